Background: an optimization exercise with open tools, aiming at small area, a short achievable clock period and few clock cycles per item. Do not read the settings as production practice. RTL that was checked went through simulation tests only; none was proved equivalent to the original. Runs are listed by start time; runs that overlapped did not see each other's results, and the first one shown may already differ from the original design. The series may have gaps, and a smaller design here may also do less where the tests do not look. The RTL of runs 1, 4 to 8, 15 and 16 was laid out without a check of its function. Power and IR drop assume default switching activity.

==> run.sh <==
#!/bin/bash
# synth_recipe.tcl (not shown) runs the flow's synth.tcl, then flattens the netlist and writes it again
# the make line also repeats each setting of config.mk as NAME=value (left out here)
make -C /OpenROAD-flow-scripts/flow DESIGN_CONFIG=/design/flow/config.mk WORK_HOME=/design/flow/orfs CLKGATE_MAP_FILE= SYNTH_SCRIPT=/design/flow/synth_recipe.tcl finish
==> design.v <==
`timescale 1ns / 1ps
`default_nettype none
module lc4_div_steps #(parameter R = 4)
   (input  wire [15:0]  rem_in,
    input  wire [R-1:0] din,
    input  wire [15:0]  divisor,
    output wire [15:0]  rem_out,
    output wire [15:0]  rem_1,      
    output wire [R-1:0] q);
   wire [15:0] r [0:R];
   assign r[0] = rem_in;
   genvar i, j;
   generate
      for (i = 0; i < R; i = i + 1) begin : g_st
         wire [16:0] x = {r[i], din[R-1-i]};
         wire [16:0] bw;                         
         assign bw[0] = 1'b0;
         for (j = 0; j < 16; j = j + 1) begin : g_b
            assign bw[j+1] = (~x[j] & divisor[j]) | (~x[j] & bw[j]) | (divisor[j] & bw[j]);
         end
         wire [15:0] d = x[15:0] ^ divisor ^ bw[15:0];
         wire ok = x[16] | ~bw[16];
         assign q[R-1-i] = ok;
         assign r[i+1] = ok ? d : x[15:0];
      end
   endgenerate
   assign rem_out = r[R];
   assign rem_1 = r[1];
endmodule
`timescale 1ns / 1ps
`default_nettype none
module lc4_processor
   (input  wire        clk,
    input  wire        rst,
    input  wire        gwe,
    output wire [15:0] o_cur_pc,
    input  wire [15:0] i_cur_insn,
    output wire [15:0] o_dmem_addr,
    input  wire [15:0] i_cur_dmem_data,
    output wire        o_dmem_we,
    output wire [15:0] o_dmem_towrite,
    output wire [1:0]  test_stall,
    output wire [15:0] test_cur_pc,
    output wire [15:0] test_cur_insn,
    output wire        test_regfile_we,
    output wire [2:0]  test_regfile_wsel,
    output wire [15:0] test_regfile_data,
    output wire        test_nzp_we,
    output wire [2:0]  test_nzp_new_bits,
    output wire        test_dmem_we,
    output wire [15:0] test_dmem_addr,
    output wire [15:0] test_dmem_data,
    input  wire [7:0]  switch_data,
    output wire [7:0]  led_data);
   assign led_data = switch_data;
   reg [15:0]  pc;       
   reg [15:0]  ir;
   reg         valid;    
   reg [2:0]   dcnt;     
   reg [15:0]  remr;     
   reg [14:0]  qr;       
   reg [2:0]   nzp;
   reg [127:0] rf;       
   wire [3:0] op = ir[15:12];
   wire is_br    = op == 4'h0;
   wire is_arith = op == 4'h1;
   wire is_cmp   = op == 4'h2;
   wire is_jsr   = op == 4'h4;
   wire is_logic = op == 4'h5;
   wire is_ldr   = op == 4'h6;
   wire is_str   = op == 4'h7;
   wire is_rti   = op == 4'h8;
   wire is_const = op == 4'h9;
   wire is_shift = op == 4'ha;
   wire is_jmp   = op == 4'hc;
   wire is_hic   = op == 4'hd;
   wire is_trap  = op == 4'hf;
   wire is_mul  = is_arith & ir[5:3] == 3'b001;
   wire is_div  = is_arith & ir[5:3] == 3'b011;
   wire is_mod  = is_shift & ir[5:4] == 2'b11;
   wire is_long = is_div | is_mod;
   wire dlast   = dcnt[2] & dcnt[0];
   wire busy    = is_long & ~dlast;       
   wire rf_we_d  = is_arith | is_jsr | is_logic | is_ldr | is_const |
                   is_shift | is_hic | is_trap;
   wire nzp_we_d = rf_we_d | is_cmp;
   wire link     = is_jsr | is_trap;
   wire [2:0] wsel = link ? 3'd7 : ir[11:9];
   wire [2:0] ra = (is_cmp | is_hic) ? ir[11:9] :
                   is_rti ? 3'd7 : ir[8:6];
   wire [2:0] rb = is_str ? ir[11:9] : ir[2:0];
   wire [15:0] a = rf[ra*16 +: 16];
   wire [15:0] b = rf[rb*16 +: 16];
   wire [15:0] sx5  = {{11{ir[4]}}, ir[4:0]};
   wire [15:0] sx6  = {{10{ir[5]}}, ir[5:0]};
   wire [15:0] sx7  = {{9{ir[6]}}, ir[6:0]};
   wire [15:0] zx7  = {9'd0, ir[6:0]};
   wire [15:0] sx9  = {{7{ir[8]}}, ir[8:0]};
   wire [15:0] sx11 = {{5{ir[10]}}, ir[10:0]};
   wire use_pc = is_br | is_jmp;
   wire [15:0] opa = use_pc ? pc : a;
   reg  [15:0] opb;
   reg         neg;        
   always @* begin
      neg = 1'b0;
      opb = b;
      if (is_arith) begin
         if (ir[5]) opb = sx5;
         else neg = ir[4];
      end else if (is_cmp) begin
         neg = 1'b1;
         case (ir[8:7])
           2'b10: opb = sx7;
           2'b11: opb = zx7;
           default: opb = b;
         endcase
      end else if (is_ldr | is_str) opb = sx6;
      else if (is_br) opb = sx9;
      else if (is_jmp) opb = sx11;
   end
   wire        cin = neg | use_pc;
   wire [16:0] sum = {1'b0, opa} + {1'b0, opb ^ {16{neg}}} + {16'd0, cin};
   wire [15:0] s = sum[15:0];
   wire lt = ir[7] ? ~sum[16] : ((opa[15] ^ opb[15]) ? opa[15] : s[15]);
   wire [15:0] addres = is_cmp ? {lt, s[14:1], s[0] | s[15]} : s;
   wire [15:0] mul = a * b;
   wire [15:0] lb = ir[5] ? sx5 : b;
   reg  [15:0] logres;
   always @* begin
      case (ir[5] ? 2'b00 : ir[4:3])
        2'b00: logres = a & lb;
        2'b01: logres = ~a;
        2'b10: logres = a | b;
        default: logres = a ^ b;
      endcase
   end
   reg [15:0] shres;
   always @* begin
      case (ir[5:4])
        2'b00: shres = a << ir[3:0];
        2'b01: shres = $signed(a) >>> ir[3:0];
        default: shres = a >> ir[3:0];
      endcase
   end
   wire [15:0] pc1 = pc + 16'd1;
   reg [2:0] din;
   always @* begin
      case (dcnt)
        3'd0: din = a[15:13];
        3'd1: din = a[12:10];
        3'd2: din = a[9:7];
        3'd3: din = a[6:4];
        3'd4: din = a[3:1];
        default: din = {a[0], 2'b00};
      endcase
   end
   wire [15:0] rem_in = (dcnt == 3'd0) ? 16'd0 : remr;
   wire [15:0] rem_out, rem_1;
   wire [2:0]  q3;
   lc4_div_steps #(.R(3)) div(.rem_in(rem_in), .din(din), .divisor(b),
                              .rem_out(rem_out), .rem_1(rem_1), .q(q3));
   wire [15:0] divres = (b == 16'd0) ? 16'd0 : is_div ? {qr, q3[2]} : rem_1;
   reg [15:0] res;
   always @* begin
      case (op)
        4'h1: res = is_mul ? mul : addres;
        4'h2: res = addres;
        4'h5: res = logres;
        4'h9: res = sx9;
        4'ha: res = shres;
        4'hd: res = {ir[7:0], a[7:0]};
        4'h4, 4'hf: res = pc1;
        default: res = addres;
      endcase
      if (is_long) res = divres;
   end
   wire [15:0] wdata = is_ldr ? i_cur_dmem_data : res;
   wire [2:0]  nzp_new = {wdata[15], wdata == 16'd0, ~wdata[15] & (wdata != 16'd0)};
   wire taken = is_br & |(ir[11:9] & nzp);
   reg [15:0] npc;
   always @* begin
      npc = pc1;
      if (valid) begin
         if (taken | (is_jmp & ir[11])) npc = s;
         else if (is_jsr & ir[11]) npc = {pc[15], ir[10:0], 4'd0};
         else if (is_jsr | is_jmp | is_rti) npc = a;
         else if (is_trap) npc = {8'h80, ir[7:0]};
      end
   end
   assign o_cur_pc = npc;
   wire adv = ~(valid & busy);       
   wire rf_we = valid & rf_we_d & ~busy;
   wire [15:0] rf_wd = wdata;
   always @(posedge clk) begin
      if (gwe) begin
         if (rst) begin
            pc    <= 16'h81ff;
            valid <= 1'b0;
            dcnt  <= 3'd0;
            nzp   <= 3'b000;
         end else begin
            if (adv) begin
               pc    <= npc;
               ir    <= i_cur_insn;
               valid <= 1'b1;
            end
            if (valid & is_long) begin
               dcnt <= dlast ? 3'd0 : dcnt + 3'd1;
               if (busy) begin
                  remr <= rem_out;
                  qr   <= {qr[11:0], q3};
               end
            end
            if (valid & nzp_we_d & ~busy) nzp <= nzp_new;
         end
      end
   end
   wire [15:0] rf_in = rst ? 16'd0 : rf_wd;
   genvar gi;
   generate
      for (gi = 0; gi < 8; gi = gi + 1) begin : g_rf
         always @(posedge clk)
            if (gwe & (rst | (rf_we & wsel == gi)))
               rf[gi*16 +: 16] <= rf_in;
      end
   endgenerate
   assign o_dmem_addr    = s;
   assign o_dmem_we      = valid & is_str;
   assign o_dmem_towrite = b;
   assign test_stall        = {1'b0, ~valid | busy};
   assign test_cur_pc       = pc;
   assign test_cur_insn     = ir;
   assign test_regfile_we   = rf_we_d;
   assign test_regfile_wsel = wsel;
   assign test_regfile_data = wdata;
   assign test_nzp_we       = nzp_we_d;
   assign test_nzp_new_bits = nzp_new;
   assign test_dmem_we      = is_str;
   assign test_dmem_addr    = (is_ldr | is_str) ? s : 16'd0;
   assign test_dmem_data    = is_ldr ? i_cur_dmem_data : is_str ? b : 16'd0;
endmodule
==> config.mk <==
export PLATFORM = sky130hd
export DESIGN_NAME = lc4_processor
export DESIGN_NICKNAME = lc4_processor
export VERILOG_FILES = /design/flow/design.v
export SDC_FILE = /design/flow/constraint.sdc
export NUM_CORES = 4
export LEC_CHECK = 0
export ABC_AREA = 1
export CAP_MARGIN = 20
export CORE_MARGIN = 2
export CORE_UTILIZATION = 30
export SLEW_MARGIN = 20
==> constraint.sdc <==
create_clock -name core_clock -period 70.0 [get_ports {clk}]
set_input_delay 14.0000 -clock core_clock [delete_from_list [all_inputs] [get_ports {clk}]]
set_output_delay 14.0000 -clock core_clock [all_outputs]
set_load 0.01 [all_outputs]
==> metrics.cfg, run 1 <==
[status]
status=finished clean

[power_and_ir_drop]
p_leak_uw=0.0115
power.density_mw_per_mm2=34.8
report.power.total_uw=881
irDropWorstVdd_uv=44.9

[route]
postRouteAntennaNets=0
wire_per_inst_um=23.2
viasPerCell=5.47
detail_route.iter0.violations=3009
drc=0
routed_wl_um=96900
first_pass_iters=7
dr_total_vias=22800

[critical_path]
path_max_fanout=3
end_kind=primary output
critical_path.startpoint=i_cur_dmem_data[3]
arrival_ns=16.41
rr_endpoint=remr[10]
reg2reg_depth=92
crit-reg2reg-launch=ir[12]
required_ns=56.00
r2r_setup_slack_ns=44.22
start_kind=primary input
crit_type=primary input to primary output
crit_path_end=test_nzp_new_bits[1]

[timing]
setup_viol=0
clock.fmax_ghz=0.0329
hold_viol_final=0
fin_ws_ns=39.59
slew_headroom_pct=22.4
tightest_slew_ns=1.16
post-route-period-util_pct=43.4
skew_ns=0.0376
slew_violations=0
fin_crit_ns=30.41
grt_setup_unrepaired=false
timing.setup.tns_ns=0

[layout]
syn_to_final_growth_pct=14.9
fillers=7809
drive_gt1_share_pct=6.51
nets=3463
final_util_pct=34.8

[synthesis]
yosys_register_bits=198
netlist_area_mm2=0.0221
ys_warn_count=2
synth_top_area_share_pct=27.0
syn_inst=3093
yosys_most_used_dff=edfxtp_1
synth_top_cell_by_area=edfxtp_1
synth.avg_cell_area_um2=7.13
synth_cell_type_count=54
ys_seq_area_share_pct=27.0
yosys-top-cells-area=edfxtp_1 27%, nand2_1 15%, fa_1 12%
synth-edff-count=198
synthArstFlopShare_pct=0

[floorplan]
die_area_mm2=0.0757
fp-row-count=99
die_h_um=275
dieWidth_um=275
io_pins=191
start_util_pct=30.3
fp.coreArea_mm2=0.0728

[place]
detailedPlace.worstSlack_ns=39.65
io_buffers=173
gp_congestion=1.04
dp_hpwl_um=71400

[clock_tree]
tritoncts=yes
htreeDepth=4
cts_resized=0
cts_hold_buf=0
cts_sinks=198
cts_buffers=17
clockBufferDepth=2
clkTransAtPathRegs_ns=0.07
post-cts-setup-buffers=0
insertion_delay_ns=0.51
root_buffer=clkbuf_16

[global_route]
grt.overflow.total=0
grt_max_degree=62
grt_pass1_wl_um=141000
grt_use_total_pct=25.5
grt_pass1_vias=21600
antenna_found_initial=3

[job]
maxCapViolations=0

[min_path]
hp-class=flop to flop

[how the worst min path moves through the flow]
| stage | from | cells past startpoint | slack, ns | end |
|---|---|---|---|---|
| 2_1_floorplan | qr[4] | 0 | 0.42 | qr[7] |
| 3_3_place_gp | qr[11] | 0 | 0.43 | qr[14] |
| 3_5_place_dp | qr[4] | 0 | 0.43 | qr[7] |
| 4_1_cts | qr[3] | 0 | 0.45 | qr[6] |
| 5_1_grt | qr[3] | 0 | 0.46 | qr[6] |
| 6_report | qr[3] | 0 | 0.46 | qr[6] |
[layout make-up]
class	count	area [um2]	area share (%)
antenna	2	5.00	0.0197
clock buffer	17	425	1.68
inverter	401	1510	5.94
timing repair buffer	241	2240	8.84
tap	959	1200	4.73
sequential	198	5950	23.5
clock inverter	15	183	0.721
multi-input combinational	2337	13800	54.6
[Yosys cell counts, types with 3 or more instances]
cell	number
mux2i_1	11
edfxtp_1	198
a21oi_1	138
nor2_2	7
nand3_1	385
o21ai_0	194
buf_4	28
o211ai_1	31
a211oi_1	5
o211ai_2	7
o21ai_2	6
a21o_1	6
a221oi_1	6
clkbuf_1	66
o2111ai_1	9
buf_2	43
ha_1	97
o21a_1	5
nand2_4	4
clkinv_1	11
xor2_1	38
or2_2	18
nor3_1	14
inv_1	369
inv_2	20
nand4_1	17
o22ai_1	16
o221ai_1	21
xnor2_1	6
nand2_2	26
fa_1	127
nand2_1	863
a31oi_1	10
nand3b_1	4
buf_6	7
a22oi_1	7
o21ai_4	3
o21ai_1	13
nor2_1	221
buf_1	13
o21bai_1	4
[stage by stage]
| stage | instance area (um2) | hold slack (ns) | cells |
|---|---|---|---|
| global placement | 24700 | 0.434 | 4136 |
| detailed placement | 24700 | 0.431 | 4136 |
| floorplan | 22100 | 0.421 | 3093 |
| finish | 25400 | 0.459 | 4170 |
| CTS | 25300 | 0.451 | 4168 |
| global route | 25300 | 0.463 | 4168 |
[power by group]
| part | switching, uW | internal (uW) |
|---|---|---|
| Clock | 50.5 | 54.1 |
| Sequential | 4.69 | 149 |
| Combinational | 397 | 227 |
[flip-flops by register name, indices dropped and copies added, names as in the netlist]
| signal | flops |
|---|---|
| rf | 128 |
| ir | 16 |
| pc | 16 |
| remr | 16 |
| qr | 15 |
| dcnt | 3 |
| nzp | 3 |
| valid | 1 |
[routing by layer]
metal	track usage, %	up-vias	share of wire, %
li1	-	10400	-
met1	33.6	10800	40
met2	39.8	1363	43
met3	4.81	265	11
met4	12.8	4	5.4
met5	0	-	0.028
[cells in the final DEF (no fill, tap or decap), types with 18 or more instances in the layout]
cell	count
buf_4	68
nand2_1	862
clkdlybuf4s50_1	173
nand3_1	385
inv_1	369
a21oi_1	130
or2_2	18
o21ai_0	192
xor2_1	38
ha_1	97
nand2_2	27
edfxtp_1	198
fa_1	127
o221ai_1	21
inv_2	20
o211ai_1	31
nor2_1	220
[worst max-delay path: stages]
cell,delay (ns)
clkdlybuf4s50_1,0.40
inv_1,0.09
nor2_1,0.06
a21oi_1,0.67
nand2_1,0.14
nor2_2,0.17
nand3_1,0.08
nor2_1,0.09
nand2_1,0.10
inv_1,0.08
clkdlybuf4s50_1,0.53
[logic make-up after synthesis]
family	share of synthesized area, %
AND/OR/NAND/NOR	30.0
buffers and inverters	10.5
AO/OA/AOI/OAI	13.2
adder cells (fa/ha/maj)	17.1
flip-flops	27.0
XOR/XNOR	1.75
multiplexers	0.499
other	0.0170
==> run 2: changes to the inputs <==
--- a/design.v
+++ b/design.v
@@ -31,2 +31,221 @@
 `default_nettype none
+module lc4_mul16(input  wire [15:0] a,
+                 input  wire [15:0] b,
+                 output wire [15:0] p);
+   wire [15:0] pn [0:15];
+   genvar gi;
+   generate
+      for (gi = 0; gi < 16; gi = gi + 1) begin : g_pp
+         assign pn[gi] = ~(a & {16{b[gi]}});
+      end
+   endgenerate
+   wire w1 = ~(pn[0][13] ^ pn[1][12]);
+   wire w2 = pn[0][13] | pn[1][12];
+   wire w3 = pn[0][14] ^ pn[1][13] ^ pn[2][12];
+   wire w4 = (pn[0][14] & pn[1][13]) | (pn[0][14] & pn[2][12]) | (pn[1][13] & pn[2][12]);
+   wire w5 = ~(pn[3][11] ^ pn[4][10]);
+   wire w6 = pn[3][11] | pn[4][10];
+   wire w7 = pn[0][15] ^ pn[1][14] ^ pn[2][13];
+   wire w9 = pn[3][12] ^ pn[4][11] ^ pn[5][10];
+   wire w11 = ~(pn[6][9] ^ pn[7][8]);
+   wire w13 = ~(pn[0][9] ^ pn[1][8]);
+   wire w14 = pn[0][9] | pn[1][8];
+   wire w15 = pn[0][10] ^ pn[1][9] ^ pn[2][8];
+   wire w16 = (pn[0][10] & pn[1][9]) | (pn[0][10] & pn[2][8]) | (pn[1][9] & pn[2][8]);
+   wire w17 = ~(pn[3][7] ^ pn[4][6]);
+   wire w18 = pn[3][7] | pn[4][6];
+   wire w19 = pn[0][11] ^ pn[1][10] ^ pn[2][9];
+   wire w20 = (pn[0][11] & pn[1][10]) | (pn[0][11] & pn[2][9]) | (pn[1][10] & pn[2][9]);
+   wire w21 = pn[3][8] ^ pn[4][7] ^ pn[5][6];
+   wire w22 = (pn[3][8] & pn[4][7]) | (pn[3][8] & pn[5][6]) | (pn[4][7] & pn[5][6]);
+   wire w23 = ~(pn[6][5] ^ pn[7][4]);
+   wire w24 = pn[6][5] | pn[7][4];
+   wire w25 = pn[0][12] ^ pn[1][11] ^ pn[2][10];
+   wire w26 = (pn[0][12] & pn[1][11]) | (pn[0][12] & pn[2][10]) | (pn[1][11] & pn[2][10]);
+   wire w27 = pn[3][9] ^ pn[4][8] ^ pn[5][7];
+   wire w28 = (pn[3][9] & pn[4][8]) | (pn[3][9] & pn[5][7]) | (pn[4][8] & pn[5][7]);
+   wire w29 = pn[6][6] ^ pn[7][5] ^ pn[8][4];
+   wire w30 = (pn[6][6] & pn[7][5]) | (pn[6][6] & pn[8][4]) | (pn[7][5] & pn[8][4]);
+   wire w31 = ~(pn[9][3] ^ pn[10][2]);
+   wire w32 = pn[9][3] | pn[10][2];
+   wire w33 = pn[2][11] ^ pn[3][10] ^ pn[4][9];
+   wire w34 = (pn[2][11] & pn[3][10]) | (pn[2][11] & pn[4][9]) | (pn[3][10] & pn[4][9]);
+   wire w35 = pn[5][8] ^ pn[6][7] ^ pn[7][6];
+   wire w36 = (pn[5][8] & pn[6][7]) | (pn[5][8] & pn[7][6]) | (pn[6][7] & pn[7][6]);
+   wire w37 = pn[8][5] ^ pn[9][4] ^ pn[10][3];
+   wire w38 = (pn[8][5] & pn[9][4]) | (pn[8][5] & pn[10][3]) | (pn[9][4] & pn[10][3]);
+   wire w39 = pn[11][2] ^ pn[12][1] ^ pn[13][0];
+   wire w40 = (pn[11][2] & pn[12][1]) | (pn[11][2] & pn[13][0]) | (pn[12][1] & pn[13][0]);
+   wire w41 = pn[5][9] ^ pn[6][8] ^ pn[7][7];
+   wire w42 = (pn[5][9] & pn[6][8]) | (pn[5][9] & pn[7][7]) | (pn[6][8] & pn[7][7]);
+   wire w43 = pn[8][6] ^ pn[9][5] ^ pn[10][4];
+   wire w44 = (pn[8][6] & pn[9][5]) | (pn[8][6] & pn[10][4]) | (pn[9][5] & pn[10][4]);
+   wire w45 = pn[11][3] ^ pn[12][2] ^ pn[13][1];
+   wire w46 = (pn[11][3] & pn[12][2]) | (pn[11][3] & pn[13][1]) | (pn[12][2] & pn[13][1]);
+   wire w47 = pn[14][0] ^ w3 ^ w5;
+   wire w48 = (pn[14][0] & w3) | (pn[14][0] & w5) | (w3 & w5);
+   wire w49 = pn[8][7] ^ pn[9][6] ^ pn[10][5];
+   wire w51 = pn[11][4] ^ pn[12][3] ^ pn[13][2];
+   wire w53 = pn[14][1] ^ pn[15][0] ^ w7;
+   wire w55 = w9 ^ w11 ^ w4;
+   wire w57 = ~(pn[0][6] ^ pn[1][5]);
+   wire w58 = pn[0][6] | pn[1][5];
+   wire w59 = pn[0][7] ^ pn[1][6] ^ pn[2][5];
+   wire w60 = (pn[0][7] & pn[1][6]) | (pn[0][7] & pn[2][5]) | (pn[1][6] & pn[2][5]);
+   wire w61 = ~(pn[3][4] ^ pn[4][3]);
+   wire w62 = pn[3][4] | pn[4][3];
+   wire w63 = pn[0][8] ^ pn[1][7] ^ pn[2][6];
+   wire w64 = (pn[0][8] & pn[1][7]) | (pn[0][8] & pn[2][6]) | (pn[1][7] & pn[2][6]);
+   wire w65 = pn[3][5] ^ pn[4][4] ^ pn[5][3];
+   wire w66 = (pn[3][5] & pn[4][4]) | (pn[3][5] & pn[5][3]) | (pn[4][4] & pn[5][3]);
+   wire w67 = ~(pn[6][2] ^ pn[7][1]);
+   wire w68 = pn[6][2] | pn[7][1];
+   wire w69 = pn[2][7] ^ pn[3][6] ^ pn[4][5];
+   wire w70 = (pn[2][7] & pn[3][6]) | (pn[2][7] & pn[4][5]) | (pn[3][6] & pn[4][5]);
+   wire w71 = pn[5][4] ^ pn[6][3] ^ pn[7][2];
+   wire w72 = (pn[5][4] & pn[6][3]) | (pn[5][4] & pn[7][2]) | (pn[6][3] & pn[7][2]);
+   wire w73 = pn[8][1] ^ pn[9][0] ^ w13;
+   wire w74 = (pn[8][1] & pn[9][0]) | (pn[8][1] & w13) | (pn[9][0] & w13);
+   wire w75 = pn[5][5] ^ pn[6][4] ^ pn[7][3];
+   wire w76 = (pn[5][5] & pn[6][4]) | (pn[5][5] & pn[7][3]) | (pn[6][4] & pn[7][3]);
+   wire w77 = pn[8][2] ^ pn[9][1] ^ pn[10][0];
+   wire w78 = (pn[8][2] & pn[9][1]) | (pn[8][2] & pn[10][0]) | (pn[9][1] & pn[10][0]);
+   wire w79 = w15 ^ w17 ^ w14;
+   wire w80 = (w15 & w17) | (w15 & w14) | (w17 & w14);
+   wire w81 = pn[8][3] ^ pn[9][2] ^ pn[10][1];
+   wire w82 = (pn[8][3] & pn[9][2]) | (pn[8][3] & pn[10][1]) | (pn[9][2] & pn[10][1]);
+   wire w83 = pn[11][0] ^ w19 ^ w21;
+   wire w84 = (pn[11][0] & w19) | (pn[11][0] & w21) | (w19 & w21);
+   wire w85 = w23 ^ w16 ^ w18;
+   wire w86 = (w23 & w16) | (w23 & w18) | (w16 & w18);
+   wire w87 = pn[11][1] ^ pn[12][0] ^ w25;
+   wire w88 = (pn[11][1] & pn[12][0]) | (pn[11][1] & w25) | (pn[12][0] & w25);
+   wire w89 = w27 ^ w29 ^ w31;
+   wire w90 = (w27 & w29) | (w27 & w31) | (w29 & w31);
+   wire w91 = w20 ^ w22 ^ w24;
+   wire w92 = (w20 & w22) | (w20 & w24) | (w22 & w24);
+   wire w93 = w1 ^ w33 ^ w35;
+   wire w94 = (w1 & w33) | (w1 & w35) | (w33 & w35);
+   wire w95 = w37 ^ w39 ^ w26;
+   wire w96 = (w37 & w39) | (w37 & w26) | (w39 & w26);
+   wire w97 = w28 ^ w30 ^ w32;
+   wire w98 = (w28 & w30) | (w28 & w32) | (w30 & w32);
+   wire w99 = w2 ^ w41 ^ w43;
+   wire w100 = (w2 & w41) | (w2 & w43) | (w41 & w43);
+   wire w101 = w45 ^ w47 ^ w34;
+   wire w102 = (w45 & w47) | (w45 & w34) | (w47 & w34);
+   wire w103 = w36 ^ w38 ^ w40;
+   wire w104 = (w36 & w38) | (w36 & w40) | (w38 & w40);
+   wire w105 = w6 ^ w49 ^ w51;
+   wire w107 = w53 ^ w55 ^ w42;
+   wire w109 = w44 ^ w46 ^ w48;
+   wire w111 = ~(pn[0][4] ^ pn[1][3]);
+   wire w112 = pn[0][4] | pn[1][3];
+   wire w113 = pn[0][5] ^ pn[1][4] ^ pn[2][3];
+   wire w114 = (pn[0][5] & pn[1][4]) | (pn[0][5] & pn[2][3]) | (pn[1][4] & pn[2][3]);
+   wire w115 = ~(pn[3][2] ^ pn[4][1]);
+   wire w116 = pn[3][2] | pn[4][1];
+   wire w117 = pn[2][4] ^ pn[3][3] ^ pn[4][2];
+   wire w118 = (pn[2][4] & pn[3][3]) | (pn[2][4] & pn[4][2]) | (pn[3][3] & pn[4][2]);
+   wire w119 = pn[5][1] ^ pn[6][0] ^ w57;
+   wire w120 = (pn[5][1] & pn[6][0]) | (pn[5][1] & w57) | (pn[6][0] & w57);
+   wire w121 = pn[5][2] ^ pn[6][1] ^ pn[7][0];
+   wire w122 = (pn[5][2] & pn[6][1]) | (pn[5][2] & pn[7][0]) | (pn[6][1] & pn[7][0]);
+   wire w123 = w59 ^ w61 ^ w58;
+   wire w124 = (w59 & w61) | (w59 & w58) | (w61 & w58);
+   wire w125 = pn[8][0] ^ w63 ^ w65;
+   wire w126 = (pn[8][0] & w63) | (pn[8][0] & w65) | (w63 & w65);
+   wire w127 = w67 ^ w60 ^ w62;
+   wire w128 = (w67 & w60) | (w67 & w62) | (w60 & w62);
+   wire w129 = w69 ^ w71 ^ w73;
+   wire w130 = (w69 & w71) | (w69 & w73) | (w71 & w73);
+   wire w131 = w64 ^ w66 ^ w68;
+   wire w132 = (w64 & w66) | (w64 & w68) | (w66 & w68);
+   wire w133 = w75 ^ w77 ^ w79;
+   wire w134 = (w75 & w77) | (w75 & w79) | (w77 & w79);
+   wire w135 = w70 ^ w72 ^ w74;
+   wire w136 = (w70 & w72) | (w70 & w74) | (w72 & w74);
+   wire w137 = w81 ^ w83 ^ w85;
+   wire w138 = (w81 & w83) | (w81 & w85) | (w83 & w85);
+   wire w139 = w76 ^ w78 ^ w80;
+   wire w140 = (w76 & w78) | (w76 & w80) | (w78 & w80);
+   wire w141 = w87 ^ w89 ^ w91;
+   wire w142 = (w87 & w89) | (w87 & w91) | (w89 & w91);
+   wire w143 = w82 ^ w84 ^ w86;
+   wire w144 = (w82 & w84) | (w82 & w86) | (w84 & w86);
+   wire w145 = w93 ^ w95 ^ w97;
+   wire w146 = (w93 & w95) | (w93 & w97) | (w95 & w97);
+   wire w147 = w88 ^ w90 ^ w92;
+   wire w148 = (w88 & w90) | (w88 & w92) | (w90 & w92);
+   wire w149 = w99 ^ w101 ^ w103;
+   wire w150 = (w99 & w101) | (w99 & w103) | (w101 & w103);
+   wire w151 = w94 ^ w96 ^ w98;
+   wire w152 = (w94 & w96) | (w94 & w98) | (w96 & w98);
+   wire w153 = w105 ^ w107 ^ w109;
+   wire w155 = w100 ^ w102 ^ w104;
+   wire w157 = ~(pn[0][3] ^ pn[1][2]);
+   wire w158 = pn[0][3] | pn[1][2];
+   wire w159 = pn[2][2] ^ pn[3][1] ^ pn[4][0];
+   wire w160 = (pn[2][2] & pn[3][1]) | (pn[2][2] & pn[4][0]) | (pn[3][1] & pn[4][0]);
+   wire w161 = pn[5][0] ^ w113 ^ w115;
+   wire w162 = (pn[5][0] & w113) | (pn[5][0] & w115) | (w113 & w115);
+   wire w163 = w117 ^ w119 ^ w114;
+   wire w164 = (w117 & w119) | (w117 & w114) | (w119 & w114);
+   wire w165 = w121 ^ w123 ^ w118;
+   wire w166 = (w121 & w123) | (w121 & w118) | (w123 & w118);
+   wire w167 = w125 ^ w127 ^ w122;
+   wire w168 = (w125 & w127) | (w125 & w122) | (w127 & w122);
+   wire w169 = w129 ^ w131 ^ w126;
+   wire w170 = (w129 & w131) | (w129 & w126) | (w131 & w126);
+   wire w171 = w133 ^ w135 ^ w130;
+   wire w172 = (w133 & w135) | (w133 & w130) | (w135 & w130);
+   wire w173 = w137 ^ w139 ^ w134;
+   wire w174 = (w137 & w139) | (w137 & w134) | (w139 & w134);
+   wire w175 = w141 ^ w143 ^ w138;
+   wire w176 = (w141 & w143) | (w141 & w138) | (w143 & w138);
+   wire w177 = w145 ^ w147 ^ w142;
+   wire w178 = (w145 & w147) | (w145 & w142) | (w147 & w142);
+   wire w179 = w149 ^ w151 ^ w146;
+   wire w180 = (w149 & w151) | (w149 & w146) | (w151 & w146);
+   wire w181 = w153 ^ w155 ^ w150;
+   wire w183 = ~(pn[0][2] ^ pn[1][1]);
+   wire w184 = pn[0][2] | pn[1][1];
+   wire w185 = pn[2][1] ^ pn[3][0] ^ w157;
+   wire w186 = (pn[2][1] & pn[3][0]) | (pn[2][1] & w157) | (pn[3][0] & w157);
+   wire w187 = w111 ^ w159 ^ w158;
+   wire w188 = (w111 & w159) | (w111 & w158) | (w159 & w158);
+   wire w189 = w112 ^ w161 ^ w160;
+   wire w190 = (w112 & w161) | (w112 & w160) | (w161 & w160);
+   wire w191 = w116 ^ w163 ^ w162;
+   wire w192 = (w116 & w163) | (w116 & w162) | (w163 & w162);
+   wire w193 = w120 ^ w165 ^ w164;
+   wire w194 = (w120 & w165) | (w120 & w164) | (w165 & w164);
+   wire w195 = w124 ^ w167 ^ w166;
+   wire w196 = (w124 & w167) | (w124 & w166) | (w167 & w166);
+   wire w197 = w128 ^ w169 ^ w168;
+   wire w198 = (w128 & w169) | (w128 & w168) | (w169 & w168);
+   wire w199 = w132 ^ w171 ^ w170;
+   wire w200 = (w132 & w171) | (w132 & w170) | (w171 & w170);
+   wire w201 = w136 ^ w173 ^ w172;
+   wire w202 = (w136 & w173) | (w136 & w172) | (w173 & w172);
+   wire w203 = w140 ^ w175 ^ w174;
+   wire w204 = (w140 & w175) | (w140 & w174) | (w175 & w174);
+   wire w205 = w144 ^ w177 ^ w176;
+   wire w206 = (w144 & w177) | (w144 & w176) | (w177 & w176);
+   wire w207 = w148 ^ w179 ^ w178;
+   wire w208 = (w148 & w179) | (w148 & w178) | (w179 & w178);
+   wire w209 = w152 ^ w181 ^ w180;
+   wire [15:0] ra = {w209, w207, w205, w203, w201, w199, w197, w195, w193, w191, w189, w187, w185, pn[2][0], pn[0][1], pn[0][0]};
+   wire [15:0] rb = {w208, w206, w204, w202, w200, w198, w196, w194, w192, w190, w188, w186, w184, w183, pn[1][0], 1'b1};
+   wire [16:0] cy;
+   assign cy[0] = 1'b1;
+   generate
+      for (gi = 0; gi < 16; gi = gi + 1) begin : g_add
+         assign cy[gi+1] = (ra[gi] & rb[gi]) | (ra[gi] & cy[gi]) | (rb[gi] & cy[gi]);
+      end
+   endgenerate
+   assign p = ~(ra ^ rb ^ cy[15:0]);
+endmodule
+`timescale 1ns / 1ps
+`default_nettype none
 module lc4_processor
@@ -116,2 +335,8 @@
          endcase
+      end else if (is_logic) begin
+         if (ir[5]) opb = sx5;
+         else if (ir[4:3] == 2'b01) begin
+            opb = 16'd0;
+            neg = 1'b1;
+         end
       end else if (is_ldr | is_str) opb = sx6;
@@ -121,25 +346,33 @@
    wire        cin = neg | use_pc;
-   wire [16:0] sum = {1'b0, opa} + {1'b0, opb ^ {16{neg}}} + {16'd0, cin};
-   wire [15:0] s = sum[15:0];
-   wire lt = ir[7] ? ~sum[16] : ((opa[15] ^ opb[15]) ? opa[15] : s[15]);
+   wire [15:0] ob = opb ^ {16{neg}};
+   wire [15:0] ap = opa ^ ob;            
+   wire [15:0] ag = opa & ob;            
+   wire [16:0] cy;
+   assign cy[0] = cin;
+   genvar gj;
+   generate
+      for (gj = 0; gj < 16; gj = gj + 1) begin : g_add
+         assign cy[gj+1] = ag[gj] | (ap[gj] & cy[gj]);
+      end
+   endgenerate
+   wire [15:0] s = ap ^ cy[15:0];
+   wire lt = ir[7] ? ~cy[16] : ((opa[15] ^ opb[15]) ? opa[15] : s[15]);
    wire [15:0] addres = is_cmp ? {lt, s[14:1], s[0] | s[15]} : s;
-   wire [15:0] mul = a * b;
-   wire [15:0] lb = ir[5] ? sx5 : b;
-   reg  [15:0] logres;
-   always @* begin
-      case (ir[5] ? 2'b00 : ir[4:3])
-        2'b00: logres = a & lb;
-        2'b01: logres = ~a;
-        2'b10: logres = a | b;
-        default: logres = a ^ b;
-      endcase
-   end
-   reg [15:0] shres;
-   always @* begin
-      case (ir[5:4])
-        2'b00: shres = a << ir[3:0];
-        2'b01: shres = $signed(a) >>> ir[3:0];
-        default: shres = a >> ir[3:0];
-      endcase
-   end
+   wire [15:0] logres = (~ir[5] & ir[3]) ? ap : (~ir[5] & ir[4]) ? (ap | ag) : ag;
+   wire shr = is_shift & (ir[5] ^ ir[4]);        
+   wire [15:0] a_rev, m_rev;
+   wire [15:0] onehot = 16'd1 << ir[3:0];
+   wire [15:0] ma = shr ? a_rev : a;
+   wire [15:0] mb = is_shift ? onehot : b;
+   wire [15:0] mul;
+   lc4_mul16 mu(.a(ma), .b(mb), .p(mul));
+   wire [15:0] fill;
+   generate
+      for (gj = 0; gj < 16; gj = gj + 1) begin : g_rev
+         assign a_rev[gj] = a[15-gj];
+         assign m_rev[gj] = mul[15-gj];
+         assign fill[gj] = ~ir[5] & a[15] & (ir[3:0] > 15 - gj);
+      end
+   endgenerate
+   wire [15:0] shres = shr ? (m_rev | fill) : mul;
    wire [15:0] pc1 = pc + 16'd1;
@@ -177,3 +410,6 @@
    wire [15:0] wdata = is_ldr ? i_cur_dmem_data : res;
-   wire [2:0]  nzp_new = {wdata[15], wdata == 16'd0, ~wdata[15] & (wdata != 16'd0)};
+   wire ld_z  = i_cur_dmem_data == 16'd0;
+   wire res_z = res == 16'd0;
+   wire [2:0] nzp_new = is_ldr ? {i_cur_dmem_data[15], ld_z, ~i_cur_dmem_data[15] & ~ld_z}
+                               : {res[15], res_z, ~res[15] & ~res_z};
    wire taken = is_br & |(ir[11:9] & nzp);
==> metrics.cfg, run 2 <==
[synthesis]
ys_warn_count=3
yosys-top-cells-area=edfxtp_1 29%, fa_1 15%, nand2_1 11%
synth.avg_cell_area_um2=7.59
synth_top_area_share_pct=29.2
netlist_area_mm2=0.0204
synthArstFlopShare_pct=0
synthTopCellsByCount=603 x nand2_1, 344 x nand3_1, 325 x inv_1
yosys_register_bits=198
synth.most_common_cell=nand2_1
syn_inst=2684
ys_seq_area_share_pct=29.2
synth_cell_type_count=54
yosys_most_used_dff=edfxtp_1
synth-edff-count=198
synth_top_cell_by_area=edfxtp_1

[place]
gp_congestion=1.03
dp.cells=3639
io_buffers=173
placed_area_mm2=0.0229
dp_hpwl_um=64900
detailedPlace.worstSlack_ns=40.16

[timing]
fin_crit_ns=29.84
clock.fmax_ghz=0.0335
tightest_slew_ns=1.13
grt_setup_unrepaired=false
slew_violations=0
fin_ws_ns=40.16
timing.setup.tns_ns=0
hold_viol_final=0
post-route-period-util_pct=42.6
slew_headroom_pct=24.5
setup_viol=0
skew_ns=0.0268

[layout]
fillers=7120
largest_reg_flops=128
stdcell_count=3673
fin_area_mm2=0.0236
top_register=rf
mostFrequentLayoutCells=603 x nand2_1, 344 x nand3_1, 325 x inv_1
syn_to_final_growth_pct=15.5
nets=3037
final_common_cell=nand2_1
drive_gt1_share_pct=6.18

[min_path]
worstHoldStart=qr[5]
worstHoldEndpoint=qr[8]
hp-class=flop to flop
whs_path_depth=0

[critical_path]
worst_path_largest_cell_delay_ns=0.54
crit_type=primary input to primary output
start_kind=primary input
required_ns=56.00
crit-reg2reg-launch=ir[13]
rr_endpoint=remr[0]
cp_cell_sequence=clkdlybuf4s50_1 > nor4_1 > nand2_1 > nor2_1 > nor2_1 > inv_1 > nand3_2 > inv_1 > clkdlybuf4s50_1
cpMaxStageDelayCell=clkdlybuf4s50_1
r2r_setup_slack_ns=44.37
path_max_fanout=2
arrival_ns=15.84
end_kind=primary output
reg2reg_depth=87

[floorplan]
die_h_um=265
dieWidth_um=265
io_pins=191
fp.coreArea_mm2=0.0673
start_util_pct=30.3
die_area_mm2=0.0700
fp-row-count=95

[clock_tree]
clockBufferDepth=2
tritoncts=yes
htreeDepth=4
cts_sinks=198
post-cts-setup-buffers=0
root_buffer=clkbuf_16
cts_buffers=17
cts_hold_buf=0
cts_resized=0
insertion_delay_ns=0.48
clkTransAtPathRegs_ns=0.08

[global_route]
grt_use_total_pct=24.4
antenna_found_initial=4
grt_pass1_vias=19000
grt_max_degree=65
grt_pass1_wl_um=127000
grt.overflow.total=0

[power_and_ir_drop]
report.power.total_uw=817
p_leak_uw=0.0101
irDropWorstVdd_uv=40.2
power.density_mw_per_mm2=34.7

[route]
postRouteAntennaNets=0
routed_wl_um=86700
viasPerCell=5.52
detail_route.iter0.violations=2908
wire_per_inst_um=23.6
drc=0
first_pass_iters=6
dr_total_vias=20300

[job]
maxCapViolations=0

[status]
status=finished clean

[run 2: cell types whose count changed in the layout (fill, tap and decap cells not counted), sizes merged, moves of 9 or more]
| cell | previous run | this run |
|---|---|---|
| nor2 | 230 | 251 |
| o22ai | 16 | 6 |
| ha | 97 | 57 |
| nand3 | 385 | 347 |
| a21oi | 140 | 124 |
| o211ai | 38 | 70 |
| buf | 68 | 47 |
| inv | 396 | 348 |
| xor2 | 38 | 29 |
| o221ai | 21 | 9 |
| nand2 | 893 | 635 |
| fa | 127 | 152 |
[run 2: cells by family (layout without fill, tap and decap cells)]
family,after synthesis,in the layout,share of synthesized area (%)
buffers and inverters,486,600,9.76
other,1,3,0.0184
multiplexers,17,17,0.835
AO/OA/AOI/OAI,461,461,13.3
adder cells (fa/ha/maj),209,209,18.4
AND/OR/NAND/NOR,1278,1278,27.0
XOR/XNOR,34,34,1.50
flip-flops,198,198,29.2
[run 2: worst max-delay path by stage]
stage	slack, ns	cells after the start	to	from
6_report	40.16	9	test_nzp_new_bits[1]	i_cur_dmem_data[10]
3_5_place_dp	40.16	9	test_nzp_new_bits[1]	i_cur_dmem_data[10]
3_3_place_gp	40.14	9	test_nzp_new_bits[1]	i_cur_dmem_data[10]
2_1_floorplan	41.29	7	test_nzp_new_bits[0]	i_cur_dmem_data[7]
5_1_grt	40.05	9	test_nzp_new_bits[1]	i_cur_dmem_data[3]
4_1_cts	40.15	9	test_nzp_new_bits[1]	i_cur_dmem_data[10]
[run 2: power breakdown]
group	switching (uW)	total, uW	internal, uW
Clock	51.6	107	55.1
Sequential	5.13	155	150
Combinational	357	555	198
Total	414	817	403
[run 2: critical path: cells and delay by family]
kind / cells / cell delay [ns]
buffers and inverters: 4 / 1.15
and+or+nand+nor: 5 / 0.69
[run 2: metrics by stage]
stage | hold WS, ns | util [%]
after global placement | 0.424 | 34.1
after detailed placement | 0.428 | 34.1
after CTS | 0.451 | 35.0
after global routing | 0.459 | 35.0
final | 0.455 | 35.0
after floorplan | 0.421 | -
[run 2: layout make-up]
class                           instances  area [um2]  area share (%)
Tap cell                              873        1090            4.64
Multi-Input combinational cell       2000       12500            53.0
Clock inverter                         15         205           0.871
Antenna cell                            2        5.00          0.0213
Sequential cell                       198        5950            25.2
Inverter                              348        1310            5.56
Timing Repair Buffer                  220        2080            8.85
Clock buffer                           17         425            1.81
[run 2: routing by layer]
layer / vias to the layer above / global-route usage (%) / wire (um)
li1: 9103 / - / -
met1: 9689 / 34.0 / 35600
met2: 1285 / 36.2 / 36400
met3: 182 / 5.98 / 10900
met4: 0 / 10.0 / 3770
met5: - / 0 / 0
Testbench counts for the RTL of run 2, summed over its fixed seeds: cycles 176,615, insns 160,000.
==> run 3: changes to the inputs <==
==> flow/run.sh (new file) <==
#!/bin/bash
# The standard layout, except that the ports are buffered with buf_1
# cells instead of the delay buffers buffer_ports picks by default. Each
# make run's full output goes to a log file of its own here.
set -euo pipefail
bash standard.sh synth > flow_synth.log 2>&1
bash standard.sh "BUFFER_PORTS_ARGS=-buffer_cell sky130_fd_sc_hd__buf_1" finish > flow_finish.log 2>&1
==> standard.sh (new file) <==
#!/bin/bash
# synth_recipe.tcl (not shown) runs the flow's synth.tcl, then flattens the netlist and writes it again
# the make line also repeats each setting of config.mk as NAME=value (left out here)
make -C /OpenROAD-flow-scripts/flow DESIGN_CONFIG=/design/flow/config.mk WORK_HOME=/design/flow/orfs CLKGATE_MAP_FILE= SYNTH_SCRIPT=/design/flow/synth_recipe.tcl "${@:-finish}"
removed: run.sh
==> metrics.cfg, run 3 <==
[status]
status=finished clean

[job]
maxCapViolations=0

[clock_tree]
clockBufferDepth=2
clkTransAtPathRegs_ns=0.08
cts_hold_buf=0
cts_sinks=198
htreeDepth=4
cts_buffers=17
root_buffer=clkbuf_16
tritoncts=yes
insertion_delay_ns=0.46
post-cts-setup-buffers=0
cts_resized=0

[power_and_ir_drop]
power.density_mw_per_mm2=35.4
p_leak_uw=0.00966
irDropWorstVdd_uv=38.1

[timing]
fin_crit_ns=29.08
setup_viol=0
clock.fmax_ghz=0.0344
grt_setup_unrepaired=false
slew_violations=0
tightest_slew_ns=1.10
skew_ns=0.0232
hold_viol_final=0
post-route-period-util_pct=41.5
slew_headroom_pct=26.7
timing.setup.tns_ns=0

[synthesis]
synth_top_area_share_pct=29.2
syn_inst=2684
yosys_register_bits=198
synth.most_common_cell=nand2_1
synthTopCellsByCount=603 x nand2_1, 344 x nand3_1, 325 x inv_1
synthArstFlopShare_pct=0
synth-edff-count=198
ys_seq_area_share_pct=29.2
yosys-top-cells-area=edfxtp_1 29%, fa_1 15%, nand2_1 11%
synth.avg_cell_area_um2=7.59
synth_cell_type_count=54
yosys_most_used_dff=edfxtp_1
ys_warn_count=3
synth_top_cell_by_area=edfxtp_1
netlist_area_mm2=0.0204

[floorplan]
fp.coreArea_mm2=0.0673
die_h_um=265
dieWidth_um=265
fp-row-count=95
io_pins=191
start_util_pct=30.3
die_area_mm2=0.0700

[critical_path]
crit-reg2reg-launch=ir[13]
worst_path_largest_cell_delay_ns=0.33
crit_type=primary input to primary output
reg2reg_depth=89
arrival_ns=15.08
end_kind=primary output
required_ns=56.00
rr_endpoint=remr[10]
cp_cell_sequence=buf_1 > nor4_1 > nand2_1 > nor2_1 > nor2_1 > inv_1 > nand3_2 > inv_1 > buf_1
path_max_fanout=2
start_kind=primary input
cpMaxStageDelayCell=nor4_1
crit_buf_inv=4
r2r_setup_slack_ns=43.80
critical_path.top_delay_family=simple AND/OR/NAND/NOR gates

[layout]
stdcell_count=3673
nets=3037
top_register=rf
drive_gt1_share_pct=6.11
final_common_cell=nand2_1
syn_to_final_growth_pct=10.1
largest_reg_flops=128
mostFrequentLayoutCells=603 x nand2_1, 344 x nand3_1, 325 x inv_1

[route]
viasPerCell=5.54
postRouteAntennaNets=0
wire_per_inst_um=23.4
routed_wl_um=85900
first_pass_iters=6
drc=0
detail_route.iter0.violations=2940
dr_total_vias=20400

[global_route]
grt_pass1_vias=18800
antenna_found_initial=7
busiest_layer=met2
grtUsageMet1_pct=33.3
grt_use_met3_pct=6.90
grt_pass1_wl_um=126000
grt_max_degree=61
grt.overflow.total=0
use_met2_pct=35.4
grt_use_total_pct=24.1

[min_path]
whs_path_depth=0
worstHoldEndpoint=qr[10]
worstHoldStart=qr[7]
hp-class=flop to flop

[place]
gp_congestion=1.03
dp_hpwl_um=64100
io_buffers=173
dp.cells=3639

## run 3: cell types whose count changed in the layout (fill, tap and decap cells not counted), moves of 2 or more
cell and change:
a21oi_2 -2, buf_1 +172, clkbuf_1 +2, clkdlybuf4s50_1 -173
## run 3: cell families after synthesis
logic type / after synthesis / synth area share, %
and+or+nand+nor: 1278 / 27.0
buffers and inverters: 486 / 9.76
AOI/OAI and AO/OA: 461 / 13.3
adders and majority gates: 209 / 18.4
DFF: 198 / 29.2
xor gates and xnor gates: 34 / 1.50
muxes: 17 / 0.835
other: 1 / 0.0184
## run 3: area by class of cell
class	instances	area, um2
diodes	3	7.51
clock buffers	19	433
clock inverters	12	163
fillers	7146	44800
inverters	348	1310
multi-input cells	2000	12500
flip-flops and latches	198	5950
well taps	873	1090
repair buffers	220	1000
## run 3: report_power, final
group,switching (uW),internal [uW],leakage (uW)
combinational,359,178,0.00749
clock,48.3,53.9,0.000288
sequential,5.18,150,0.00188
## run 3: layer usage
metal  vias up  wire length (um)  share of wire (%)
met5         -                34              0.040
met2      1413             36000                 42
met4         4              3610                4.2
li1       9090                 -                  -
met1      9642             34400                 40
met3       206             11900                 14
## run 3: stage by stage
stage                     worst slack (ns)  total power [uW]  utilization [%]  hold slack (ns)  area, um2
after floorplan                      41.29               492                -            0.421      20400
after global placement               40.87               681             32.5            0.424      21800
after detailed placement             40.91               688             32.5            0.428      21800
after CTS                            40.91               791             33.4            0.448      22400
after global routing                 40.73               855             33.4            0.469      22400
final                                40.92               794             33.4            0.448      22400
## run 3: worst max path at each step
| stage | from | to | slack (ns) | cells past startpoint |
|---|---|---|---|---|
| 3_3_place_gp | i_cur_dmem_data[11] | test_nzp_new_bits[1] | 40.87 | 9 |
| 6_report | i_cur_dmem_data[10] | test_nzp_new_bits[1] | 40.92 | 9 |
| 5_1_grt | i_cur_dmem_data[3] | test_nzp_new_bits[1] | 40.73 | 9 |
| 2_1_floorplan | i_cur_dmem_data[7] | test_nzp_new_bits[0] | 41.29 | 7 |
| 4_1_cts | i_cur_dmem_data[11] | test_nzp_new_bits[1] | 40.91 | 9 |
| 3_5_place_dp | i_cur_dmem_data[11] | test_nzp_new_bits[1] | 40.91 | 9 |
==> run 4: changes to the inputs <==
--- a/design.v
+++ b/design.v
@@ -2,2 +2,45 @@
 `default_nettype none
+module lc4_ldout(input  wire [15:0] dmem,
+                 input  wire [15:0] res,
+                 input  wire [15:0] b,
+                 input  wire        is_ldr,
+                 input  wire        is_str,
+                 output wire [15:0] wdata,
+                 output wire [2:0]  nzp,
+                 output wire [15:0] dmem_data);
+   assign wdata = is_ldr ? dmem : res;
+   wire ld_z  = dmem == 16'd0;
+   wire res_z = res == 16'd0;
+   assign nzp = is_ldr ? {dmem[15], ld_z, ~dmem[15] & ~ld_z}
+                       : {res[15], res_z, ~res[15] & ~res_z};
+   assign dmem_data = is_ldr ? dmem : is_str ? b : 16'd0;
+endmodule
+`timescale 1ns / 1ps
+`default_nettype none
+module lc4_addlog(input  wire [15:0] ir,
+                  input  wire [15:0] opa,
+                  input  wire [15:0] opb,
+                  input  wire        neg,
+                  input  wire        cin,
+                  output wire [15:0] s,
+                  output wire [15:0] addres,    
+                  output wire [15:0] logres);
+   wire [15:0] ob = opb ^ {16{neg}};
+   wire [15:0] ap = opa ^ ob;            
+   wire [15:0] ag = opa & ob;            
+   wire [16:0] cy;
+   assign cy[0] = cin;
+   genvar gj;
+   generate
+      for (gj = 0; gj < 16; gj = gj + 1) begin : g_add
+         assign cy[gj+1] = ag[gj] | (ap[gj] & cy[gj]);
+      end
+   endgenerate
+   assign s = ap ^ cy[15:0];
+   wire lt = ir[7] ? ~cy[16] : ((opa[15] ^ opb[15]) ? opa[15] : s[15]);
+   assign addres = (ir[15:12] == 4'h2) ? {lt, s[14:1], s[0] | s[15]} : s;
+   assign logres = (~ir[5] & ir[3]) ? ap : (~ir[5] & ir[4]) ? (ap | ag) : ag;
+endmodule
+`timescale 1ns / 1ps
+`default_nettype none
 module lc4_div_steps #(parameter R = 4)
@@ -31,6 +74,6 @@
 `default_nettype none
-module lc4_mul16(input  wire [15:0] a,
-                 input  wire [15:0] b,
+module lc4_mul16(input  wire [15:0] an,    
+                 input  wire [15:0] bn,    
                  output wire [15:0] p);
-   wire [15:0] pn [0:15];
+   wire [15:0] pp [0:15];
    genvar gi;
@@ -38,86 +81,86 @@
       for (gi = 0; gi < 16; gi = gi + 1) begin : g_pp
-         assign pn[gi] = ~(a & {16{b[gi]}});
+         assign pp[gi] = ~(an | {16{bn[gi]}});
       end
    endgenerate
-   wire w1 = ~(pn[0][13] ^ pn[1][12]);
-   wire w2 = pn[0][13] | pn[1][12];
-   wire w3 = pn[0][14] ^ pn[1][13] ^ pn[2][12];
-   wire w4 = (pn[0][14] & pn[1][13]) | (pn[0][14] & pn[2][12]) | (pn[1][13] & pn[2][12]);
-   wire w5 = ~(pn[3][11] ^ pn[4][10]);
-   wire w6 = pn[3][11] | pn[4][10];
-   wire w7 = pn[0][15] ^ pn[1][14] ^ pn[2][13];
-   wire w9 = pn[3][12] ^ pn[4][11] ^ pn[5][10];
-   wire w11 = ~(pn[6][9] ^ pn[7][8]);
-   wire w13 = ~(pn[0][9] ^ pn[1][8]);
-   wire w14 = pn[0][9] | pn[1][8];
-   wire w15 = pn[0][10] ^ pn[1][9] ^ pn[2][8];
-   wire w16 = (pn[0][10] & pn[1][9]) | (pn[0][10] & pn[2][8]) | (pn[1][9] & pn[2][8]);
-   wire w17 = ~(pn[3][7] ^ pn[4][6]);
-   wire w18 = pn[3][7] | pn[4][6];
-   wire w19 = pn[0][11] ^ pn[1][10] ^ pn[2][9];
-   wire w20 = (pn[0][11] & pn[1][10]) | (pn[0][11] & pn[2][9]) | (pn[1][10] & pn[2][9]);
-   wire w21 = pn[3][8] ^ pn[4][7] ^ pn[5][6];
-   wire w22 = (pn[3][8] & pn[4][7]) | (pn[3][8] & pn[5][6]) | (pn[4][7] & pn[5][6]);
-   wire w23 = ~(pn[6][5] ^ pn[7][4]);
-   wire w24 = pn[6][5] | pn[7][4];
-   wire w25 = pn[0][12] ^ pn[1][11] ^ pn[2][10];
-   wire w26 = (pn[0][12] & pn[1][11]) | (pn[0][12] & pn[2][10]) | (pn[1][11] & pn[2][10]);
-   wire w27 = pn[3][9] ^ pn[4][8] ^ pn[5][7];
-   wire w28 = (pn[3][9] & pn[4][8]) | (pn[3][9] & pn[5][7]) | (pn[4][8] & pn[5][7]);
-   wire w29 = pn[6][6] ^ pn[7][5] ^ pn[8][4];
-   wire w30 = (pn[6][6] & pn[7][5]) | (pn[6][6] & pn[8][4]) | (pn[7][5] & pn[8][4]);
-   wire w31 = ~(pn[9][3] ^ pn[10][2]);
-   wire w32 = pn[9][3] | pn[10][2];
-   wire w33 = pn[2][11] ^ pn[3][10] ^ pn[4][9];
-   wire w34 = (pn[2][11] & pn[3][10]) | (pn[2][11] & pn[4][9]) | (pn[3][10] & pn[4][9]);
-   wire w35 = pn[5][8] ^ pn[6][7] ^ pn[7][6];
-   wire w36 = (pn[5][8] & pn[6][7]) | (pn[5][8] & pn[7][6]) | (pn[6][7] & pn[7][6]);
-   wire w37 = pn[8][5] ^ pn[9][4] ^ pn[10][3];
-   wire w38 = (pn[8][5] & pn[9][4]) | (pn[8][5] & pn[10][3]) | (pn[9][4] & pn[10][3]);
-   wire w39 = pn[11][2] ^ pn[12][1] ^ pn[13][0];
-   wire w40 = (pn[11][2] & pn[12][1]) | (pn[11][2] & pn[13][0]) | (pn[12][1] & pn[13][0]);
-   wire w41 = pn[5][9] ^ pn[6][8] ^ pn[7][7];
-   wire w42 = (pn[5][9] & pn[6][8]) | (pn[5][9] & pn[7][7]) | (pn[6][8] & pn[7][7]);
-   wire w43 = pn[8][6] ^ pn[9][5] ^ pn[10][4];
-   wire w44 = (pn[8][6] & pn[9][5]) | (pn[8][6] & pn[10][4]) | (pn[9][5] & pn[10][4]);
-   wire w45 = pn[11][3] ^ pn[12][2] ^ pn[13][1];
-   wire w46 = (pn[11][3] & pn[12][2]) | (pn[11][3] & pn[13][1]) | (pn[12][2] & pn[13][1]);
-   wire w47 = pn[14][0] ^ w3 ^ w5;
-   wire w48 = (pn[14][0] & w3) | (pn[14][0] & w5) | (w3 & w5);
-   wire w49 = pn[8][7] ^ pn[9][6] ^ pn[10][5];
-   wire w51 = pn[11][4] ^ pn[12][3] ^ pn[13][2];
-   wire w53 = pn[14][1] ^ pn[15][0] ^ w7;
+   wire w1 = pp[0][13] ^ pp[1][12];
+   wire w2 = pp[0][13] & pp[1][12];
+   wire w3 = pp[0][14] ^ pp[1][13] ^ pp[2][12];
+   wire w4 = (pp[0][14] & pp[1][13]) | (pp[0][14] & pp[2][12]) | (pp[1][13] & pp[2][12]);
+   wire w5 = pp[3][11] ^ pp[4][10];
+   wire w6 = pp[3][11] & pp[4][10];
+   wire w7 = pp[0][15] ^ pp[1][14] ^ pp[2][13];
+   wire w9 = pp[3][12] ^ pp[4][11] ^ pp[5][10];
+   wire w11 = pp[6][9] ^ pp[7][8];
+   wire w13 = pp[0][9] ^ pp[1][8];
+   wire w14 = pp[0][9] & pp[1][8];
+   wire w15 = pp[0][10] ^ pp[1][9] ^ pp[2][8];
+   wire w16 = (pp[0][10] & pp[1][9]) | (pp[0][10] & pp[2][8]) | (pp[1][9] & pp[2][8]);
+   wire w17 = pp[3][7] ^ pp[4][6];
+   wire w18 = pp[3][7] & pp[4][6];
+   wire w19 = pp[0][11] ^ pp[1][10] ^ pp[2][9];
+   wire w20 = (pp[0][11] & pp[1][10]) | (pp[0][11] & pp[2][9]) | (pp[1][10] & pp[2][9]);
+   wire w21 = pp[3][8] ^ pp[4][7] ^ pp[5][6];
+   wire w22 = (pp[3][8] & pp[4][7]) | (pp[3][8] & pp[5][6]) | (pp[4][7] & pp[5][6]);
+   wire w23 = pp[6][5] ^ pp[7][4];
+   wire w24 = pp[6][5] & pp[7][4];
+   wire w25 = pp[0][12] ^ pp[1][11] ^ pp[2][10];
+   wire w26 = (pp[0][12] & pp[1][11]) | (pp[0][12] & pp[2][10]) | (pp[1][11] & pp[2][10]);
+   wire w27 = pp[3][9] ^ pp[4][8] ^ pp[5][7];
+   wire w28 = (pp[3][9] & pp[4][8]) | (pp[3][9] & pp[5][7]) | (pp[4][8] & pp[5][7]);
+   wire w29 = pp[6][6] ^ pp[7][5] ^ pp[8][4];
+   wire w30 = (pp[6][6] & pp[7][5]) | (pp[6][6] & pp[8][4]) | (pp[7][5] & pp[8][4]);
+   wire w31 = pp[9][3] ^ pp[10][2];
+   wire w32 = pp[9][3] & pp[10][2];
+   wire w33 = pp[2][11] ^ pp[3][10] ^ pp[4][9];
+   wire w34 = (pp[2][11] & pp[3][10]) | (pp[2][11] & pp[4][9]) | (pp[3][10] & pp[4][9]);
+   wire w35 = pp[5][8] ^ pp[6][7] ^ pp[7][6];
+   wire w36 = (pp[5][8] & pp[6][7]) | (pp[5][8] & pp[7][6]) | (pp[6][7] & pp[7][6]);
+   wire w37 = pp[8][5] ^ pp[9][4] ^ pp[10][3];
+   wire w38 = (pp[8][5] & pp[9][4]) | (pp[8][5] & pp[10][3]) | (pp[9][4] & pp[10][3]);
+   wire w39 = pp[11][2] ^ pp[12][1] ^ pp[13][0];
+   wire w40 = (pp[11][2] & pp[12][1]) | (pp[11][2] & pp[13][0]) | (pp[12][1] & pp[13][0]);
+   wire w41 = pp[5][9] ^ pp[6][8] ^ pp[7][7];
+   wire w42 = (pp[5][9] & pp[6][8]) | (pp[5][9] & pp[7][7]) | (pp[6][8] & pp[7][7]);
+   wire w43 = pp[8][6] ^ pp[9][5] ^ pp[10][4];
+   wire w44 = (pp[8][6] & pp[9][5]) | (pp[8][6] & pp[10][4]) | (pp[9][5] & pp[10][4]);
+   wire w45 = pp[11][3] ^ pp[12][2] ^ pp[13][1];
+   wire w46 = (pp[11][3] & pp[12][2]) | (pp[11][3] & pp[13][1]) | (pp[12][2] & pp[13][1]);
+   wire w47 = pp[14][0] ^ w3 ^ w5;
+   wire w48 = (pp[14][0] & w3) | (pp[14][0] & w5) | (w3 & w5);
+   wire w49 = pp[8][7] ^ pp[9][6] ^ pp[10][5];
+   wire w51 = pp[11][4] ^ pp[12][3] ^ pp[13][2];
+   wire w53 = pp[14][1] ^ pp[15][0] ^ w7;
    wire w55 = w9 ^ w11 ^ w4;
-   wire w57 = ~(pn[0][6] ^ pn[1][5]);
-   wire w58 = pn[0][6] | pn[1][5];
-   wire w59 = pn[0][7] ^ pn[1][6] ^ pn[2][5];
-   wire w60 = (pn[0][7] & pn[1][6]) | (pn[0][7] & pn[2][5]) | (pn[1][6] & pn[2][5]);
-   wire w61 = ~(pn[3][4] ^ pn[4][3]);
-   wire w62 = pn[3][4] | pn[4][3];
-   wire w63 = pn[0][8] ^ pn[1][7] ^ pn[2][6];
-   wire w64 = (pn[0][8] & pn[1][7]) | (pn[0][8] & pn[2][6]) | (pn[1][7] & pn[2][6]);
-   wire w65 = pn[3][5] ^ pn[4][4] ^ pn[5][3];
-   wire w66 = (pn[3][5] & pn[4][4]) | (pn[3][5] & pn[5][3]) | (pn[4][4] & pn[5][3]);
-   wire w67 = ~(pn[6][2] ^ pn[7][1]);
-   wire w68 = pn[6][2] | pn[7][1];
-   wire w69 = pn[2][7] ^ pn[3][6] ^ pn[4][5];
-   wire w70 = (pn[2][7] & pn[3][6]) | (pn[2][7] & pn[4][5]) | (pn[3][6] & pn[4][5]);
-   wire w71 = pn[5][4] ^ pn[6][3] ^ pn[7][2];
-   wire w72 = (pn[5][4] & pn[6][3]) | (pn[5][4] & pn[7][2]) | (pn[6][3] & pn[7][2]);
-   wire w73 = pn[8][1] ^ pn[9][0] ^ w13;
-   wire w74 = (pn[8][1] & pn[9][0]) | (pn[8][1] & w13) | (pn[9][0] & w13);
-   wire w75 = pn[5][5] ^ pn[6][4] ^ pn[7][3];
-   wire w76 = (pn[5][5] & pn[6][4]) | (pn[5][5] & pn[7][3]) | (pn[6][4] & pn[7][3]);
-   wire w77 = pn[8][2] ^ pn[9][1] ^ pn[10][0];
-   wire w78 = (pn[8][2] & pn[9][1]) | (pn[8][2] & pn[10][0]) | (pn[9][1] & pn[10][0]);
+   wire w57 = pp[0][6] ^ pp[1][5];
+   wire w58 = pp[0][6] & pp[1][5];
+   wire w59 = pp[0][7] ^ pp[1][6] ^ pp[2][5];
+   wire w60 = (pp[0][7] & pp[1][6]) | (pp[0][7] & pp[2][5]) | (pp[1][6] & pp[2][5]);
+   wire w61 = pp[3][4] ^ pp[4][3];
+   wire w62 = pp[3][4] & pp[4][3];
+   wire w63 = pp[0][8] ^ pp[1][7] ^ pp[2][6];
+   wire w64 = (pp[0][8] & pp[1][7]) | (pp[0][8] & pp[2][6]) | (pp[1][7] & pp[2][6]);
+   wire w65 = pp[3][5] ^ pp[4][4] ^ pp[5][3];
+   wire w66 = (pp[3][5] & pp[4][4]) | (pp[3][5] & pp[5][3]) | (pp[4][4] & pp[5][3]);
+   wire w67 = pp[6][2] ^ pp[7][1];
+   wire w68 = pp[6][2] & pp[7][1];
+   wire w69 = pp[2][7] ^ pp[3][6] ^ pp[4][5];
+   wire w70 = (pp[2][7] & pp[3][6]) | (pp[2][7] & pp[4][5]) | (pp[3][6] & pp[4][5]);
+   wire w71 = pp[5][4] ^ pp[6][3] ^ pp[7][2];
+   wire w72 = (pp[5][4] & pp[6][3]) | (pp[5][4] & pp[7][2]) | (pp[6][3] & pp[7][2]);
+   wire w73 = pp[8][1] ^ pp[9][0] ^ w13;
+   wire w74 = (pp[8][1] & pp[9][0]) | (pp[8][1] & w13) | (pp[9][0] & w13);
+   wire w75 = pp[5][5] ^ pp[6][4] ^ pp[7][3];
+   wire w76 = (pp[5][5] & pp[6][4]) | (pp[5][5] & pp[7][3]) | (pp[6][4] & pp[7][3]);
+   wire w77 = pp[8][2] ^ pp[9][1] ^ pp[10][0];
+   wire w78 = (pp[8][2] & pp[9][1]) | (pp[8][2] & pp[10][0]) | (pp[9][1] & pp[10][0]);
    wire w79 = w15 ^ w17 ^ w14;
    wire w80 = (w15 & w17) | (w15 & w14) | (w17 & w14);
-   wire w81 = pn[8][3] ^ pn[9][2] ^ pn[10][1];
-   wire w82 = (pn[8][3] & pn[9][2]) | (pn[8][3] & pn[10][1]) | (pn[9][2] & pn[10][1]);
-   wire w83 = pn[11][0] ^ w19 ^ w21;
-   wire w84 = (pn[11][0] & w19) | (pn[11][0] & w21) | (w19 & w21);
+   wire w81 = pp[8][3] ^ pp[9][2] ^ pp[10][1];
+   wire w82 = (pp[8][3] & pp[9][2]) | (pp[8][3] & pp[10][1]) | (pp[9][2] & pp[10][1]);
+   wire w83 = pp[11][0] ^ w19 ^ w21;
+   wire w84 = (pp[11][0] & w19) | (pp[11][0] & w21) | (w19 & w21);
    wire w85 = w23 ^ w16 ^ w18;
    wire w86 = (w23 & w16) | (w23 & w18) | (w16 & w18);
-   wire w87 = pn[11][1] ^ pn[12][0] ^ w25;
-   wire w88 = (pn[11][1] & pn[12][0]) | (pn[11][1] & w25) | (pn[12][0] & w25);
+   wire w87 = pp[11][1] ^ pp[12][0] ^ w25;
+   wire w88 = (pp[11][1] & pp[12][0]) | (pp[11][1] & w25) | (pp[12][0] & w25);
    wire w89 = w27 ^ w29 ^ w31;
@@ -141,18 +184,18 @@
    wire w109 = w44 ^ w46 ^ w48;
-   wire w111 = ~(pn[0][4] ^ pn[1][3]);
-   wire w112 = pn[0][4] | pn[1][3];
-   wire w113 = pn[0][5] ^ pn[1][4] ^ pn[2][3];
-   wire w114 = (pn[0][5] & pn[1][4]) | (pn[0][5] & pn[2][3]) | (pn[1][4] & pn[2][3]);
-   wire w115 = ~(pn[3][2] ^ pn[4][1]);
-   wire w116 = pn[3][2] | pn[4][1];
-   wire w117 = pn[2][4] ^ pn[3][3] ^ pn[4][2];
-   wire w118 = (pn[2][4] & pn[3][3]) | (pn[2][4] & pn[4][2]) | (pn[3][3] & pn[4][2]);
-   wire w119 = pn[5][1] ^ pn[6][0] ^ w57;
-   wire w120 = (pn[5][1] & pn[6][0]) | (pn[5][1] & w57) | (pn[6][0] & w57);
-   wire w121 = pn[5][2] ^ pn[6][1] ^ pn[7][0];
-   wire w122 = (pn[5][2] & pn[6][1]) | (pn[5][2] & pn[7][0]) | (pn[6][1] & pn[7][0]);
+   wire w111 = pp[0][4] ^ pp[1][3];
+   wire w112 = pp[0][4] & pp[1][3];
+   wire w113 = pp[0][5] ^ pp[1][4] ^ pp[2][3];
+   wire w114 = (pp[0][5] & pp[1][4]) | (pp[0][5] & pp[2][3]) | (pp[1][4] & pp[2][3]);
+   wire w115 = pp[3][2] ^ pp[4][1];
+   wire w116 = pp[3][2] & pp[4][1];
+   wire w117 = pp[2][4] ^ pp[3][3] ^ pp[4][2];
+   wire w118 = (pp[2][4] & pp[3][3]) | (pp[2][4] & pp[4][2]) | (pp[3][3] & pp[4][2]);
+   wire w119 = pp[5][1] ^ pp[6][0] ^ w57;
+   wire w120 = (pp[5][1] & pp[6][0]) | (pp[5][1] & w57) | (pp[6][0] & w57);
+   wire w121 = pp[5][2] ^ pp[6][1] ^ pp[7][0];
+   wire w122 = (pp[5][2] & pp[6][1]) | (pp[5][2] & pp[7][0]) | (pp[6][1] & pp[7][0]);
    wire w123 = w59 ^ w61 ^ w58;
    wire w124 = (w59 & w61) | (w59 & w58) | (w61 & w58);
-   wire w125 = pn[8][0] ^ w63 ^ w65;
-   wire w126 = (pn[8][0] & w63) | (pn[8][0] & w65) | (w63 & w65);
+   wire w125 = pp[8][0] ^ w63 ^ w65;
+   wire w126 = (pp[8][0] & w63) | (pp[8][0] & w65) | (w63 & w65);
    wire w127 = w67 ^ w60 ^ w62;
@@ -185,8 +228,8 @@
    wire w155 = w100 ^ w102 ^ w104;
-   wire w157 = ~(pn[0][3] ^ pn[1][2]);
-   wire w158 = pn[0][3] | pn[1][2];
-   wire w159 = pn[2][2] ^ pn[3][1] ^ pn[4][0];
-   wire w160 = (pn[2][2] & pn[3][1]) | (pn[2][2] & pn[4][0]) | (pn[3][1] & pn[4][0]);
-   wire w161 = pn[5][0] ^ w113 ^ w115;
-   wire w162 = (pn[5][0] & w113) | (pn[5][0] & w115) | (w113 & w115);
+   wire w157 = pp[0][3] ^ pp[1][2];
+   wire w158 = pp[0][3] & pp[1][2];
+   wire w159 = pp[2][2] ^ pp[3][1] ^ pp[4][0];
+   wire w160 = (pp[2][2] & pp[3][1]) | (pp[2][2] & pp[4][0]) | (pp[3][1] & pp[4][0]);
+   wire w161 = pp[5][0] ^ w113 ^ w115;
+   wire w162 = (pp[5][0] & w113) | (pp[5][0] & w115) | (w113 & w115);
    wire w163 = w117 ^ w119 ^ w114;
@@ -210,6 +253,6 @@
    wire w181 = w153 ^ w155 ^ w150;
-   wire w183 = ~(pn[0][2] ^ pn[1][1]);
-   wire w184 = pn[0][2] | pn[1][1];
-   wire w185 = pn[2][1] ^ pn[3][0] ^ w157;
-   wire w186 = (pn[2][1] & pn[3][0]) | (pn[2][1] & w157) | (pn[3][0] & w157);
+   wire w183 = pp[0][2] ^ pp[1][1];
+   wire w184 = pp[0][2] & pp[1][1];
+   wire w185 = pp[2][1] ^ pp[3][0] ^ w157;
+   wire w186 = (pp[2][1] & pp[3][0]) | (pp[2][1] & w157) | (pp[3][0] & w157);
    wire w187 = w111 ^ w159 ^ w158;
@@ -237,6 +280,6 @@
    wire w209 = w152 ^ w181 ^ w180;
-   wire [15:0] ra = {w209, w207, w205, w203, w201, w199, w197, w195, w193, w191, w189, w187, w185, pn[2][0], pn[0][1], pn[0][0]};
-   wire [15:0] rb = {w208, w206, w204, w202, w200, w198, w196, w194, w192, w190, w188, w186, w184, w183, pn[1][0], 1'b1};
+   wire [15:0] ra = {w209, w207, w205, w203, w201, w199, w197, w195, w193, w191, w189, w187, w185, pp[2][0], pp[0][1], pp[0][0]};
+   wire [15:0] rb = {w208, w206, w204, w202, w200, w198, w196, w194, w192, w190, w188, w186, w184, w183, pp[1][0], 1'b0};
    wire [16:0] cy;
-   assign cy[0] = 1'b1;
+   assign cy[0] = 1'b0;
    generate
@@ -246,3 +289,71 @@
    endgenerate
-   assign p = ~(ra ^ rb ^ cy[15:0]);
+   assign p = ra ^ rb ^ cy[15:0];
+endmodule
+`timescale 1ns / 1ps
+`default_nettype none
+module lc4_rd8(input  wire [127:0] rf,
+               input  wire [2:0]   sel,
+               output reg  [15:0]  d);
+   always @* begin
+      case (sel)
+        3'd0: d = rf[15:0];
+        3'd1: d = rf[31:16];
+        3'd2: d = rf[47:32];
+        3'd3: d = rf[63:48];
+        3'd4: d = rf[79:64];
+        3'd5: d = rf[95:80];
+        3'd6: d = rf[111:96];
+        default: d = rf[127:112];
+      endcase
+   end
+endmodule
+`timescale 1ns / 1ps
+`default_nettype none
+module lc4_opsel(input  wire [15:0] ir,
+                 input  wire [15:0] pc,
+                 input  wire [15:0] a,
+                 input  wire [15:0] b,
+                 output wire [15:0] opa,
+                 output reg  [15:0] opb,
+                 output reg         neg,     
+                 output wire        cin);
+   wire [3:0] op = ir[15:12];
+   wire [15:0] sx5  = {{11{ir[4]}}, ir[4:0]};
+   wire [15:0] sx6  = {{10{ir[5]}}, ir[5:0]};
+   wire [15:0] sx7  = {{9{ir[6]}}, ir[6:0]};
+   wire [15:0] zx7  = {9'd0, ir[6:0]};
+   wire [15:0] sx9  = {{7{ir[8]}}, ir[8:0]};
+   wire [15:0] sx11 = {{5{ir[10]}}, ir[10:0]};
+   wire use_pc = op == 4'h0 || op == 4'hc;
+   assign opa = use_pc ? pc : a;
+   always @* begin
+      neg = 1'b0;
+      opb = b;
+      case (op)
+        4'h1: begin
+           if (ir[5]) opb = sx5;
+           else neg = ir[4];
+        end
+        4'h2: begin
+           neg = 1'b1;
+           case (ir[8:7])
+             2'b10: opb = sx7;
+             2'b11: opb = zx7;
+             default: opb = b;
+           endcase
+        end
+        4'h5: begin
+           if (ir[5]) opb = sx5;
+           else if (ir[4:3] == 2'b01) begin
+              opb = 16'd0;
+              neg = 1'b1;
+           end
+        end
+        4'h6, 4'h7: opb = sx6;
+        4'h0: opb = sx9;
+        4'hc: opb = sx11;
+        default: opb = b;
+      endcase
+   end
+   assign cin = neg | use_pc;
 endmodule
@@ -310,53 +421,11 @@
    wire [2:0] rb = is_str ? ir[11:9] : ir[2:0];
-   wire [15:0] a = rf[ra*16 +: 16];
-   wire [15:0] b = rf[rb*16 +: 16];
-   wire [15:0] sx5  = {{11{ir[4]}}, ir[4:0]};
-   wire [15:0] sx6  = {{10{ir[5]}}, ir[5:0]};
-   wire [15:0] sx7  = {{9{ir[6]}}, ir[6:0]};
-   wire [15:0] zx7  = {9'd0, ir[6:0]};
+   wire [15:0] a, b;
+   lc4_rd8 rda(.rf(rf), .sel(ra), .d(a));
+   lc4_rd8 rdb(.rf(rf), .sel(rb), .d(b));
+   wire [15:0] opa, opb, s, addres, logres;
+   wire        neg, cin;
+   lc4_opsel  os(.ir(ir), .pc(pc), .a(a), .b(b), .opa(opa), .opb(opb), .neg(neg), .cin(cin));
+   lc4_addlog al(.ir(ir), .opa(opa), .opb(opb), .neg(neg), .cin(cin),
+                 .s(s), .addres(addres), .logres(logres));
    wire [15:0] sx9  = {{7{ir[8]}}, ir[8:0]};
-   wire [15:0] sx11 = {{5{ir[10]}}, ir[10:0]};
-   wire use_pc = is_br | is_jmp;
-   wire [15:0] opa = use_pc ? pc : a;
-   reg  [15:0] opb;
-   reg         neg;        
-   always @* begin
-      neg = 1'b0;
-      opb = b;
-      if (is_arith) begin
-         if (ir[5]) opb = sx5;
-         else neg = ir[4];
-      end else if (is_cmp) begin
-         neg = 1'b1;
-         case (ir[8:7])
-           2'b10: opb = sx7;
-           2'b11: opb = zx7;
-           default: opb = b;
-         endcase
-      end else if (is_logic) begin
-         if (ir[5]) opb = sx5;
-         else if (ir[4:3] == 2'b01) begin
-            opb = 16'd0;
-            neg = 1'b1;
-         end
-      end else if (is_ldr | is_str) opb = sx6;
-      else if (is_br) opb = sx9;
-      else if (is_jmp) opb = sx11;
-   end
-   wire        cin = neg | use_pc;
-   wire [15:0] ob = opb ^ {16{neg}};
-   wire [15:0] ap = opa ^ ob;            
-   wire [15:0] ag = opa & ob;            
-   wire [16:0] cy;
-   assign cy[0] = cin;
-   genvar gj;
-   generate
-      for (gj = 0; gj < 16; gj = gj + 1) begin : g_add
-         assign cy[gj+1] = ag[gj] | (ap[gj] & cy[gj]);
-      end
-   endgenerate
-   wire [15:0] s = ap ^ cy[15:0];
-   wire lt = ir[7] ? ~cy[16] : ((opa[15] ^ opb[15]) ? opa[15] : s[15]);
-   wire [15:0] addres = is_cmp ? {lt, s[14:1], s[0] | s[15]} : s;
-   wire [15:0] logres = (~ir[5] & ir[3]) ? ap : (~ir[5] & ir[4]) ? (ap | ag) : ag;
    wire shr = is_shift & (ir[5] ^ ir[4]);        
@@ -367,4 +436,5 @@
    wire [15:0] mul;
-   lc4_mul16 mu(.a(ma), .b(mb), .p(mul));
+   lc4_mul16 mu(.an(~ma), .bn(~mb), .p(mul));
    wire [15:0] fill;
+   genvar gj;
    generate
@@ -409,7 +479,6 @@
    end
-   wire [15:0] wdata = is_ldr ? i_cur_dmem_data : res;
-   wire ld_z  = i_cur_dmem_data == 16'd0;
-   wire res_z = res == 16'd0;
-   wire [2:0] nzp_new = is_ldr ? {i_cur_dmem_data[15], ld_z, ~i_cur_dmem_data[15] & ~ld_z}
-                               : {res[15], res_z, ~res[15] & ~res_z};
+   wire [15:0] wdata, dmem_data;
+   wire [2:0]  nzp_new;
+   lc4_ldout ld(.dmem(i_cur_dmem_data), .res(res), .b(b), .is_ldr(is_ldr), .is_str(is_str),
+                .wdata(wdata), .nzp(nzp_new), .dmem_data(dmem_data));
    wire taken = is_br & |(ir[11:9] & nzp);
@@ -475,3 +544,3 @@
    assign test_dmem_addr    = (is_ldr | is_str) ? s : 16'd0;
-   assign test_dmem_data    = is_ldr ? i_cur_dmem_data : is_str ? b : 16'd0;
+   assign test_dmem_data    = dmem_data;
 endmodule
--- a/config.mk
+++ b/config.mk
@@ -7,3 +7,2 @@
 export LEC_CHECK = 0
-export ABC_AREA = 1
 export CAP_MARGIN = 20
@@ -12 +11,2 @@
 export SLEW_MARGIN = 20
+export SYNTH_HIERARCHICAL = 1
==> metrics.cfg, run 4 <==
[synthesis]
ys_warn_count=11
synth_top_cell_by_area=edfxtp_1
synth-edff-count=198
ys_seq_area_share_pct=29.6
syn_inst=2079
yosys_register_bits=198
synthArstFlopShare_pct=0
synth.most_common_cell=edfxtp_1
netlist_area_mm2=0.0201
yosys-top-cells-area=edfxtp_1 30%, fa_1 15%, nor2_1 3.7%
yosys_most_used_dff=edfxtp_1
synth_top_area_share_pct=29.6
synthTopCellsByCount=198 x edfxtp_1, 197 x nor2_1, 192 x inv_1
synth.avg_cell_area_um2=9.67
synth_cell_type_count=107

[route]
drc=0
detail_route.iter0.violations=2076
postRouteAntennaNets=0
dr_total_vias=17800
viasPerCell=5.82
first_pass_iters=6
wire_per_inst_um=26.4
routed_wl_um=80700

[timing]
post-route-period-util_pct=41.5
grt_setup_unrepaired=false
hold_viol_final=0
setup_viol=0
slew_headroom_pct=25.4
fin_crit_ns=29.04
slew_violations=0
tightest_slew_ns=1.12
clock.fmax_ghz=0.0344
skew_ns=0.0155
timing.setup.tns_ns=0

[place]
placed_area_mm2=0.0215
dp_hpwl_um=59900
io_buffers=173
dp.cells=3025
gp_congestion=0.980

[layout]
final_common_cell=edfxtp_1
n_antenna_cell=0
stdcell_count=3056
fin_area_mm2=0.0221
largest_reg_flops=128
top_register=rf
mostFrequentLayoutCells=198 x edfxtp_1, 195 x nor2_1, 192 x inv_1
nets=2430
drive_gt1_share_pct=12.0
final_util_pct=33.5
syn_to_final_growth_pct=9.99

[critical_path]
worst_path_largest_cell_delay_ns=0.89
start_kind=flop
arrival_ns=15.04
crit_type=flop to primary output
required_ns=56.00
cpMaxStageDelayCell=mux2_2
crit_top_cell=fa_1
path_max_fanout=33
end_kind=primary output

[floorplan]
start_util_pct=30.4
die_area_mm2=0.0691
dieWidth_um=263
io_pins=191
fp-row-count=94
fp.coreArea_mm2=0.0661
die_h_um=263

[clock_tree]
clockBufferDepth=2
root_buffer=clkbuf_16
clkTransAtPathRegs_ns=0.08
cts_resized=0
htreeDepth=4
post-cts-setup-buffers=0
cts_hold_buf=0
cts_sinks=198
insertion_delay_ns=0.50
cts_buffers=17
tritoncts=yes

[global_route]
grt_use_total_pct=22.9
antenna_found_initial=2
grt_max_degree=46
grt_pass1_vias=17300
grt.overflow.total=0
grt_pass1_wl_um=117000

[status]
status=finished clean

[power_and_ir_drop]
power.density_mw_per_mm2=53.4
irDropWorstVdd_uv=105
p_leak_uw=0.00823

[job]
maxCapViolations=0

[min_path]
hp-class=flop to flop

## run 4: modules after synthesis (local to each module, per instance), a selection
module | copies in the design | cells | flops+latches
lc4_opsel | 1 | 108 | 0
lc4_mul16 | 1 | 367 | 0
lc4_rd8 | 2 | 154 | 0
lc4_ldout | 1 | 54 | 0
lc4_addlog | 1 | 210 | 0
lc4_processor | 1 | 876 | 198
## run 4: worst paths after layout
check	endpoint	depth (start not counted)	slack [ns]	startpoint
min reg2reg	qr[5]	0	0.45	qr[2]
max	test_nzp_new_bits[1]	39	40.96	ir[14]
max reg2reg	remr[4]	68	44.22	ir[14]
min	qr[5]	0	0.45	qr[2]
## run 4: layout make-up
| type | instances | area, um2 |
|---|---|---|
| Clock inverter | 14 | 158 |
| Tap cell | 864 | 1080 |
| Sequential cell | 198 | 5950 |
| Multi-Input combinational cell | 1521 | 12600 |
| Clock buffer | 17 | 425 |
| Fill cell | 6811 | 44000 |
| Inverter | 194 | 728 |
| Timing Repair Buffer | 248 | 1220 |
## run 4: per-layer routing
metal / routed length [um] / track usage, % / share of wire, % / vias to the layer above
met5: 0 / 0 / 0 / -
met4: 4110 / 10.9 / 5.1 / 0
met3: 8930 / 6.47 / 11 / 217
met2: 34800 / 34.5 / 43 / 1057
met1: 32900 / 30.4 / 41 / 8949
li1: - / - / - / 7557
## run 4: metrics by stage
stage / total power [uW] / worst slack, ns / hold slack, ns
floorplan: 739 / 41.33 / 0.426
global placement: 1060 / 40.97 / 0.430
detailed placement: 1070 / 40.97 / 0.434
CTS: 1180 / 40.97 / 0.454
global route: 1260 / 40.60 / 0.461
finish: 1180 / 40.96 / 0.454
## run 4: where the power goes
group / leakage (uW) / internal (uW) / switching [uW]
clock network: 0.000281 / 50.5 / 54.8
logic: 0.00608 / 357 / 556
registers: 0.00188 / 155 / 7.37
## run 4: cells by family (layout without fill, tap and decap cells)
family	count (synthesis)	in the layout	share of synthesized area, %
compound gates	500	500	17.2
other cells	1	1	0.0187
fa+ha+maj	208	208	18.6
buf+inv	360	473	8.45
simple gates	610	610	15.8
mux	140	140	7.61
xor+xnor	62	62	2.77
flops	198	198	29.6
## run 4: worst max-delay path: cells and delay by family (launching register included)
kind,cells,cell delay [ns]
adder cells (fa/ha/maj),15,6.25
AO/OA/AOI/OAI,10,2.84
AND/OR/NAND/NOR,5,1.95
buffers and inverters,5,1.36
multiplexers,3,1.28
flip-flops,1,0.62
XOR/XNOR,1,0.20
==> run 5: changes to the inputs <==
--- a/design.v
+++ b/design.v
@@ -35,3 +35,7 @@
       for (gj = 0; gj < 16; gj = gj + 1) begin : g_add
-         assign cy[gj+1] = ag[gj] | (ap[gj] & cy[gj]);
+         if (gj % 2 == 1) begin : g_la
+            assign cy[gj+1] = ag[gj] | (ap[gj] & ag[gj-1]) | (ap[gj] & ap[gj-1] & cy[gj-1]);
+         end else begin : g_r
+            assign cy[gj+1] = ag[gj] | (ap[gj] & cy[gj]);
+         end
       end
==> metrics.cfg, run 5 <==
[clock_tree]
cts_sinks=198
cts_hold_buf=0
clkTransAtPathRegs_ns=0.09
clockBufferDepth=2
cts_resized=0
htreeDepth=4
cts_buffers=17
root_buffer=clkbuf_16
insertion_delay_ns=0.50
post-cts-setup-buffers=0
tritoncts=yes

[critical_path]
end_kind=primary output
required_ns=56.00
r2r_setup_slack_ns=44.38
path_max_fanout=3
reg2reg_depth=75
arrival_ns=15.09
start_kind=primary input
crit-reg2reg-launch=ir[15]
rr_endpoint=remr[15]
crit_type=primary input to primary output

[route]
first_pass_iters=6
wire_per_inst_um=25.4
postRouteAntennaNets=0
routed_wl_um=78500
detail_route.iter0.violations=2139
viasPerCell=5.81
drc=0
dr_total_vias=18000

[layout]
final_common_cell=nor2_1
multiInputGateArea_mm2=0.0126
mostFrequentLayoutCells=213 x nor2_1, 198 x edfxtp_1, 184 x inv_1
drive_gt1_share_pct=12.9
syn_to_final_growth_pct=10.7
top_register=rf
nets=2461
layout.area.seq_mm2=0.00595
fillers=6799
largest_reg_flops=128
stdcell_count=3096

[job]
maxCapViolations=0

[place]
dp_hpwl_um=56900
dp.cells=3063
io_buffers=173
gp_congestion=1.01

[floorplan]
io_pins=191
start_util_pct=30.4
dieWidth_um=263
die_h_um=263
die_area_mm2=0.0691
fp.coreArea_mm2=0.0661
fp-row-count=94

[min_path]
worstHoldEndpoint=qr[13]
hp-class=flop to flop
worstHoldStart=qr[10]
whs_path_depth=0

[timing]
clock.fmax_ghz=0.0344
hold_viol_final=0
fin_crit_ns=29.09
grt_setup_unrepaired=false
skew_ns=0.0308
timing.setup.tns_ns=0
tightest_slew_ns=1.15
slew_headroom_pct=23.1
post-route-period-util_pct=41.6
setup_viol=0
slew_violations=0

[synthesis]
ys_seq_area_share_pct=29.6
netlist_area_mm2=0.0201
synth_top_cell_by_area=edfxtp_1
yosys_register_bits=198
synthTopCellsByCount=215 x nor2_1, 198 x edfxtp_1, 184 x inv_1
synth.most_common_cell=nor2_1
synthArstFlopShare_pct=0
syn_inst=2105
synth-edff-count=198
yosys_most_used_dff=edfxtp_1
synth.avg_cell_area_um2=9.55
yosys-top-cells-area=edfxtp_1 30%, fa_1 14%, nor2_1 4.0%
ys_warn_count=11
synth_top_area_share_pct=29.6
synth_cell_type_count=107

[global_route]
grt_max_degree=54
grt_use_total_pct=22.5
grt_pass1_wl_um=117000
antenna_found_initial=6
grt_pass1_vias=17800
grt.overflow.total=0

[status]
status=finished clean

[power_and_ir_drop]
p_leak_uw=0.00834
power.density_mw_per_mm2=54.8
irDropWorstVdd_uv=89.1

-- run 5: cell count changes after synthesis, sizes merged, moves of 8 or more --
cell,delta
nor3b,-16
nor2,+19
inv,-8
fa,-8
-- run 5: how the worst max path moves through the flow --
stage                                   from  slack (ns)              endpoint
after floorplan           i_cur_dmem_data[8]       41.33  test_nzp_new_bits[0]
final                     i_cur_dmem_data[0]       40.91  test_nzp_new_bits[0]
after detailed placement  i_cur_dmem_data[0]       40.90  test_nzp_new_bits[0]
after CTS                 i_cur_dmem_data[0]       40.89  test_nzp_new_bits[0]
after global routing      i_cur_dmem_data[0]       40.85  test_nzp_new_bits[1]
after global placement    i_cur_dmem_data[0]       40.89  test_nzp_new_bits[0]
-- run 5: layout make-up --
class                           count  share of cell area [%]
Clock inverter                     14                   0.877
Antenna cell                        2                  0.0225
Tap cell                          864                    4.86
Inverter                          186                    3.14
Sequential cell                   198                    26.7
Clock buffer                       17                    1.91
Timing Repair Buffer              258                    5.79
Multi-Input combinational cell   1557                    56.7
-- run 5: where the power goes --
part	switching [uW]	internal, uW	total (uW)	leakage [uW]
combinational	591	357	948	0.00617
clock	56.3	51.9	108	0.000297
sequential	6.87	156	162	0.00188
-- run 5: routing by layer --
metal	global-route usage, %	vias up	wire length, um	part of all wire (%)
li1	-	7704	-	-
met1	29.9	8911	32000	41
met2	33.8	1158	33700	43
met3	6.61	213	9170	12
met4	10.1	6	3670	4.7
met5	0.139	-	28	0.036
-- run 5: cells by family (layout without fill, tap and decap cells) --
group	Yosys count	count (layout)	share of synthesized area, %
simple gates	624	624	15.8
compound gates	521	521	17.9
buf+inv	350	475	8.15
fa+ha+maj	201	201	17.8
flops	198	198	29.6
mux	140	140	7.61
xor+xnor	70	70	3.12
other cells	1	3	0.0187
-- run 5: per-stage QoR --
| step | instance area (um2) | power (uW) | util [%] | hold WS, ns | setup WS, ns |
|---|---|---|---|---|---|
| 5_1_grt | 22200 | 1300 | 33.7 | 0.466 | 40.85 |
| 3_5_place_dp | 21600 | 1090 | 32.7 | 0.437 | 40.90 |
| 4_1_cts | 22200 | 1200 | 33.6 | 0.459 | 40.89 |
| 3_3_place_gp | 21600 | 1080 | 32.7 | 0.432 | 40.89 |
| 2_1_floorplan | 20100 | 752 | - | 0.426 | 41.33 |
| 6_report | 22200 | 1220 | 33.7 | 0.459 | 40.91 |
-- run 5: critical path: stages --
cell	delay, ns
buf_1	0.11
nor4_2	0.37
nand4_1	0.17
a32o_2	0.30
buf_1	0.13
-- run 5: Yosys stat by module, one instance, submodules excluded, a selection --
module	cell area, um2	cells
lc4_addlog	1620	236
lc4_rd8	1030	154
lc4_opsel	787	108
lc4_processor	10200	876
lc4_ldout	495	54
lc4_mul16	3220	367
==> run 6: changes to the inputs <==
--- a/config.mk
+++ b/config.mk
@@ -7,6 +7,6 @@
 export LEC_CHECK = 0
-export CAP_MARGIN = 20
+export CAP_MARGIN = 0
 export CORE_MARGIN = 2
-export CORE_UTILIZATION = 30
-export SLEW_MARGIN = 20
+export CORE_UTILIZATION = 50
+export SLEW_MARGIN = 0
 export SYNTH_HIERARCHICAL = 1
==> metrics.cfg, run 6 <==
[critical_path]
required_ns=56.00
arrival_ns=15.34
path_max_fanout=3
end_kind=primary output
crit_type=primary input to primary output
start_kind=primary input

[clock_tree]
cts_resized=0
cts_sinks=198
clockBufferDepth=2
cts_buffers=17
post-cts-setup-buffers=0
insertion_delay_ns=0.48
root_buffer=clkbuf_16
clkTransAtPathRegs_ns=0.07
tritoncts=yes
htreeDepth=4
cts_hold_buf=0

[floorplan]
fp.coreArea_mm2=0.0397
start_util_pct=50.6
io_pins=191
die_area_mm2=0.0418
dieWidth_um=205
fp-row-count=73
die_h_um=205

[timing]
setup_viol=0
tightest_slew_ns=1.23
grt_setup_unrepaired=false
slew_violations=0
timing.setup.tns_ns=0
post-route-period-util_pct=41.9
skew_ns=0.0159
fin_crit_ns=29.34
slew_headroom_pct=18.3
clock.fmax_ghz=0.0341
hold_viol_final=0

[global_route]
grt_pass1_vias=16700
grt_pass1_wl_um=109000
grt_max_degree=54
grt.overflow.total=0
antenna_found_initial=4
grt_use_total_pct=35.8

[power_and_ir_drop]
power.density_mw_per_mm2=54.9
p_leak_uw=0.00828
irDropWorstVdd_uv=148

[layout]
nets=2450
fillers=3695
stdcell_count=2746
drive_gt1_share_pct=12.5
syn_to_final_growth_pct=7.92
top_register=rf
final_common_cell=nor2_1
mostFrequentLayoutCells=213 x nor2_1, 198 x edfxtp_1, 184 x inv_1
largest_reg_flops=128
multiInputGateArea_mm2=0.0126
layout.area.seq_mm2=0.00595

[synthesis]
synth-edff-count=198
synthTopCellsByCount=215 x nor2_1, 198 x edfxtp_1, 184 x inv_1
netlist_area_mm2=0.0201
ys_warn_count=11
syn_inst=2105
synth_top_cell_by_area=edfxtp_1
synth.avg_cell_area_um2=9.55
ys_seq_area_share_pct=29.6
yosys-top-cells-area=edfxtp_1 30%, fa_1 14%, nor2_1 4.0%
synth_top_area_share_pct=29.6
synthArstFlopShare_pct=0
yosys_most_used_dff=edfxtp_1
synth.most_common_cell=nor2_1
synth_cell_type_count=107
yosys_register_bits=198

[route]
wire_per_inst_um=27.1
viasPerCell=6.41
dr_total_vias=17600
first_pass_iters=9
routed_wl_um=74500
postRouteAntennaNets=0
drc=0
detail_route.iter0.violations=2238

[min_path]
hp-class=flop to flop

[place]
gp_congestion=0.989
dp_hpwl_um=54000
dp.cells=2713
io_buffers=173

[status]
status=finished clean

[job]
maxCapViolations=0

==> run 6: cell types whose count changed in the layout (fill, tap and decap cells not counted), moves of 2 or more <==
cell | before | now
o21ai_2 | 2 | 4
inv_6 | 2 | 5
a41oi_2 | 3 | 1
a41oi_1 | 3 | 5
inv_8 | 3 | 1
buf_4 | 85 | 74
o21ai_1 | 24 | 22
clkinv_2 | 0 | 2
==> run 6: per-stage QoR <==
step	utilization (%)	area (um2)	hold slack, ns	power (uW)	setup WS [ns]
2_1_floorplan	-	20100	0.426	752	41.33
3_3_place_gp	53.1	21100	0.436	1070	40.67
3_5_place_dp	53.1	21100	0.437	1080	40.70
4_1_cts	54.6	21700	0.458	1190	40.70
5_1_grt	54.6	21700	0.477	1270	40.49
6_report	54.6	21700	0.458	1190	40.66
==> run 6: report_power, final <==
part / internal, uW / leakage [uW] / total (uW) / switching, uW
Combinational: 360 / 0.00612 / 923 / 564
Clock: 50.8 / 0.000290 / 104 / 53.2
Sequential: 156 / 0.00188 / 163 / 7.43
==> run 6: routing by layer <==
layer | vias to the layer above | wire length (um) | track usage, % | part of all wire, %
met5 | - | 112 | 1.79 | 0.15
met4 | 4 | 3580 | 15.9 | 4.8
met3 | 203 | 8150 | 8.27 | 11
met2 | 1049 | 32800 | 54.1 | 44
met1 | 8666 | 29900 | 49.0 | 40
li1 | 7672 | - | - | -
==> run 6: cells by family after synthesis <==
| family | count (synthesis) | synth area share (%) |
|---|---|---|
| and+or+nand+nor | 624 | 15.8 |
| AOI/OAI and AO/OA | 521 | 17.9 |
| buffers and inverters | 350 | 8.15 |
| adders and majority gates | 201 | 17.8 |
| DFF | 198 | 29.6 |
| muxes | 140 | 7.61 |
| xor gates and xnor gates | 70 | 3.12 |
| other | 1 | 0.0187 |
==> run 6: cell type report <==
cell class,instances,share of cell area (%)
multi-input combinational,1557,58.0
sequential,198,27.4
clock buffer,18,1.98
tap,525,3.03
inverter,186,3.22
antenna,1,0.0115
timing repair buffer,247,5.56
clock inverter,14,0.755
==> run 6: worst max-delay path, cell delays in order <==
cell and delay [ns]:
buf_1 0.11, nor4_2 0.34, nand4_1 0.30, mux2i_1 0.39, buf_1 0.21
==> run 6: Yosys stat by module (local to each module, per instance), a selection <==
module	times used	cells inside	flops+latches
lc4_rd8	2	154	0
lc4_opsel	1	108	0
lc4_processor	1	876	198
lc4_mul16	1	367	0
lc4_ldout	1	54	0
lc4_addlog	1	236	0
==> run 6: final timing paths <==
kind	slack, ns	endpoint	startpoint	cells past startpoint
hold / removal	0.46	qr[6]	qr[3]	0
hold reg to reg	0.46	qr[6]	qr[3]	0
setup reg to reg	43.84	remr[15]	ir[14]	71
setup / recovery	40.66	test_nzp_new_bits[1]	i_cur_dmem_data[8]	5
==> run 7: changes to the inputs <==
--- a/design.v
+++ b/design.v
@@ -17,16 +17,30 @@
 endmodule
+module lc4_resmux(input  wire [8:0]  sel,
+                  input  wire [15:0] addres, mul, shr, logres, sx9, hic, pc1, quo, rem,
+                  output wire [15:0] res);
+   assign res = ({16{sel[0]}} & addres) | ({16{sel[1]}} & mul) | ({16{sel[2]}} & shr) |
+                ({16{sel[3]}} & logres) | ({16{sel[4]}} & sx9) | ({16{sel[5]}} & hic) |
+                ({16{sel[6]}} & pc1)    | ({16{sel[7]}} & quo) | ({16{sel[8]}} & rem);
+endmodule
+module lc4_npcmux(input  wire [4:0]  sel,
+                  input  wire [15:0] pc1, s, jsr, a, trap,
+                  output wire [15:0] npc);
+   assign npc = ({16{sel[0]}} & pc1) | ({16{sel[1]}} & s) | ({16{sel[2]}} & jsr) |
+                ({16{sel[3]}} & a)   | ({16{sel[4]}} & trap);
+endmodule
 `timescale 1ns / 1ps
 `default_nettype none
-module lc4_addlog(input  wire [15:0] ir,
-                  input  wire [15:0] opa,
-                  input  wire [15:0] opb,
-                  input  wire        neg,
-                  input  wire        cin,
-                  output wire [15:0] s,
-                  output wire [15:0] addres,    
-                  output wire [15:0] logres);
+module lc4_pg(input  wire [15:0] opa,
+              input  wire [15:0] opb,
+              input  wire        neg,
+              output wire [15:0] ap,       
+              output wire [15:0] ag);      
    wire [15:0] ob = opb ^ {16{neg}};
-   wire [15:0] ap = opa ^ ob;            
-   wire [15:0] ag = opa & ob;            
-   wire [16:0] cy;
+   assign ap = opa ^ ob;
+   assign ag = opa & ob;
+endmodule
+module lc4_carry(input  wire [15:0] ap,
+                 input  wire [15:0] ag,
+                 input  wire        cin,
+                 output wire [16:0] cy);
    assign cy[0] = cin;
@@ -34,3 +48,3 @@
    generate
-      for (gj = 0; gj < 16; gj = gj + 1) begin : g_add
+      for (gj = 0; gj < 16; gj = gj + 1) begin : g_c
          if (gj % 2 == 1) begin : g_la
@@ -42,6 +56,18 @@
    endgenerate
+endmodule
+module lc4_sumlog(input  wire [15:0] ap,
+                  input  wire [15:0] ag,
+                  input  wire [16:0] cy,
+                  input  wire        is_cmp,
+                  input  wire        cmpu,      
+                  input  wire        a15,       
+                  input  wire        b15,
+                  input  wire [2:0]  lsel,
+                  output wire [15:0] s,
+                  output wire [15:0] addres,    
+                  output wire [15:0] logres);
    assign s = ap ^ cy[15:0];
-   wire lt = ir[7] ? ~cy[16] : ((opa[15] ^ opb[15]) ? opa[15] : s[15]);
-   assign addres = (ir[15:12] == 4'h2) ? {lt, s[14:1], s[0] | s[15]} : s;
-   assign logres = (~ir[5] & ir[3]) ? ap : (~ir[5] & ir[4]) ? (ap | ag) : ag;
+   wire lt = cmpu ? ~cy[16] : ((a15 ^ b15) ? a15 : s[15]);
+   assign addres = is_cmp ? {lt, s[14:1], s[0] | s[15]} : s;
+   assign logres = ({16{lsel[0]}} & ag) | ({16{lsel[1]}} & (ap | ag)) | ({16{lsel[2]}} & ap);
 endmodule
@@ -298,16 +324,12 @@
 module lc4_rd8(input  wire [127:0] rf,
-               input  wire [2:0]   sel,
-               output reg  [15:0]  d);
-   always @* begin
-      case (sel)
-        3'd0: d = rf[15:0];
-        3'd1: d = rf[31:16];
-        3'd2: d = rf[47:32];
-        3'd3: d = rf[63:48];
-        3'd4: d = rf[79:64];
-        3'd5: d = rf[95:80];
-        3'd6: d = rf[111:96];
-        default: d = rf[127:112];
-      endcase
-   end
+               input  wire [7:0]   oh,
+               output wire [15:0]  d);
+   assign d = ({16{oh[0]}} & rf[15:0])   | ({16{oh[1]}} & rf[31:16]) |
+              ({16{oh[2]}} & rf[47:32])  | ({16{oh[3]}} & rf[63:48]) |
+              ({16{oh[4]}} & rf[79:64])  | ({16{oh[5]}} & rf[95:80]) |
+              ({16{oh[6]}} & rf[111:96]) | ({16{oh[7]}} & rf[127:112]);
+endmodule
+module lc4_dec8(input  wire [2:0] sel,
+                output wire [7:0] oh);
+   assign oh = 8'd1 << sel;
 endmodule
@@ -315,49 +337,15 @@
 `default_nettype none
-module lc4_opsel(input  wire [15:0] ir,
-                 input  wire [15:0] pc,
-                 input  wire [15:0] a,
-                 input  wire [15:0] b,
-                 output wire [15:0] opa,
-                 output reg  [15:0] opb,
-                 output reg         neg,     
-                 output wire        cin);
-   wire [3:0] op = ir[15:12];
-   wire [15:0] sx5  = {{11{ir[4]}}, ir[4:0]};
-   wire [15:0] sx6  = {{10{ir[5]}}, ir[5:0]};
-   wire [15:0] sx7  = {{9{ir[6]}}, ir[6:0]};
-   wire [15:0] zx7  = {9'd0, ir[6:0]};
-   wire [15:0] sx9  = {{7{ir[8]}}, ir[8:0]};
-   wire [15:0] sx11 = {{5{ir[10]}}, ir[10:0]};
-   wire use_pc = op == 4'h0 || op == 4'hc;
-   assign opa = use_pc ? pc : a;
-   always @* begin
-      neg = 1'b0;
-      opb = b;
-      case (op)
-        4'h1: begin
-           if (ir[5]) opb = sx5;
-           else neg = ir[4];
-        end
-        4'h2: begin
-           neg = 1'b1;
-           case (ir[8:7])
-             2'b10: opb = sx7;
-             2'b11: opb = zx7;
-             default: opb = b;
-           endcase
-        end
-        4'h5: begin
-           if (ir[5]) opb = sx5;
-           else if (ir[4:3] == 2'b01) begin
-              opb = 16'd0;
-              neg = 1'b1;
-           end
-        end
-        4'h6, 4'h7: opb = sx6;
-        4'h0: opb = sx9;
-        4'hc: opb = sx11;
-        default: opb = b;
-      endcase
-   end
-   assign cin = neg | use_pc;
+module lc4_opbmux(input  wire [6:0]  sel,
+                  input  wire [15:0] b,
+                  input  wire [10:0] imm,      
+                  output wire [15:0] opb);
+   wire [15:0] sx5  = {{11{imm[4]}}, imm[4:0]};
+   wire [15:0] sx6  = {{10{imm[5]}}, imm[5:0]};
+   wire [15:0] sx7  = {{9{imm[6]}}, imm[6:0]};
+   wire [15:0] zx7  = {9'd0, imm[6:0]};
+   wire [15:0] sx9  = {{7{imm[8]}}, imm[8:0]};
+   wire [15:0] sx11 = {{5{imm[10]}}, imm[10:0]};
+   assign opb = ({16{sel[0]}} & b)   | ({16{sel[1]}} & sx5) | ({16{sel[2]}} & sx6) |
+                ({16{sel[3]}} & sx7) | ({16{sel[4]}} & zx7) | ({16{sel[5]}} & sx9) |
+                ({16{sel[6]}} & sx11);
 endmodule
@@ -426,9 +414,30 @@
    wire [15:0] a, b;
-   lc4_rd8 rda(.rf(rf), .sel(ra), .d(a));
-   lc4_rd8 rdb(.rf(rf), .sel(rb), .d(b));
+   wire [7:0] oha, ohb;
+   lc4_dec8 dca(.sel(ra), .oh(oha));
+   lc4_dec8 dcb(.sel(rb), .oh(ohb));
+   lc4_rd8 rda(.rf(rf), .oh(oha), .d(a));
+   lc4_rd8 rdb(.rf(rf), .oh(ohb), .d(b));
    wire [15:0] opa, opb, s, addres, logres;
    wire        neg, cin;
-   lc4_opsel  os(.ir(ir), .pc(pc), .a(a), .b(b), .opa(opa), .opb(opb), .neg(neg), .cin(cin));
-   lc4_addlog al(.ir(ir), .opa(opa), .opb(opb), .neg(neg), .cin(cin),
-                 .s(s), .addres(addres), .logres(logres));
+   wire use_pc = is_br | is_jmp;
+   wire is_not = is_logic & ~ir[5] & ir[4:3] == 2'b01;
+   wire [6:0] osel;
+   assign osel[0] = (is_arith & ~ir[5]) | (is_cmp & ~ir[8]) | (is_logic & ~ir[5] & ~is_not);
+   assign osel[1] = (is_arith | is_logic) & ir[5];                
+   assign osel[2] = is_ldr | is_str;
+   assign osel[3] = is_cmp & ir[8:7] == 2'b10;                    
+   assign osel[4] = is_cmp & ir[8:7] == 2'b11;                    
+   assign osel[5] = is_br;
+   assign osel[6] = is_jmp;
+   assign neg = (is_arith & ~ir[5] & ir[4]) | is_cmp | is_not;
+   assign cin = neg | use_pc;
+   assign opa = use_pc ? pc : a;
+   lc4_opbmux os(.sel(osel), .b(b), .imm(ir[10:0]), .opb(opb));
+   wire [15:0] ap, ag;
+   wire [16:0] cy;
+   wire [2:0]  lsel = {~ir[5] & ir[3], ~ir[5] & ir[4] & ~ir[3], ir[5] | ~ir[4] & ~ir[3]};
+   lc4_pg     pg(.opa(opa), .opb(opb), .neg(neg), .ap(ap), .ag(ag));
+   lc4_carry  ca(.ap(ap), .ag(ag), .cin(cin), .cy(cy));
+   lc4_sumlog sl(.ap(ap), .ag(ag), .cy(cy), .is_cmp(is_cmp), .cmpu(ir[7]), .a15(opa[15]),
+                 .b15(opb[15]), .lsel(lsel), .s(s), .addres(addres), .logres(logres));
    wire [15:0] sx9  = {{7{ir[8]}}, ir[8:0]};
@@ -450,3 +459,2 @@
    endgenerate
-   wire [15:0] shres = shr ? (m_rev | fill) : mul;
    wire [15:0] pc1 = pc + 16'd1;
@@ -468,17 +476,17 @@
                               .rem_out(rem_out), .rem_1(rem_1), .q(q3));
-   wire [15:0] divres = (b == 16'd0) ? 16'd0 : is_div ? {qr, q3[2]} : rem_1;
-   reg [15:0] res;
-   always @* begin
-      case (op)
-        4'h1: res = is_mul ? mul : addres;
-        4'h2: res = addres;
-        4'h5: res = logres;
-        4'h9: res = sx9;
-        4'ha: res = shres;
-        4'hd: res = {ir[7:0], a[7:0]};
-        4'h4, 4'hf: res = pc1;
-        default: res = addres;
-      endcase
-      if (is_long) res = divres;
-   end
+   wire bnz = b != 16'd0;
+   wire [15:0] res;
+   wire [8:0]  rsel;
+   assign rsel[0] = (is_arith & ~is_mul & ~is_div) | is_cmp;      
+   assign rsel[1] = is_mul | (is_shift & ir[5:4] == 2'b00);       
+   assign rsel[2] = shr;                                           
+   assign rsel[3] = is_logic;
+   assign rsel[4] = is_const;
+   assign rsel[5] = is_hic;
+   assign rsel[6] = link;                                          
+   assign rsel[7] = is_div & bnz;
+   assign rsel[8] = is_mod & bnz;
+   lc4_resmux rm(.sel(rsel), .addres(addres), .mul(mul), .shr(m_rev | fill),
+                 .logres(logres), .sx9(sx9), .hic({ir[7:0], a[7:0]}), .pc1(pc1),
+                 .quo({qr, q3[2]}), .rem(rem_1), .res(res));
    wire [15:0] wdata, dmem_data;
@@ -488,12 +496,11 @@
    wire taken = is_br & |(ir[11:9] & nzp);
-   reg [15:0] npc;
-   always @* begin
-      npc = pc1;
-      if (valid) begin
-         if (taken | (is_jmp & ir[11])) npc = s;
-         else if (is_jsr & ir[11]) npc = {pc[15], ir[10:0], 4'd0};
-         else if (is_jsr | is_jmp | is_rti) npc = a;
-         else if (is_trap) npc = {8'h80, ir[7:0]};
-      end
-   end
+   wire [15:0] npc;
+   wire [4:0]  nsel;
+   assign nsel[1] = valid & (taken | (is_jmp & ir[11]));             
+   assign nsel[2] = valid & is_jsr & ir[11];                         
+   assign nsel[3] = valid & ((is_jsr | is_jmp) & ~ir[11] | is_rti);  
+   assign nsel[4] = valid & is_trap;
+   assign nsel[0] = ~(nsel[1] | nsel[2] | nsel[3] | nsel[4]);        
+   lc4_npcmux nm(.sel(nsel), .pc1(pc1), .s(s), .jsr({pc[15], ir[10:0], 4'd0}), .a(a),
+                 .trap({8'h80, ir[7:0]}), .npc(npc));
    assign o_cur_pc = npc;
--- a/config.mk
+++ b/config.mk
@@ -7,6 +7,7 @@
 export LEC_CHECK = 0
-export CAP_MARGIN = 0
+export CAP_MARGIN = 20
 export CORE_MARGIN = 2
-export CORE_UTILIZATION = 50
-export SLEW_MARGIN = 0
+export CORE_UTILIZATION = 30
+export CTS_BUF_LIST = sky130_fd_sc_hd__clkbuf_8
+export SLEW_MARGIN = 20
 export SYNTH_HIERARCHICAL = 1
==> metrics.cfg, run 7 <==
[clock_tree]
root_buffer=clkbuf_8
htreeDepth=4
cts_sinks=198
tritoncts=yes
post-cts-setup-buffers=0
cts_hold_buf=0
clockBufferDepth=2
cts_buffers=17
insertion_delay_ns=0.54
cts_resized=0
clkTransAtPathRegs_ns=0.12

[route]
routed_wl_um=72900
wire_per_inst_um=27.3
dr_total_vias=15800
drc=0
first_pass_iters=9
viasPerCell=5.91
detail_route.iter0.violations=2394
postRouteAntennaNets=0

[min_path]
worstHoldEndpoint=qr[6]
hp-class=flop to flop
worstHoldStart=qr[3]
whs_path_depth=0

[layout]
syn_to_final_growth_pct=9.48
nets=2090
final_common_cell=edfxtp_1
fillers=6071
top_register=rf
fin_area_mm2=0.0202
mostFrequentLayoutCells=198 x edfxtp_1, 172 x buf_1, 165 x a22oi_1
largest_reg_flops=128
drive_gt1_share_pct=15.1

[synthesis]
netlist_area_mm2=0.0185
synth-edff-count=198
synthTopCellsByCount=198 x edfxtp_1, 165 x a22oi_1, 142 x inv_1
yosys_register_bits=198
synth_cell_type_count=86
synth_top_cell_by_area=edfxtp_1
ys_warn_count=9
yosys_most_used_dff=edfxtp_1
ys_seq_area_share_pct=32.2
synth_top_area_share_pct=32.2
synthArstFlopShare_pct=0
syn_inst=1730
yosys-top-cells-area=edfxtp_1 32%, fa_1 15%, a22oi_1 6.7%
synth.avg_cell_area_um2=10.7
synth.most_common_cell=edfxtp_1

[timing]
fin_crit_ns=29.49
timing.setup.tns_ns=0
slew_violations=0
slew_headroom_pct=25.4
setup_viol=0
post-route-period-util_pct=42.1
hold_viol_final=0
grt_setup_unrepaired=false
clock.fmax_ghz=0.0339
skew_ns=0.0202
tightest_slew_ns=1.12

[critical_path]
crit_buf_inv=2
reg2reg_depth=72
arrival_ns=15.49
crit-reg2reg-launch=ir[13]
cp_cell_sequence=buf_1 > nor4_2 > nand4_1 > a32o_2 > buf_1
cpMaxStageDelayCell=nor4_2
crit_top_cell=buf_1
rr_endpoint=remr[5]
crit_type=primary input to primary output
r2r_setup_slack_ns=44.81
path_max_fanout=3
start_kind=primary input
worst_path_largest_cell_delay_ns=0.70
critical_path.top_delay_family=simple AND/OR/NAND/NOR gates
end_kind=primary output
required_ns=56.00

[floorplan]
start_util_pct=30.5
dieWidth_um=252
io_pins=191
die_area_mm2=0.0636
fp.coreArea_mm2=0.0606
fp-row-count=90
die_h_um=252

[global_route]
grt_use_total_pct=22.6
antenna_found_initial=2
grt_max_degree=44
grt.overflow.total=0
grt_pass1_vias=15600
grt_pass1_wl_um=105000

[power_and_ir_drop]
p_leak_uw=0.00777
internal_power_uw=344
swShare_pct=47.0
power.net_switching_uw=305
comb_power_share_pct=64.4
pwr-share-seq_pct=23.5
irDropWorstVdd_uv=24.1
power.density_mw_per_mm2=32.1
p_clk_share_pct=12.1

[place]
dp_hpwl_um=53200
gp_congestion=0.947
placed_area_mm2=0.0198
io_buffers=173

[job]
maxCapViolations=0

[status]
status=finished clean

==> run 7: cell types whose count changed after synthesis, sizes merged, moves of 26 or more <==
cell    before  now
a222oi       3   35
nand4        6   42
o21ai      106   25
o22a        26    0
a221oi      53   17
a21oi      136   29
mux2i       74   47
a22oi       36  171
a22o        22   49
nand2      127   65
inv        185  144
nor2       225  137
==> run 7: layer usage <==
metal | global-route usage (%) | routed length [um] | up-vias | share of wire, %
met5 | 0 | 0 | - | 0
met4 | 10.9 | 3260 | 0 | 4.5
met3 | 7.03 | 9270 | 198 | 13
met2 | 33.1 | 31200 | 1104 | 43
met1 | 30.1 | 29100 | 7839 | 40
li1 | - | - | 6626 | -
==> run 7: how the worst max path moves through the flow <==
| stage | slack, ns | cells after the start | end | start |
|---|---|---|---|---|
| floorplan | 41.33 | 3 | test_nzp_new_bits[0] | i_cur_dmem_data[8] |
| global placement | 40.47 | 5 | test_nzp_new_bits[0] | i_cur_dmem_data[11] |
| detailed placement | 40.52 | 5 | test_nzp_new_bits[0] | i_cur_dmem_data[11] |
| CTS | 40.51 | 5 | test_nzp_new_bits[0] | i_cur_dmem_data[11] |
| global route | 40.41 | 5 | test_nzp_new_bits[1] | i_cur_dmem_data[11] |
| finish | 40.51 | 5 | test_nzp_new_bits[0] | i_cur_dmem_data[11] |
==> run 7: Yosys stat by module (local to each module, per instance), excerpt <==
module | times used | flops+latches
lc4_carry | 1 | 0
lc4_dec8 | 2 | 0
lc4_ldout | 1 | 0
lc4_mul16 | 1 | 0
lc4_npcmux | 1 | 0
lc4_opbmux | 1 | 0
lc4_pg | 1 | 0
lc4_processor | 1 | 198
lc4_rd8 | 2 | 0
lc4_resmux | 1 | 0
lc4_sumlog | 1 | 0
==> run 7: cells by family (layout without fill, tap and decap cells) <==
kind of cell,count (synthesis),after routing,share of synthesized area (%)
AO/OA/AOI/OAI,402,402,17.6
XOR/XNOR,77,77,3.73
AND/OR/NAND/NOR,483,483,14.0
buffers and inverters,293,434,9.11
flip-flops,198,198,32.2
multiplexers,97,97,5.81
other,2,19,0.0407
adder cells (fa/ha/maj),178,178,17.5
==> run 7: power groups by stage <==
stage	registers, uW	clock network [uW]	logic, uW
detailed placement	155	0	415
global placement	154	0	409
finish	152	78.6	419
CTS	152	79.8	418
global route	153	83.9	453
floorplan	154	0	283
==> run 7: area by class of cell <==
cell class | instances | area (um2) | area share (%)
flip-flops and latches | 198 | 5950 | 29.4
diodes | 6 | 15.0 | 0.0742
clock inverters | 14 | 183 | 0.903
well taps | 782 | 978 | 4.84
repair buffers | 259 | 1300 | 6.41
clock buffers | 17 | 234 | 1.16
inverters | 144 | 541 | 2.67
multi-input cells | 1250 | 11000 | 54.5
==> run 7: through the flow <==
stage               setup WS, ns  hold slack [ns]  power [uW]  std cells  util [%]
floorplan                  41.33            0.428         437       1741         -
global placement           40.47            0.434         564       2633      32.6
detailed placement         40.52            0.443         570       2633      32.6
CTS                        40.51            0.472         650       2664      33.3
global route               40.41            0.483         691       2664      33.4
finish                     40.51            0.475         650       2670      33.4
==> run 8: changes to the inputs <==
--- a/config.mk
+++ b/config.mk
@@ -10,3 +10,2 @@
 export CORE_UTILIZATION = 30
-export CTS_BUF_LIST = sky130_fd_sc_hd__clkbuf_8
 export SLEW_MARGIN = 20
==> metrics.cfg, run 8 <==
[global_route]
grt_use_total_pct=22.6
antenna_found_initial=1
grt_max_degree=44
grt_pass1_wl_um=105000
grt.overflow.total=0
grt_pass1_vias=15600

[clock_tree]
post-cts-setup-buffers=0
clkTransAtPathRegs_ns=0.08
clockBufferDepth=2
cts_resized=0
insertion_delay_ns=0.48
htreeDepth=4
cts_hold_buf=0
cts_buffers=17
root_buffer=clkbuf_16
tritoncts=yes
cts_sinks=198

[critical_path]
r2r_setup_slack_ns=44.86
cp.depth=5
end_kind=primary output
crit-reg2reg-launch=ir[13]
start_kind=primary input
required_ns=56.00
rr_endpoint=remr[5]
crit_type=primary input to primary output
reg2reg_depth=72
arrival_ns=15.48
cpMaxStageDelayCell=nor4_2
crit_buf_inv=2
worst_path_largest_cell_delay_ns=0.68
critical_path.top_delay_family=simple AND/OR/NAND/NOR gates
crit_top_cell=buf_1
cp_cell_sequence=buf_1 > nor4_2 > nand4_1 > a32o_2 > buf_1
path_max_fanout=3

[floorplan]
fp-row-count=90
fp.coreArea_mm2=0.0606
dieWidth_um=252
die_area_mm2=0.0636
start_util_pct=30.5
die_h_um=252
io_pins=191

[status]
status=finished clean

[synthesis]
yosys-top-cells-area=edfxtp_1 32%, fa_1 15%, a22oi_1 6.7%
ys_seq_area_share_pct=32.2
ys_warn_count=9
synth_top_cell_by_area=edfxtp_1
yosys_register_bits=198
synth.avg_cell_area_um2=10.7
synth_top_area_share_pct=32.2
syn_inst=1730
yosys_most_used_dff=edfxtp_1
netlist_area_mm2=0.0185
synthArstFlopShare_pct=0
synth_cell_type_count=86
synth.most_common_cell=edfxtp_1
synth-edff-count=198
synthTopCellsByCount=198 x edfxtp_1, 165 x a22oi_1, 142 x inv_1

[layout]
largest_reg_flops=128
syn_to_final_growth_pct=10.5
nets=2090
drive_gt1_share_pct=15.1
final_common_cell=edfxtp_1
final_util_pct=33.7
mostFrequentLayoutCells=198 x edfxtp_1, 172 x buf_1, 165 x a22oi_1
top_register=rf

[min_path]
worstHoldEndpoint=qr[5]
worstHoldStart=qr[2]
hp-class=flop to flop
whs_path_depth=0

[timing]
timing.setup.tns_ns=0
skew_ns=0.0132
fin_crit_ns=29.48
post-route-period-util_pct=42.1
slew_violations=0
clock.fmax_ghz=0.0339
tightest_slew_ns=1.10
setup_viol=0
hold_viol_final=0
grt_setup_unrepaired=false
slew_headroom_pct=27.0

[power_and_ir_drop]
report.power.total_uw=674
irDropWorstVdd_uv=23.9
p_leak_uw=0.00785
power.density_mw_per_mm2=33.1

[place]
gp_congestion=0.947
io_buffers=173
dp_hpwl_um=53200

[route]
detail_route.iter0.violations=2531
wire_per_inst_um=27.4
dr_total_vias=15900
postRouteAntennaNets=0
routed_wl_um=73000
drc=0
first_pass_iters=10
viasPerCell=5.95

[job]
maxCapViolations=0

-- run 8: cell counts after synthesis --
Identical to the previous run, type by type.
-- run 8: cells by family (layout without fill, tap and decap cells) --
| kind of cell | Yosys count | after routing | share of synthesized area (%) |
|---|---|---|---|
| compound gates | 402 | 402 | 17.6 |
| fa+ha+maj | 178 | 178 | 17.5 |
| simple gates | 483 | 483 | 14.0 |
| buf+inv | 293 | 434 | 9.11 |
| other cells | 2 | 15 | 0.0407 |
| flops | 198 | 198 | 32.2 |
| mux | 97 | 97 | 5.81 |
| xor+xnor | 77 | 77 | 3.73 |
-- run 8: power by group --
part	internal (uW)	leakage (uW)	switching (uW)
logic	167	0.00568	252
clock network	51.1	0.000284	52.0
registers	147	0.00189	5.50
-- run 8: cell type report --
class | count | area [um2]
Clock buffer | 17 | 425
Clock inverter | 14 | 183
Antenna cell | 2 | 5.00
Sequential cell | 198 | 5950
Fill cell | 6064 | 40200
Tap cell | 782 | 978
Multi-Input combinational cell | 1250 | 11000
Inverter | 144 | 541
Timing Repair Buffer | 259 | 1300
-- run 8: through the flow --
step / cells / hold slack (ns) / setup WS (ns) / area (um2)
6_report: 2666 / 0.466 / 40.52 / 20400
3_5_place_dp: 2633 / 0.443 / 40.52 / 19800
5_1_grt: 2664 / 0.474 / 40.47 / 20400
2_1_floorplan: 1741 / 0.428 / 41.33 / 18500
3_3_place_gp: 2633 / 0.434 / 40.47 / 19800
4_1_cts: 2664 / 0.463 / 40.51 / 20400
-- run 8: per-layer routing --
layer,vias up,part of all wire [%],global-route usage (%)
met2,1103,42,33.2
met5,-,0,0
met3,199,12,6.68
met1,7938,41,30.5
met4,0,4.6,10.4
li1,6630,-,-
-- run 8: modules after synthesis, one instance, submodules excluded, a selection --
module         cell area, um2  flops+latches  times used
lc4_carry                 314              0           1
lc4_ldout                 495              0           1
lc4_opbmux                308              0           1
lc4_pg                    372              0           1
lc4_processor            8670            198           1
lc4_rd8                   779              0           2
lc4_resmux                801              0           1
-- run 8: how the worst max path moves through the flow --
stage                              startpoint                    to
after floorplan            i_cur_dmem_data[8]  test_nzp_new_bits[0]
after global placement    i_cur_dmem_data[11]  test_nzp_new_bits[0]
after detailed placement  i_cur_dmem_data[11]  test_nzp_new_bits[0]
after CTS                 i_cur_dmem_data[11]  test_nzp_new_bits[0]
after global routing      i_cur_dmem_data[11]  test_nzp_new_bits[1]
final                     i_cur_dmem_data[11]  test_nzp_new_bits[0]
==> run 9: changes to the inputs <==
--- a/design.v
+++ b/design.v
@@ -17,8 +17,8 @@
 endmodule
-module lc4_resmux(input  wire [8:0]  sel,
-                  input  wire [15:0] addres, mul, shr, logres, sx9, hic, pc1, quo, rem,
+module lc4_resmux(input  wire [7:0]  sel,
+                  input  wire [15:0] addres, shr, logres, sx9, hic, pc1, quo, rem,
                   output wire [15:0] res);
-   assign res = ({16{sel[0]}} & addres) | ({16{sel[1]}} & mul) | ({16{sel[2]}} & shr) |
-                ({16{sel[3]}} & logres) | ({16{sel[4]}} & sx9) | ({16{sel[5]}} & hic) |
-                ({16{sel[6]}} & pc1)    | ({16{sel[7]}} & quo) | ({16{sel[8]}} & rem);
+   assign res = ({16{sel[0]}} & addres) | ({16{sel[1]}} & shr) | ({16{sel[2]}} & logres) |
+                ({16{sel[3]}} & sx9)    | ({16{sel[4]}} & hic) | ({16{sel[5]}} & pc1) |
+                ({16{sel[6]}} & quo)    | ({16{sel[7]}} & rem);
 endmodule
@@ -80,3 +80,2 @@
     output wire [15:0]  rem_out,
-    output wire [15:0]  rem_1,      
     output wire [R-1:0] q);
@@ -100,3 +99,2 @@
    assign rem_out = r[R];
-   assign rem_1 = r[1];
 endmodule
@@ -106,3 +104,4 @@
                  input  wire [15:0] bn,    
-                 output wire [15:0] p);
+                 output wire [15:0] ra,
+                 output wire [15:0] rb);
    wire [15:0] pp [0:15];
@@ -310,12 +309,4 @@
    wire w209 = w152 ^ w181 ^ w180;
-   wire [15:0] ra = {w209, w207, w205, w203, w201, w199, w197, w195, w193, w191, w189, w187, w185, pp[2][0], pp[0][1], pp[0][0]};
-   wire [15:0] rb = {w208, w206, w204, w202, w200, w198, w196, w194, w192, w190, w188, w186, w184, w183, pp[1][0], 1'b0};
-   wire [16:0] cy;
-   assign cy[0] = 1'b0;
-   generate
-      for (gi = 0; gi < 16; gi = gi + 1) begin : g_add
-         assign cy[gi+1] = (ra[gi] & rb[gi]) | (ra[gi] & cy[gi]) | (rb[gi] & cy[gi]);
-      end
-   endgenerate
-   assign p = ra ^ rb ^ cy[15:0];
+   assign ra = {w209, w207, w205, w203, w201, w199, w197, w195, w193, w191, w189, w187, w185, pp[2][0], pp[0][1], pp[0][0]};
+   assign rb = {w208, w206, w204, w202, w200, w198, w196, w194, w192, w190, w188, w186, w184, w183, pp[1][0], 1'b0};
 endmodule
@@ -337,4 +328,14 @@
 `default_nettype none
-module lc4_opbmux(input  wire [6:0]  sel,
+module lc4_opamux(input  wire [3:0]  sel,
+                  input  wire [15:0] a,
+                  input  wire [15:0] pc,
+                  input  wire [15:0] ra,
+                  input  wire [15:0] x0,
+                  output wire [15:0] opa);
+   assign opa = ({16{sel[0]}} & a) | ({16{sel[1]}} & pc) | ({16{sel[2]}} & ra) |
+                ({16{sel[3]}} & x0);
+endmodule
+module lc4_opbmux(input  wire [7:0]  sel,
                   input  wire [15:0] b,
+                  input  wire [15:0] rb,
                   input  wire [10:0] imm,      
@@ -349,3 +350,3 @@
                 ({16{sel[3]}} & sx7) | ({16{sel[4]}} & zx7) | ({16{sel[5]}} & sx9) |
-                ({16{sel[6]}} & sx11);
+                ({16{sel[6]}} & sx11) | ({16{sel[7]}} & rb);
 endmodule
@@ -419,26 +420,2 @@
    lc4_rd8 rdb(.rf(rf), .oh(ohb), .d(b));
-   wire [15:0] opa, opb, s, addres, logres;
-   wire        neg, cin;
-   wire use_pc = is_br | is_jmp;
-   wire is_not = is_logic & ~ir[5] & ir[4:3] == 2'b01;
-   wire [6:0] osel;
-   assign osel[0] = (is_arith & ~ir[5]) | (is_cmp & ~ir[8]) | (is_logic & ~ir[5] & ~is_not);
-   assign osel[1] = (is_arith | is_logic) & ir[5];                
-   assign osel[2] = is_ldr | is_str;
-   assign osel[3] = is_cmp & ir[8:7] == 2'b10;                    
-   assign osel[4] = is_cmp & ir[8:7] == 2'b11;                    
-   assign osel[5] = is_br;
-   assign osel[6] = is_jmp;
-   assign neg = (is_arith & ~ir[5] & ir[4]) | is_cmp | is_not;
-   assign cin = neg | use_pc;
-   assign opa = use_pc ? pc : a;
-   lc4_opbmux os(.sel(osel), .b(b), .imm(ir[10:0]), .opb(opb));
-   wire [15:0] ap, ag;
-   wire [16:0] cy;
-   wire [2:0]  lsel = {~ir[5] & ir[3], ~ir[5] & ir[4] & ~ir[3], ir[5] | ~ir[4] & ~ir[3]};
-   lc4_pg     pg(.opa(opa), .opb(opb), .neg(neg), .ap(ap), .ag(ag));
-   lc4_carry  ca(.ap(ap), .ag(ag), .cin(cin), .cy(cy));
-   lc4_sumlog sl(.ap(ap), .ag(ag), .cy(cy), .is_cmp(is_cmp), .cmpu(ir[7]), .a15(opa[15]),
-                 .b15(opb[15]), .lsel(lsel), .s(s), .addres(addres), .logres(logres));
-   wire [15:0] sx9  = {{7{ir[8]}}, ir[8:0]};
    wire shr = is_shift & (ir[5] ^ ir[4]);        
@@ -448,4 +425,4 @@
    wire [15:0] mb = is_shift ? onehot : b;
-   wire [15:0] mul;
-   lc4_mul16 mu(.an(~ma), .bn(~mb), .p(mul));
+   wire [15:0] mra, mrb;
+   lc4_mul16 mu(.an(~ma), .bn(~mb), .ra(mra), .rb(mrb));
    wire [15:0] fill;
@@ -455,3 +432,3 @@
          assign a_rev[gj] = a[15-gj];
-         assign m_rev[gj] = mul[15-gj];
+         assign m_rev[gj] = s[15-gj];
          assign fill[gj] = ~ir[5] & a[15] & (ir[3:0] > 15 - gj);
@@ -459,3 +436,2 @@
    endgenerate
-   wire [15:0] pc1 = pc + 16'd1;
    reg [2:0] din;
@@ -472,19 +448,52 @@
    wire [15:0] rem_in = (dcnt == 3'd0) ? 16'd0 : remr;
-   wire [15:0] rem_out, rem_1;
-   wire [2:0]  q3;
-   lc4_div_steps #(.R(3)) div(.rem_in(rem_in), .din(din), .divisor(b),
-                              .rem_out(rem_out), .rem_1(rem_1), .q(q3));
+   wire [15:0] x0 = {rem_in[14:0], din[2]};
+   wire [15:0] opa, opb, s, addres, logres;
+   wire        neg, cin;
+   wire use_pc = is_br | is_jmp;
+   wire use_mul = is_mul | (is_shift & ~(ir[5] & ir[4]));        
+   wire is_not = is_logic & ~ir[5] & ir[4:3] == 2'b01;
+   wire [7:0] osel;
+   assign osel[0] = (is_arith & ~ir[5] & ~is_mul) | (is_cmp & ~ir[8]) | (is_logic & ~ir[5] & ~is_not) |
+                    is_mod;
+   assign osel[1] = (is_arith | is_logic) & ir[5];                
+   assign osel[2] = is_ldr | is_str;
+   assign osel[3] = is_cmp & ir[8:7] == 2'b10;                    
+   assign osel[4] = is_cmp & ir[8:7] == 2'b11;                    
+   assign osel[5] = is_br;
+   assign osel[6] = is_jmp;
+   assign osel[7] = use_mul;                                      
+   assign neg = (is_arith & ~ir[5] & ir[4]) | is_cmp | is_not | is_mod;    
+   assign cin = neg | use_pc;
+   lc4_opamux oa(.sel({is_long, use_mul, use_pc, ~use_pc & ~use_mul & ~is_long}), .a(a), .pc(pc),
+                 .ra(mra), .x0(x0), .opa(opa));
+   lc4_opbmux os(.sel(osel), .b(b), .rb(mrb), .imm(ir[10:0]), .opb(opb));
+   wire [15:0] ap, ag;
+   wire [16:0] cy;
+   wire [2:0]  lsel = {~ir[5] & ir[3], ~ir[5] & ir[4] & ~ir[3], ir[5] | ~ir[4] & ~ir[3]};
+   lc4_pg     pg(.opa(opa), .opb(opb), .neg(neg), .ap(ap), .ag(ag));
+   lc4_carry  ca(.ap(ap), .ag(ag), .cin(cin), .cy(cy));
+   lc4_sumlog sl(.ap(ap), .ag(ag), .cy(cy), .is_cmp(is_cmp), .cmpu(ir[7]), .a15(opa[15]),
+                 .b15(opb[15]), .lsel(lsel), .s(s), .addres(addres), .logres(logres));
+   wire [15:0] sx9  = {{7{ir[8]}}, ir[8:0]};
+   wire [15:0] pc1 = pc + 16'd1;
+   wire ok0 = rem_in[15] | cy[16];
+   wire [15:0] rem_1 = ok0 ? s : x0;
+   wire [15:0] rem_out;
+   wire [1:0]  q2;
+   lc4_div_steps #(.R(2)) div(.rem_in(rem_1), .din(din[1:0]), .divisor(b),
+                              .rem_out(rem_out), .q(q2));
+   wire [2:0]  q3 = {ok0, q2};
    wire bnz = b != 16'd0;
    wire [15:0] res;
-   wire [8:0]  rsel;
-   assign rsel[0] = (is_arith & ~is_mul & ~is_div) | is_cmp;      
-   assign rsel[1] = is_mul | (is_shift & ir[5:4] == 2'b00);       
-   assign rsel[2] = shr;                                           
-   assign rsel[3] = is_logic;
-   assign rsel[4] = is_const;
-   assign rsel[5] = is_hic;
-   assign rsel[6] = link;                                          
-   assign rsel[7] = is_div & bnz;
-   assign rsel[8] = is_mod & bnz;
-   lc4_resmux rm(.sel(rsel), .addres(addres), .mul(mul), .shr(m_rev | fill),
+   wire [7:0]  rsel;
+   assign rsel[0] = (is_arith & ~is_div) | is_cmp |               
+                    (is_shift & ir[5:4] == 2'b00);                
+   assign rsel[1] = shr;                                           
+   assign rsel[2] = is_logic;
+   assign rsel[3] = is_const;
+   assign rsel[4] = is_hic;
+   assign rsel[5] = link;                                          
+   assign rsel[6] = is_div & bnz;
+   assign rsel[7] = is_mod & bnz;
+   lc4_resmux rm(.sel(rsel), .addres(addres), .shr(m_rev | fill),
                  .logres(logres), .sx9(sx9), .hic({ir[7:0], a[7:0]}), .pc1(pc1),
--- a/config.mk
+++ b/config.mk
@@ -10,2 +10,3 @@
 export CORE_UTILIZATION = 30
+export CTS_BUF_LIST = sky130_fd_sc_hd__clkbuf_8
 export SLEW_MARGIN = 20
==> metrics.cfg, run 9 <==
[synthesis]
netlist_area_mm2=0.0183
synth_top_cell_by_area=edfxtp_1
yosys_most_used_dff=edfxtp_1
synth-edff-count=198
ys_warn_count=9
syn_inst=1726
synthArstFlopShare_pct=0
synth.most_common_cell=a22oi_1
synthTopCellsByCount=230 x a22oi_1, 198 x edfxtp_1, 121 x inv_1
synth_top_area_share_pct=32.5
yosys_register_bits=198
synth_cell_type_count=91
synth.avg_cell_area_um2=10.6
ys_seq_area_share_pct=32.5
yosys-top-cells-area=edfxtp_1 32%, fa_1 12%, a22oi_1 9.4%

[layout]
mostFrequentLayoutCells=230 x a22oi_1, 198 x edfxtp_1, 172 x buf_1
final_common_cell=a22oi_1
syn_to_final_growth_pct=6.66
nets=2001
largest_reg_flops=128
drive_gt1_share_pct=16.6
fillers=6240
final_util_pct=32.3
top_register=rf

[floorplan]
io_pins=191
dieWidth_um=251
fp-row-count=90
die_h_um=251
die_area_mm2=0.0630
fp.coreArea_mm2=0.0604
start_util_pct=30.3

[critical_path]
crit_top_cell=buf_1
cpMaxStageDelayCell=nor4_2
required_ns=56.00
start_kind=primary input
arrival_ns=15.38
crit_type=primary input to primary output
cp_cell_sequence=buf_1 > nor4_2 > nand4_1 > a32o_2 > buf_1
crit_buf_inv=2
worst_path_largest_cell_delay_ns=0.41
path_max_fanout=3
critical_path.top_delay_family=simple AND/OR/NAND/NOR gates
end_kind=primary output

[clock_tree]
post-cts-setup-buffers=0
root_buffer=clkbuf_8
insertion_delay_ns=0.52
clockBufferDepth=2
cts_hold_buf=0
htreeDepth=4
tritoncts=yes
cts_sinks=198
cts_resized=0
clkTransAtPathRegs_ns=0.11
cts_buffers=17

[timing]
fin_crit_ns=29.38
post-route-period-util_pct=42.0
timing.setup.tns_ns=0
clock.fmax_ghz=0.0340
tightest_slew_ns=1.27
hold_ws_ns=0.458
slew_violations=0
slew_headroom_pct=14.9
grt_setup_unrepaired=false
skew_ns=0.0250
setup_viol=0
hold_viol_final=0

[status]
status=finished clean

[global_route]
antenna_found_initial=6
grt.overflow.total=0
grt_pass1_wl_um=107000
grt_use_total_pct=23.2
use_met2_pct=36.5
grt_max_degree=43
busiest_layer=met2
grt_use_met3_pct=6.36
grtUsageMet1_pct=28.6
grt_pass1_vias=15400

[min_path]
hp-class=flop to flop

[power_and_ir_drop]
pwr-share-seq_pct=25.9
swShare_pct=44.9
internal_power_uw=325
power.density_mw_per_mm2=30.3
comb_power_share_pct=62.0
p_leak_uw=0.00716
p_clk_share_pct=12.1
power.net_switching_uw=265
irDropWorstVdd_uv=17.8
report.power.total_uw=591

[route]
wire_per_inst_um=28.5
first_pass_iters=6
postRouteAntennaNets=0
detail_route.iter0.violations=2334
routed_wl_um=74400
drc=0
dr_total_vias=15700
viasPerCell=6.03

[place]
gp_congestion=0.986
dp_hpwl_um=54600
io_buffers=173

[job]
maxCapViolations=0

-- run 9: cell count changes in the layout (fill, tap and decap cells not counted), moves of 15 or more --
cell | before | now
a22oi_1 | 165 | 230
fa_1 | 135 | 108
clkbuf_8 | 0 | 17
buf_4 | 86 | 63
nand3_1 | 40 | 17
a22oi_2 | 6 | 23
clkbuf_16 | 17 | 0
inv_1 | 142 | 122
mux2i_1 | 46 | 19
or2_2 | 36 | 51
nor2_1 | 132 | 116
mux2_2 | 34 | 54
-- run 9: cell families after synthesis --
family | after synthesis | synth area share (%)
adder cells (fa/ha/maj) | 148 | 14.5
AO/OA/AOI/OAI | 440 | 19.3
buffers and inverters | 307 | 10.6
flip-flops | 198 | 32.5
XOR/XNOR | 74 | 3.66
other | 3 | 0.0615
multiplexers | 86 | 5.31
AND/OR/NAND/NOR | 470 | 14.0
-- run 9: final timing paths --
kind	start	slack (ns)	endpoint	depth (start not counted)
worst max-delay path	i_cur_dmem_data[8]	40.62	test_nzp_new_bits[0]	5
worst min-delay path	qr[4]	0.46	qr[7]	0
worst max register to register	ir[14]	45.19	remr[6]	61
worst min register to register	qr[4]	0.46	qr[7]	0
-- run 9: per-module statistics from Yosys, one instance, submodules excluded, a selection --
module | flops+latches | cells | cell area [um2]
lc4_rd8 | 0 | 96 | 779
lc4_carry | 0 | 42 | 314
lc4_npcmux | 0 | 55 | 388
lc4_pg | 0 | 34 | 372
lc4_mul16 | 0 | 370 | 3140
lc4_processor | 198 | 619 | 8750
lc4_ldout | 0 | 54 | 495
lc4_opbmux | 0 | 42 | 278
-- run 9: area by class of cell --
type	instances	area (um2)	area share, %
multi-input cells	1232	10600	54.3
clock buffers	17	234	1.20
repair buffers	237	1140	5.83
inverters	124	468	2.40
clock inverters	14	143	0.731
diodes	4	10.0	0.0513
well taps	782	978	5.01
flip-flops and latches	198	5950	30.5
-- run 9: power groups by stage --
stage	clock network (uW)	logic [uW]	registers, uW
6_report	71.3	366	153
5_1_grt	76.3	397	154
4_1_cts	73.0	361	153
3_5_place_dp	0	358	155
3_3_place_gp	0	352	155
2_1_floorplan	0	281	154
-- run 9: routing by layer --
| layer | wire (um) | share of wire, % |
|---|---|---|
| met2 | 33500 | 45 |
| met1 | 28100 | 38 |
| met3 | 8080 | 11 |
| met5 | 57 | 0.077 |
| met4 | 4670 | 6.3 |
-- run 9: stage by stage --
| stage | cell area [um2] | instances | setup slack [ns] |
|---|---|---|---|
| floorplan | 18300 | 1737 | 41.33 |
| global placement | 19100 | 2572 | 40.60 |
| detailed placement | 19100 | 2572 | 40.59 |
| CTS | 19500 | 2603 | 40.59 |
| global route | 19500 | 2604 | 40.57 |
| finish | 19500 | 2608 | 40.62 |
Testbench counts for the RTL of run 9, summed over its fixed seeds: cycles 176,615, insns 160,000.
==> run 10: changes to the inputs <==
--- a/design.v
+++ b/design.v
@@ -100,2 +100,15 @@
 endmodule
+module lc4_lt16(input  wire [15:0] x,
+                input  wire [15:0] y,
+                output wire        lt);
+   wire [16:0] c;
+   assign c[0] = 1'b0;
+   genvar j;
+   generate
+      for (j = 0; j < 16; j = j + 1) begin : g_c
+         assign c[j+1] = (~x[j] & y[j]) | (~x[j] & c[j]) | (y[j] & c[j]);
+      end
+   endgenerate
+   assign lt = c[16];
+endmodule
 `timescale 1ns / 1ps
@@ -404,4 +417,2 @@
    wire is_long = is_div | is_mod;
-   wire dlast   = dcnt[2] & dcnt[0];
-   wire busy    = is_long & ~dlast;       
    wire rf_we_d  = is_arith | is_jsr | is_logic | is_ldr | is_const |
@@ -436,2 +447,4 @@
    endgenerate
+   wire c0    = dcnt == 3'd0;
+   wire dlast = dcnt[2] & dcnt[1];        
    reg [2:0] din;
@@ -439,12 +452,13 @@
       case (dcnt)
-        3'd0: din = a[15:13];
-        3'd1: din = a[12:10];
-        3'd2: din = a[9:7];
-        3'd3: din = a[6:4];
-        3'd4: din = a[3:1];
-        default: din = {a[0], 2'b00};
+        3'd1: din = a[15:13];
+        3'd2: din = a[12:10];
+        3'd3: din = a[9:7];
+        3'd4: din = a[6:4];
+        3'd5: din = a[3:1];
+        3'd6: din = {a[0], 2'b00};
+        default: din = {1'b0, a[1], 1'b0};
       endcase
    end
-   wire [15:0] rem_in = (dcnt == 3'd0) ? 16'd0 : remr;
-   wire [15:0] x0 = {rem_in[14:0], din[2]};
+   wire [15:0] rem_in = (dcnt[2:1] == 2'b00) ? 16'd0 : remr;    
+   wire [15:0] x0 = c0 ? a : {rem_in[14:0], din[2]};
    wire [15:0] opa, opb, s, addres, logres;
@@ -486,2 +500,6 @@
    wire bnz = b != 16'd0;
+   wire lt2;
+   lc4_lt16 lt(.x({1'b0, a[15:1]}), .y(b), .lt(lt2));
+   wire early = c0 & (~bnz | lt2);
+   wire busy  = is_long & ~dlast & ~early;    
    wire [15:0] res;
@@ -499,3 +517,3 @@
                  .logres(logres), .sx9(sx9), .hic({ir[7:0], a[7:0]}), .pc1(pc1),
-                 .quo({qr, q3[2]}), .rem(rem_1), .res(res));
+                 .quo({qr & {15{~c0}}, ok0}), .rem(rem_1), .res(res));
    wire [15:0] wdata, dmem_data;
@@ -532,3 +550,3 @@
             if (valid & is_long) begin
-               dcnt <= dlast ? 3'd0 : dcnt + 3'd1;
+               dcnt <= busy ? dcnt + 3'd1 : 3'd0;
                if (busy) begin
==> flow/run.sh (replaced) <==
#!/bin/bash
# The standard layout, except that the ports are buffered with buf_1
# cells instead of the delay buffers buffer_ports picks by default, and the
# pin placer keeps the load data pins next to the outputs that pass it on
# (test_regfile_data, test_dmem_data, test_nzp_new_bits). Each make run's
# full output goes to a log file of its own here.
set -euo pipefail
bash standard.sh synth > flow_synth.log 2>&1
bash standard.sh "BUFFER_PORTS_ARGS=-buffer_cell sky130_fd_sc_hd__buf_1" \
  "PLACE_PINS_ARGS=-group_pins {i_cur_dmem_data[0] test_regfile_data[0] test_dmem_data[0] i_cur_dmem_data[1] test_regfile_data[1] test_dmem_data[1] i_cur_dmem_data[2] test_regfile_data[2] test_dmem_data[2] i_cur_dmem_data[3] test_regfile_data[3] test_dmem_data[3] i_cur_dmem_data[4] test_regfile_data[4] test_dmem_data[4] i_cur_dmem_data[5] test_regfile_data[5] test_dmem_data[5] i_cur_dmem_data[6] test_regfile_data[6] test_dmem_data[6] i_cur_dmem_data[7] test_regfile_data[7] test_dmem_data[7] test_nzp_new_bits[0] test_nzp_new_bits[1] test_nzp_new_bits[2] i_cur_dmem_data[8] test_regfile_data[8] test_dmem_data[8] i_cur_dmem_data[9] test_regfile_data[9] test_dmem_data[9] i_cur_dmem_data[10] test_regfile_data[10] test_dmem_data[10] i_cur_dmem_data[11] test_regfile_data[11] test_dmem_data[11] i_cur_dmem_data[12] test_regfile_data[12] test_dmem_data[12] i_cur_dmem_data[13] test_regfile_data[13] test_dmem_data[13] i_cur_dmem_data[14] test_regfile_data[14] test_dmem_data[14] i_cur_dmem_data[15] test_regfile_data[15] test_dmem_data[15]}" finish > flow_finish.log 2>&1
--- a/config.mk
+++ b/config.mk
@@ -10,3 +10,2 @@
 export CORE_UTILIZATION = 30
-export CTS_BUF_LIST = sky130_fd_sc_hd__clkbuf_8
 export SLEW_MARGIN = 20
==> metrics.cfg, run 10 <==
[status]
status=finished clean

[synthesis]
ys_seq_area_share_pct=31.7
yosys_register_bits=198
syn_inst=1780
yosys_most_used_dff=edfxtp_1
synth_top_cell_by_area=edfxtp_1
synth-edff-count=198
synthArstFlopShare_pct=0
synth_cell_type_count=97
synth_top_area_share_pct=31.7
ys_warn_count=9
yosys-top-cells-area=edfxtp_1 32%, fa_1 12%, a22oi_1 9.1%
synth.most_common_cell=a22oi_1
synthTopCellsByCount=228 x a22oi_1, 198 x edfxtp_1, 132 x inv_1
netlist_area_mm2=0.0188
synth.avg_cell_area_um2=10.5

[route]
wire_per_inst_um=27.2
detail_route.iter0.violations=2061
drc=0
postRouteAntennaNets=0
routed_wl_um=74400
viasPerCell=5.85
first_pass_iters=9
dr_total_vias=16000

[clock_tree]
clkTransAtPathRegs_ns=0.08
clockBufferDepth=2
insertion_delay_ns=0.47
htreeDepth=4
cts_sinks=198
cts_resized=0
root_buffer=clkbuf_16
post-cts-setup-buffers=0
cts_hold_buf=0
tritoncts=yes
cts_buffers=17

[timing]
hold_viol_final=0
clock.fmax_ghz=0.0345
slew_headroom_pct=19.5
grt_setup_unrepaired=false
timing.setup.tns_ns=0
setup_viol=0
skew_ns=0.0180
tightest_slew_ns=1.20
slew_violations=0
fin_crit_ns=29.01
post-route-period-util_pct=41.4

[place]
gp_congestion=1.02
io_buffers=173
dp_hpwl_um=55700

[global_route]
grt_pass1_vias=15300
grt_max_degree=41
grt_pass1_wl_um=106000
antenna_found_initial=3
grt_use_total_pct=22.6
grt.overflow.total=0

[floorplan]
start_util_pct=30.4
fp-row-count=91
io_pins=191
dieWidth_um=254
fp.coreArea_mm2=0.0617
die_h_um=254
die_area_mm2=0.0645

[critical_path]
required_ns=56.00
arrival_ns=15.01
crit_type=primary input to primary output
crit-reg2reg-launch=ir[14]
path_max_fanout=3
end_kind=primary output
start_kind=primary input
critical_path.startpoint=i_cur_dmem_data[0]
reg2reg_depth=65

[min_path]
worstHoldStart=qr[2]
hp-class=flop to flop
whs_path_depth=0

[layout]
top_register=rf
syn_to_final_growth_pct=9.26
largest_reg_flops=128
drive_gt1_share_pct=18.2
layout.area.seq_mm2=0.00595
multiInputGateArea_mm2=0.0110
final_common_cell=a22oi_1
nets=2077
mostFrequentLayoutCells=228 x a22oi_1, 198 x edfxtp_1, 172 x buf_1
fillers=6333

[power_and_ir_drop]
power.density_mw_per_mm2=30.9
irDropWorstVdd_uv=28.0
p_leak_uw=0.00761
report.power.total_uw=633

[job]
maxCapViolations=0

run 10: cell families after synthesis:
group,count (synthesis),share of synthesized area [%]
other,3,0.0600
buffers and inverters,324,10.8
XOR/XNOR,73,3.56
flip-flops,198,31.7
multiplexers,85,5.14
AND/OR/NAND/NOR,475,14.1
AO/OA/AOI/OAI,469,20.2
adder cells (fa/ha/maj),153,14.5
run 10: worst paths after layout:
kind | end | slack [ns]
max | test_nzp_new_bits[0] | 40.99
min | qr[5] | 0.45
max reg2reg | remr[6] | 45.72
min reg2reg | qr[5] | 0.45
run 10: worst max-delay path, stage by stage:
cell and delay (ns):
buf_1 0.13, nor4_2 0.30, nand4_1 0.14, a32o_2 0.30, buf_1 0.13
run 10: area by class of cell:
| class | instances | area share, % |
|---|---|---|
| Clock buffer | 17 | 2.08 |
| Tap cell | 837 | 5.11 |
| Multi-Input combinational cell | 1271 | 53.7 |
| Sequential cell | 198 | 29.0 |
| Timing Repair Buffer | 261 | 6.58 |
| Antenna cell | 3 | 0.0366 |
| Clock inverter | 15 | 0.928 |
| Inverter | 137 | 2.52 |
run 10: metrics by stage:
| step | instances | util (%) | worst slack (ns) | cell area, um2 | hold slack (ns) |
|---|---|---|---|---|---|
| 2_1_floorplan | 1793 | - | 41.33 | 18800 | 0.418 |
| 3_3_place_gp | 2696 | 32.0 | 41.01 | 19800 | 0.427 |
| 3_5_place_dp | 2698 | 32.1 | 40.99 | 19800 | 0.428 |
| 4_1_cts | 2730 | 33.1 | 40.99 | 20400 | 0.446 |
| 5_1_grt | 2736 | 33.2 | 40.94 | 20500 | 0.453 |
| 6_report | 2739 | 33.2 | 40.99 | 20500 | 0.447 |
run 10: metal layers:
layer	routed length (um)	global-route usage, %
met4	4130	12.0
met2	32700	34.7
met1	29700	29.9
met5	15	0
met3	7810	4.65
run 10: Yosys stat by module, one instance, submodules excluded, a selection:
module         cells  copies in the design  cell area (um2)  flip-flops and latches
lc4_opbmux        42                     1              278                       0
lc4_npcmux        55                     1              388                       0
lc4_rd8           96                     2              779                       0
lc4_processor    628                     1             8880                     198
lc4_dec8           8                     2             65.1                       0
lc4_lt16          45                     1              305                       0
lc4_ldout         54                     1              495                       0
lc4_mul16        370                     1             3160                       0
lc4_resmux        96                     1              779                       0
lc4_pg            34                     1              372                       0
run 10: report_power, final:
part	internal (uW)	switching [uW]
Combinational	156	220
Clock	57.1	47.7
Sequential	147	5.92
Total	360	273
Testbench counts for the RTL of run 10, summed over its fixed seeds: cycles 161,966, insns 160,000.
==> run 11: changes to the inputs <==
--- a/config.mk
+++ b/config.mk
@@ -10,2 +10,5 @@
 export CORE_UTILIZATION = 30
+export CTS_BUF_LIST = sky130_fd_sc_hd__clkbuf_8
+export CTS_CLUSTER_DIAMETER = 50
+export CTS_CLUSTER_SIZE = 10
 export SLEW_MARGIN = 20
==> metrics.cfg, run 11 <==
[status]
status=finished clean

[power_and_ir_drop]
swShare_pct=44.4
p_clk_share_pct=13.3
power.density_mw_per_mm2=30.0
power.net_switching_uw=271
p_leak_uw=0.00752
pwr-share-seq_pct=25.1
irDropWorstVdd_uv=19.2
comb_power_share_pct=61.7
internal_power_uw=339
report.power.total_uw=610

[floorplan]
fp.coreArea_mm2=0.0617
die_h_um=254
dieWidth_um=254
start_util_pct=30.4
io_pins=191
fp-row-count=91
die_area_mm2=0.0645

[timing]
slew_violations=0
clock.fmax_ghz=0.0345
slew_headroom_pct=18.4
hold_viol_final=0
fin_crit_ns=29.00
timing.setup.tns_ns=0
tightest_slew_ns=1.22
grt_setup_unrepaired=false
skew_ns=0.0297
post-route-period-util_pct=41.4
hold_ws_ns=0.452
fin_ws_ns=41.00
setup_viol=0

[route]
routed_wl_um=74400
viasPerCell=5.87
drc=0
postRouteAntennaNets=0
detail_route.iter0.violations=2094
first_pass_iters=6
dr_total_vias=16100
wire_per_inst_um=27.1

[critical_path]
cpMaxStageDelayCell=nor4_2
r2r_setup_slack_ns=45.74
path_max_fanout=3
cp_cell_sequence=buf_1 > nor4_2 > nand4_1 > a32o_2 > buf_1
arrival_ns=15.00
crit_type=primary input to primary output
worst_path_largest_cell_delay_ns=0.30
end_kind=primary output
required_ns=56.00
crit_top_cell=buf_1
start_kind=primary input

[global_route]
grt_pass1_vias=15300
busiest_layer=met2
antenna_found_initial=4
grt_pass1_wl_um=106000
grt_use_total_pct=22.6
use_met2_pct=34.9
grtUsageMet1_pct=30.1
grt_use_met3_pct=4.53
grt_max_degree=41
grt.overflow.total=0

[clock_tree]
insertion_delay_ns=0.52
clkTransAtPathRegs_ns=0.11
cts_hold_buf=0
clockBufferDepth=2
cts_resized=0
htreeDepth=4
cts_buffers=17
post-cts-setup-buffers=0
tritoncts=yes
cts_sinks=198
root_buffer=clkbuf_8

[layout]
drive_gt1_share_pct=18.2
nets=2077
final_common_cell=a22oi_1
mostFrequentLayoutCells=228 x a22oi_1, 198 x edfxtp_1, 172 x buf_1
largest_reg_flops=128
syn_to_final_growth_pct=8.26
top_register=rf

[place]
dp_hpwl_um=55700
detailedPlace.worstSlack_ns=40.99
io_buffers=173
gp_congestion=1.02

[synthesis]
synthTopCellsByCount=228 x a22oi_1, 198 x edfxtp_1, 132 x inv_1
synth-edff-count=198
yosys_register_bits=198
synth.avg_cell_area_um2=10.5
synth_top_area_share_pct=31.7
netlist_area_mm2=0.0188
yosys-top-cells-area=edfxtp_1 32%, fa_1 12%, a22oi_1 9.1%
synth_cell_type_count=97
syn_inst=1780
yosys_most_used_dff=edfxtp_1
ys_warn_count=9
synth_top_cell_by_area=edfxtp_1
synthArstFlopShare_pct=0
ys_seq_area_share_pct=31.7
synth.most_common_cell=a22oi_1

[job]
maxCapViolations=0

[min_path]
hp-class=flop to flop

## run 11: cell counts after synthesis
Identical to the previous run, type by type.
## run 11: cell families (layout without fill, tap and decap cells)
kind of cell | after synthesis | count (layout) | share of synthesized area [%]
other | 3 | 19 | 0.0600
flip-flops | 198 | 198 | 31.7
buffers and inverters | 324 | 430 | 10.8
adder cells (fa/ha/maj) | 153 | 153 | 14.5
AO/OA/AOI/OAI | 469 | 469 | 20.2
AND/OR/NAND/NOR | 475 | 475 | 14.1
XOR/XNOR | 73 | 73 | 3.56
multiplexers | 85 | 85 | 5.14
## run 11: path summary, 6_finish.rpt
| path | start | to | cells past startpoint |
|---|---|---|---|
| worst max-delay path | i_cur_dmem_data[0] | test_nzp_new_bits[0] | 5 |
| worst min-delay path | qr[2] | qr[5] | 0 |
| worst max register to register | ir[14] | remr[1] | 65 |
| worst min register to register | qr[2] | qr[5] | 0 |
## run 11: modules after synthesis, one instance, submodules excluded, a selection
module,area [um2],flops+latches
lc4_npcmux,388,0
lc4_dec8,65.1,0
lc4_opamux,464,0
lc4_processor,8880,198
lc4_rd8,779,0
lc4_pg,372,0
lc4_resmux,779,0
lc4_ldout,495,0
lc4_carry,314,0
lc4_lt16,305,0
lc4_opbmux,278,0
lc4_sumlog,482,0
## run 11: per-layer routing
metal,routed length (um),share of wire [%],up-vias
li1,-,-,6753
met1,29700,40,7977
met2,32800,44,1148
met3,7640,10,191
met4,4120,5.5,2
met5,15,0.020,-
## run 11: worst max-delay path: cells and delay by family
kind	cells	cell delay, ns
buffers and inverters	2	0.26
AO/OA/AOI/OAI	1	0.30
AND/OR/NAND/NOR	2	0.44
## run 11: per-stage QoR
stage | instance area [um2] | instances | utilization [%]
5_1_grt | 20300 | 2737 | 32.9
2_1_floorplan | 18800 | 1793 | -
4_1_cts | 20200 | 2730 | 32.8
6_report | 20300 | 2739 | 32.9
3_5_place_dp | 19800 | 2698 | 32.1
3_3_place_gp | 19800 | 2696 | 32.0
## run 11: area by class of cell
cell class | instances | area (um2)
well taps | 837 | 1050
flip-flops and latches | 198 | 5950
clock inverters | 15 | 190
repair buffers | 261 | 1350
multi-input cells | 1271 | 11000
diodes | 3 | 7.51
fillers | 6350 | 41400
inverters | 137 | 515
clock buffers | 17 | 234
## run 11: power groups by stage
stage	Combinational, uW	Clock [uW]	Sequential, uW
3_5_place_dp	367	0	155
6_report	376	80.9	153
3_3_place_gp	361	0	155
2_1_floorplan	285	0	154
4_1_cts	370	82.0	153
5_1_grt	406	86.4	153
==> run 12: changes to the inputs <==
--- a/design.v
+++ b/design.v
@@ -24,3 +24,3 @@
 endmodule
-module lc4_npcmux(input  wire [4:0]  sel,
+module lc4_npcmux(input  wire [5:0]  sel,
                   input  wire [15:0] pc1, s, jsr, a, trap,
@@ -28,3 +28,3 @@
    assign npc = ({16{sel[0]}} & pc1) | ({16{sel[1]}} & s) | ({16{sel[2]}} & jsr) |
-                ({16{sel[3]}} & a)   | ({16{sel[4]}} & trap);
+                ({16{sel[3]}} & a)   | ({16{sel[4]}} & trap) | ({16{sel[5]}} & 16'h8200);
 endmodule
@@ -394,3 +394,3 @@
    reg         valid;    
-   reg [2:0]   dcnt;     
+   reg [4:0]   dcnt;     
    reg [15:0]  remr;     
@@ -447,18 +447,9 @@
    endgenerate
-   wire c0    = dcnt == 3'd0;
-   wire dlast = dcnt[2] & dcnt[1];        
-   reg [2:0] din;
-   always @* begin
-      case (dcnt)
-        3'd1: din = a[15:13];
-        3'd2: din = a[12:10];
-        3'd3: din = a[9:7];
-        3'd4: din = a[6:4];
-        3'd5: din = a[3:1];
-        3'd6: din = {a[0], 2'b00};
-        default: din = {1'b0, a[1], 1'b0};
-      endcase
-   end
-   wire [15:0] rem_in = (dcnt[2:1] == 2'b00) ? 16'd0 : remr;    
-   wire [15:0] x0 = c0 ? a : {rem_in[14:0], din[2]};
+   wire c0    = dcnt == 5'd0;
+   wire dlast = dcnt[4];                  
+   wire [3:0] bidx = 4'd0 - dcnt[3:0];    
+   wire din   = a[bidx];
+   wire [15:0] rem_in = (dcnt[4:1] == 4'd0) ? 16'd0 : remr;    
+   wire [15:0] x0 = {rem_in[14:0], din};
+   wire dstep = is_long & ~c0;            
    wire [15:0] opa, opb, s, addres, logres;
@@ -480,3 +471,3 @@
    assign cin = neg | use_pc;
-   lc4_opamux oa(.sel({is_long, use_mul, use_pc, ~use_pc & ~use_mul & ~is_long}), .a(a), .pc(pc),
+   lc4_opamux oa(.sel({dstep, use_mul, use_pc, ~use_pc & ~use_mul & ~dstep}), .a(a), .pc(pc),
                  .ra(mra), .x0(x0), .opa(opa));
@@ -493,8 +484,3 @@
    wire ok0 = rem_in[15] | cy[16];
-   wire [15:0] rem_1 = ok0 ? s : x0;
-   wire [15:0] rem_out;
-   wire [1:0]  q2;
-   lc4_div_steps #(.R(2)) div(.rem_in(rem_1), .din(din[1:0]), .divisor(b),
-                              .rem_out(rem_out), .q(q2));
-   wire [2:0]  q3 = {ok0, q2};
+   wire [15:0] rem_1 = ok0 ? s : opa;
    wire bnz = b != 16'd0;
@@ -524,3 +510,3 @@
    wire [15:0] npc;
-   wire [4:0]  nsel;
+   wire [5:0]  nsel;
    assign nsel[1] = valid & (taken | (is_jmp & ir[11]));             
@@ -529,3 +515,4 @@
    assign nsel[4] = valid & is_trap;
-   assign nsel[0] = ~(nsel[1] | nsel[2] | nsel[3] | nsel[4]);        
+   assign nsel[0] = valid & ~(nsel[1] | nsel[2] | nsel[3] | nsel[4]);  
+   assign nsel[5] = ~valid;                                          
    lc4_npcmux nm(.sel(nsel), .pc1(pc1), .s(s), .jsr({pc[15], ir[10:0], 4'd0}), .a(a),
@@ -539,5 +526,4 @@
          if (rst) begin
-            pc    <= 16'h81ff;
             valid <= 1'b0;
-            dcnt  <= 3'd0;
+            dcnt  <= 5'd0;
             nzp   <= 3'b000;
@@ -550,6 +536,6 @@
             if (valid & is_long) begin
-               dcnt <= busy ? dcnt + 3'd1 : 3'd0;
+               dcnt <= busy ? dcnt + 5'd1 : 5'd0;
                if (busy) begin
-                  remr <= rem_out;
-                  qr   <= {qr[11:0], q3};
+                  remr <= rem_1;
+                  qr   <= {qr[13:0], ok0};
                end
--- a/config.mk
+++ b/config.mk
@@ -10,5 +10,2 @@
 export CORE_UTILIZATION = 30
-export CTS_BUF_LIST = sky130_fd_sc_hd__clkbuf_8
-export CTS_CLUSTER_DIAMETER = 50
-export CTS_CLUSTER_SIZE = 10
 export SLEW_MARGIN = 20
==> metrics.cfg, run 12 <==
[floorplan]
start_util_pct=30.3
die_area_mm2=0.0602
die_h_um=245
fp-row-count=88
io_pins=191
fp.coreArea_mm2=0.0577
dieWidth_um=245

[synthesis]
syn_inst=1677
synth_top_area_share_pct=34.3
synth_cell_type_count=91
synth_top_family_by_area=compound AO/OA/AOI/OAI gates
synth.avg_cell_area_um2=10.4
synth.most_common_cell=a22oi_1
synth-edff-count=200
yosys_register_bits=200
synth_compound_area_share_pct=20.2
synth-adder-area-share_pct=11.7
synth_top_cell_by_area=edfxtp_1
yosys-top-cells-area=edfxtp_1 34%, a22oi_1 9.8%, fa_1 8.9%
synthArstFlopShare_pct=0
synthTopCellsByCount=228 x a22oi_1, 200 x edfxtp_1, 114 x nor2_1
synth-simple-area-share_pct=15.0
synth_xor_area_share_pct=3.99
ys_warn_count=8
ys_seq_area_share_pct=34.3
synth_mux_area_share_pct=3.96
yosys_most_used_dff=edfxtp_1
netlist_area_mm2=0.0175

[route]
first_pass_iters=7
dr_total_vias=15100
wire_per_inst_um=26.4
drc=0
routed_wl_um=67300
viasPerCell=5.91
postRouteAntennaNets=0
detail_route.iter0.violations=2069

[layout]
final_common_cell=a22oi_1
n_antenna_cell=0
nets=1926
drive_gt1_share_pct=15.4
syn_to_final_growth_pct=8.49
mostFrequentLayoutCells=228 x a22oi_1, 200 x edfxtp_1, 173 x buf_1
top_register=rf
largest_reg_flops=128

[critical_path]
cp_cell_sequence=buf_1 > nor4_2 > nand4_1 > a32o_2 > buf_1
required_ns=56.00
start_kind=primary input
arrival_ns=15.01
cpMaxStageDelayCell=nor4_2
end_kind=primary output
worst_path_largest_cell_delay_ns=0.31
r2r_setup_slack_ns=57.18
path_max_fanout=3
crit_type=primary input to primary output
crit_top_cell=buf_1

[timing]
slew_violations=0
clock.fmax_ghz=0.0345
hold_ws_ns=0.453
slew_headroom_pct=20.4
skew_ns=0.0123
timing.setup.tns_ns=0
tightest_slew_ns=1.19
fin_crit_ns=29.01
grt_setup_unrepaired=false
post-route-period-util_pct=41.4
hold_viol_final=0
setup_viol=0

[clock_tree]
clockBufferDepth=2
insertion_delay_ns=0.47
cts_hold_buf=0
post-cts-setup-buffers=0
tritoncts=yes
cts_sinks=200
cts_buffers=17
root_buffer=clkbuf_16
htreeDepth=4
cts_resized=0
clkTransAtPathRegs_ns=0.08

[global_route]
grt.overflow.total=0
grt_pass1_wl_um=98000
grt_max_degree=37
grt_use_total_pct=22.0
grt_pass1_vias=14700
antenna_found_initial=1

[place]
dp_hpwl_um=48200
io_buffers=173
gp_congestion=0.953

[power_and_ir_drop]
irDropWorstVdd_uv=20.7
p_leak_uw=0.00700
power.density_mw_per_mm2=26.4

[job]
maxCapViolations=0

[status]
status=finished clean

[min_path]
hp-class=flop to flop

run 12: Yosys stat by module, one instance, submodules excluded, excerpt:
module,flip-flops and latches,cells
lc4_dec8,0,8
lc4_mul16,0,370
lc4_npcmux,0,57
lc4_processor,200,614
lc4_resmux,0,96
lc4_sumlog,0,59
run 12: cells by family after synthesis:
| group | Yosys count |
|---|---|
| xor+xnor | 78 |
| simple gates | 482 |
| compound gates | 446 |
| fa+ha+maj | 118 |
| mux | 56 |
| buf+inv | 294 |
| flops | 200 |
| other cells | 3 |
run 12: area by class of cell:
type	instances	area, um2
tap	765	957
sequential	200	6010
fill	5876	38700
timing repair buffer	241	1160
clock buffer	17	425
clock inverter	15	149
multi-input combinational	1196	9840
inverter	114	429
run 12: path summary, 6_finish.rpt:
kind	start	to	depth (start not counted)
max	i_cur_dmem_data[0]	test_nzp_new_bits[0]	5
min	qr[1]	qr[2]	0
max reg2reg	ir[14]	nzp[1]	33
min reg2reg	qr[1]	qr[2]	0
run 12: layer usage:
metal / GRT usage, % / part of all wire, %
met1: 28.3 / 39
met2: 33.0 / 43
met3: 4.17 / 9.5
met4: 15.8 / 8.1
met5: 0 / 0.019
run 12: through the flow:
step | setup slack [ns] | cell area [um2] | instances | util [%] | power [uW]
after floorplan | 41.33 | 17500 | 1690 | - | 346
after global placement | 40.99 | 18400 | 2515 | 31.9 | 398
after detailed placement | 41.00 | 18400 | 2515 | 31.9 | 401
after CTS | 41.00 | 19000 | 2547 | 32.8 | 500
after global routing | 40.93 | 19000 | 2548 | 32.9 | 525
final | 40.99 | 19000 | 2548 | 32.9 | 501
run 12: where the power goes:
group          internal [uW]  switching, uW
logic                   94.5            161
registers                141           5.00
clock network           47.7           51.1
run 12: critical path, delay by kind of cell:
kind	cells	cell delay, ns
AND/OR/NAND/NOR	2	0.45
AO/OA/AOI/OAI	1	0.29
buffers and inverters	2	0.26
Testbench counts for the RTL of run 12, summed over its fixed seeds: cycles 164,976, insns 160,000.
==> run 13: changes to the inputs <==
--- a/config.mk
+++ b/config.mk
@@ -7,6 +7,6 @@
 export LEC_CHECK = 0
-export CAP_MARGIN = 20
+export CAP_MARGIN = 0
 export CORE_MARGIN = 2
 export CORE_UTILIZATION = 30
-export SLEW_MARGIN = 20
+export SLEW_MARGIN = 0
 export SYNTH_HIERARCHICAL = 1
==> metrics.cfg, run 13 <==
[timing]
tightest_slew_ns=1.30
setup_viol=0
clock.fmax_ghz=0.0345
slew_violations=0
skew_ns=0.0104
fin_crit_ns=29.00
grt_setup_unrepaired=false
post-route-period-util_pct=41.4
hold_viol_final=0
slew_headroom_pct=13.0
timing.setup.tns_ns=0

[critical_path]
end_kind=primary output
crit_type=primary input to primary output
path_max_fanout=3
arrival_ns=15.00
reg2reg_depth=33
required_ns=56.00
start_kind=primary input

[synthesis]
netlist_area_mm2=0.0175
synthTopCellsByCount=228 x a22oi_1, 200 x edfxtp_1, 114 x nor2_1
synth.most_common_cell=a22oi_1
yosys_most_used_dff=edfxtp_1
synth-edff-count=200
yosys-top-cells-area=edfxtp_1 34%, a22oi_1 9.8%, fa_1 8.9%
synthArstFlopShare_pct=0
synth_top_cell_by_area=edfxtp_1
synth.avg_cell_area_um2=10.4
ys_seq_area_share_pct=34.3
synth_cell_type_count=91
syn_inst=1677
synth_top_area_share_pct=34.3
ys_warn_count=8
yosys_register_bits=200

[layout]
drive_gt1_share_pct=15.3
fin_area_mm2=0.0190
syn_to_final_growth_pct=8.36
top_register=rf
n_antenna_cell=0
fillers=5879
final_util_pct=32.8
final_common_cell=a22oi_1
nets=1925
mostFrequentLayoutCells=228 x a22oi_1, 200 x edfxtp_1, 173 x buf_1
largest_reg_flops=128

[floorplan]
start_util_pct=30.3
die_area_mm2=0.0602
die_h_um=245
fp.coreArea_mm2=0.0577
fp-row-count=88
io_pins=191
dieWidth_um=245

[clock_tree]
clkTransAtPathRegs_ns=0.08
htreeDepth=4
cts_sinks=200
insertion_delay_ns=0.47
cts_resized=0
cts_buffers=17
clockBufferDepth=2
cts_hold_buf=0
root_buffer=clkbuf_16
tritoncts=yes
post-cts-setup-buffers=0

[power_and_ir_drop]
swShare_pct=43.3
internal_power_uw=284
irDropWorstVdd_uv=20.7
power.density_mw_per_mm2=26.4
p_leak_uw=0.00700
p_clk_share_pct=19.8
power.net_switching_uw=217
report.power.total_uw=500
comb_power_share_pct=51.0
pwr-share-seq_pct=29.3

[place]
gp_congestion=0.953
dp_hpwl_um=48200
io_buffers=173
placed_area_mm2=0.0184

[global_route]
grt_max_degree=37
grt_pass1_wl_um=98000
grt_pass1_vias=14700
antenna_found_initial=1
grt_use_total_pct=22.0
grt.overflow.total=0

[job]
maxCapViolations=0

[status]
status=finished clean

[route]
drc=0
routed.top_layer=met5
first_pass_iters=9
met1_length_um=26400
detail_route.iter0.violations=1953
viasPerCell=5.87
routed_wl_um=67300
wire_per_inst_um=26.4
dr_total_vias=14900
routed-wl-met2_um=29400
wl_met3_um=6200
postRouteAntennaNets=0

[min_path]
whs_path_depth=0
hp-class=flop to flop

run 13: layer usage:
| metal | global-route usage [%] | vias up |
|---|---|---|
| met2 | 33.0 | 901 |
| met5 | 0 | - |
| met4 | 15.8 | 2 |
| met1 | 28.3 | 7474 |
| li1 | - | 6374 |
| met3 | 4.17 | 196 |
run 13: metrics by stage:
step / std cells / hold WS, ns / worst slack (ns)
finish: 2547 / 0.450 / 41.00
global route: 2547 / 0.465 / 40.93
CTS: 2547 / 0.450 / 41.00
detailed placement: 2515 / 0.431 / 41.00
global placement: 2515 / 0.424 / 40.99
floorplan: 1690 / 0.418 / 41.33
run 13: worst paths after layout:
path | slack (ns) | to | start
worst max-delay path | 41.00 | test_nzp_new_bits[0] | i_cur_dmem_data[0]
worst min-delay path | 0.45 | qr[6] | qr[5]
worst max register to register | 57.17 | nzp[1] | ir[14]
worst min register to register | 0.45 | qr[6] | qr[5]
run 13: power groups by stage:
stage | clock [uW] | sequential [uW] | combinational, uW
3_3_place_gp | 0 | 149 | 250
3_5_place_dp | 0 | 149 | 252
2_1_floorplan | 0 | 148 | 198
6_report | 98.9 | 146 | 255
4_1_cts | 100 | 146 | 254
5_1_grt | 104 | 147 | 274
run 13: final cells by class:
type | instances | area (um2) | share of cell area (%)
clock buffers | 17 | 425 | 2.24
clock inverters | 15 | 149 | 0.786
inverters | 114 | 429 | 2.26
multi-input cells | 1196 | 9830 | 51.9
flip-flops and latches | 200 | 6010 | 31.7
well taps | 765 | 957 | 5.05
repair buffers | 240 | 1150 | 6.08
run 13: cell families after synthesis:
family	share of synthesized area [%]
buffers and inverters	10.7
AOI/OAI and AO/OA	20.2
adders and majority gates	11.7
and+or+nand+nor	15.0
DFF	34.3
muxes	3.96
xor gates and xnor gates	3.99
other	0.0644
run 13: Yosys stat by module, one instance, submodules excluded, excerpt:
module	area, um2	cells inside	flops+latches
lc4_processor	8780	614	200
lc4_opamux	464	56	0
lc4_resmux	779	96	0
lc4_opbmux	278	42	0
lc4_pg	372	34	0
lc4_ldout	495	54	0
lc4_npcmux	395	57	0
lc4_dec8	65.1	8	0
run 13: worst max-delay path, cell delays in order:
cell and delay (ns):
buf_1 0.13, nor4_2 0.30, nand4_1 0.14, a32o_2 0.29
buf_1 0.13
==> run 14: changes to the inputs <==
--- a/config.mk
+++ b/config.mk
@@ -7,6 +7,8 @@
 export LEC_CHECK = 0
-export CAP_MARGIN = 0
+export CAP_MARGIN = 20
 export CORE_MARGIN = 2
 export CORE_UTILIZATION = 30
-export SLEW_MARGIN = 0
+export CTS_CLUSTER_DIAMETER = 150
+export CTS_CLUSTER_SIZE = 30
+export SLEW_MARGIN = 20
 export SYNTH_HIERARCHICAL = 1
==> metrics.cfg, run 14 <==
[status]
status=finished clean

[layout]
drive_gt1_share_pct=15.4
syn_to_final_growth_pct=8.49
top_register=rf
final_common_cell=a22oi_1
mostFrequentLayoutCells=228 x a22oi_1, 200 x edfxtp_1, 173 x buf_1
largest_reg_flops=128
final_util_pct=32.9
n_antenna_cell=0
nets=1926

[synthesis]
synth.most_common_cell=a22oi_1
synthArstFlopShare_pct=0
yosys_most_used_dff=edfxtp_1
ys_seq_area_share_pct=34.3
ys_warn_count=8
synth_top_area_share_pct=34.3
netlist_area_mm2=0.0175
syn_inst=1677
synthTopCellsByCount=228 x a22oi_1, 200 x edfxtp_1, 114 x nor2_1
yosys_register_bits=200
synth.avg_cell_area_um2=10.4
synth_top_cell_by_area=edfxtp_1
synth_cell_type_count=91
synth-edff-count=200
yosys-top-cells-area=edfxtp_1 34%, a22oi_1 9.8%, fa_1 8.9%

[clock_tree]
tritoncts=yes
post-cts-setup-buffers=0
root_buffer=clkbuf_16
clockBufferDepth=2
cts_sinks=200
cts_buffers=17
cts_resized=0
clkTransAtPathRegs_ns=0.08
htreeDepth=4
cts_hold_buf=0
insertion_delay_ns=0.47

[power_and_ir_drop]
p_leak_uw=0.00700
power.density_mw_per_mm2=26.4
irDropWorstVdd_uv=20.7

[timing]
tightest_slew_ns=1.19
slew_headroom_pct=20.4
slew_violations=0
timing.setup.tns_ns=0
post-route-period-util_pct=41.4
hold_viol_final=0
fin_ws_ns=40.99
skew_ns=0.0123
setup_viol=0
grt_setup_unrepaired=false
clock.fmax_ghz=0.0345
fin_crit_ns=29.01

[floorplan]
die_h_um=245
die_area_mm2=0.0602
io_pins=191
fp.coreArea_mm2=0.0577
dieWidth_um=245
start_util_pct=30.3
fp-row-count=88

[global_route]
grt.overflow.total=0
grt_pass1_vias=14700
grt_pass1_wl_um=98000
grt_max_degree=37
grt_use_total_pct=22.0
antenna_found_initial=1

[critical_path]
start_kind=primary input
crit_path_end=test_nzp_new_bits[0]
reg2reg_depth=33
required_ns=56.00
r2r_setup_slack_ns=57.18
crit_type=primary input to primary output
rr_endpoint=nzp[1]
end_kind=primary output
arrival_ns=15.01
critical_path.startpoint=i_cur_dmem_data[0]
path_max_fanout=3
crit-reg2reg-launch=ir[14]

[route]
viasPerCell=5.91
dr_total_vias=15100
first_pass_iters=7
routed_wl_um=67300
detail_route.iter0.violations=2069
drc=0
postRouteAntennaNets=0
wire_per_inst_um=26.4

[job]
maxCapViolations=0

[min_path]
hp-class=flop to flop
worstHoldStart=qr[1]

[place]
dp_hpwl_um=48200
io_buffers=173
gp_congestion=0.953
detailedPlace.worstSlack_ns=41.00

run 14: worst min-delay path by stage:
stage               slack, ns  cells past startpoint  endpoint
floorplan                0.42                      0    qr[10]
global placement         0.42                      0     qr[8]
detailed placement       0.43                      0     qr[6]
CTS                      0.45                      0     qr[6]
global route             0.47                      0     qr[6]
finish                   0.45                      0     qr[2]
run 14: metrics by stage:
step / std cells / hold slack (ns) / power [uW] / cell area [um2]
6_report: 2548 / 0.453 / 501 / 19000
5_1_grt: 2548 / 0.465 / 525 / 19000
4_1_cts: 2547 / 0.450 / 500 / 19000
3_5_place_dp: 2515 / 0.431 / 401 / 18400
3_3_place_gp: 2515 / 0.424 / 398 / 18400
2_1_floorplan: 1690 / 0.418 / 346 / 17500
run 14: area by class of cell:
cell class / instances / area [um2]
clock buffers: 17 / 425
flip-flops and latches: 200 / 6010
multi-input cells: 1196 / 9840
repair buffers: 241 / 1160
well taps: 765 / 957
inverters: 114 / 429
clock inverters: 15 / 149
fillers: 5876 / 38700
run 14: per-layer routing:
layer	up-vias	track usage, %	wire [um]
li1	6378	-	-
met1	7537	28.3	26300
met2	926	33.0	29100
met3	212	4.17	6400
met4	2	15.8	5430
met5	-	0	13
run 14: kinds of logic (layout without fill, tap and decap cells):
| kind of cell | Yosys count | after routing | share of synthesized area [%] |
|---|---|---|---|
| and+or+nand+nor | 482 | 482 | 15.0 |
| DFF | 200 | 200 | 34.3 |
| buffers and inverters | 294 | 387 | 10.7 |
| muxes | 56 | 56 | 3.96 |
| adders and majority gates | 118 | 118 | 11.7 |
| other | 3 | 16 | 0.0644 |
| AOI/OAI and AO/OA | 446 | 446 | 20.2 |
| xor gates and xnor gates | 78 | 78 | 3.99 |
run 14: report_power, final:
part	switching, uW	internal [uW]
Clock	51.1	47.7
Sequential	5.00	141
Combinational	161	94.5
run 14: worst max-delay path, cell delays in order:
cell	delay, ns
buf_1	0.13
nor4_2	0.31
nand4_1	0.14
a32o_2	0.29
buf_1	0.13
run 14: per-module statistics from Yosys (local to each module, per instance):
module | flops+latches | cells | area [um2] | copies in the design
lc4_opbmux | 0 | 42 | 278 | 1
lc4_mul16 | 0 | 370 | 3130 | 1
lc4_processor | 200 | 614 | 8780 | 1
lc4_carry | 0 | 42 | 314 | 1
lc4_pg | 0 | 34 | 372 | 1
lc4_npcmux | 0 | 57 | 395 | 1
lc4_rd8 | 0 | 96 | 779 | 2
lc4_sumlog | 0 | 59 | 482 | 1
lc4_ldout | 0 | 54 | 495 | 1
lc4_lt16 | 0 | 45 | 305 | 1
lc4_opamux | 0 | 56 | 464 | 1
lc4_resmux | 0 | 96 | 779 | 1
lc4_dec8 | 0 | 8 | 65.1 | 2
==> run 15: changes to the inputs <==
--- a/design.v
+++ b/design.v
@@ -11,8 +11,23 @@
    assign wdata = is_ldr ? dmem : res;
-   wire ld_z  = dmem == 16'd0;
-   wire res_z = res == 16'd0;
-   assign nzp = is_ldr ? {dmem[15], ld_z, ~dmem[15] & ~ld_z}
-                       : {res[15], res_z, ~res[15] & ~res_z};
+   wire ld_nz, res_nz;
+   lc4_or16 zl(.d(dmem), .nz(ld_nz));
+   lc4_or16 zr(.d(res), .nz(res_nz));
+   lc4_nzpsel ns(.ldr(is_ldr), .d15(dmem[15]), .ldnz(ld_nz), .r15(res[15]), .rnz(res_nz),
+                 .nzp(nzp));
    assign dmem_data = is_ldr ? dmem : is_str ? b : 16'd0;
 endmodule
+module lc4_or16(input  wire [15:0] d,
+                output wire        nz);
+   assign nz = |d;
+endmodule
+module lc4_nzpsel(input  wire       ldr,
+                  input  wire       d15,
+                  input  wire       ldnz,
+                  input  wire       r15,
+                  input  wire       rnz,
+                  output wire [2:0] nzp);
+   assign nzp[2] = ldr ? d15 : r15;
+   assign nzp[1] = ~(ldr ? ldnz : rnz);
+   assign nzp[0] = ldr ? (~d15 & ldnz) : (~r15 & rnz);
+endmodule
 module lc4_resmux(input  wire [7:0]  sel,
--- a/config.mk
+++ b/config.mk
@@ -10,4 +10,2 @@
 export CORE_UTILIZATION = 30
-export CTS_CLUSTER_DIAMETER = 150
-export CTS_CLUSTER_SIZE = 30
 export SLEW_MARGIN = 20
==> metrics.cfg, run 15 <==
[status]
status=finished clean

[layout]
fillers=5957
layout.area.seq_mm2=0.00601
multiInputGateArea_mm2=0.00985
n_antenna_cell=0
syn_to_final_growth_pct=8.30
nets=1919
mostFrequentLayoutCells=228 x a22oi_1, 200 x edfxtp_1, 173 x buf_1
drive_gt1_share_pct=14.8
final_util_pct=32.8
final_common_cell=a22oi_1
top_register=rf
largest_reg_flops=128

[synthesis]
ys_warn_count=8
synth.most_common_cell=a22oi_1
yosys-top-cells-area=edfxtp_1 34%, a22oi_1 9.8%, fa_1 8.9%
synth_top_area_share_pct=34.3
synthTopCellsByCount=228 x a22oi_1, 200 x edfxtp_1, 114 x nor2_1
yosys_register_bits=200
netlist_area_mm2=0.0175
synth_top_cell_by_area=edfxtp_1
synthArstFlopShare_pct=0
syn_inst=1677
synth-edff-count=200
yosys_most_used_dff=edfxtp_1
synth.avg_cell_area_um2=10.4
ys_seq_area_share_pct=34.3
synth_cell_type_count=90

[route]
dr_total_vias=15100
routed_wl_um=68000
wire_per_inst_um=26.8
first_pass_iters=9
drc=0
postRouteAntennaNets=0
detail_route.iter0.violations=2250
viasPerCell=5.92

[power_and_ir_drop]
p_leak_uw=0.00698
irDropWorstVdd_uv=20.9
power.density_mw_per_mm2=26.6

[global_route]
grt_pass1_wl_um=98500
grt.overflow.total=0
antenna_found_initial=1
grt_max_degree=38
grt_use_total_pct=22.1
grt_pass1_vias=14700

[floorplan]
fp.coreArea_mm2=0.0577
fp-row-count=88
dieWidth_um=245
die_h_um=245
io_pins=191
die_area_mm2=0.0603
start_util_pct=30.3

[timing]
slew_headroom_pct=22.4
timing.setup.tns_ns=0
grt_setup_unrepaired=false
slew_violations=0
tightest_slew_ns=1.16
fin_crit_ns=29.05
hold_viol_final=0
skew_ns=0.0122
setup_viol=0
clock.fmax_ghz=0.0344
post-route-period-util_pct=41.5

[critical_path]
worst_path_largest_cell_delay_ns=0.38
crit_top_cell=buf_1
start_kind=primary input
crit_type=primary input to primary output
crit_buf_inv=2
required_ns=56.00
end_kind=primary output
path_max_fanout=3
cp_cell_sequence=buf_1 > nor4_1 > nand4_1 > mux2i_1 > buf_1
cpMaxStageDelayCell=nor4_1
critical_path.top_delay_family=simple AND/OR/NAND/NOR gates
arrival_ns=15.05

[clock_tree]
insertion_delay_ns=0.48
tritoncts=yes
cts_buffers=17
cts_hold_buf=0
clkTransAtPathRegs_ns=0.08
cts_resized=0
htreeDepth=4
root_buffer=clkbuf_16
clockBufferDepth=2
post-cts-setup-buffers=0
cts_sinks=200

[place]
dp_hpwl_um=48000
io_buffers=173
gp_congestion=0.926

[min_path]
hp-class=flop to flop

[job]
maxCapViolations=0

run 15: cell types whose count changed after synthesis, moves of 4 or more:
| cell | previous run | this run |
|---|---|---|
| buf_4 | 58 | 54 |
| buf_6 | 59 | 63 |
| nor4_1 | 10 | 14 |
| nor4_2 | 4 | 0 |
run 15: per-layer routing:
layer	vias to the layer above	share of wire (%)	track usage [%]
met3	178	9.7	4.59
met4	2	6.5	13.8
li1	6362	-	-
met5	-	0.019	0
met1	7522	39	28.2
met2	987	45	34.3
run 15: modules after synthesis (local to each module, per instance):
module | flops+latches | times used | cells
lc4_opamux | 0 | 1 | 56
lc4_rd8 | 0 | 2 | 96
lc4_carry | 0 | 1 | 42
lc4_resmux | 0 | 1 | 96
lc4_processor | 200 | 1 | 614
lc4_opbmux | 0 | 1 | 42
lc4_lt16 | 0 | 1 | 45
lc4_pg | 0 | 1 | 34
lc4_or16 | 0 | 2 | 5
lc4_mul16 | 0 | 1 | 370
lc4_nzpsel | 0 | 1 | 5
lc4_dec8 | 0 | 2 | 8
lc4_ldout | 0 | 1 | 39
lc4_sumlog | 0 | 1 | 59
lc4_npcmux | 0 | 1 | 57
run 15: logic make-up (layout without fill, tap and decap cells):
logic type               Yosys count  count (layout)  synth area share (%)
other                              3              16                0.0644
XOR/XNOR                          78              78                  3.98
AO/OA/AOI/OAI                    446             446                  20.2
adder cells (fa/ha/maj)          118             118                  11.7
multiplexers                      57              57                  4.04
flip-flops                       200             200                  34.3
AND/OR/NAND/NOR                  483             483                  14.9
buffers and inverters            292             378                  10.7
run 15: final timing paths:
path,from,to,slack [ns],cells past startpoint
worst min-delay path,qr[1],qr[2],0.45,0
worst min register to register,qr[1],qr[2],0.45,0
worst max register to register,ir[14],nzp[1],57.06,33
worst max-delay path,i_cur_dmem_data[1],test_nzp_new_bits[1],40.95,5
run 15: layout make-up:
cell class	count	area share (%)
clock inverter	15	0.958
timing repair buffer	233	5.81
clock buffer	17	2.25
sequential	200	31.7
multi-input combinational	1198	52.0
inverter	113	2.25
tap	765	5.05
run 15: metrics by stage:
stage / total power (uW) / instance area [um2] / hold slack (ns) / setup WS, ns / std cells
after CTS: 504 / 18900 / 0.448 / 40.99 / 2540
final: 504 / 18900 / 0.445 / 40.95 / 2541
after floorplan: 346 / 17500 / 0.418 / 41.35 / 1690
after global placement: 397 / 18300 / 0.427 / 40.99 / 2508
after detailed placement: 400 / 18300 / 0.428 / 41.00 / 2508
after global routing: 530 / 18900 / 0.463 / 40.84 / 2541
run 15: power breakdown:
group / internal [uW] / switching [uW]
sequential: 141 / 5.00
combinational: 93.7 / 160
clock: 51.2 / 52.6
==> run 16: changes to the inputs <==
--- a/config.mk
+++ b/config.mk
@@ -9,3 +9,3 @@
 export CORE_MARGIN = 2
-export CORE_UTILIZATION = 30
+export CORE_UTILIZATION = 50
 export SLEW_MARGIN = 20
==> metrics.cfg, run 16 <==
[status]
status=finished clean

[layout]
drive_gt1_share_pct=14.9
syn_to_final_growth_pct=6.95
fillers=3123
largest_reg_flops=128
final_common_cell=a22oi_1
mostFrequentLayoutCells=228 x a22oi_1, 200 x edfxtp_1, 173 x buf_1
fin_area_mm2=0.0187
nets=1921
top_register=rf
stdcell_count=2235
final_util_pct=54.3

[place]
gp_congestion=0.955
placed_area_mm2=0.0180
dp.cells=2198
dp_hpwl_um=47100
io_buffers=173
detailedPlace.worstSlack_ns=40.99

[synthesis]
synthArstFlopShare_pct=0
synth.avg_cell_area_um2=10.4
yosys-top-cells-area=edfxtp_1 34%, a22oi_1 9.8%, fa_1 8.9%
yosys_register_bits=200
synth_top_area_share_pct=34.3
ys_warn_count=8
synth_top_cell_by_area=edfxtp_1
syn_inst=1677
ys_seq_area_share_pct=34.3
synth.most_common_cell=a22oi_1
netlist_area_mm2=0.0175
synth-edff-count=200
synthTopCellsByCount=228 x a22oi_1, 200 x edfxtp_1, 114 x nor2_1
synth_cell_type_count=90
yosys_most_used_dff=edfxtp_1

[critical_path]
crit_type=primary input to primary output
required_ns=56.00
crit-reg2reg-launch=ir[14]
end_kind=primary output
r2r_setup_slack_ns=57.04
arrival_ns=15.03
start_kind=primary input
path_max_fanout=5
rr_endpoint=nzp[1]
reg2reg_depth=33

[clock_tree]
cts_resized=0
tritoncts=yes
cts_buffers=17
clkTransAtPathRegs_ns=0.08
cts_sinks=200
root_buffer=clkbuf_16
cts_hold_buf=0
insertion_delay_ns=0.48
post-cts-setup-buffers=0
htreeDepth=4
clockBufferDepth=2

[power_and_ir_drop]
power.density_mw_per_mm2=27.9
p_leak_uw=0.00702
irDropWorstVdd_uv=22.2

[min_path]
worstHoldStart=qr[1]
whs_path_depth=0
hp-class=flop to flop
worstHoldEndpoint=qr[2]

[timing]
timing.setup.tns_ns=0
grt_setup_unrepaired=false
fin_ws_ns=40.97
hold_viol_final=0
tightest_slew_ns=1.16
slew_violations=0
skew_ns=0.0256
slew_headroom_pct=22.6
clock.fmax_ghz=0.0344
post-route-period-util_pct=41.5
setup_viol=0
fin_crit_ns=29.03

[floorplan]
start_util_pct=50.8
die_area_mm2=0.0365
fp-row-count=68
die_h_um=191
dieWidth_um=191
fp.coreArea_mm2=0.0345
io_pins=191

[route]
routed.top_layer=met4
postRouteAntennaNets=0
drc=0
first_pass_iters=10
wire_per_inst_um=29.3
viasPerCell=6.68
detail_route.iter0.violations=2388
dr_total_vias=14900
routed_wl_um=65500
wl_met3_um=8130
routed-wl-met2_um=29400
met1_length_um=25100

[job]
maxCapViolations=0

[global_route]
grt_pass1_vias=14100
grt.overflow.total=0
grt_max_degree=38
antenna_found_initial=1
grt_pass1_wl_um=94500
grt_use_total_pct=35.8

run 16: changes by cell type in the layout (fill, tap and decap cells not counted), sizes merged:
cell / before / now
buf: 233 / 235
bufinv: 1 / 0
diode: 0 / 2
inv: 118 / 121
clkinv: 7 / 5
run 16: how the worst max path moves through the flow:
stage	start	end	slack [ns]	cells past startpoint
global placement	i_cur_dmem_data[15]	test_nzp_new_bits[1]	40.97	5
global route	i_cur_dmem_data[15]	test_nzp_new_bits[1]	40.93	5
finish	i_cur_dmem_data[15]	test_nzp_new_bits[1]	40.97	5
floorplan	i_cur_dmem_data[4]	test_nzp_new_bits[1]	41.35	3
detailed placement	i_cur_dmem_data[15]	test_nzp_new_bits[1]	40.99	5
CTS	i_cur_dmem_data[15]	test_nzp_new_bits[1]	40.98	5
run 16: power by group:
part	switching, uW	internal [uW]	leakage [uW]	total [uW]
Sequential	5.12	141	0.00191	147
Clock	57.4	50.0	0.000303	107
Combinational	171	96.1	0.00480	267
Total	234	288	0.00702	521
run 16: critical path, stage by stage:
cell     delay (ns)
buf_1          0.14
nor4_1         0.33
nand4_1        0.17
mux2i_1        0.21
buf_1          0.19
run 16: Yosys stat by module (local to each module, per instance), a selection:
| module | copies in the design | flops+latches | cell area (um2) | cells inside |
|---|---|---|---|---|
| lc4_pg | 1 | 0 | 372 | 34 |
| lc4_resmux | 1 | 0 | 779 | 96 |
| lc4_npcmux | 1 | 0 | 395 | 57 |
| lc4_dec8 | 2 | 0 | 65.1 | 8 |
| lc4_opamux | 1 | 0 | 464 | 56 |
| lc4_sumlog | 1 | 0 | 482 | 59 |
| lc4_lt16 | 1 | 0 | 305 | 45 |
| lc4_rd8 | 2 | 0 | 779 | 96 |
| lc4_or16 | 2 | 0 | 31.3 | 5 |
run 16: per-layer routing:
layer	vias to the layer above	global-route usage [%]
met1	7329	47.7
met4	0	15.9
met5	-	0
met2	1062	54.5
li1	6365	-
met3	182	9.75
run 16: stage by stage:
stage                     total power [uW]  hold WS [ns]
final                                  521         0.465
after global routing                   544         0.481
after CTS                              518         0.469
after detailed placement               411         0.444
after global placement                 409         0.427
after floorplan                        346         0.418
run 16: area by class of cell:
cell class,instances,area (um2),share of cell area [%]
multi-input cells,1198,9920,53.0
diodes,2,5.00,0.0268
repair buffers,235,1150,6.15
flip-flops and latches,200,6010,32.1
clock buffers,17,425,2.27
clock inverters,15,209,1.12
inverters,113,425,2.27
well taps,455,569,3.04
run 16: cell families (layout without fill, tap and decap cells):
family                     count (synthesis)  in the layout  share of synthesized area (%)
and+or+nand+nor                          483            483                           14.9
AOI/OAI and AO/OA                        446            446                           20.2
buffers and inverters                    292            380                           10.7
DFF                                      200            200                           34.3
adders and majority gates                118            118                           11.7
xor gates and xnor gates                  78             78                           3.98
muxes                                     57             57                           4.04
other                                      3             18                         0.0644
==> run 17: changes to the inputs <==
--- a/design.v
+++ b/design.v
@@ -90,27 +90,2 @@
 `default_nettype none
-module lc4_div_steps #(parameter R = 4)
-   (input  wire [15:0]  rem_in,
-    input  wire [R-1:0] din,
-    input  wire [15:0]  divisor,
-    output wire [15:0]  rem_out,
-    output wire [R-1:0] q);
-   wire [15:0] r [0:R];
-   assign r[0] = rem_in;
-   genvar i, j;
-   generate
-      for (i = 0; i < R; i = i + 1) begin : g_st
-         wire [16:0] x = {r[i], din[R-1-i]};
-         wire [16:0] bw;                         
-         assign bw[0] = 1'b0;
-         for (j = 0; j < 16; j = j + 1) begin : g_b
-            assign bw[j+1] = (~x[j] & divisor[j]) | (~x[j] & bw[j]) | (divisor[j] & bw[j]);
-         end
-         wire [15:0] d = x[15:0] ^ divisor ^ bw[15:0];
-         wire ok = x[16] | ~bw[16];
-         assign q[R-1-i] = ok;
-         assign r[i+1] = ok ? d : x[15:0];
-      end
-   endgenerate
-   assign rem_out = r[R];
-endmodule
 module lc4_lt16(input  wire [15:0] x,
@@ -446,2 +421,4 @@
    lc4_rd8 rdb(.rf(rf), .oh(ohb), .d(b));
+   wire [15:0] opa, opb, s, addres, logres;
+   wire        neg, cin;
    wire shr = is_shift & (ir[5] ^ ir[4]);        
@@ -469,4 +446,2 @@
    wire dstep = is_long & ~c0;            
-   wire [15:0] opa, opb, s, addres, logres;
-   wire        neg, cin;
    wire use_pc = is_br | is_jmp;
--- a/config.mk
+++ b/config.mk
@@ -9,3 +9,4 @@
 export CORE_MARGIN = 2
-export CORE_UTILIZATION = 50
+export CORE_UTILIZATION = 30
+export CTS_BUF_LIST = sky130_fd_sc_hd__clkbuf_8 sky130_fd_sc_hd__clkbuf_16
 export SLEW_MARGIN = 20
==> metrics.cfg, run 17 <==
[global_route]
grt_max_degree=38
antenna_found_initial=1
grt_pass1_vias=14700
grt_use_total_pct=22.1
grt_pass1_wl_um=98500
grt.overflow.total=0

[synthesis]
syn_inst=1677
synth.avg_cell_area_um2=10.4
synth-edff-count=200
ys_warn_count=8
synth_top_cell_by_area=edfxtp_1
ys_seq_area_share_pct=34.3
synthArstFlopShare_pct=0
yosys_register_bits=200
synth.most_common_cell=a22oi_1
yosys-top-cells-area=edfxtp_1 34%, a22oi_1 9.8%, fa_1 8.9%
synth_top_area_share_pct=34.3
synthTopCellsByCount=228 x a22oi_1, 200 x edfxtp_1, 114 x nor2_1
netlist_area_mm2=0.0175
yosys_most_used_dff=edfxtp_1
synth_cell_type_count=90

[timing]
fin_crit_ns=29.05
hold_viol_final=0
setup_viol=0
post-route-period-util_pct=41.5
clock.fmax_ghz=0.0344
timing.setup.tns_ns=0
grt_setup_unrepaired=false
slew_headroom_pct=22.4
slew_violations=0
skew_ns=0.0122
tightest_slew_ns=1.16

[route]
first_pass_iters=9
dr_total_vias=15100
viasPerCell=5.92
detail_route.iter0.violations=2250
postRouteAntennaNets=0
routed_wl_um=68000
drc=0
wire_per_inst_um=26.8

[job]
maxCapViolations=0

[critical_path]
end_kind=primary output
start_kind=primary input
critical_path.startpoint=i_cur_dmem_data[1]
arrival_ns=15.05
path_max_fanout=3
crit_type=primary input to primary output
required_ns=56.00
reg2reg_depth=33
crit-reg2reg-launch=ir[14]
rr_endpoint=nzp[1]
r2r_setup_slack_ns=57.06

[clock_tree]
clockBufferDepth=2
insertion_delay_ns=0.48
cts_sinks=200
htreeDepth=4
root_buffer=clkbuf_16
cts_hold_buf=0
cts_buffers=17
tritoncts=yes
cts_resized=0
clkTransAtPathRegs_ns=0.08
post-cts-setup-buffers=0

[layout]
syn_to_final_growth_pct=8.30
top_register=rf
nets=1919
mostFrequentLayoutCells=228 x a22oi_1, 200 x edfxtp_1, 173 x buf_1
drive_gt1_share_pct=14.8
largest_reg_flops=128
final_util_pct=32.8
n_antenna_cell=0
final_common_cell=a22oi_1

[floorplan]
fp.coreArea_mm2=0.0577
die_area_mm2=0.0603
io_pins=191
fp-row-count=88
start_util_pct=30.3
die_h_um=245
dieWidth_um=245

[min_path]
worstHoldStart=qr[1]
worstHoldEndpoint=qr[2]
whs_path_depth=0
hp-class=flop to flop

[power_and_ir_drop]
irDropWorstVdd_uv=20.9
p_leak_uw=0.00698
power.density_mw_per_mm2=26.6

[place]
dp_hpwl_um=48000
gp_congestion=0.926
io_buffers=173

[status]
status=finished clean

run 17: changes by cell type in the layout (fill, tap and decap cells not counted), sizes merged:
cell,change
buf,-2
inv,-3
bufinv,+1
diode,-2
clkinv,+2
run 17: area by class of cell:
cell class              instances  area, um2
clock buffers                  17        425
fillers                      5957      38800
well taps                     765        957
multi-input cells            1198       9850
repair buffers                233       1100
clock inverters                15        181
flip-flops and latches        200       6010
inverters                     113        425
run 17: per-module statistics from Yosys (local to each module, per instance):
module	area [um2]	times used	flip-flops and latches
lc4_mul16	3130	1	0
lc4_npcmux	395	1	0
lc4_or16	31.3	2	0
lc4_processor	8780	1	200
lc4_lt16	305	1	0
lc4_resmux	779	1	0
lc4_carry	314	1	0
lc4_sumlog	482	1	0
lc4_opamux	464	1	0
lc4_rd8	779	2	0
lc4_pg	372	1	0
lc4_nzpsel	41.3	1	0
lc4_opbmux	278	1	0
lc4_ldout	395	1	0
lc4_dec8	65.1	2	0
run 17: worst max-delay path by stage:
stage | cells after the start | slack (ns) | endpoint
2_1_floorplan | 3 | 41.35 | test_nzp_new_bits[1]
3_3_place_gp | 5 | 40.99 | test_nzp_new_bits[1]
3_5_place_dp | 5 | 41.00 | test_nzp_new_bits[1]
4_1_cts | 5 | 40.99 | test_nzp_new_bits[1]
5_1_grt | 5 | 40.84 | test_nzp_new_bits[1]
6_report | 5 | 40.95 | test_nzp_new_bits[1]
run 17: power by group:
part           leakage (uW)  switching (uW)  total, uW  internal (uW)
combinational       0.00478             160        254           93.7
sequential          0.00191            5.00        146            141
clock              0.000291            52.6        104           51.2
run 17: critical path, stage by stage:
cell     delay (ns)
buf_1          0.10
nor4_1         0.38
nand4_1        0.18
mux2i_1        0.20
buf_1          0.19
run 17: metal layers:
layer	GRT usage [%]	wire length (um)	vias up
met5	0	13	-
met4	13.8	4410	2
met3	4.59	6620	178
met2	34.3	30500	987
met1	28.2	26500	7522
li1	-	-	6362
run 17: cell families after synthesis:
kind of cell,synth area share [%]
AND/OR/NAND/NOR,14.9
AO/OA/AOI/OAI,20.2
buffers and inverters,10.7
flip-flops,34.3
adder cells (fa/ha/maj),11.7
XOR/XNOR,3.98
multiplexers,4.04
other,0.0644
run 17: metrics by stage:
| step | instance area, um2 | total power (uW) | std cells | hold WS [ns] | setup WS [ns] |
|---|---|---|---|---|---|
| floorplan | 17500 | 346 | 1690 | 0.418 | 41.35 |
| global placement | 18300 | 397 | 2508 | 0.427 | 40.99 |
| detailed placement | 18300 | 400 | 2508 | 0.428 | 41.00 |
| CTS | 18900 | 504 | 2540 | 0.448 | 40.99 |
| global route | 18900 | 530 | 2541 | 0.463 | 40.84 |
| finish | 18900 | 504 | 2541 | 0.445 | 40.95 |
Testbench counts for the RTL of run 17, summed over its fixed seeds: cycles 164,976, insns 160,000.
==> run 18: changes to the inputs <==
--- a/config.mk
+++ b/config.mk
@@ -10,3 +10,2 @@
 export CORE_UTILIZATION = 30
-export CTS_BUF_LIST = sky130_fd_sc_hd__clkbuf_8 sky130_fd_sc_hd__clkbuf_16
 export SLEW_MARGIN = 20
==> metrics.cfg, run 18 <==
[status]
status=finished clean

[clock_tree]
cts_buffers=17
root_buffer=clkbuf_16
insertion_delay_ns=0.48
cts_hold_buf=0
clockBufferDepth=2
cts_sinks=200
htreeDepth=4
tritoncts=yes
cts_resized=0
clkTransAtPathRegs_ns=0.08
post-cts-setup-buffers=0

[critical_path]
end_kind=primary output
arrival_ns=15.05
path_max_fanout=3
required_ns=56.00
start_kind=primary input
crit_type=primary input to primary output

[global_route]
grt_max_degree=38
grt_pass1_vias=14700
grt.overflow.total=0
grt_use_total_pct=22.1
antenna_found_initial=1
grt_pass1_wl_um=98500

[synthesis]
synth_top_area_share_pct=34.3
synthTopCellsByCount=228 x a22oi_1, 200 x edfxtp_1, 114 x nor2_1
synth.most_common_cell=a22oi_1
syn_inst=1677
yosys-top-cells-area=edfxtp_1 34%, a22oi_1 9.8%, fa_1 8.9%
ys_seq_area_share_pct=34.3
synth_cell_type_count=90
synth.avg_cell_area_um2=10.4
ys_warn_count=8
netlist_area_mm2=0.0175
yosys_most_used_dff=edfxtp_1
synthArstFlopShare_pct=0
synth-edff-count=200
synth_top_cell_by_area=edfxtp_1
yosys_register_bits=200

[layout]
final_common_cell=a22oi_1
fillers=5957
nets=1919
n_antenna_cell=0
top_register=rf
syn_to_final_growth_pct=8.30
drive_gt1_share_pct=14.8
largest_reg_flops=128
mostFrequentLayoutCells=228 x a22oi_1, 200 x edfxtp_1, 173 x buf_1

[timing]
setup_viol=0
slew_headroom_pct=22.4
grt_setup_unrepaired=false
skew_ns=0.0122
hold_ws_ns=0.445
tightest_slew_ns=1.16
timing.setup.tns_ns=0
clock.fmax_ghz=0.0344
post-route-period-util_pct=41.5
fin_crit_ns=29.05
slew_violations=0
hold_viol_final=0

[power_and_ir_drop]
report.power.total_uw=504
swShare_pct=43.2
p_leak_uw=0.00698
p_clk_share_pct=20.6
power.density_mw_per_mm2=26.6
pwr-share-seq_pct=29.0
power.net_switching_uw=218
internal_power_uw=286
irDropWorstVdd_uv=20.9
comb_power_share_pct=50.4

[floorplan]
fp.coreArea_mm2=0.0577
die_h_um=245
dieWidth_um=245
io_pins=191
start_util_pct=30.3
die_area_mm2=0.0603
fp-row-count=88

[route]
first_pass_iters=9
postRouteAntennaNets=0
routed_wl_um=68000
detail_route.iter0.violations=2250
viasPerCell=5.92
dr_total_vias=15100
wire_per_inst_um=26.8
drc=0

[place]
dp_hpwl_um=48000
gp_congestion=0.926
io_buffers=173

[min_path]
hp-class=flop to flop

[job]
maxCapViolations=0

run 18: cell counts after synthesis:
No cell type changed its count.
run 18: final timing paths:
| check | to | depth (start not counted) | from | slack (ns) |
|---|---|---|---|---|
| setup / recovery | test_nzp_new_bits[1] | 5 | i_cur_dmem_data[1] | 40.95 |
| hold reg to reg | qr[2] | 0 | qr[1] | 0.45 |
| hold / removal | qr[2] | 0 | qr[1] | 0.45 |
| setup reg to reg | nzp[1] | 33 | ir[14] | 57.06 |
run 18: cell type report:
cell class / instances / area (um2) / share of cell area, %
inverters: 113 / 425 / 2.25
flip-flops and latches: 200 / 6010 / 31.7
clock inverters: 15 / 181 / 0.958
repair buffers: 233 / 1100 / 5.81
clock buffers: 17 / 425 / 2.25
well taps: 765 / 957 / 5.05
multi-input cells: 1198 / 9850 / 52.0
run 18: worst max-delay path, cell delays in order:
cell,delay [ns]
buf_1,0.10
nor4_1,0.38
nand4_1,0.18
mux2i_1,0.20
buf_1,0.19
run 18: power by group through the flow:
stage,registers (uW),clock network (uW),logic (uW)
finish,146,104,254
global placement,149,0,249
floorplan,148,0,198
CTS,146,105,252
detailed placement,149,0,251
global route,147,109,274
run 18: modules after synthesis, one instance, submodules excluded:
module / flops+latches / cell area [um2] / cells inside
lc4_carry: 0 / 314 / 42
lc4_dec8: 0 / 65.1 / 8
lc4_ldout: 0 / 395 / 39
lc4_lt16: 0 / 305 / 45
lc4_mul16: 0 / 3130 / 370
lc4_npcmux: 0 / 395 / 57
lc4_nzpsel: 0 / 41.3 / 5
lc4_opamux: 0 / 464 / 56
lc4_opbmux: 0 / 278 / 42
lc4_or16: 0 / 31.3 / 5
lc4_pg: 0 / 372 / 34
lc4_processor: 200 / 8780 / 614
lc4_rd8: 0 / 779 / 96
lc4_resmux: 0 / 779 / 96
lc4_sumlog: 0 / 482 / 59
run 18: logic make-up after synthesis:
kind of cell / Yosys count / synth area share (%)
xor gates and xnor gates: 78 / 3.98
adders and majority gates: 118 / 11.7
AOI/OAI and AO/OA: 446 / 20.2
buffers and inverters: 292 / 10.7
and+or+nand+nor: 483 / 14.9
DFF: 200 / 34.3
other: 3 / 0.0644
muxes: 57 / 4.04
run 18: stage by stage:
stage,std cells,util [%],cell area (um2),setup WS (ns)
floorplan,1690,-,17500,41.35
global placement,2508,31.8,18300,40.99
detailed placement,2508,31.8,18300,41.00
CTS,2540,32.8,18900,40.99
global route,2541,32.8,18900,40.84
finish,2541,32.8,18900,40.95
run 18: routing by layer:
layer | part of all wire (%) | track usage [%] | wire (um)
met2 | 45 | 34.3 | 30500
met5 | 0.019 | 0 | 13
met4 | 6.5 | 13.8 | 4410
met1 | 39 | 28.2 | 26500
met3 | 9.7 | 4.59 | 6620
==> run 19: changes to the inputs <==
--- a/design.v
+++ b/design.v
@@ -88,2 +88,14 @@
 endmodule
+module lc4_inc16(input  wire [15:0] a,
+                 output wire [15:0] y);
+   wire [16:0] c;
+   assign c[0] = 1'b1;
+   genvar gj;
+   generate
+      for (gj = 0; gj < 16; gj = gj + 1) begin : g_c
+         assign c[gj+1] = a[gj] & c[gj];
+      end
+   endgenerate
+   assign y = a ^ c[15:0];
+endmodule
 `timescale 1ns / 1ps
@@ -472,3 +484,4 @@
    wire [15:0] sx9  = {{7{ir[8]}}, ir[8:0]};
-   wire [15:0] pc1 = pc + 16'd1;
+   wire [15:0] pc1;
+   lc4_inc16 inc(.a(pc), .y(pc1));
    wire ok0 = rem_in[15] | cy[16];
==> metrics.cfg, run 19 <==
[status]
status=finished clean

[layout]
fillers=5862
top_register=rf
largest_reg_flops=128
mostFrequentLayoutCells=229 x a22oi_1, 200 x edfxtp_1, 172 x buf_1
drive_gt1_share_pct=15.7
fin_area_mm2=0.0190
stdcell_count=2533
syn_to_final_growth_pct=8.72
nets=1922
final_common_cell=a22oi_1

[timing]
grt_setup_unrepaired=false
post-route-period-util_pct=41.4
slew_violations=0
setup_viol=0
slew_headroom_pct=18.7
hold_viol_final=0
timing.setup.tns_ns=0
clock.fmax_ghz=0.0345
skew_ns=0.0248
tightest_slew_ns=1.21
fin_crit_ns=29.00

[floorplan]
fp-row-count=88
dieWidth_um=245
start_util_pct=30.3
io_pins=191
die_h_um=245
fp.coreArea_mm2=0.0576
die_area_mm2=0.0601

[place]
io_buffers=173
dp.cells=2499
placed_area_mm2=0.0183
gp_congestion=0.970
dp_hpwl_um=48500

[global_route]
grt_max_degree=38
grt.overflow.total=0
grt_use_total_pct=22.2
busiest_layer=met2
grtUsageMet1_pct=28.6
grt_use_met3_pct=4.66
grt_pass1_vias=14500
grt_pass1_wl_um=98300
use_met2_pct=34.6
antenna_found_initial=2

[synthesis]
syn_inst=1648
ys_warn_count=8
synth.avg_cell_area_um2=10.6
synth.most_common_cell=a22oi_1
synthArstFlopShare_pct=0
synthTopCellsByCount=229 x a22oi_1, 200 x edfxtp_1, 112 x nor2_1
synth_top_area_share_pct=34.4
synth_top_cell_by_area=edfxtp_1
yosys_register_bits=200
netlist_area_mm2=0.0174
yosys_most_used_dff=edfxtp_1
synth-edff-count=200
ys_seq_area_share_pct=34.4
synth_cell_type_count=90
yosys-top-cells-area=edfxtp_1 34%, a22oi_1 9.9%, fa_1 9.0%

[critical_path]
cp_cell_sequence=buf_1 > nor4_1 > nand4_1 > mux2i_1 > buf_1
cpMaxStageDelayCell=nor4_1
worst_path_largest_cell_delay_ns=0.32
crit_type=primary input to primary output
end_kind=primary output
crit_buf_inv=2
path_max_fanout=5
arrival_ns=15.00
critical_path.top_delay_family=simple AND/OR/NAND/NOR gates
required_ns=56.00
crit_top_cell=buf_1
start_kind=primary input

[route]
first_pass_iters=9
drc=0
viasPerCell=5.94
wire_per_inst_um=26.8
dr_total_vias=15000
detail_route.iter0.violations=1968
postRouteAntennaNets=0
routed_wl_um=67900

[clock_tree]
cts_sinks=200
clockBufferDepth=2
htreeDepth=4
cts_hold_buf=0
cts_buffers=17
clkTransAtPathRegs_ns=0.09
post-cts-setup-buffers=0
tritoncts=yes
insertion_delay_ns=0.49
cts_resized=0
root_buffer=clkbuf_16

[power_and_ir_drop]
p_leak_uw=0.00707
irDropWorstVdd_uv=17.3
power.density_mw_per_mm2=27.0

[job]
maxCapViolations=0

[min_path]
hp-class=flop to flop

-- run 19: worst register-to-register path, delay by kind of cell (launching register included) --
family | cells | cell delay (ns)
AOI/OAI and AO/OA | 9 | 3.78
xor gates and xnor gates | 5 | 1.23
adders and majority gates | 6 | 2.87
buffers and inverters | 1 | 0.05
DFF | 1 | 0.69
muxes | 1 | 0.48
and+or+nand+nor | 10 | 3.35
-- run 19: per-layer routing --
layer  part of all wire (%)  up-vias
met1                     39     7394
met5                  0.019        -
li1                       -     6300
met2                     44     1125
met4                    5.9        2
met3                     11      214
-- run 19: cell type report --
type | count | area [um2] | area share [%]
clock buffers | 17 | 425 | 2.24
inverters | 113 | 425 | 2.24
multi-input cells | 1176 | 9760 | 51.5
diodes | 2 | 5.00 | 0.0264
flip-flops and latches | 200 | 6010 | 31.7
clock inverters | 15 | 188 | 0.990
repair buffers | 245 | 1190 | 6.28
well taps | 765 | 957 | 5.05
-- run 19: per-module statistics from Yosys (local to each module, per instance), excerpt --
module,times used,cells inside
lc4_processor,1,569
lc4_rd8,2,96
lc4_resmux,1,96
lc4_sumlog,1,59
lc4_opamux,1,56
lc4_npcmux,1,57
lc4_pg,1,34
lc4_carry,1,42
lc4_lt16,1,45
lc4_opbmux,1,42
lc4_inc16,1,16
lc4_dec8,2,8
lc4_nzpsel,1,5
lc4_or16,2,5
-- run 19: cells by family (layout without fill, tap and decap cells) --
group,after synthesis,after routing,synth area share [%]
mux,57,57,4.10
fa+ha+maj,131,131,12.7
xor+xnor,65,65,3.34
simple gates,464,464,14.5
other cells,3,18,0.0646
buf+inv,285,390,10.7
flops,200,200,34.4
compound gates,443,443,20.2
-- run 19: path summary, 6_finish.rpt --
| path | from | to | slack [ns] | cells past startpoint |
|---|---|---|---|---|
| worst max register to register | ir[15] | nzp[0] | 57.29 | 32 |
| worst max-delay path | i_cur_dmem_data[15] | test_nzp_new_bits[1] | 41.00 | 5 |
| worst min register to register | qr[8] | qr[9] | 0.44 | 0 |
| worst min-delay path | qr[8] | qr[9] | 0.44 | 0 |
-- run 19: report_power, final --
part	internal [uW]	leakage (uW)	total [uW]	switching, uW
Clock	49.3	0.000301	105	56.0
Combinational	94.9	0.00485	260	165
Sequential	142	0.00191	146	4.67
-- run 19: per-stage QoR --
step	setup slack, ns	hold slack, ns	utilization [%]	power, uW
2_1_floorplan	41.35	0.418	-	347
3_3_place_gp	40.97	0.428	31.8	401
3_5_place_dp	40.99	0.428	31.8	404
4_1_cts	40.99	0.445	32.9	509
5_1_grt	40.90	0.457	32.9	536
6_report	41.00	0.443	32.9	512
Testbench counts for the RTL of run 19, summed over its fixed seeds: cycles 164,976, insns 160,000.

## afterwards: timing with drivers on the ports
Ports are ideal in the flow. The routed layouts listed here were re-timed in OpenROAD. Step 1 assumes that a clkbuf_16 drives the clock port and a buf_2 every other input. Step 2 adds t to the input delays and takes it off the output delays; t is the mean of the earliest and latest rising clock arrival at the registers after step 1. Input paths then give back, and output paths get back, about the clock's delay inside the block. Slacks: no drivers / after step 1 / after step 2; pairs: no drivers / after step 1.
run | shift t [ns] | slack for setup (ns) | slew at the worst register clock pin (ns)
run 1 | 0.555 | 39.589 / 39.568 / 39.568 | 0.09 / 0.09
run 2 | 0.518 | 40.163 / 40.142 / 40.142 | 0.09 / 0.09
run 3 | 0.508 | 40.924 / 40.900 / 40.900 | 0.08 / 0.08
run 4 | 0.555 | 40.956 / 40.895 / 40.953 | 0.09 / 0.09
run 5 | 0.540 | 40.909 / 40.882 / 40.882 | 0.10 / 0.10
run 6 | 0.535 | 40.659 / 40.638 / 40.638 | 0.09 / 0.09
run 7 | 0.576 | 40.509 / 40.485 / 40.485 | 0.12 / 0.12
run 8 | 0.520 | 40.519 / 40.495 / 40.495 | 0.08 / 0.08
run 9 | 0.554 | 40.624 / 40.604 / 40.604 | 0.12 / 0.12
run 10 | 0.516 | 40.994 / 40.971 / 40.971 | 0.08 / 0.08
run 11 | 0.562 | 40.998 / 40.974 / 40.974 | 0.12 / 0.12
run 12 | 0.525 | 40.990 / 40.970 / 40.970 | 0.09 / 0.09
run 13 | 0.524 | 40.998 / 40.977 / 40.977 | 0.08 / 0.08
run 14 | 0.525 | 40.990 / 40.970 / 40.970 | 0.09 / 0.09
run 15 | 0.533 | 40.945 / 40.925 / 40.925 | 0.09 / 0.09
run 16 | 0.522 | 40.965 / 40.943 / 40.943 | 0.10 / 0.10
run 17 | 0.533 | 40.945 / 40.925 / 40.925 | 0.09 / 0.09
run 18 | 0.533 | 40.945 / 40.925 / 40.925 | 0.09 / 0.09
run 19 | 0.530 | 41.000 / 40.979 / 40.979 | 0.10 / 0.10
After both steps every run listed still meets setup and hold. For run 5, which loses most, drivers alone change the setup slack by -0.027 ns; drivers and shift together by -0.027 ns.
